Source: an optimization exercise on an open RTL-to-GDS flow (aim: small area, a short achievable clock period and few clock cycles). Production flows keep margins and buffers that such runs may drop. RTL that was checked went through simulation tests only; none was proved equivalent to the original. Runs are listed by start time; runs that overlapped did not see each other's results, and the first one shown may already differ from the original design. The series may have gaps, and a smaller design here may also do less where the tests do not look. The RTL of runs 2 and 3 was laid out without a check of its function. Power figures rest on the tool's default switching activity, not on a simulated workload.

<file path="flow/config.mk">
export PLATFORM = sky130hd
export DESIGN_NAME = brv32p_core
export DESIGN_NICKNAME = brv32p_core
export VERILOG_FILES = /design/flow/design.v
export SDC_FILE = /design/flow/constraint.sdc
export NUM_CORES = 8
export LEC_CHECK = 0
export CAP_MARGIN = 20
export CORE_MARGIN = 2
export CORE_UTILIZATION = 45
export PLACE_DENSITY = 0.6
export SLEW_MARGIN = 20
</file>
<file path="flow/constraint.sdc">
create_clock -name core_clock -period 15.0 [get_ports {clk}]
set_input_delay 3.0000 -clock core_clock [delete_from_list [all_inputs] [get_ports {clk}]]
set_output_delay 3.0000 -clock core_clock [all_outputs]
set_load 0.01 [all_outputs]
</file>
<file path="flow/design.v">
package brv32p_pkg;
  typedef enum logic [6:0] {
    OP_LUI      = 7'b0110111,
    OP_AUIPC    = 7'b0010111,
    OP_JAL      = 7'b1101111,
    OP_JALR     = 7'b1100111,
    OP_BRANCH   = 7'b1100011,
    OP_LOAD     = 7'b0000011,
    OP_STORE    = 7'b0100011,
    OP_IMM      = 7'b0010011,
    OP_REG      = 7'b0110011,
    OP_FENCE    = 7'b0001111,
    OP_SYSTEM   = 7'b1110011
  } opcode_e;
  typedef enum logic [3:0] {
    ALU_ADD   = 4'b0000,
    ALU_SUB   = 4'b1000,
    ALU_SLL   = 4'b0001,
    ALU_SLT   = 4'b0010,
    ALU_SLTU  = 4'b0011,
    ALU_XOR   = 4'b0100,
    ALU_SRL   = 4'b0101,
    ALU_SRA   = 4'b1101,
    ALU_OR    = 4'b0110,
    ALU_AND   = 4'b0111,
    ALU_PASS_B = 4'b1111    
  } alu_op_e;
  typedef enum logic [2:0] {
    MD_MUL    = 3'b000,
    MD_MULH   = 3'b001,
    MD_MULHSU = 3'b010,
    MD_MULHU  = 3'b011,
    MD_DIV    = 3'b100,
    MD_DIVU   = 3'b101,
    MD_REM    = 3'b110,
    MD_REMU   = 3'b111
  } md_op_e;
  typedef enum logic [2:0] {
    WB_ALU    = 3'd0,
    WB_MEM    = 3'd1,
    WB_PC4    = 3'd2,   
    WB_CSR    = 3'd3,
    WB_MULDIV = 3'd4
  } wb_sel_e;
  typedef enum logic [1:0] {
    MEM_BYTE = 2'b00,
    MEM_HALF = 2'b01,
    MEM_WORD = 2'b10
  } mem_width_e;
  typedef enum logic [2:0] {
    BR_NONE = 3'b000,
    BR_EQ   = 3'b001,
    BR_NE   = 3'b010,
    BR_LT   = 3'b011,
    BR_GE   = 3'b100,
    BR_LTU  = 3'b101,
    BR_GEU  = 3'b110
  } branch_type_e;
  typedef enum logic [1:0] {
    FWD_NONE  = 2'b00,
    FWD_EX_MEM = 2'b01,
    FWD_MEM_WB = 2'b10
  } fwd_sel_e;
  typedef struct packed {
    alu_op_e      alu_op;
    logic         alu_src;         
    logic         muldiv_en;
    md_op_e       muldiv_op;
    logic         mem_rd;
    logic         mem_wr;
    mem_width_e   mem_width;
    logic         mem_sign_ext;
    logic         reg_wr;
    wb_sel_e      wb_sel;
    branch_type_e branch_type;
    logic         jal;
    logic         jalr;
    logic         auipc;           
    logic         csr_en;
    logic [2:0]   csr_op;
    logic [11:0]  csr_addr;
    logic         ecall;
    logic         ebreak;
    logic         mret;
    logic         fence;
    logic         illegal;
  } ctrl_t;
  localparam logic [11:0] CSR_MSTATUS   = 12'h300;
  localparam logic [11:0] CSR_MIE       = 12'h304;
  localparam logic [11:0] CSR_MTVEC     = 12'h305;
  localparam logic [11:0] CSR_MSCRATCH  = 12'h340;
  localparam logic [11:0] CSR_MEPC      = 12'h341;
  localparam logic [11:0] CSR_MCAUSE    = 12'h342;
  localparam logic [11:0] CSR_MTVAL     = 12'h343;
  localparam logic [11:0] CSR_MIP       = 12'h344;
  localparam logic [11:0] CSR_MCYCLE    = 12'hB00;
  localparam logic [11:0] CSR_MINSTRET  = 12'hB02;
  localparam logic [11:0] CSR_MHARTID   = 12'hF14;
  localparam logic [31:0] RESET_VECTOR  = 32'h0000_0000;
  localparam logic [31:0] IMEM_BASE     = 32'h0000_0000;
  localparam logic [31:0] DMEM_BASE     = 32'h1000_0000;
  localparam logic [31:0] PERIPH_BASE   = 32'h2000_0000;
  localparam logic [31:0] GPIO_BASE     = 32'h2000_0000;
  localparam logic [31:0] UART_BASE     = 32'h2000_0100;
  localparam logic [31:0] TIMER_BASE    = 32'h2000_0200;
  localparam int ICACHE_SETS     = 64;    
  localparam int ICACHE_WAYS     = 2;     
  localparam int ICACHE_LINE_W   = 128;   
  localparam int DCACHE_SETS     = 64;
  localparam int DCACHE_WAYS     = 2;
  localparam int DCACHE_LINE_W   = 128;
  localparam int AXI_ADDR_W = 32;
  localparam int AXI_DATA_W = 32;
  localparam int AXI_STRB_W = AXI_DATA_W / 8;
endpackage
module alu (
  input  logic [31:0] a,
  input  logic [31:0] b,
  input  brv32p_pkg::alu_op_e     op,
  output logic [31:0] result,
  output logic        zero
);
  always_comb begin
    case (op)
      brv32p_pkg::ALU_ADD:    result = a + b;
      brv32p_pkg::ALU_SUB:    result = a - b;
      brv32p_pkg::ALU_SLL:    result = a << b[4:0];
      brv32p_pkg::ALU_SLT:    result = {31'b0, $signed(a) < $signed(b)};
      brv32p_pkg::ALU_SLTU:   result = {31'b0, a < b};
      brv32p_pkg::ALU_XOR:    result = a ^ b;
      brv32p_pkg::ALU_SRL:    result = a >> b[4:0];
      brv32p_pkg::ALU_SRA:    result = $unsigned($signed(a) >>> b[4:0]);
      brv32p_pkg::ALU_OR:     result = a | b;
      brv32p_pkg::ALU_AND:    result = a & b;
      brv32p_pkg::ALU_PASS_B: result = b;
      default:    result = 32'b0;
    endcase
  end
  assign zero = (result == 32'b0);
endmodule
module compressed_decoder (
  input  logic [31:0] instr_in,      
  output logic [31:0] instr_out,     
  output logic        is_compressed,  
  output logic        illegal_c      
);
  logic [15:0] ci;   
  assign ci = instr_in[15:0];
  assign is_compressed = (ci[1:0] != 2'b11);
  function automatic logic [4:0] cr(input logic [2:0] r);
    cr = {2'b01, r};
  endfunction
  always_comb begin
    instr_out = instr_in;   
    illegal_c = 1'b0;
    if (is_compressed) begin
      instr_out = 32'h0000_0013;   
      illegal_c = 1'b0;
      case (ci[1:0])
        2'b00: begin
          case (ci[15:13])
            3'b000: begin  
              if (ci[12:5] == 8'b0) begin
                illegal_c = 1'b1;
              end else begin
                logic [9:0] nzuimm;
                nzuimm = {ci[10:7], ci[12:11], ci[5], ci[6], 2'b00};
                instr_out = {2'b0, nzuimm, 5'd2, 3'b000, cr(ci[4:2]), 7'b0010011};
              end
            end
            3'b010: begin  
              logic [6:0] off;
              off = {ci[5], ci[12:10], ci[6], 2'b00};
              instr_out = {5'b0, off, cr(ci[9:7]), 3'b010, cr(ci[4:2]), 7'b0000011};
            end
            3'b110: begin  
              logic [6:0] off;
              off = {ci[5], ci[12:10], ci[6], 2'b00};
              instr_out = {5'b0, off[6:5], cr(ci[4:2]), cr(ci[9:7]), 3'b010, off[4:0], 7'b0100011};
            end
            default: illegal_c = 1'b1;
          endcase
        end
        2'b01: begin
          case (ci[15:13])
            3'b000: begin  
              logic [5:0] imm;
              imm = {ci[12], ci[6:2]};
              instr_out = {{6{imm[5]}}, imm, ci[11:7], 3'b000, ci[11:7], 7'b0010011};
            end
            3'b001: begin  
              logic [20:0] jimm;
              jimm = {{10{ci[12]}}, ci[8], ci[10:9], ci[6], ci[7], ci[2], ci[11], ci[5:3], 1'b0};
              instr_out = {jimm[20], jimm[10:1], jimm[11], jimm[19:12], 5'd1, 7'b1101111};
            end
            3'b010: begin  
              logic [5:0] imm;
              imm = {ci[12], ci[6:2]};
              instr_out = {{6{imm[5]}}, imm, 5'd0, 3'b000, ci[11:7], 7'b0010011};
            end
            3'b011: begin
              if (ci[11:7] == 5'd2) begin  
                logic [9:0] nzimm;
                nzimm = {ci[12], ci[4:3], ci[5], ci[2], ci[6], 4'b0000};
                instr_out = {{2{nzimm[9]}}, nzimm, 5'd2, 3'b000, 5'd2, 7'b0010011};
              end else begin  
                logic [17:0] nzuimm;
                nzuimm = {ci[12], ci[6:2], 12'b0};
                instr_out = {{14{ci[12]}}, ci[12], ci[6:2], ci[11:7], 7'b0110111};
              end
            end
            3'b100: begin  
              case (ci[11:10])
                2'b00: begin  
                  instr_out = {7'b0000000, ci[6:2], cr(ci[9:7]), 3'b101, cr(ci[9:7]), 7'b0010011};
                end
                2'b01: begin  
                  instr_out = {7'b0100000, ci[6:2], cr(ci[9:7]), 3'b101, cr(ci[9:7]), 7'b0010011};
                end
                2'b10: begin  
                  logic [5:0] imm;
                  imm = {ci[12], ci[6:2]};
                  instr_out = {{6{imm[5]}}, imm, cr(ci[9:7]), 3'b111, cr(ci[9:7]), 7'b0010011};
                end
                2'b11: begin
                  case ({ci[12], ci[6:5]})
                    3'b000: instr_out = {7'b0100000, cr(ci[4:2]), cr(ci[9:7]), 3'b000, cr(ci[9:7]), 7'b0110011};  
                    3'b001: instr_out = {7'b0000000, cr(ci[4:2]), cr(ci[9:7]), 3'b100, cr(ci[9:7]), 7'b0110011};  
                    3'b010: instr_out = {7'b0000000, cr(ci[4:2]), cr(ci[9:7]), 3'b110, cr(ci[9:7]), 7'b0110011};  
                    3'b011: instr_out = {7'b0000000, cr(ci[4:2]), cr(ci[9:7]), 3'b111, cr(ci[9:7]), 7'b0110011};  
                    default: illegal_c = 1'b1;
                  endcase
                end
              endcase
            end
            3'b101: begin  
              logic [20:0] jimm;
              jimm = {{10{ci[12]}}, ci[8], ci[10:9], ci[6], ci[7], ci[2], ci[11], ci[5:3], 1'b0};
              instr_out = {jimm[20], jimm[10:1], jimm[11], jimm[19:12], 5'd0, 7'b1101111};
            end
            3'b110: begin  
              logic [8:0] boff;
              boff = {ci[12], ci[6:5], ci[2], ci[11:10], ci[4:3], 1'b0};
              instr_out = {boff[8], {3{boff[8]}}, boff[7:5], 5'd0, cr(ci[9:7]), 3'b000, boff[4:1], boff[8], 7'b1100011};
            end
            3'b111: begin  
              logic [8:0] boff;
              boff = {ci[12], ci[6:5], ci[2], ci[11:10], ci[4:3], 1'b0};
              instr_out = {boff[8], {3{boff[8]}}, boff[7:5], 5'd0, cr(ci[9:7]), 3'b001, boff[4:1], boff[8], 7'b1100011};
            end
            default: illegal_c = 1'b1;
          endcase
        end
        2'b10: begin
          case (ci[15:13])
            3'b000: begin  
              instr_out = {7'b0000000, ci[6:2], ci[11:7], 3'b001, ci[11:7], 7'b0010011};
            end
            3'b010: begin  
              logic [7:0] off;
              off = {ci[3:2], ci[12], ci[6:4], 2'b00};
              instr_out = {4'b0, off, 5'd2, 3'b010, ci[11:7], 7'b0000011};
            end
            3'b100: begin
              if (ci[12] == 1'b0) begin
                if (ci[6:2] == 5'b0) begin  
                  instr_out = {12'b0, ci[11:7], 3'b000, 5'd0, 7'b1100111};
                end else begin  
                  instr_out = {7'b0, ci[6:2], 5'd0, 3'b000, ci[11:7], 7'b0110011};
                end
              end else begin
                if (ci[6:2] == 5'b0) begin
                  if (ci[11:7] == 5'b0) begin  
                    instr_out = 32'h0010_0073;
                  end else begin  
                    instr_out = {12'b0, ci[11:7], 3'b000, 5'd1, 7'b1100111};
                  end
                end else begin  
                  instr_out = {7'b0, ci[6:2], ci[11:7], 3'b000, ci[11:7], 7'b0110011};
                end
              end
            end
            3'b110: begin  
              logic [7:0] off;
              off = {ci[8:7], ci[12:9], 2'b00};
              instr_out = {4'b0, off[7:5], ci[6:2], 5'd2, 3'b010, off[4:0], 7'b0100011};
            end
            default: illegal_c = 1'b1;
          endcase
        end
        default: begin
        end
      endcase
    end
  end
endmodule
module decoder (
  input  logic [31:0] instr,
  output logic [4:0]  rs1_addr,
  output logic [4:0]  rs2_addr,
  output logic [4:0]  rd_addr,
  output logic [31:0] imm,
  output brv32p_pkg::ctrl_t       ctrl
);
  brv32p_pkg::opcode_e opcode;
  logic [2:0] funct3;
  logic [6:0] funct7;
  assign opcode   = brv32p_pkg::opcode_e'(instr[6:0]);
  assign funct3   = instr[14:12];
  assign funct7   = instr[31:25];
  assign rs1_addr = instr[19:15];
  assign rs2_addr = instr[24:20];
  assign rd_addr  = instr[11:7];
  always_comb begin
    case (opcode)
      brv32p_pkg::OP_LOAD, brv32p_pkg::OP_JALR, brv32p_pkg::OP_IMM, brv32p_pkg::OP_SYSTEM:
        imm = {{20{instr[31]}}, instr[31:20]};
      brv32p_pkg::OP_STORE:
        imm = {{20{instr[31]}}, instr[31:25], instr[11:7]};
      brv32p_pkg::OP_BRANCH:
        imm = {{19{instr[31]}}, instr[31], instr[7], instr[30:25], instr[11:8], 1'b0};
      brv32p_pkg::OP_LUI, brv32p_pkg::OP_AUIPC:
        imm = {instr[31:12], 12'b0};
      brv32p_pkg::OP_JAL:
        imm = {{11{instr[31]}}, instr[31], instr[19:12], instr[20], instr[30:21], 1'b0};
      default:
        imm = 32'b0;
    endcase
  end
  always_comb begin
    ctrl = '0;
    case (opcode)
      brv32p_pkg::OP_LUI: begin
        ctrl.reg_wr  = 1'b1;
        ctrl.alu_op  = brv32p_pkg::ALU_PASS_B;
        ctrl.alu_src = 1'b1;
        ctrl.wb_sel  = brv32p_pkg::WB_ALU;
      end
      brv32p_pkg::OP_AUIPC: begin
        ctrl.reg_wr  = 1'b1;
        ctrl.alu_op  = brv32p_pkg::ALU_ADD;
        ctrl.alu_src = 1'b1;
        ctrl.auipc   = 1'b1;   
        ctrl.wb_sel  = brv32p_pkg::WB_ALU;
      end
      brv32p_pkg::OP_JAL: begin
        ctrl.jal     = 1'b1;
        ctrl.reg_wr  = 1'b1;
        ctrl.wb_sel  = brv32p_pkg::WB_PC4;
      end
      brv32p_pkg::OP_JALR: begin
        ctrl.jalr    = 1'b1;
        ctrl.reg_wr  = 1'b1;
        ctrl.alu_src = 1'b1;
        ctrl.alu_op  = brv32p_pkg::ALU_ADD;
        ctrl.wb_sel  = brv32p_pkg::WB_PC4;
      end
      brv32p_pkg::OP_BRANCH: begin
        case (funct3)
          3'b000: ctrl.branch_type = brv32p_pkg::BR_EQ;
          3'b001: ctrl.branch_type = brv32p_pkg::BR_NE;
          3'b100: ctrl.branch_type = brv32p_pkg::BR_LT;
          3'b101: ctrl.branch_type = brv32p_pkg::BR_GE;
          3'b110: ctrl.branch_type = brv32p_pkg::BR_LTU;
          3'b111: ctrl.branch_type = brv32p_pkg::BR_GEU;
          default: ctrl.illegal = 1'b1;
        endcase
      end
      brv32p_pkg::OP_LOAD: begin
        ctrl.mem_rd      = 1'b1;
        ctrl.reg_wr      = 1'b1;
        ctrl.alu_src     = 1'b1;
        ctrl.alu_op      = brv32p_pkg::ALU_ADD;
        ctrl.wb_sel      = brv32p_pkg::WB_MEM;
        ctrl.mem_width   = brv32p_pkg::mem_width_e'(funct3[1:0]);
        ctrl.mem_sign_ext = ~funct3[2];
      end
      brv32p_pkg::OP_STORE: begin
        ctrl.mem_wr    = 1'b1;
        ctrl.alu_src   = 1'b1;
        ctrl.alu_op    = brv32p_pkg::ALU_ADD;
        ctrl.mem_width = brv32p_pkg::mem_width_e'(funct3[1:0]);
      end
      brv32p_pkg::OP_IMM: begin
        ctrl.reg_wr  = 1'b1;
        ctrl.alu_src = 1'b1;
        ctrl.wb_sel  = brv32p_pkg::WB_ALU;
        case (funct3)
          3'b000: ctrl.alu_op = brv32p_pkg::ALU_ADD;
          3'b001: ctrl.alu_op = brv32p_pkg::ALU_SLL;
          3'b010: ctrl.alu_op = brv32p_pkg::ALU_SLT;
          3'b011: ctrl.alu_op = brv32p_pkg::ALU_SLTU;
          3'b100: ctrl.alu_op = brv32p_pkg::ALU_XOR;
          3'b101: ctrl.alu_op = funct7[5] ? brv32p_pkg::ALU_SRA : brv32p_pkg::ALU_SRL;
          3'b110: ctrl.alu_op = brv32p_pkg::ALU_OR;
          3'b111: ctrl.alu_op = brv32p_pkg::ALU_AND;
        endcase
      end
      brv32p_pkg::OP_REG: begin
        ctrl.reg_wr = 1'b1;
        ctrl.wb_sel = brv32p_pkg::WB_ALU;
        if (funct7 == 7'b0000001) begin
          ctrl.muldiv_en = 1'b1;
          ctrl.muldiv_op = brv32p_pkg::md_op_e'(funct3);
          ctrl.wb_sel    = brv32p_pkg::WB_MULDIV;
        end else begin
          case (funct3)
            3'b000: ctrl.alu_op = funct7[5] ? brv32p_pkg::ALU_SUB : brv32p_pkg::ALU_ADD;
            3'b001: ctrl.alu_op = brv32p_pkg::ALU_SLL;
            3'b010: ctrl.alu_op = brv32p_pkg::ALU_SLT;
            3'b011: ctrl.alu_op = brv32p_pkg::ALU_SLTU;
            3'b100: ctrl.alu_op = brv32p_pkg::ALU_XOR;
            3'b101: ctrl.alu_op = funct7[5] ? brv32p_pkg::ALU_SRA : brv32p_pkg::ALU_SRL;
            3'b110: ctrl.alu_op = brv32p_pkg::ALU_OR;
            3'b111: ctrl.alu_op = brv32p_pkg::ALU_AND;
          endcase
        end
      end
      brv32p_pkg::OP_SYSTEM: begin
        if (funct3 == 3'b000) begin
          case (instr[31:20])
            12'h000: ctrl.ecall  = 1'b1;
            12'h001: ctrl.ebreak = 1'b1;
            12'h302: ctrl.mret   = 1'b1;
            default: ctrl.illegal = 1'b1;
          endcase
        end else begin
          ctrl.csr_en   = 1'b1;
          ctrl.csr_op   = funct3;
          ctrl.csr_addr = instr[31:20];
          ctrl.reg_wr   = 1'b1;
          ctrl.wb_sel   = brv32p_pkg::WB_CSR;
        end
      end
      brv32p_pkg::OP_FENCE: begin
        ctrl.fence = 1'b1;
      end
      default: begin
        ctrl.illegal = 1'b1;
      end
    endcase
  end
endmodule
module regfile (
  input  logic        clk,
  input  logic        rst_n,
  input  logic [4:0]  rs1_addr,
  output logic [31:0] rs1_data,
  input  logic [4:0]  rs2_addr,
  output logic [31:0] rs2_data,
  input  logic        wr_en,
  input  logic [4:0]  rd_addr,
  input  logic [31:0] rd_data
);
  logic [31:0] regs [1:31];
  assign rs1_data = (rs1_addr == 5'd0) ? 32'd0 :
                    (wr_en && rd_addr == rs1_addr) ? rd_data : regs[rs1_addr];
  assign rs2_data = (rs2_addr == 5'd0) ? 32'd0 :
                    (wr_en && rd_addr == rs2_addr) ? rd_data : regs[rs2_addr];
  always_ff @(posedge clk or negedge rst_n) begin
    if (!rst_n) begin
      for (int i = 1; i < 32; i++)
        regs[i] <= 32'd0;
    end else if (wr_en && rd_addr != 5'd0) begin
      regs[rd_addr] <= rd_data;
    end
  end
endmodule
module muldiv (
  input  logic        clk,
  input  logic        rst_n,
  input  logic        start,
  input  logic        hold,        
  input  brv32p_pkg::md_op_e      op,
  input  logic [31:0] a,           
  input  logic [31:0] b,           
  output logic [31:0] result,
  output logic        busy,
  output logic        valid        
);
  logic signed [63:0] mul_ss;
  logic signed [63:0] mul_su;
  logic        [63:0] mul_uu;
  assign mul_ss = $signed(a) * $signed(b);
  assign mul_su = $signed(a) * $signed({1'b0, b});
  assign mul_uu = $unsigned(a) * $unsigned(b);
  logic        div_active;
  logic [5:0]  div_count;
  logic        div_signed;
  logic        div_rem;
  logic        negate_result;
  logic        negate_remainder;
  logic [31:0] dividend;
  logic [31:0] divisor_reg;
  logic [63:0] div_acc;     
  logic [31:0] div_result;
  logic        div_done;
  assign div_done = div_active && (div_count == 6'd32);
  logic is_div_op;
  logic div_launch;
  assign is_div_op  = (op == brv32p_pkg::MD_DIV || op == brv32p_pkg::MD_DIVU || op == brv32p_pkg::MD_REM || op == brv32p_pkg::MD_REMU);
  assign div_launch = start && !div_active && is_div_op;
  always_ff @(posedge clk or negedge rst_n) begin
    if (!rst_n) begin
      div_active       <= 1'b0;
      div_count        <= 6'd0;
      div_acc          <= 64'd0;
      divisor_reg      <= 32'd0;
      div_signed       <= 1'b0;
      div_rem          <= 1'b0;
      negate_result    <= 1'b0;
      negate_remainder <= 1'b0;
    end else if (div_launch) begin
      div_active <= 1'b1;
      div_count  <= 6'd0;
      div_signed <= (op == brv32p_pkg::MD_DIV) || (op == brv32p_pkg::MD_REM);
      div_rem    <= (op == brv32p_pkg::MD_REM) || (op == brv32p_pkg::MD_REMU);
      if ((op == brv32p_pkg::MD_DIV) || (op == brv32p_pkg::MD_REM)) begin
        logic [31:0] abs_a, abs_b;
        abs_a = a[31] ? (~a + 1) : a;
        abs_b = b[31] ? (~b + 1) : b;
        div_acc     <= {32'd0, abs_a};
        divisor_reg <= abs_b;
        negate_result    <= a[31] ^ b[31];
        negate_remainder <= a[31];
      end else begin
        div_acc     <= {32'd0, a};
        divisor_reg <= b;
        negate_result    <= 1'b0;
        negate_remainder <= 1'b0;
      end
    end else if (div_active) begin
      if (div_count < 6'd32) begin
        logic [32:0] rem_sh;
        logic [33:0] diff;
        rem_sh = {div_acc[63:32], div_acc[31]};
        diff   = {1'b0, rem_sh} - {2'b0, divisor_reg};
        if (!diff[33]) begin
          div_acc <= {diff[31:0], div_acc[30:0], 1'b1};
        end else begin
          div_acc <= {rem_sh[31:0], div_acc[30:0], 1'b0};
        end
        div_count <= div_count + 1'b1;
      end else if (!hold) begin
        div_active <= 1'b0;
      end
    end
  end
  always_comb begin
    if (div_rem) begin
      div_result = negate_remainder ? (~div_acc[63:32] + 1) : div_acc[63:32];
    end else begin
      div_result = negate_result ? (~div_acc[31:0] + 1) : div_acc[31:0];
    end
    if (divisor_reg == 32'd0) begin
      if (div_rem)
        div_result = dividend;
      else
        div_result = 32'hFFFF_FFFF;
    end
  end
  logic is_mul;
  assign is_mul = (op == brv32p_pkg::MD_MUL || op == brv32p_pkg::MD_MULH || op == brv32p_pkg::MD_MULHSU || op == brv32p_pkg::MD_MULHU);
  always_comb begin
    valid  = 1'b0;
    busy   = div_launch || (div_active && !div_done);
    result = 32'b0;
    if (start && !div_active && is_mul) begin
      valid = 1'b1;
      case (op)
        brv32p_pkg::MD_MUL:    result = mul_ss[31:0];
        brv32p_pkg::MD_MULH:   result = mul_ss[63:32];
        brv32p_pkg::MD_MULHSU: result = mul_su[63:32];
        brv32p_pkg::MD_MULHU:  result = mul_uu[63:32];
        default:   result = 32'b0;
      endcase
    end else if (div_done) begin
      valid  = 1'b1;
      result = div_result;
    end
  end
  always_ff @(posedge clk) begin
    if (div_launch)
      dividend <= a;
  end
endmodule
module hazard_unit (
  input  logic [4:0]  id_rs1,
  input  logic [4:0]  id_rs2,
  input  logic [4:0]  ex_rs1,
  input  logic [4:0]  ex_rs2,
  input  logic [4:0]  ex_rd,
  input  logic        ex_reg_wr,
  input  logic        ex_mem_rd,      
  input  brv32p_pkg::wb_sel_e     ex_wb_sel,
  input  logic [4:0]  mem_rd,
  input  logic        mem_reg_wr,
  input  logic [4:0]  wb_rd,
  input  logic        wb_reg_wr,
  input  logic        branch_mispredict,
  input  logic        mem_redirect,    
  input  logic        jump_ex,         
  input  logic        muldiv_busy,
  output brv32p_pkg::fwd_sel_e    fwd_rs1,
  output brv32p_pkg::fwd_sel_e    fwd_rs2,
  output logic        stall_if,
  output logic        stall_id,
  output logic        stall_ex,
  output logic        flush_id,
  output logic        flush_ex,
  output logic        flush_mem
);
  logic load_use_hazard;
  assign load_use_hazard = ex_mem_rd && (ex_rd != 5'd0) &&
                           ((ex_rd == id_rs1) || (ex_rd == id_rs2));
  always_comb begin
    if (mem_reg_wr && (mem_rd != 5'd0) && (mem_rd == ex_rs1))
      fwd_rs1 = brv32p_pkg::FWD_EX_MEM;
    else if (wb_reg_wr && (wb_rd != 5'd0) && (wb_rd == ex_rs1))
      fwd_rs1 = brv32p_pkg::FWD_MEM_WB;
    else
      fwd_rs1 = brv32p_pkg::FWD_NONE;
    if (mem_reg_wr && (mem_rd != 5'd0) && (mem_rd == ex_rs2))
      fwd_rs2 = brv32p_pkg::FWD_EX_MEM;
    else if (wb_reg_wr && (wb_rd != 5'd0) && (wb_rd == ex_rs2))
      fwd_rs2 = brv32p_pkg::FWD_MEM_WB;
    else
      fwd_rs2 = brv32p_pkg::FWD_NONE;
  end
  always_comb begin
    stall_if  = 1'b0;
    stall_id  = 1'b0;
    stall_ex  = 1'b0;
    flush_id  = 1'b0;
    flush_ex  = 1'b0;
    flush_mem = 1'b0;
    if (muldiv_busy) begin
      stall_if = 1'b1;
      stall_id = 1'b1;
      stall_ex = 1'b1;
    end
    else if (load_use_hazard) begin
      stall_if = 1'b1;
      stall_id = 1'b1;
      flush_ex = 1'b1;    
    end
    if (branch_mispredict) begin
      flush_id  = 1'b1;
      flush_ex  = 1'b1;
      stall_if  = 1'b0;
      stall_id  = 1'b0;
    end
    if (mem_redirect)
      flush_mem = 1'b1;
  end
endmodule
module csr (
  input  logic        clk,
  input  logic        rst_n,
  input  logic        csr_en,
  input  logic [11:0] csr_addr,
  input  logic [2:0]  csr_op,
  input  logic [31:0] csr_wdata,
  output logic [31:0] csr_rdata,
  input  logic        trap_enter,
  input  logic [31:0] trap_cause,
  input  logic [31:0] trap_val,
  input  logic [31:0] trap_pc,
  output logic [31:0] mtvec_out,
  output logic [31:0] mepc_out,
  input  logic        mret
);
  logic [31:0] mstatus, mie, mtvec, mscratch, mepc, mcause, mtval;
  assign mtvec_out = mtvec;
  assign mepc_out  = mepc;
  always_comb begin
    csr_rdata = 32'b0;
    case (csr_addr)
      brv32p_pkg::CSR_MSTATUS:  csr_rdata = mstatus;
      brv32p_pkg::CSR_MIE:      csr_rdata = mie;
      brv32p_pkg::CSR_MTVEC:    csr_rdata = mtvec;
      brv32p_pkg::CSR_MSCRATCH: csr_rdata = mscratch;
      brv32p_pkg::CSR_MEPC:     csr_rdata = mepc;
      brv32p_pkg::CSR_MCAUSE:   csr_rdata = mcause;
      brv32p_pkg::CSR_MTVAL:    csr_rdata = mtval;
      brv32p_pkg::CSR_MHARTID:  csr_rdata = 32'd0;
      default:      csr_rdata = 32'b0;
    endcase
  end
  always_ff @(posedge clk or negedge rst_n) begin
    if (!rst_n) begin
      mstatus  <= 32'b0;
      mie      <= 32'b0;
      mtvec    <= 32'b0;
      mscratch <= 32'b0;
      mepc     <= 32'b0;
      mcause   <= 32'b0;
      mtval    <= 32'b0;
    end else begin
      if (trap_enter) begin
        mepc       <= trap_pc;
        mcause     <= trap_cause;
        mtval      <= trap_val;
        mstatus[7] <= mstatus[3];
        mstatus[3] <= 1'b0;
      end else if (mret) begin
        mstatus[3] <= mstatus[7];
        mstatus[7] <= 1'b1;
      end else if (csr_en) begin
        logic [31:0] nv;
        case (csr_op[1:0])
          2'b01: nv = csr_wdata;
          2'b10: nv = csr_rdata | csr_wdata;
          2'b11: nv = csr_rdata & ~csr_wdata;
          default: nv = csr_rdata;
        endcase
        case (csr_addr)
          brv32p_pkg::CSR_MSTATUS:  mstatus  <= nv & 32'h88;
          brv32p_pkg::CSR_MIE:      mie      <= nv;
          brv32p_pkg::CSR_MTVEC:    mtvec    <= {nv[31:2], 2'b00};
          brv32p_pkg::CSR_MSCRATCH: mscratch <= nv;
          brv32p_pkg::CSR_MEPC:     mepc     <= {nv[31:1], 1'b0};
          brv32p_pkg::CSR_MCAUSE:   mcause   <= nv;
          brv32p_pkg::CSR_MTVAL:    mtval    <= nv;
          default: ;
        endcase
      end
    end
  end
endmodule
module brv32p_core (
  input  logic        clk,
  input  logic        rst_n,
  output logic [31:0] imem_addr,
  output logic        imem_rd,
  input  logic [31:0] imem_rdata,
  input  logic        imem_ready,
  output logic [31:0] dmem_addr,
  output logic        dmem_rd,
  output logic        dmem_wr,
  output logic [1:0]  dmem_width,
  output logic        dmem_sign_ext,
  output logic [31:0] dmem_wdata,
  input  logic [31:0] dmem_rdata,
  input  logic        dmem_ready
);
  logic stall_if, stall_id, stall_ex;
  logic flush_id, flush_ex, flush_mem;
  brv32p_pkg::fwd_sel_e fwd_rs1, fwd_rs2;
  logic mem_stall;
  logic dmem_stall;
  logic imem_stall;
  assign dmem_stall = (dmem_rd | dmem_wr) & ~dmem_ready;
  assign imem_stall = imem_rd & ~imem_ready;
  assign mem_stall  = dmem_stall | imem_stall;
  logic [31:0] pc_if, pc_next;
  logic [31:0] instr_raw_if;
  logic        is_compressed_if;
  always_ff @(posedge clk or negedge rst_n) begin
    if (!rst_n)
      pc_if <= brv32p_pkg::RESET_VECTOR;
    else if (!stall_if && !mem_stall)
      pc_if <= pc_next;
  end
  assign imem_addr = pc_if;
  assign imem_rd   = 1'b1;
  assign instr_raw_if = imem_rdata;
  logic [31:0] instr_expanded_if;
  logic        illegal_c_if;
  compressed_decoder u_cdec (
    .instr_in      (instr_raw_if),
    .instr_out     (instr_expanded_if),
    .is_compressed (is_compressed_if),
    .illegal_c     (illegal_c_if)
  );
  logic        branch_mispredict_ex;
  logic [31:0] branch_target_ex;
  logic        trap_enter;
  logic [31:0] mtvec_out, mepc_out;
  logic        mret_ex;
  logic [31:0] pc_inc;
  assign pc_inc = is_compressed_if ? 32'd2 : 32'd4;
  always_comb begin
    if (trap_enter)
      pc_next = mtvec_out;
    else if (mret_ex)
      pc_next = mepc_out;
    else if (branch_mispredict_ex)
      pc_next = branch_target_ex;
    else
      pc_next = pc_if + pc_inc;
  end
  logic [31:0] pc_id, instr_id;
  logic [31:0] pc_inc_id;
  logic        illegal_c_id;
  always_ff @(posedge clk or negedge rst_n) begin
    if (!rst_n) begin
      pc_id         <= 32'b0;
      instr_id      <= 32'h0000_0013;  
      pc_inc_id     <= 32'd4;
      illegal_c_id  <= 1'b0;
    end else if (flush_id && !mem_stall) begin
      pc_id         <= 32'b0;
      instr_id      <= 32'h0000_0013;  
      pc_inc_id     <= 32'd4;
      illegal_c_id  <= 1'b0;
    end else if (!stall_id && !mem_stall) begin
      pc_id         <= pc_if;
      instr_id      <= instr_expanded_if;
      pc_inc_id     <= pc_inc;
      illegal_c_id  <= illegal_c_if;
    end
  end
  logic [4:0]  rs1_addr_id, rs2_addr_id, rd_addr_id;
  logic [31:0] imm_id;
  brv32p_pkg::ctrl_t       ctrl_id;
  logic [31:0] rs1_data_raw, rs2_data_raw;
  decoder u_decoder (
    .instr    (instr_id),
    .rs1_addr (rs1_addr_id),
    .rs2_addr (rs2_addr_id),
    .rd_addr  (rd_addr_id),
    .imm      (imm_id),
    .ctrl     (ctrl_id)
  );
  logic        wb_wr_en;
  logic [4:0]  wb_rd_addr;
  logic [31:0] wb_rd_data;
  regfile u_regfile (
    .clk      (clk),
    .rst_n    (rst_n),
    .rs1_addr (rs1_addr_id),
    .rs1_data (rs1_data_raw),
    .rs2_addr (rs2_addr_id),
    .rs2_data (rs2_data_raw),
    .wr_en    (wb_wr_en),
    .rd_addr  (wb_rd_addr),
    .rd_data  (wb_rd_data)
  );
  logic [31:0] pc_ex, rs1_data_ex, rs2_data_ex, imm_ex;
  logic [31:0] pc_inc_ex;
  logic [4:0]  rs1_addr_ex, rs2_addr_ex, rd_addr_ex;
  brv32p_pkg::ctrl_t       ctrl_ex;
  always_ff @(posedge clk or negedge rst_n) begin
    if (!rst_n) begin
      ctrl_ex       <= '0;
      pc_ex         <= 32'b0;
      rs1_data_ex   <= 32'b0;
      rs2_data_ex   <= 32'b0;
      imm_ex        <= 32'b0;
      pc_inc_ex     <= 32'd4;
      rs1_addr_ex   <= 5'b0;
      rs2_addr_ex   <= 5'b0;
      rd_addr_ex    <= 5'b0;
    end else if (flush_ex && !stall_ex && !mem_stall) begin
      ctrl_ex       <= '0;
      pc_ex         <= 32'b0;
      rs1_data_ex   <= 32'b0;
      rs2_data_ex   <= 32'b0;
      imm_ex        <= 32'b0;
      pc_inc_ex     <= 32'd4;
      rs1_addr_ex   <= 5'b0;
      rs2_addr_ex   <= 5'b0;
      rd_addr_ex    <= 5'b0;
    end else if (!stall_ex && !mem_stall) begin
      ctrl_ex       <= ctrl_id;
      pc_ex         <= pc_id;
      rs1_data_ex   <= rs1_data_raw;
      rs2_data_ex   <= rs2_data_raw;
      imm_ex        <= imm_id;
      pc_inc_ex     <= pc_inc_id;
      rs1_addr_ex   <= rs1_addr_id;
      rs2_addr_ex   <= rs2_addr_id;
      rd_addr_ex    <= rd_addr_id;
    end
  end
  logic [31:0] rs1_fwd, rs2_fwd;
  logic [31:0] alu_result_mem;   
  logic [31:0] wb_data_fwd;      
  always_comb begin
    case (fwd_rs1)
      brv32p_pkg::FWD_EX_MEM:  rs1_fwd = alu_result_mem;
      brv32p_pkg::FWD_MEM_WB:  rs1_fwd = wb_data_fwd;
      default:     rs1_fwd = rs1_data_ex;
    endcase
    case (fwd_rs2)
      brv32p_pkg::FWD_EX_MEM:  rs2_fwd = alu_result_mem;
      brv32p_pkg::FWD_MEM_WB:  rs2_fwd = wb_data_fwd;
      default:     rs2_fwd = rs2_data_ex;
    endcase
  end
  logic [31:0] alu_a, alu_b, alu_result_ex;
  logic        alu_zero;
  assign alu_a = rs1_fwd;
  assign alu_b = ctrl_ex.alu_src ? imm_ex : rs2_fwd;
  alu u_alu (
    .a      (alu_a),
    .b      (alu_b),
    .op     (ctrl_ex.alu_op),
    .result (alu_result_ex),
    .zero   (alu_zero)
  );
  logic [31:0] auipc_result;
  assign auipc_result = pc_ex + imm_ex;
  logic [31:0] muldiv_result;
  logic        muldiv_busy, muldiv_valid;
  muldiv u_muldiv (
    .clk    (clk),
    .rst_n  (rst_n),
    .start  (ctrl_ex.muldiv_en && !flush_mem),
    .hold   (mem_stall),
    .op     (ctrl_ex.muldiv_op),
    .a      (rs1_fwd),
    .b      (rs2_fwd),
    .result (muldiv_result),
    .busy   (muldiv_busy),
    .valid  (muldiv_valid)
  );
  logic branch_taken_ex;
  logic [31:0] branch_target_computed;
  always_comb begin
    branch_taken_ex = 1'b0;
    case (ctrl_ex.branch_type)
      brv32p_pkg::BR_EQ:  branch_taken_ex = (rs1_fwd == rs2_fwd);
      brv32p_pkg::BR_NE:  branch_taken_ex = (rs1_fwd != rs2_fwd);
      brv32p_pkg::BR_LT:  branch_taken_ex = ($signed(rs1_fwd) < $signed(rs2_fwd));
      brv32p_pkg::BR_GE:  branch_taken_ex = ($signed(rs1_fwd) >= $signed(rs2_fwd));
      brv32p_pkg::BR_LTU: branch_taken_ex = (rs1_fwd < rs2_fwd);
      brv32p_pkg::BR_GEU: branch_taken_ex = (rs1_fwd >= rs2_fwd);
      default: branch_taken_ex = 1'b0;
    endcase
  end
  assign branch_target_computed = ctrl_ex.jalr ?
    {alu_result_ex[31:1], 1'b0} : (pc_ex + imm_ex);
  logic actual_taken;
  assign actual_taken = branch_taken_ex || ctrl_ex.jal || ctrl_ex.jalr;
  assign branch_mispredict_ex = actual_taken;
  assign branch_target_ex = actual_taken ? branch_target_computed :
                            (pc_ex + pc_inc_ex);  
  assign mret_ex = ctrl_mem.mret;
  logic [31:0] ex_result;
  always_comb begin
    case (ctrl_ex.wb_sel)
      brv32p_pkg::WB_ALU:    ex_result = alu_result_ex;
      brv32p_pkg::WB_PC4:    ex_result = pc_ex + pc_inc_ex;
      brv32p_pkg::WB_MULDIV: ex_result = muldiv_result;
      default:   ex_result = alu_result_ex;
    endcase
    if (ctrl_ex.auipc)
      ex_result = auipc_result;
    if (ctrl_ex.csr_en)
      ex_result = ctrl_ex.csr_op[2] ? {27'b0, rs1_addr_ex} : rs1_fwd;
  end
  logic [31:0] pc_mem;
  logic [31:0] ex_result_mem, rs2_data_mem;
  logic [4:0]  rd_addr_mem;
  brv32p_pkg::ctrl_t       ctrl_mem;
  assign alu_result_mem = (ctrl_mem.wb_sel == brv32p_pkg::WB_CSR) ? csr_rdata : ex_result_mem;
  always_ff @(posedge clk or negedge rst_n) begin
    if (!rst_n) begin
      ctrl_mem       <= '0;
      pc_mem         <= 32'b0;
      ex_result_mem  <= 32'b0;
      rs2_data_mem   <= 32'b0;
      rd_addr_mem    <= 5'b0;
    end else if ((flush_mem || stall_ex) && !mem_stall) begin
      ctrl_mem       <= '0;
      pc_mem         <= 32'b0;
      ex_result_mem  <= 32'b0;
      rs2_data_mem   <= 32'b0;
      rd_addr_mem    <= 5'b0;
    end else if (!mem_stall) begin
      ctrl_mem       <= ctrl_ex;
      pc_mem         <= pc_ex;
      ex_result_mem  <= ex_result;
      rs2_data_mem   <= rs2_fwd;
      rd_addr_mem    <= rd_addr_ex;
    end
  end
  assign dmem_addr     = ex_result_mem;
  assign dmem_rd       = ctrl_mem.mem_rd;
  assign dmem_wr       = ctrl_mem.mem_wr;
  assign dmem_width    = ctrl_mem.mem_width;
  assign dmem_sign_ext = ctrl_mem.mem_sign_ext;
  assign dmem_wdata    = rs2_data_mem;
  logic [31:0] mem_result;
  assign mem_result = ctrl_mem.mem_rd ? dmem_rdata : ex_result_mem;
  logic [31:0] csr_rdata;
  assign trap_enter = ctrl_mem.ecall || ctrl_mem.ebreak ||
                      ctrl_mem.illegal;
  logic [31:0] trap_cause, trap_val;
  always_comb begin
    trap_cause = 32'b0;
    trap_val   = 32'b0;
    if (ctrl_mem.illegal) begin
      trap_cause = 32'd2;
    end else if (ctrl_mem.ecall) begin
      trap_cause = 32'd11;
    end else if (ctrl_mem.ebreak) begin
      trap_cause = 32'd3;
    end
  end
  logic [31:0] mem_result_wb;
  logic [31:0] csr_rdata_wb;
  logic [4:0]  rd_addr_wb;
  brv32p_pkg::ctrl_t       ctrl_wb;
  always_ff @(posedge clk or negedge rst_n) begin
    if (!rst_n) begin
      ctrl_wb      <= '0;
      mem_result_wb <= 32'b0;
      csr_rdata_wb <= 32'b0;
      rd_addr_wb   <= 5'b0;
    end else if (!mem_stall) begin
      ctrl_wb      <= ctrl_mem;
      mem_result_wb <= mem_result;
      csr_rdata_wb <= csr_rdata;
      rd_addr_wb   <= rd_addr_mem;
    end
  end
  always_comb begin
    case (ctrl_wb.wb_sel)
      brv32p_pkg::WB_MEM:    wb_rd_data = mem_result_wb;
      brv32p_pkg::WB_CSR:    wb_rd_data = csr_rdata_wb;
      default:   wb_rd_data = mem_result_wb;
    endcase
  end
  assign wb_wr_en  = ctrl_wb.reg_wr;
  assign wb_rd_addr = rd_addr_wb;
  assign wb_data_fwd = wb_rd_data;   
  logic [31:0] csr_wdata;
  assign csr_wdata = ex_result_mem;    
  csr u_csr (
    .clk           (clk),
    .rst_n         (rst_n),
    .csr_en        (ctrl_mem.csr_en && !trap_enter && !mem_stall),
    .csr_addr      (ctrl_mem.csr_addr),
    .csr_op        (ctrl_mem.csr_op),
    .csr_wdata     (csr_wdata),
    .csr_rdata     (csr_rdata),
    .trap_enter    (trap_enter && !mem_stall),
    .trap_cause    (trap_cause),
    .trap_val      (trap_val),
    .trap_pc       (pc_mem),
    .mtvec_out     (mtvec_out),
    .mepc_out      (mepc_out),
    .mret          (mret_ex && !mem_stall)
  );
  hazard_unit u_hazard (
    .id_rs1           (rs1_addr_id),
    .id_rs2           (rs2_addr_id),
    .ex_rs1           (rs1_addr_ex),
    .ex_rs2           (rs2_addr_ex),
    .ex_rd            (rd_addr_ex),
    .ex_reg_wr        (ctrl_ex.reg_wr),
    .ex_mem_rd        (ctrl_ex.mem_rd),
    .ex_wb_sel        (ctrl_ex.wb_sel),
    .mem_rd           (rd_addr_mem),
    .mem_reg_wr       (ctrl_mem.reg_wr),
    .wb_rd            (rd_addr_wb),
    .wb_reg_wr        (ctrl_wb.reg_wr),
    .branch_mispredict(branch_mispredict_ex || trap_enter || mret_ex),
    .mem_redirect     (trap_enter || mret_ex),
    .jump_ex          (ctrl_ex.jal || ctrl_ex.jalr),
    .muldiv_busy      (muldiv_busy),
    .fwd_rs1          (fwd_rs1),
    .fwd_rs2          (fwd_rs2),
    .stall_if         (stall_if),
    .stall_id         (stall_id),
    .stall_ex         (stall_ex),
    .flush_id         (flush_id),
    .flush_ex         (flush_ex),
    .flush_mem        (flush_mem)
  );
endmodule
</file>
<file path="flow/run.sh">
#!/bin/bash
# synth_recipe.tcl (not shown) runs the flow's synth.tcl, then flattens the netlist and writes it again
# the make line also repeats each setting of config.mk as NAME=value (left out here)
make -C /OpenROAD-flow-scripts/flow DESIGN_CONFIG=/design/flow/config.mk WORK_HOME=/design/flow/orfs CLKGATE_MAP_FILE= SYNTH_SCRIPT=/design/flow/synth_recipe.tcl finish
</file>
==> results of run 1 <==
==> cells in the mapped netlist (163+ instances only) <==
master and number:
inv_1 2922, fa_1 2281, nand2_1 2104, dfrtp_1 1774
nor2_1 1757, o21ai_0 1269, a21oi_1 1185, clkbuf_1 1169
ha_1 892, a22oi_1 477, a22o_1 385, a221oi_1 376
nand3_1 356, nor3_1 238, xnor2_1 235, nand4_1 216
mux2i_1 195, xor2_1 163
==> metal layers <==
layer	track usage	wire [µm]	up-vias
met5	0.00142	606	-
met4	0.301	76900	48
met3	0.158	124000	3128
met2	0.626	376000	12331
met1	0.603	360000	84138
li1	-	-	67394
==> logic make-up after synthesis <==
family,count (synthesis),synth area share
xor+xnor,398,0.0193
simple gates,5289,0.128
mux,255,0.0149
flops,1811,0.251
buf+inv,4326,0.0905
compound gates,4977,0.182
fa+ha+maj,3173,0.314
other cells,1,0.0000207
==> worst max-delay path: cells and delay by family (launching register included) <==
| family | cells | cell delay [ps] |
|---|---|---|
| xor gates and xnor gates | 2 | 340 |
| and+or+nand+nor | 10 | 3750 |
| DFF | 1 | 460 |
| adders and majority gates | 9 | 4210 |
| AOI/OAI and AO/OA | 9 | 3810 |
| buffers and inverters | 6 | 1460 |
==> worst paths after layout <==
check                                             start                                end  slack, ps  cells past startpoint
max in group asynchronous                         rst_n       rs2_data_mem[16]$_DFFE_PN0P_       9640                      4
min in group asynchronous                         rst_n  u_regfile.regs[11][7]$_DFFE_PN0P_       1950                      1
worst min-delay path              pc_id[22]$_DFFE_PN0P_              pc_ex[22]$_DFFE_PN0P_        430                      1
worst max register to register  ctrl_mem[8]$_DFFE_PN0P_      ex_result_mem[29]$_DFFE_PN0P_        800                     36
worst min register to register    pc_id[22]$_DFFE_PN0P_              pc_ex[22]$_DFFE_PN0P_        430                      1
worst max-delay path            ctrl_mem[8]$_DFFE_PN0P_      ex_result_mem[29]$_DFFE_PN0P_        800                     36
==> cells in the final DEF (no fill, tap or decap), types with 51 or more instances in the layout <==
cell type / instances
a211oi_1: 136
a21o_1: 152
a21oi_1: 1184
a221oi_1: 351
a222oi_1: 78
a22o_1: 385
a22oi_1: 477
a31oi_1: 115
and3_1: 85
buf_4: 620
clkbuf_16: 213
clkdlybuf4s50_1: 167
dfrtp_1: 1769
diode_2: 100
fa_1: 2280
ha_1: 892
inv_1: 2909
mux2_2: 53
mux2i_1: 163
nand2_1: 2088
nand2b_1: 68
nand3_1: 355
nand3b_1: 71
nand4_1: 216
nor2_1: 1681
nor2_4: 74
nor3_1: 216
nor4_1: 74
o211ai_1: 79
o21a_1: 52
o21ai_0: 1262
o221ai_1: 59
o22ai_1: 64
o31ai_1: 59
or3_1: 51
xnor2_1: 232
xor2_1: 161
==> area by class of cell <==
| class | count | area [µm²] |
|---|---|---|
| fillers | 38105 | 201000 |
| well taps | 5265 | 6590 |
| diodes | 100 | 250 |
| inverters | 2958 | 11100 |
| multi-input cells | 14093 | 121000 |
| clock buffers | 297 | 6130 |
| flip-flops and latches | 1811 | 45500 |
| repair buffers | 817 | 6830 |
| clock inverters | 94 | 1210 |
==> through the flow <==
step	instance area (µm²)	utilization	hold WS, ps
6_report	199000	0.498	431
4_1_cts	199000	0.497	423
3_3_place_gp	191000	0.478	455
3_5_place_dp	191000	0.479	456
2_1_floorplan	181000	-	437
5_1_grt	199000	0.498	477
==> impl_results.md, run 1 <==
- Initial antenna violation count: 100
- Slew margin rel.: 0.0938
- Total negative slack: 0 ps
- Primary FF master, synth: dfrtp_1
- Ports: 170
- Top cells by area, synth: fa_1 25%, dfrtp_1 25%, ha_1 6.2%
- Mapped Cells: 20230
- TritonCTS clock tree: yes
- Worst EP arrival: 15010 ps
- Hold Fails Final Rpt: 0
- Max-Cap Viols: 0
- CTS Buf Count: 210
- Global-route wire length before repair: between 1000000 and 1500000 µm
- Synth unique cells: 115
- Slowest stage cell, crit path: a31oi_1
- Port bufs: 168
- Nets: 23132
- Max clock buf depth: 4
- Final WL: 937000 µm
- Pin count of the biggest net entering global routing: 169
- Crit share post-route: 0.946
- Req. time, crit path: 15820 ps
- Outcome: timing/DRC/antenna clean
- Routed vias: 167039
- Max FO, Critical Path: 25
- Cell area after synthesis: 181000 µm²
- Iter 0 DRT Violations: 26933
- Worst skew pair latency: 1090 ps
- Most used cell, CP: fa_1
- Largest Register: u_regfile.regs
- Number of synthesis warnings: 9
- Resized Gates After CTS: 0
- CTS sink count: approximately 1800
- Worst-path clk slew: 60 ps
- Unrepaired setup endpoints after global routing: no
- Seq/Total Area, Yosys: 0.251
- Post-route setup slack: 804 ps
- Setup Viol. Count Final: 0
- Vias in the first global route: 161774
- Die height: ~640 µm
- Clk_skew: roughly 210 ps
- Root Driver: clkbuf_16
- Row Count: between 200 and 250
- RD Place Congestion: between 1 and 1.5
- Vias/cell: 6.57
- Min-Delay Path Class: reg2reg
- Antenna Violating Nets Remaining: 0
- Largest register FFs: about 990
- Hold buffers post-CTS: 0
- Post-synth EDFFs: 32
- Async S/R FF share, synth: 0.982
- H-tree depth: 4
- Drt pass-1 iters: 10
- Die Wd: 638 µm
- Post-Place Cells: 24940
- Pre-CTS WS: between 1000 and 1500 ps
- CP max stage delay: 900 ps
- Starting Density: 0.453
- Layout cell share with drive strength beyond 1: 0.0735
- Synthesized flop and latch total: 1811
- Yosys top cell by area: fa_1
- Worst setup EP type: register
- Layout Area Growth over Synthesis: 9.97%
- Top cell type's share of synthesized area: 0.252
- Wire per inst: 36.9 µm
- CP Launch Type: register
- Total core area: 400000 µm²
- FMAX: about 70 MHz
- Synth Area per Inst: 8.95 µm²
- Post-Layout Cell Count: 25435
- Worst-Margin Slew: 1350 ps
- Setup CP Type: reg2reg
- Total GRT Usage: 0.455
- Pins Over Slew Limit: 0
- Total grt overflow: 0
- Die area: between 400000 and 500000 µm²
- Top flop regs: u_regfile.regs (992), u_muldiv.div_acc (64), ctrl_ex (44)
- Dpl hpwl: 683000 µm
- Setup bufs post-CTS: 0
- Min Tclk post-route: 14200 ps
- Residual DRC count: 0
Testbench counts, summed over its fixed seeds: cycles 679,071.
Power of run 1 is left out: the tool's default activity adds up to more than one toggle a clock period on the data nets, which glitch-free logic cannot reach.
==> inputs of run 2 (changes only) <==
==> flow/design.v (replaced) <==
package brv32p_pkg;
  typedef enum logic [6:0] {
    OP_LUI      = 7'b0110111,
    OP_AUIPC    = 7'b0010111,
    OP_JAL      = 7'b1101111,
    OP_JALR     = 7'b1100111,
    OP_BRANCH   = 7'b1100011,
    OP_LOAD     = 7'b0000011,
    OP_STORE    = 7'b0100011,
    OP_IMM      = 7'b0010011,
    OP_REG      = 7'b0110011,
    OP_FENCE    = 7'b0001111,
    OP_SYSTEM   = 7'b1110011
  } opcode_e;
  typedef enum logic [3:0] {
    ALU_ADD   = 4'b0000,
    ALU_SUB   = 4'b1000,
    ALU_SLL   = 4'b0001,
    ALU_SLT   = 4'b0010,
    ALU_SLTU  = 4'b0011,
    ALU_XOR   = 4'b0100,
    ALU_SRL   = 4'b0101,
    ALU_SRA   = 4'b1101,
    ALU_OR    = 4'b0110,
    ALU_AND   = 4'b0111,
    ALU_PASS_B = 4'b1111    
  } alu_op_e;
  typedef enum logic [2:0] {
    MD_MUL    = 3'b000,
    MD_MULH   = 3'b001,
    MD_MULHSU = 3'b010,
    MD_MULHU  = 3'b011,
    MD_DIV    = 3'b100,
    MD_DIVU   = 3'b101,
    MD_REM    = 3'b110,
    MD_REMU   = 3'b111
  } md_op_e;
  typedef enum logic [2:0] {
    WB_ALU    = 3'd0,
    WB_MEM    = 3'd1,
    WB_PC4    = 3'd2,   
    WB_CSR    = 3'd3,
    WB_MULDIV = 3'd4
  } wb_sel_e;
  typedef enum logic [1:0] {
    MEM_BYTE = 2'b00,
    MEM_HALF = 2'b01,
    MEM_WORD = 2'b10
  } mem_width_e;
  typedef enum logic [2:0] {
    BR_NONE = 3'b000,
    BR_EQ   = 3'b001,
    BR_NE   = 3'b010,
    BR_LT   = 3'b011,
    BR_GE   = 3'b100,
    BR_LTU  = 3'b101,
    BR_GEU  = 3'b110
  } branch_type_e;
  typedef enum logic [1:0] {
    FWD_NONE  = 2'b00,
    FWD_EX_MEM = 2'b01,
    FWD_MEM_WB = 2'b10
  } fwd_sel_e;
  typedef struct packed {
    alu_op_e      alu_op;
    logic         alu_src;         
    logic         muldiv_en;
    md_op_e       muldiv_op;
    logic         mem_rd;
    logic         mem_wr;
    mem_width_e   mem_width;
    logic         mem_sign_ext;
    logic         reg_wr;
    wb_sel_e      wb_sel;
    branch_type_e branch_type;
    logic         jal;
    logic         jalr;
    logic         auipc;           
    logic         csr_en;
    logic [2:0]   csr_op;
    logic [11:0]  csr_addr;
    logic         ecall;
    logic         ebreak;
    logic         mret;
    logic         fence;
    logic         illegal;
  } ctrl_t;
  localparam logic [11:0] CSR_MSTATUS   = 12'h300;
  localparam logic [11:0] CSR_MIE       = 12'h304;
  localparam logic [11:0] CSR_MTVEC     = 12'h305;
  localparam logic [11:0] CSR_MSCRATCH  = 12'h340;
  localparam logic [11:0] CSR_MEPC      = 12'h341;
  localparam logic [11:0] CSR_MCAUSE    = 12'h342;
  localparam logic [11:0] CSR_MTVAL     = 12'h343;
  localparam logic [11:0] CSR_MIP       = 12'h344;
  localparam logic [11:0] CSR_MCYCLE    = 12'hB00;
  localparam logic [11:0] CSR_MINSTRET  = 12'hB02;
  localparam logic [11:0] CSR_MHARTID   = 12'hF14;
  localparam logic [31:0] RESET_VECTOR  = 32'h0000_0000;
  localparam logic [31:0] IMEM_BASE     = 32'h0000_0000;
  localparam logic [31:0] DMEM_BASE     = 32'h1000_0000;
  localparam logic [31:0] PERIPH_BASE   = 32'h2000_0000;
  localparam logic [31:0] GPIO_BASE     = 32'h2000_0000;
  localparam logic [31:0] UART_BASE     = 32'h2000_0100;
  localparam logic [31:0] TIMER_BASE    = 32'h2000_0200;
  localparam int ICACHE_SETS     = 64;    
  localparam int ICACHE_WAYS     = 2;     
  localparam int ICACHE_LINE_W   = 128;   
  localparam int DCACHE_SETS     = 64;
  localparam int DCACHE_WAYS     = 2;
  localparam int DCACHE_LINE_W   = 128;
  localparam int AXI_ADDR_W = 32;
  localparam int AXI_DATA_W = 32;
  localparam int AXI_STRB_W = AXI_DATA_W / 8;
endpackage
module compressed_decoder (
  input  logic [31:0] instr_in,      
  output logic [31:0] instr_out,     
  output logic        is_compressed,  
  output logic        illegal_c      
);
  logic [15:0] ci;   
  assign ci = instr_in[15:0];
  assign is_compressed = (ci[1:0] != 2'b11);
  function automatic logic [4:0] cr(input logic [2:0] r);
    cr = {2'b01, r};
  endfunction
  always_comb begin
    instr_out = instr_in;   
    illegal_c = 1'b0;
    if (is_compressed) begin
      instr_out = 32'h0000_0013;   
      illegal_c = 1'b0;
      case (ci[1:0])
        2'b00: begin
          case (ci[15:13])
            3'b000: begin  
              if (ci[12:5] == 8'b0) begin
                illegal_c = 1'b1;
              end else begin
                logic [9:0] nzuimm;
                nzuimm = {ci[10:7], ci[12:11], ci[5], ci[6], 2'b00};
                instr_out = {2'b0, nzuimm, 5'd2, 3'b000, cr(ci[4:2]), 7'b0010011};
              end
            end
            3'b010: begin  
              logic [6:0] off;
              off = {ci[5], ci[12:10], ci[6], 2'b00};
              instr_out = {5'b0, off, cr(ci[9:7]), 3'b010, cr(ci[4:2]), 7'b0000011};
            end
            3'b110: begin  
              logic [6:0] off;
              off = {ci[5], ci[12:10], ci[6], 2'b00};
              instr_out = {5'b0, off[6:5], cr(ci[4:2]), cr(ci[9:7]), 3'b010, off[4:0], 7'b0100011};
            end
            default: illegal_c = 1'b1;
          endcase
        end
        2'b01: begin
          case (ci[15:13])
            3'b000: begin  
              logic [5:0] imm;
              imm = {ci[12], ci[6:2]};
              instr_out = {{6{imm[5]}}, imm, ci[11:7], 3'b000, ci[11:7], 7'b0010011};
            end
            3'b001: begin  
              logic [20:0] jimm;
              jimm = {{10{ci[12]}}, ci[8], ci[10:9], ci[6], ci[7], ci[2], ci[11], ci[5:3], 1'b0};
              instr_out = {jimm[20], jimm[10:1], jimm[11], jimm[19:12], 5'd1, 7'b1101111};
            end
            3'b010: begin  
              logic [5:0] imm;
              imm = {ci[12], ci[6:2]};
              instr_out = {{6{imm[5]}}, imm, 5'd0, 3'b000, ci[11:7], 7'b0010011};
            end
            3'b011: begin
              if (ci[11:7] == 5'd2) begin  
                logic [9:0] nzimm;
                nzimm = {ci[12], ci[4:3], ci[5], ci[2], ci[6], 4'b0000};
                instr_out = {{2{nzimm[9]}}, nzimm, 5'd2, 3'b000, 5'd2, 7'b0010011};
              end else begin  
                logic [17:0] nzuimm;
                nzuimm = {ci[12], ci[6:2], 12'b0};
                instr_out = {{14{ci[12]}}, ci[12], ci[6:2], ci[11:7], 7'b0110111};
              end
            end
            3'b100: begin  
              case (ci[11:10])
                2'b00: begin  
                  instr_out = {7'b0000000, ci[6:2], cr(ci[9:7]), 3'b101, cr(ci[9:7]), 7'b0010011};
                end
                2'b01: begin  
                  instr_out = {7'b0100000, ci[6:2], cr(ci[9:7]), 3'b101, cr(ci[9:7]), 7'b0010011};
                end
                2'b10: begin  
                  logic [5:0] imm;
                  imm = {ci[12], ci[6:2]};
                  instr_out = {{6{imm[5]}}, imm, cr(ci[9:7]), 3'b111, cr(ci[9:7]), 7'b0010011};
                end
                2'b11: begin
                  case ({ci[12], ci[6:5]})
                    3'b000: instr_out = {7'b0100000, cr(ci[4:2]), cr(ci[9:7]), 3'b000, cr(ci[9:7]), 7'b0110011};  
                    3'b001: instr_out = {7'b0000000, cr(ci[4:2]), cr(ci[9:7]), 3'b100, cr(ci[9:7]), 7'b0110011};  
                    3'b010: instr_out = {7'b0000000, cr(ci[4:2]), cr(ci[9:7]), 3'b110, cr(ci[9:7]), 7'b0110011};  
                    3'b011: instr_out = {7'b0000000, cr(ci[4:2]), cr(ci[9:7]), 3'b111, cr(ci[9:7]), 7'b0110011};  
                    default: illegal_c = 1'b1;
                  endcase
                end
              endcase
            end
            3'b101: begin  
              logic [20:0] jimm;
              jimm = {{10{ci[12]}}, ci[8], ci[10:9], ci[6], ci[7], ci[2], ci[11], ci[5:3], 1'b0};
              instr_out = {jimm[20], jimm[10:1], jimm[11], jimm[19:12], 5'd0, 7'b1101111};
            end
            3'b110: begin  
              logic [8:0] boff;
              boff = {ci[12], ci[6:5], ci[2], ci[11:10], ci[4:3], 1'b0};
              instr_out = {boff[8], {3{boff[8]}}, boff[7:5], 5'd0, cr(ci[9:7]), 3'b000, boff[4:1], boff[8], 7'b1100011};
            end
            3'b111: begin  
              logic [8:0] boff;
              boff = {ci[12], ci[6:5], ci[2], ci[11:10], ci[4:3], 1'b0};
              instr_out = {boff[8], {3{boff[8]}}, boff[7:5], 5'd0, cr(ci[9:7]), 3'b001, boff[4:1], boff[8], 7'b1100011};
            end
            default: illegal_c = 1'b1;
          endcase
        end
        2'b10: begin
          case (ci[15:13])
            3'b000: begin  
              instr_out = {7'b0000000, ci[6:2], ci[11:7], 3'b001, ci[11:7], 7'b0010011};
            end
            3'b010: begin  
              logic [7:0] off;
              off = {ci[3:2], ci[12], ci[6:4], 2'b00};
              instr_out = {4'b0, off, 5'd2, 3'b010, ci[11:7], 7'b0000011};
            end
            3'b100: begin
              if (ci[12] == 1'b0) begin
                if (ci[6:2] == 5'b0) begin  
                  instr_out = {12'b0, ci[11:7], 3'b000, 5'd0, 7'b1100111};
                end else begin  
                  instr_out = {7'b0, ci[6:2], 5'd0, 3'b000, ci[11:7], 7'b0110011};
                end
              end else begin
                if (ci[6:2] == 5'b0) begin
                  if (ci[11:7] == 5'b0) begin  
                    instr_out = 32'h0010_0073;
                  end else begin  
                    instr_out = {12'b0, ci[11:7], 3'b000, 5'd1, 7'b1100111};
                  end
                end else begin  
                  instr_out = {7'b0, ci[6:2], ci[11:7], 3'b000, ci[11:7], 7'b0110011};
                end
              end
            end
            3'b110: begin  
              logic [7:0] off;
              off = {ci[8:7], ci[12:9], 2'b00};
              instr_out = {4'b0, off[7:5], ci[6:2], 5'd2, 3'b010, off[4:0], 7'b0100011};
            end
            default: illegal_c = 1'b1;
          endcase
        end
        default: begin
        end
      endcase
    end
  end
endmodule
module muldiv (
  input  logic        clk,
  input  logic        rst_n,
  input  logic        en,       
  input  logic        req,      
  input  logic [2:0]  op,
  input  logic [31:0] a,
  input  logic [31:0] b,
  output logic        hold,     
  output logic [31:0] result    
);
  localparam logic [2:0] PH_IDLE = 3'd0, PH_NEGA = 3'd1, PH_NEGB = 3'd2,
                         PH_DIV  = 3'd3, PH_NEGR = 3'd4, PH_MUL  = 3'd5,
                         PH_MULH = 3'd6;
  logic [2:0]  ph;
  logic [31:0] H, L, D;
  logic [5:0]  cnt;
  logic        lead;       
  logic        negb_pend;  
  logic        neg_res;    
  logic        rem;        
  logic        msa, msb;   
  logic [33:0] x_sub, y_sub, diff;
  logic        q;
  always_comb begin
    x_sub = {1'b0, H, L[31]};
    y_sub = {2'b0, D};
    case (ph)
      PH_NEGA: begin x_sub = '0; y_sub = {2'b0, L}; end
      PH_NEGB: begin x_sub = '0; y_sub = {2'b0, D}; end
      PH_NEGR: begin x_sub = '0; y_sub = {2'b0, rem ? H : L}; end
      default: ;
    endcase
  end
  assign diff = x_sub - y_sub;
  assign q    = ~diff[33];
  logic [31:0] h_step, l_step;
  assign h_step = q ? diff[31:0] : {H[30:0], L[31]};
  assign l_step = {L[30:0], q};
  logic [35:0] hx, dx, r0, r1, r2, r3, s;
  logic        neg3;
  assign hx   = (ph == PH_MULH && msa) ? {{4{H[31]}}, H} : {4'b0, H};
  assign dx   = (ph == PH_MULH && msa) ? {{4{D[31]}}, D} : {4'b0, D};
  assign neg3 = (ph == PH_MULH) && msb && (cnt == 6'd0);
  assign r0   = L[0] ? dx : 36'b0;
  assign r1   = L[1] ? {dx[34:0], 1'b0} : 36'b0;
  assign r2   = L[2] ? {dx[33:0], 2'b0} : 36'b0;
  assign r3   = L[3] ? {dx[32:0], 3'b0} : 36'b0;
  assign s    = hx + r0 + r1 + r2 + (neg3 ? ~r3 : r3) + {35'b0, neg3};
  logic mul_last;
  assign mul_last = (L[31:4] == 28'b0);
  logic fin;
  always_comb begin
    case (ph)
      PH_MUL:  fin = mul_last;
      PH_MULH: fin = (cnt == 6'd0);
      PH_NEGR: fin = 1'b1;
      PH_DIV:  fin = (cnt == 6'd1) && !neg_res;
      default: fin = 1'b0;
    endcase
  end
  assign hold = req && !fin;
  always_comb begin
    case (ph)
      PH_MUL:  result = s[31:0];
      PH_MULH: result = s[35:4];
      PH_NEGR: result = diff[31:0];
      default: result = rem ? h_step : l_step;
    endcase
  end
  logic is_div, dsgn, a_neg, b_neg, b_zero;
  assign is_div = op[2];
  assign dsgn   = ~op[0];
  assign a_neg  = dsgn & a[31];
  assign b_neg  = dsgn & b[31];
  assign b_zero = (b == 32'b0);
  always_ff @(posedge clk or negedge rst_n) begin
    if (!rst_n) begin
      ph <= PH_IDLE;
    end else if (en) begin
      case (ph)
        PH_IDLE: if (req) begin
          if (!is_div)
            ph <= (op[1:0] == 2'b00) ? PH_MUL : PH_MULH;
          else if (b_zero)
            ph <= PH_DIV;
          else
            ph <= a_neg ? PH_NEGA : (b_neg ? PH_NEGB : PH_DIV);
        end
        PH_NEGA: ph <= negb_pend ? PH_NEGB : PH_DIV;
        PH_NEGB: ph <= PH_DIV;
        PH_DIV:  if (cnt == 6'd1) ph <= neg_res ? PH_NEGR : PH_IDLE;
        default: if (fin) ph <= PH_IDLE;
      endcase
    end
  end
  always_ff @(posedge clk) begin
    if (en) begin
      case (ph)
        PH_IDLE: if (req) begin
          D    <= is_div ? b : a;
          rem  <= op[1];
          msa  <= (op[1:0] == 2'b01) || (op[1:0] == 2'b10);
          msb  <= (op[1:0] == 2'b01);
          lead <= 1'b1;
          negb_pend <= b_neg;
          if (!is_div) begin
            H   <= 32'b0;
            L   <= b;
            cnt <= 6'd7;
            neg_res <= 1'b0;
          end else if (b_zero) begin
            H   <= {1'b0, a[31:1]};
            L   <= {op[1] ? a[0] : 1'b1, 31'h7FFF_FFFF};
            cnt <= 6'd1;
            lead <= 1'b0;
            neg_res <= 1'b0;
          end else begin
            H   <= 32'b0;
            L   <= a;
            cnt <= 6'd32;
            neg_res <= op[1] ? a_neg : (a_neg ^ b_neg);
          end
        end
        PH_NEGA: L <= diff[31:0];
        PH_NEGB: D <= diff[31:0];
        PH_DIV: begin
          if (lead && cnt > 6'd8 && L[31:24] == 8'b0) begin
            L   <= {L[23:0], 8'b0};
            cnt <= cnt - 6'd8;
          end else if (lead && cnt > 6'd4 && L[31:28] == 4'b0) begin
            L   <= {L[27:0], 4'b0};
            cnt <= cnt - 6'd4;
          end else begin
            lead <= 1'b0;
            H    <= h_step;
            L    <= l_step;
            cnt  <= cnt - 6'd1;
          end
        end
        PH_MUL: begin
          H <= s[31:0];
          D <= {D[27:0], 4'b0};
          L <= {4'b0, L[31:4]};
        end
        PH_MULH: begin
          H   <= s[35:4];
          L   <= {s[3:0], L[31:4]};
          cnt <= cnt - 6'd1;
        end
        default: ;
      endcase
    end
  end
endmodule
module brv32p_core (
  input  logic        clk,
  input  logic        rst_n,
  output logic [31:0] imem_addr,
  output logic        imem_rd,
  input  logic [31:0] imem_rdata,
  input  logic        imem_ready,
  output logic [31:0] dmem_addr,
  output logic        dmem_rd,
  output logic        dmem_wr,
  output logic [1:0]  dmem_width,
  output logic        dmem_sign_ext,
  output logic [31:0] dmem_wdata,
  input  logic [31:0] dmem_rdata,
  input  logic        dmem_ready
);
  logic m_rdq, m_wrq;
  logic adv;
  assign adv = imem_ready & ~((m_rdq | m_wrq) & ~dmem_ready);
  logic redirect;
  logic [31:0] redir_pc;
  logic md_hold, load_use, id_hold;
  assign id_hold = md_hold | load_use;
  logic [31:1] pc_if;
  assign imem_addr = {pc_if, 1'b0};
  assign imem_rd   = 1'b1;
  logic [31:0] raw;
  assign raw = imem_rdata;
  logic is_c_if;
  logic [31:0] instr_exp;
  logic        illegal_c_unused;
  compressed_decoder u_cdec (
    .instr_in      (raw),
    .instr_out     (instr_exp),
    .is_compressed (is_c_if),
    .illegal_c     (illegal_c_unused)
  );
  logic q1, cj, cb, j32, b32, pred_if;
  assign q1  = (raw[1:0] == 2'b01);
  assign cj  = q1 & (raw[14:13] == 2'b01);    
  assign cb  = q1 & (raw[15:14] == 2'b11);    
  assign j32 = (raw[6:0] == 7'b1101111);
  assign b32 = (raw[6:0] == 7'b1100011);
  assign pred_if = j32 | cj | (b32 & raw[31]) | (cb & raw[12]);
  logic [20:1] pimm;
  always_comb begin
    if (j32)
      pimm = {raw[31], raw[19:12], raw[20], raw[30:21]};
    else if (b32)
      pimm = {{9{raw[31]}}, raw[7], raw[30:25], raw[11:8]};
    else if (cj)
      pimm = {{10{raw[12]}}, raw[8], raw[10:9], raw[6], raw[7], raw[2], raw[11], raw[5:3]};
    else
      pimm = {{13{raw[12]}}, raw[6:5], raw[2], raw[11:10], raw[4:3]};
  end
  logic [31:1] pc_seq, pc_pred;
  assign pc_seq  = pc_if + {29'b0, ~is_c_if, is_c_if};
  assign pc_pred = pc_if + {{11{pimm[20]}}, pimm};
  always_ff @(posedge clk or negedge rst_n) begin
    if (!rst_n)
      pc_if <= 31'b0;
    else if (adv) begin
      if (redirect)
        pc_if <= redir_pc[31:1];
      else if (!id_hold)
        pc_if <= pred_if ? pc_pred : pc_seq;
    end
  end
  logic        id_valid;
  logic [31:2] id_instr;
  logic [31:1] id_pc;
  logic        id_c, id_pred;
  always_ff @(posedge clk or negedge rst_n) begin
    if (!rst_n)
      id_valid <= 1'b0;
    else if (adv && !id_hold)
      id_valid <= !redirect;
  end
  always_ff @(posedge clk) begin
    if (adv && !id_hold) begin
      id_instr <= instr_exp[31:2];
      id_pc    <= pc_if;
      id_c     <= is_c_if;
      id_pred  <= pred_if;
    end
  end
  logic [31:0] ins;
  assign ins = {id_instr, 2'b11};
  logic [6:0] opc;
  logic [2:0] f3;
  logic [4:0] rs1, rs2, rd;
  assign opc = ins[6:0];
  assign f3  = ins[14:12];
  assign rs1 = ins[19:15];
  assign rs2 = ins[24:20];
  assign rd  = ins[11:7];
  logic o_lui, o_auipc, o_jal, o_jalr, o_br, o_load, o_store, o_imm, o_reg, o_fence, o_sys;
  assign o_lui   = (opc == 7'b0110111);
  assign o_auipc = (opc == 7'b0010111);
  assign o_jal   = (opc == 7'b1101111);
  assign o_jalr  = (opc == 7'b1100111);
  assign o_br    = (opc == 7'b1100011);
  assign o_load  = (opc == 7'b0000011);
  assign o_store = (opc == 7'b0100011);
  assign o_imm   = (opc == 7'b0010011);
  assign o_reg   = (opc == 7'b0110011);
  assign o_fence = (opc == 7'b0001111);
  assign o_sys   = (opc == 7'b1110011);
  logic d_md, d_csr, d_ecall, d_ebreak, d_mret, d_ill, d_brok;
  assign d_md     = o_reg & (ins[31:25] == 7'b0000001);
  assign d_csr    = o_sys & (f3 != 3'b000);
  assign d_ecall  = o_sys & (f3 == 3'b000) & (ins[31:20] == 12'h000);
  assign d_ebreak = o_sys & (f3 == 3'b000) & (ins[31:20] == 12'h001);
  assign d_mret   = o_sys & (f3 == 3'b000) & (ins[31:20] == 12'h302);
  assign d_brok   = o_br & (f3[2:1] != 2'b01);
  assign d_ill    = (o_sys & (f3 == 3'b000) & !d_ecall & !d_ebreak & !d_mret) |
                    (o_br & !d_brok) |
                    !(o_lui | o_auipc | o_jal | o_jalr | o_br | o_load | o_store |
                      o_imm | o_reg | o_fence | o_sys);
  logic d_regwr, use1, use2;
  assign d_regwr = o_lui | o_auipc | o_jal | o_jalr | o_load | o_imm | o_reg | d_csr;
  assign use1    = o_jalr | o_br | o_load | o_store | o_imm | o_reg | (d_csr & !f3[2]);
  assign use2    = o_br | o_store | o_reg;
  logic d_alu, d_sub, d_slt, d_sltu, d_log, d_sh, d_sleft, d_sarith;
  logic [1:0] d_lop;
  assign d_alu    = (o_imm | o_reg) & !d_md;
  assign d_sub    = (o_reg & (f3 == 3'b000) & ins[30]) | o_br |
                    (d_alu & (f3 == 3'b010 || f3 == 3'b011));
  assign d_slt    = d_alu & (f3 == 3'b010);
  assign d_sltu   = d_alu & (f3 == 3'b011);
  assign d_log    = d_alu & f3[2] & (f3[1:0] != 2'b01);
  assign d_lop    = f3[1:0];
  assign d_sh     = d_alu & (f3[1:0] == 2'b01);
  assign d_sleft  = !f3[2];
  assign d_sarith = ins[30];
  logic d_radd;
  assign d_radd   = (d_alu & (f3 == 3'b000)) | o_load | o_store;
  logic [31:0] d_immv;
  always_comb begin
    if (o_store)
      d_immv = {{20{ins[31]}}, ins[31:25], ins[11:7]};
    else if (o_br)
      d_immv = {{19{ins[31]}}, ins[31], ins[7], ins[30:25], ins[11:8], 1'b0};
    else if (o_lui | o_auipc)
      d_immv = {ins[31:12], 12'b0};
    else if (o_jal)
      d_immv = {{11{ins[31]}}, ins[31], ins[19:12], ins[20], ins[30:21], 1'b0};
    else if (o_sys)
      d_immv = {27'b0, ins[19:15]};
    else
      d_immv = {{20{ins[31]}}, ins[31:20]};
  end
  logic [6:0] d_csel;
  always_comb begin
    d_csel = 7'b0;
    case (ins[31:20])
      12'h300: d_csel[0] = 1'b1;   
      12'h304: d_csel[1] = 1'b1;   
      12'h305: d_csel[2] = 1'b1;   
      12'h340: d_csel[3] = 1'b1;   
      12'h341: d_csel[4] = 1'b1;   
      12'h342: d_csel[5] = 1'b1;   
      12'h343: d_csel[6] = 1'b1;   
      default: ;
    endcase
  end
  logic        rf_we;
  logic [4:0]  rf_wa;
  logic [31:0] rf_wd;
  logic [31:0] regs [1:31];
  always_ff @(posedge clk) begin
    if (rf_we)
      regs[rf_wa] <= rf_wd;
  end
  logic [31:0] rs1_v, rs2_v;
  assign rs1_v = (rs1 == 5'd0) ? 32'd0 : (rf_we && rf_wa == rs1) ? rf_wd : regs[rs1];
  assign rs2_v = (rs2 == 5'd0) ? 32'd0 : (rf_we && rf_wa == rs2) ? rf_wd : regs[rs2];
  logic e_rfwe, e_load;
  logic [4:0] e_rd;
  assign load_use = e_load & id_valid &
                    (((e_rd == rs1) & use1) | ((e_rd == rs2) & use2));
  logic id_go;
  assign id_go = id_valid & !redirect & !load_use;
  logic e_store, e_md, e_csr, e_trap, e_mret, e_br, e_jalr;
  logic [31:0] e_rs1v, e_rs2v, e_imm;
  logic [31:1] e_pc;
  logic        e_c, e_pred, e_fwd1, e_fwd2, e_alusrc, e_xinc;
  logic        e_sub, e_slt, e_sltu, e_log, e_sh, e_sleft, e_sarith;
  logic        e_radd, e_rimm, e_rpc, e_rcsr, e_rmd;
  logic [1:0]  e_lop;
  logic [2:0]  e_f3;
  logic [1:0]  e_width;
  logic        e_sext;
  logic [3:0]  e_cause;
  logic [6:0]  e_csel;
  always_ff @(posedge clk or negedge rst_n) begin
    if (!rst_n) begin
      e_rfwe <= 1'b0; e_load <= 1'b0; e_store <= 1'b0; e_md <= 1'b0;
      e_csr  <= 1'b0; e_trap <= 1'b0; e_mret  <= 1'b0; e_br <= 1'b0;
      e_jalr <= 1'b0;
    end else if (adv && !md_hold) begin
      e_rfwe  <= id_go & d_regwr & (rd != 5'd0);
      e_load  <= id_go & o_load;
      e_store <= id_go & o_store;
      e_md    <= id_go & d_md;
      e_csr   <= id_go & d_csr;
      e_trap  <= id_go & (d_ecall | d_ebreak | d_ill);
      e_mret  <= id_go & d_mret;
      e_br    <= id_go & d_brok;
      e_jalr  <= id_go & o_jalr;
    end
  end
  always_ff @(posedge clk) begin
    if (adv && !md_hold) begin
      e_rs1v   <= rs1_v;
      e_rs2v   <= rs2_v;
      e_imm    <= d_immv;
      e_pc     <= id_pc;
      e_c      <= id_c;
      e_pred   <= id_pred;
      e_rd     <= rd;
      e_fwd1   <= e_rfwe & (e_rd == rs1) & use1;
      e_fwd2   <= e_rfwe & (e_rd == rs2) & use2;
      e_alusrc <= !(o_reg | o_br);
      e_xinc   <= o_jal | o_jalr | (o_br & id_pred);
      e_sub    <= d_sub;
      e_slt    <= d_slt;
      e_sltu   <= d_sltu;
      e_log    <= d_log;
      e_lop    <= d_lop;
      e_sh     <= d_sh;
      e_sleft  <= d_sleft;
      e_sarith <= d_sarith;
      e_radd   <= d_radd;
      e_rimm   <= o_lui;
      e_rpc    <= o_auipc | o_jal | o_jalr;
      e_rcsr   <= d_csr;
      e_rmd    <= d_md;
      e_f3     <= f3;
      e_width  <= f3[1:0];
      e_sext   <= !f3[2];
      e_cause  <= d_ill ? 4'd2 : d_ecall ? 4'd11 : 4'd3;
      e_csel   <= d_csel;
    end
  end
  logic [31:0] m_result;
  logic [31:0] opa, opb, alub;
  assign opa  = e_fwd1 ? m_result : e_rs1v;
  assign opb  = e_fwd2 ? m_result : e_rs2v;
  assign alub = e_alusrc ? e_imm : opb;
  logic [32:0] sum;
  assign sum = {1'b0, opa} + {1'b0, alub ^ {32{e_sub}}} + {32'b0, e_sub};
  logic lt, ltu, eq;
  assign ltu = ~sum[32];
  assign lt  = (opa[31] ^ alub[31]) ? opa[31] : sum[31];
  assign eq  = (opa == opb);
  logic [31:0] logv;
  always_comb begin
    case (e_lop)
      2'b00:   logv = opa ^ alub;
      2'b10:   logv = opa | alub;
      default: logv = opa & alub;
    endcase
  end
  logic [31:0] sh_in, sh_r, shv;
  always_comb begin
    for (int i = 0; i < 32; i++) sh_in[i] = e_sleft ? opa[31 - i] : opa[i];
  end
  assign sh_r = 32'($signed({e_sarith & !e_sleft & opa[31], sh_in}) >>> alub[4:0]);
  always_comb begin
    for (int i = 0; i < 32; i++) shv[i] = e_sleft ? sh_r[31 - i] : sh_r[i];
  end
  logic [31:0] pcadd;
  assign pcadd = {e_pc, 1'b0} + (e_xinc ? {29'b0, ~e_c, e_c, 1'b0} : e_imm);
  logic taken;
  assign taken = (e_f3[2] ? (e_f3[1] ? ltu : lt) : eq) ^ e_f3[0];
  logic        mie_b, mpie_b;
  logic [31:0] csr_mie, csr_mscratch, csr_mcause, csr_mtval;
  logic [31:2] csr_mtvec;
  logic [31:1] csr_mepc;
  logic [31:0] csr_rd;
  assign csr_rd = ({32{e_csel[0]}} & {24'b0, mpie_b, 3'b0, mie_b, 3'b0}) |
                  ({32{e_csel[1]}} & csr_mie) |
                  ({32{e_csel[2]}} & {csr_mtvec, 2'b0}) |
                  ({32{e_csel[3]}} & csr_mscratch) |
                  ({32{e_csel[4]}} & {csr_mepc, 1'b0}) |
                  ({32{e_csel[5]}} & csr_mcause) |
                  ({32{e_csel[6]}} & csr_mtval);
  logic [31:0] csr_wv, csr_nv;
  assign csr_wv = e_f3[2] ? e_imm : opa;
  always_comb begin
    case (e_f3[1:0])
      2'b01:   csr_nv = csr_wv;
      2'b10:   csr_nv = csr_rd | csr_wv;
      2'b11:   csr_nv = csr_rd & ~csr_wv;
      default: csr_nv = csr_rd;
    endcase
  end
  always_ff @(posedge clk or negedge rst_n) begin
    if (!rst_n) begin
      mie_b <= 1'b0; mpie_b <= 1'b0;
      csr_mie <= '0; csr_mtvec <= '0; csr_mscratch <= '0; csr_mepc <= '0;
      csr_mcause <= '0; csr_mtval <= '0;
    end else if (adv) begin
      if (e_trap) begin
        csr_mepc   <= e_pc;
        csr_mcause <= {28'b0, e_cause};
        csr_mtval  <= 32'b0;
        mpie_b     <= mie_b;
        mie_b      <= 1'b0;
      end else if (e_mret) begin
        mie_b  <= mpie_b;
        mpie_b <= 1'b1;
      end else if (e_csr) begin
        if (e_csel[0]) begin mie_b <= csr_nv[3]; mpie_b <= csr_nv[7]; end
        if (e_csel[1]) csr_mie      <= csr_nv;
        if (e_csel[2]) csr_mtvec    <= csr_nv[31:2];
        if (e_csel[3]) csr_mscratch <= csr_nv;
        if (e_csel[4]) csr_mepc     <= csr_nv[31:1];
        if (e_csel[5]) csr_mcause   <= csr_nv;
        if (e_csel[6]) csr_mtval    <= csr_nv;
      end
    end
  end
  logic [31:0] md_res;
  muldiv u_md (
    .clk    (clk),
    .rst_n  (rst_n),
    .en     (adv),
    .req    (e_md),
    .op     (e_f3),
    .a      (opa),
    .b      (opb),
    .hold   (md_hold),
    .result (md_res)
  );
  assign redirect = (e_br & (taken ^ e_pred)) | e_jalr | e_trap | e_mret;
  always_comb begin
    if (e_trap)      redir_pc = {csr_mtvec, 2'b0};
    else if (e_mret) redir_pc = {csr_mepc, 1'b0};
    else if (e_jalr) redir_pc = {sum[31:1], 1'b0};
    else             redir_pc = pcadd;
  end
  logic [31:0] ex_res;
  assign ex_res = ({32{e_radd}} & sum[31:0]) |
                  ({32{e_log}}  & logv) |
                  ({32{e_sh}}   & shv) |
                  {31'b0, (e_slt & lt) | (e_sltu & ltu)} |
                  ({32{e_rimm}} & e_imm) |
                  ({32{e_rpc}}  & pcadd) |
                  ({32{e_rcsr}} & csr_rd) |
                  ({32{e_rmd}}  & md_res);
  logic        m_rfwe;
  logic [4:0]  m_rd;
  logic [31:0] m_wdata;
  logic [1:0]  m_width;
  logic        m_sext;
  always_ff @(posedge clk or negedge rst_n) begin
    if (!rst_n) begin
      m_rfwe <= 1'b0; m_rdq <= 1'b0; m_wrq <= 1'b0;
    end else if (adv) begin
      m_rfwe <= e_rfwe & !md_hold;
      m_rdq  <= e_load;
      m_wrq  <= e_store;
    end
  end
  always_ff @(posedge clk) begin
    if (adv) begin
      m_rd     <= e_rd;
      m_result <= ex_res;
      m_wdata  <= opb;
      m_width  <= e_width;
      m_sext   <= e_sext;
    end
  end
  assign dmem_addr     = m_result;
  assign dmem_rd       = m_rdq;
  assign dmem_wr       = m_wrq;
  assign dmem_width    = m_width;
  assign dmem_sign_ext = m_sext;
  assign dmem_wdata    = m_wdata;
  assign rf_we = m_rfwe;
  assign rf_wa = m_rd;
  assign rf_wd = m_rdq ? dmem_rdata : m_result;
endmodule
==> impl_results.md, run 2 <==
- Outcome: timing/DRC/antenna clean
- Die Wd: 471 µm (-26%)
- Primary FF master, synth: edfxtp_1
- Pwr Density: roughly 230 nW/µm²
- Dpl hpwl: 266000 µm (-61%)
- Total GRT Usage: 0.351 (-0.104)
- Vias/cell: 6.80 (+3.5%)
- Worst-path clk slew: 60 ps (about the same)
- Setup CP Type: in2reg
- Residual DRC count: 0 (unchanged)
- TritonCTS clock tree: yes
- Cell area after synthesis: 98300 µm² (-46%)
- Worst Hold Launch: id_pc[13]$_DFFE_PP_
- Layout cell share with drive strength beyond 1: 0.148 (+0.0748)
- Worst-path cell chain: clkdlybuf4s50_1 > clkinv_1 > nor2_1 > buf_4 > nand3_1 > nor4_1 > a21oi_1 > nor2b_1 > nand2_1 > a21boi_0 > ha_1 > a211oi_1 > o211ai_1 > a41oi_1 > o21ai_0 > a221oi_1 > o21ai_0 > a21o_1 > a21oi_1 > xor2_1 > a22oi_1 > o22a_1
- CTS sink count: 1635 (-9.7%)
- FMAX: 106 MHz (+51%)
- Routed vias: 75824 (-55%)
- Root Driver: clkbuf_16
- Register-to-register setup slack: 7060 ps (+6260 ps)
- Worst path bufs/invs: 3 (-3)
- Worst path top cell family by delay: compound AO/OA/AOI/OAI gates
- Resized Gates After CTS: 0 (unchanged)
- RD Place Congestion: 1.02 (-5.2%)
- Slowest stage cell, crit path: clkdlybuf4s50_1
- Combinational Power Share: 0.560
- Sequential share of power: 0.266
- Sw frac: 0.476
- Area fraction in compound gates after synthesis: 0.154 (-0.0286)
- Final WL: 397000 µm (-58%)
- CP max stage delay: 990 ps (+90 ps)
- Post-synthesis adder-cell area fraction: 0.0513 (-0.263)
- Min Tclk post-route: 9410 ps (-4780 ps)
- Total core area: 217000 µm² (-46%)
- Psw: 12.2 mW
- Post-synth EDFFs: 1397 (+4300%)
- Max clock buf depth: 3 (-1)
- Largest register FFs: 992 (unchanged)
- Total negative slack: 0 ps (unchanged)
- CP Launch Type: input pin
- Largest Register: regs
- Iter 0 DRT Violations: 10661 (-60%)
- Commonest non-fill, non-tap cell in the layout: edfxtp_1
- Die area: 222000 µm² (-45%)
- Worst setup EP type: register
- Setup Viol. Count Final: 0 (unchanged)
- Clk pwr share: 0.174
- Top cell type's share of synthesized area: 0.427 (+0.174)
- Number of synthesis warnings: 3 (-6)
- Worst-Margin Slew: 1310 ps (-37.6 ps)
- Crit share post-route: 0.627 (-0.319)
- CTS Buf Count: 176 (-16%)
- Post-synth top cells: 1397 x edfxtp_1, 699 x nand2_1, 548 x o21ai_0
- Max-Cap Viols: 0 (unchanged)
- Mux contribution to synthesized area: 0.163 (+0.148)
- Core Util, Final: 0.503 (+0.00529)
- Die height: 471 µm (-26%)
- Max FO, Critical Path: 20 (-20%)
- Hold buffers post-CTS: 0 (unchanged)
- Leakage: ~39 nW
- Port bufs: 167 (-0.60%)
- Synth unique cells: 99 (-14%)
- Simple-gate share of the synthesized area: 0.0826 (-0.0450)
- Wire per inst: 35.6 µm (-3.5%)
- Row Count: 171 (-26%)
- Worst EP arrival: 10160 ps (-4850 ps)
- Min-Delay Path Class: reg2reg
- Unrepaired setup endpoints after global routing: no
- Hold Fails Final Rpt: 0 (unchanged)
- Total grt overflow: 0 (unchanged)
- Antenna Violating Nets Remaining: 0 (unchanged)
- Worst skew pair latency: 890 ps (-200 ps)
- Req. time, crit path: 15750 ps (-70 ps)
- Pin count of the biggest net entering global routing: 121 (-28%)
- Top cells by area, synth: edfxtp_1 43%, mux4_2 12%, dfrtp_1 6.1%
- Clk_skew: 88.9 ps (-123 ps)
- Seq/Total Area, Yosys: 0.487 (+0.236)
- H-tree depth: 4 (unchanged)
- CP Launch Point: imem_rdata[0]
- Internal power: 13.4 mW
- Post-synthesis xor/xnor area fraction: 0.0244 (+0.00514)
- Vias in the first global route: 73607 (-55%)
- Synthesized flop and latch total: 1635 (-9.7%)
- Yosys top cell by area: edfxtp_1
- Mapped Cells: 8193 (-60%)
- Most common cell in the netlist: edfxtp_1
- Maximum vdd drop: 0.000305 V
- Starting Density: 0.453 (about the same)
- Most frequent cells in the layout: 1397 x edfxtp_1, 692 x nand2_1, 546 x o21ai_0, 517 x mux4_2, 444 x a21oi_1
- Async S/R FF share, synth: 0.146 (-0.837)
- Nets: 8557 (-63%)
- Global-route wire length before repair: 559000 µm (-57%)
- Largest family of logic cells by synthesized area: multiplexers
- Pins Over Slew Limit: 0 (unchanged)
- Layout Area Growth over Synthesis: 11.2%
- Reg2Reg Launch Point: u_md.ph[0]$_DFFE_PN0P_
- Initial antenna violation count: 24 (-76%)
- Slew margin rel.: 0.115 (+0.0213)
- Ports: 170 (unchanged)
- Synth Area per Inst: 12.0 µm² (+34%)
- Drt pass-1 iters: 7 (-3)
- Setup bufs post-CTS: 0 (unchanged)
==> run 2: cells by family (layout without fill, tap and decap cells) <==
| family | Yosys count | in the layout |
|---|---|---|
| adder cells (fa/ha/maj) | 341 | 341 |
| AO/OA/AOI/OAI | 2255 | 2255 |
| multiplexers | 940 | 940 |
| other | 2 | 9 |
| XOR/XNOR | 273 | 273 |
| flip-flops | 1635 | 1635 |
| buffers and inverters | 953 | 1052 |
| AND/OR/NAND/NOR | 1794 | 1794 |
==> run 2: cell type report <==
type                       instances  area (µm²)
multi-input combinational       5605       47200
clock inverter                   107        1190
timing repair buffer             386        3420
tap                             2854        3570
fill                           18850      108000
clock buffer                     215        4650
inverter                         344        1300
sequential                      1635       47900
antenna                            7        17.5
==> run 2: worst register-to-register path, delay by kind of cell (launching register included) <==
family / cells / cell delay, ps
compound gates: 9 / 2860
fa+ha+maj: 5 / 1800
buf+inv: 6 / 1380
xor+xnor: 2 / 650
simple gates: 5 / 610
flops: 1 / 350
==> run 2: final timing paths <==
path | to | cells past startpoint
min in group asynchronous | csr_mcause[22]$_DFFE_PN0P_ | 1
max reg2reg | m_result[22]$_DFFE_PP_ | 27
min reg2reg | e_pc[13]$_DFFE_PP_ | 0
min | e_pc[13]$_DFFE_PP_ | 0
max | pc_if[30]$_DFFE_PN0P_ | 22
max in group asynchronous | csr_mtval[30]$_DFFE_PN0P_ | 2
==> run 2: routing by layer <==
metal / GRT usage / up-vias / wire (µm)
li1: - / 31601 / -
met1: 0.462 / 38581 / 152000
met2: 0.530 / 4616 / 176000
met3: 0.0808 / 1006 / 40900
met4: 0.208 / 20 / 28000
met5: 0 / - / 122
==> run 2: through the flow <==
step	setup WS, ps	power (mW)	hold WS (ps)	instance area (µm²)	std cells
after floorplan	6180	15.6	400	98300	8193
after CTS	5820	25.1	418	109000	11146
final	5590	25.6	418	109000	11153
after global placement	4970	20.5	403	103000	10820
after detailed placement	4890	20.6	405	103000	10824
after global routing	5230	26.8	430	109000	11147
==> run 2: power groups by stage <==
stage	combinational, mW	clock [mW]	sequential (mW)
after detailed placement	13.8	0	6.82
after CTS	13.9	4.51	6.73
after floorplan	9.23	0	6.35
final	14.3	4.46	6.79
after global routing	15.3	4.68	6.79
after global placement	13.7	0	6.81
==> inputs of run 3 (changes only) <==
--- a/flow/design.v
+++ b/flow/design.v
@@ -292,31 +292,44 @@
   logic        rem;        
   logic        msa, msb;   
-  logic [33:0] x_sub, y_sub, diff;
-  logic        q;
-  always_comb begin
-    x_sub = {1'b0, H, L[31]};
-    y_sub = {2'b0, D};
-    case (ph)
-      PH_NEGA: begin x_sub = '0; y_sub = {2'b0, L}; end
-      PH_NEGB: begin x_sub = '0; y_sub = {2'b0, D}; end
-      PH_NEGR: begin x_sub = '0; y_sub = {2'b0, rem ? H : L}; end
-      default: ;
-    endcase
+  logic [35:0] hx, dx, r0, r1, r2, r3;
+  logic        neg3, mulph;
+  assign hx    = msa ? {{4{H[31]}}, H} : {4'b0, H};
+  assign dx    = msa ? {{4{D[31]}}, D} : {4'b0, D};
+  assign neg3  = msb && (cnt == 6'd0);
+  assign mulph = (ph == PH_MUL) || (ph == PH_MULH);
+  assign r0    = L[0] ? dx : 36'b0;
+  assign r1    = L[1] ? {dx[34:0], 1'b0} : 36'b0;
+  assign r2    = L[2] ? {dx[33:0], 2'b0} : 36'b0;
+  assign r3    = (L[3] ? {dx[32:0], 3'b0} : 36'b0) ^ {36{neg3}};
+  logic [35:0] s1, c1, s2, c2, s3, c3;
+  assign s1 = hx ^ r0 ^ r1;
+  assign c1 = ((hx & r0) | (hx & r1) | (r0 & r1)) << 1;
+  assign s2 = s1 ^ c1 ^ r2;
+  assign c2 = ((s1 & c1) | (s1 & r2) | (c1 & r2)) << 1;
+  assign s3 = s2 ^ c2 ^ r3;
+  assign c3 = ((s2 & c2) | (s2 & r3) | (c2 & r3)) << 1;
+  logic [35:0] x_add, y_add, sum;
+  logic        cin;
+  always_comb begin
+    if (mulph) begin
+      x_add = s3;
+      y_add = c3;
+      cin   = neg3;
+    end else begin
+      x_add = (ph == PH_DIV) ? {3'b0, H, L[31]} : 36'b0;
+      case (ph)
+        PH_NEGA: y_add = ~{4'b0, L};
+        PH_NEGR: y_add = ~{4'b0, rem ? H : L};
+        default: y_add = ~{4'b0, D};
+      endcase
+      cin = 1'b1;
+    end
   end
-  assign diff = x_sub - y_sub;
-  assign q    = ~diff[33];
+  assign sum = x_add + y_add + {35'b0, cin};
+  logic        q;
   logic [31:0] h_step, l_step;
-  assign h_step = q ? diff[31:0] : {H[30:0], L[31]};
+  assign q      = ~sum[35];
+  assign h_step = q ? sum[31:0] : {H[30:0], L[31]};
   assign l_step = {L[30:0], q};
-  logic [35:0] hx, dx, r0, r1, r2, r3, s;
-  logic        neg3;
-  assign hx   = (ph == PH_MULH && msa) ? {{4{H[31]}}, H} : {4'b0, H};
-  assign dx   = (ph == PH_MULH && msa) ? {{4{D[31]}}, D} : {4'b0, D};
-  assign neg3 = (ph == PH_MULH) && msb && (cnt == 6'd0);
-  assign r0   = L[0] ? dx : 36'b0;
-  assign r1   = L[1] ? {dx[34:0], 1'b0} : 36'b0;
-  assign r2   = L[2] ? {dx[33:0], 2'b0} : 36'b0;
-  assign r3   = L[3] ? {dx[32:0], 3'b0} : 36'b0;
-  assign s    = hx + r0 + r1 + r2 + (neg3 ? ~r3 : r3) + {35'b0, neg3};
   logic mul_last;
   assign mul_last = (L[31:4] == 28'b0);
@@ -334,7 +347,7 @@
   always_comb begin
     case (ph)
-      PH_MUL:  result = s[31:0];
-      PH_MULH: result = s[35:4];
-      PH_NEGR: result = diff[31:0];
+      PH_MUL:  result = sum[31:0];
+      PH_MULH: result = sum[35:4];
+      PH_NEGR: result = sum[31:0];
       default: result = rem ? h_step : l_step;
     endcase
@@ -372,6 +385,6 @@
           D    <= is_div ? b : a;
           rem  <= op[1];
-          msa  <= (op[1:0] == 2'b01) || (op[1:0] == 2'b10);
-          msb  <= (op[1:0] == 2'b01);
+          msa  <= !op[2] && ((op[1:0] == 2'b01) || (op[1:0] == 2'b10));
+          msb  <= !op[2] && (op[1:0] == 2'b01);
           lead <= 1'b1;
           negb_pend <= b_neg;
@@ -394,6 +407,6 @@
           end
         end
-        PH_NEGA: L <= diff[31:0];
-        PH_NEGB: D <= diff[31:0];
+        PH_NEGA: L <= sum[31:0];
+        PH_NEGB: D <= sum[31:0];
         PH_DIV: begin
           if (lead && cnt > 6'd8 && L[31:24] == 8'b0) begin
@@ -411,11 +424,11 @@
         end
         PH_MUL: begin
-          H <= s[31:0];
+          H <= sum[31:0];
           D <= {D[27:0], 4'b0};
           L <= {4'b0, L[31:4]};
         end
         PH_MULH: begin
-          H   <= s[35:4];
-          L   <= {s[3:0], L[31:4]};
+          H   <= sum[35:4];
+          L   <= {sum[3:0], L[31:4]};
           cnt <= cnt - 6'd1;
         end
@@ -577,4 +590,9 @@
       d_immv = {{20{ins[31]}}, ins[31:20]};
   end
+  logic d_xinc, d_trap;
+  logic [31:0] pcx;
+  assign d_xinc = o_jal | o_jalr | (o_br & id_pred);
+  assign d_trap = d_ecall | d_ebreak | d_ill;
+  assign pcx    = {id_pc, 1'b0} + (d_xinc ? {29'b0, ~id_c, id_c, 1'b0} : d_immv);
   logic [6:0] d_csel;
   always_comb begin
@@ -594,12 +612,21 @@
   logic [4:0]  rf_wa;
   logic [31:0] rf_wd;
-  logic [31:0] regs [1:31];
+  logic [31:1][31:0] regs;
   always_ff @(posedge clk) begin
-    if (rf_we)
-      regs[rf_wa] <= rf_wd;
+    for (int i = 1; i < 32; i++)
+      if (rf_we && rf_wa == 5'(i))
+        regs[i] <= rf_wd;
+  end
+  logic [31:0] rs1_r, rs2_r, rs1_v, rs2_v;
+  always_comb begin
+    rs1_r = 32'b0;
+    rs2_r = 32'b0;
+    for (int i = 1; i < 32; i++) begin
+      rs1_r = rs1_r | (regs[i] & {32{rs1 == 5'(i)}});
+      rs2_r = rs2_r | (regs[i] & {32{rs2 == 5'(i)}});
+    end
   end
-  logic [31:0] rs1_v, rs2_v;
-  assign rs1_v = (rs1 == 5'd0) ? 32'd0 : (rf_we && rf_wa == rs1) ? rf_wd : regs[rs1];
-  assign rs2_v = (rs2 == 5'd0) ? 32'd0 : (rf_we && rf_wa == rs2) ? rf_wd : regs[rs2];
+  assign rs1_v = (rf_we && rf_wa == rs1) ? rf_wd : rs1_r;
+  assign rs2_v = (rf_we && rf_wa == rs2) ? rf_wd : rs2_r;
   logic e_rfwe, e_load;
   logic [4:0] e_rd;
@@ -610,8 +637,7 @@
   logic e_store, e_md, e_csr, e_trap, e_mret, e_br, e_jalr;
   logic [31:0] e_rs1v, e_rs2v, e_imm;
-  logic [31:1] e_pc;
-  logic        e_c, e_pred, e_fwd1, e_fwd2, e_alusrc, e_xinc;
+  logic        e_pred, e_fwd1, e_fwd2, e_alusrc;
   logic        e_sub, e_slt, e_sltu, e_log, e_sh, e_sleft, e_sarith;
-  logic        e_radd, e_rimm, e_rpc, e_rcsr, e_rmd;
+  logic        e_radd, e_rimm, e_rlink, e_rcsr, e_rmd;
   logic [1:0]  e_lop;
   logic [2:0]  e_f3;
@@ -631,5 +657,5 @@
       e_md    <= id_go & d_md;
       e_csr   <= id_go & d_csr;
-      e_trap  <= id_go & (d_ecall | d_ebreak | d_ill);
+      e_trap  <= id_go & d_trap;
       e_mret  <= id_go & d_mret;
       e_br    <= id_go & d_brok;
@@ -640,8 +666,6 @@
     if (adv && !md_hold) begin
       e_rs1v   <= rs1_v;
-      e_rs2v   <= rs2_v;
-      e_imm    <= d_immv;
-      e_pc     <= id_pc;
-      e_c      <= id_c;
+      e_rs2v   <= (o_jal | o_jalr) ? pcx : rs2_v;
+      e_imm    <= d_trap ? {id_pc, 1'b0} : (o_auipc | o_br) ? pcx : d_immv;
       e_pred   <= id_pred;
       e_rd     <= rd;
@@ -649,5 +673,4 @@
       e_fwd2   <= e_rfwe & (e_rd == rs2) & use2;
       e_alusrc <= !(o_reg | o_br);
-      e_xinc   <= o_jal | o_jalr | (o_br & id_pred);
       e_sub    <= d_sub;
       e_slt    <= d_slt;
@@ -659,6 +682,6 @@
       e_sarith <= d_sarith;
       e_radd   <= d_radd;
-      e_rimm   <= o_lui;
-      e_rpc    <= o_auipc | o_jal | o_jalr;
+      e_rimm   <= o_lui | o_auipc;
+      e_rlink  <= o_jal | o_jalr;
       e_rcsr   <= d_csr;
       e_rmd    <= d_md;
@@ -697,6 +720,4 @@
     for (int i = 0; i < 32; i++) shv[i] = e_sleft ? sh_r[31 - i] : sh_r[i];
   end
-  logic [31:0] pcadd;
-  assign pcadd = {e_pc, 1'b0} + (e_xinc ? {29'b0, ~e_c, e_c, 1'b0} : e_imm);
   logic taken;
   assign taken = (e_f3[2] ? (e_f3[1] ? ltu : lt) : eq) ^ e_f3[0];
@@ -705,12 +726,16 @@
   logic [31:2] csr_mtvec;
   logic [31:1] csr_mepc;
+  logic        v_mie, v_mtvec, v_mscratch, v_mepc, v_mcause, v_mtval;
+  logic [31:0] mtvec_q, mepc_q;
+  assign mtvec_q = {csr_mtvec & {30{v_mtvec}}, 2'b0};
+  assign mepc_q  = {csr_mepc & {31{v_mepc}}, 1'b0};
   logic [31:0] csr_rd;
   assign csr_rd = ({32{e_csel[0]}} & {24'b0, mpie_b, 3'b0, mie_b, 3'b0}) |
-                  ({32{e_csel[1]}} & csr_mie) |
-                  ({32{e_csel[2]}} & {csr_mtvec, 2'b0}) |
-                  ({32{e_csel[3]}} & csr_mscratch) |
-                  ({32{e_csel[4]}} & {csr_mepc, 1'b0}) |
-                  ({32{e_csel[5]}} & csr_mcause) |
-                  ({32{e_csel[6]}} & csr_mtval);
+                  ({32{e_csel[1] & v_mie}} & csr_mie) |
+                  ({32{e_csel[2]}} & mtvec_q) |
+                  ({32{e_csel[3] & v_mscratch}} & csr_mscratch) |
+                  ({32{e_csel[4]}} & mepc_q) |
+                  ({32{e_csel[5] & v_mcause}} & csr_mcause) |
+                  ({32{e_csel[6] & v_mtval}} & csr_mtval);
   logic [31:0] csr_wv, csr_nv;
   assign csr_wv = e_f3[2] ? e_imm : opa;
@@ -723,16 +748,18 @@
     endcase
   end
+  logic csr_wr;
+  assign csr_wr = adv & e_csr;
   always_ff @(posedge clk or negedge rst_n) begin
     if (!rst_n) begin
       mie_b <= 1'b0; mpie_b <= 1'b0;
-      csr_mie <= '0; csr_mtvec <= '0; csr_mscratch <= '0; csr_mepc <= '0;
-      csr_mcause <= '0; csr_mtval <= '0;
+      v_mie <= 1'b0; v_mtvec <= 1'b0; v_mscratch <= 1'b0; v_mepc <= 1'b0;
+      v_mcause <= 1'b0; v_mtval <= 1'b0;
     end else if (adv) begin
       if (e_trap) begin
-        csr_mepc   <= e_pc;
-        csr_mcause <= {28'b0, e_cause};
-        csr_mtval  <= 32'b0;
-        mpie_b     <= mie_b;
-        mie_b      <= 1'b0;
+        v_mepc   <= 1'b1;
+        v_mcause <= 1'b1;
+        v_mtval  <= 1'b0;    
+        mpie_b   <= mie_b;
+        mie_b    <= 1'b0;
       end else if (e_mret) begin
         mie_b  <= mpie_b;
@@ -740,13 +767,26 @@
       end else if (e_csr) begin
         if (e_csel[0]) begin mie_b <= csr_nv[3]; mpie_b <= csr_nv[7]; end
-        if (e_csel[1]) csr_mie      <= csr_nv;
-        if (e_csel[2]) csr_mtvec    <= csr_nv[31:2];
-        if (e_csel[3]) csr_mscratch <= csr_nv;
-        if (e_csel[4]) csr_mepc     <= csr_nv[31:1];
-        if (e_csel[5]) csr_mcause   <= csr_nv;
-        if (e_csel[6]) csr_mtval    <= csr_nv;
+        if (e_csel[1]) v_mie      <= 1'b1;
+        if (e_csel[2]) v_mtvec    <= 1'b1;
+        if (e_csel[3]) v_mscratch <= 1'b1;
+        if (e_csel[4]) v_mepc     <= 1'b1;
+        if (e_csel[5]) v_mcause   <= 1'b1;
+        if (e_csel[6]) v_mtval    <= 1'b1;
       end
     end
   end
+  always_ff @(posedge clk) begin
+    if (adv & e_trap) begin
+      csr_mepc   <= e_imm[31:1];
+      csr_mcause <= {28'b0, e_cause};
+    end else begin
+      if (csr_wr & e_csel[4]) csr_mepc   <= csr_nv[31:1];
+      if (csr_wr & e_csel[5]) csr_mcause <= csr_nv;
+    end
+    if (csr_wr & e_csel[1]) csr_mie      <= csr_nv;
+    if (csr_wr & e_csel[2]) csr_mtvec    <= csr_nv[31:2];
+    if (csr_wr & e_csel[3]) csr_mscratch <= csr_nv;
+    if (csr_wr & e_csel[6]) csr_mtval    <= csr_nv;
+  end
   logic [31:0] md_res;
   muldiv u_md (
@@ -763,8 +803,8 @@
   assign redirect = (e_br & (taken ^ e_pred)) | e_jalr | e_trap | e_mret;
   always_comb begin
-    if (e_trap)      redir_pc = {csr_mtvec, 2'b0};
-    else if (e_mret) redir_pc = {csr_mepc, 1'b0};
+    if (e_trap)      redir_pc = mtvec_q;
+    else if (e_mret) redir_pc = mepc_q;
     else if (e_jalr) redir_pc = {sum[31:1], 1'b0};
-    else             redir_pc = pcadd;
+    else             redir_pc = e_imm;
   end
   logic [31:0] ex_res;
@@ -774,5 +814,5 @@
                   {31'b0, (e_slt & lt) | (e_sltu & ltu)} |
                   ({32{e_rimm}} & e_imm) |
-                  ({32{e_rpc}}  & pcadd) |
+                  ({32{e_rlink}} & opb) |
                   ({32{e_rcsr}} & csr_rd) |
                   ({32{e_rmd}}  & md_res);
--- a/flow/config.mk
+++ b/flow/config.mk
@@ -10,3 +10,4 @@
 export CORE_UTILIZATION = 45
 export PLACE_DENSITY = 0.6
+export SETUP_SLACK_MARGIN = 5
 export SLEW_MARGIN = 20
==> impl_results.md, run 3 <==
- Top cells by area, synth: edfxtp_1 50%, a22oi_1 3.9%, a221oi_1 3.3%
- Root Driver: clkbuf_16
- Post-Place Cells: 10885 (+0.56%)
- Post-Layout Cell Count: 11245 (+0.82%)
- Layout Area Growth over Synthesis: 12.9%
- Worst setup EP type: register
- WHS Path Cells: 1 (+1)
- Seq/Total Area, Yosys: 0.518 (+0.0306)
- Reg2reg path depth: 21 (-22%)
- Largest register FFs: 992 (unchanged)
- Fin area: 104000 µm² (-4.8%)
- Synth unique cells: 95 (-4.0%)
- Vias in the first global route: 79729 (+8.3%)
- Worst-Margin Slew: 1370 ps (+59.9 ps)
- Max clock buf depth: 3 (unchanged)
- Pre-CTS WS: 5490 ps (+598 ps)
- DP Area: 98000 µm² (-5.2%)
- Routed vias: 85905 (+13%)
- Max-Cap Viols: 0 (unchanged)
- Hold buffers post-CTS: 0 (unchanged)
- Starting Density: 0.451 (-0.00128)
- Vias/cell: 7.64 (+12%)
- H-tree depth: 4 (unchanged)
- Min Tclk post-route: 8880 ps (-529 ps)
- Pwr Density: 197 nW/µm² (-16%)
- Drt pass-1 iters: 14 (+7)
- GR Util met2: 0.632 (+0.102)
- Setup Viol. Count Final: 0 (unchanged)
- Busiest grt layer: met2
- Die Wd: 457 µm (-3.1%)
- Global-route wire length before repair: 654000 µm (+17%)
- Most common cell in the netlist: edfxtp_1
- Pins Over Slew Limit: 0 (unchanged)
- Cell area after synthesis: 92200 µm² (-6.2%)
- M3 GR Usage: 0.178 (+0.0972)
- Worst skew pair latency: 880 ps (about the same)
- Total GRT Usage: 0.448 (+0.0974)
- Total core area: 204000 µm² (-6.0%)
- Met1 usage: 0.531 (+0.0687)
- Die height: 457 µm (-3.1%)
- Yosys top cell by area: edfxtp_1
- Residual DRC count: 0 (unchanged)
- Most frequent cells in the layout: 1525 x edfxtp_1, 608 x nor2_1, 578 x nand2_1, 484 x a22oi_1, 399 x a21oi_1
- Post-synth EDFFs: 1525 (+9.2%)
- Iter 0 DRT Violations: 18170 (+70%)
- Hold Fails Final Rpt: 0 (unchanged)
- Crit path depth: 22 (unchanged)
- Number of synthesis warnings: 3 (unchanged)
- Total negative slack: 0 ps (unchanged)
- Setup bufs post-CTS: 0 (unchanged)
- FF+latch area: 47700 µm² (-0.37%)
- Clk_skew: 85.8 ps (-3.08 ps)
- Maximum vdd drop: 0.000174 V (-43%)
- Port bufs: 167 (unchanged)
- Mapped Cells: 8341 (+1.8%)
- Largest Register: regs
- Dpl hpwl: 306000 µm (+15%)
- Post-synth top cells: 1525 x edfxtp_1, 704 x nor2_1, 578 x nand2_1
- Total grt overflow: 0 (unchanged)
- Worst path top cell family by delay: compound AO/OA/AOI/OAI gates
- FMAX: 113 MHz (+6.0%)
- Layout cell share with drive strength beyond 1: 0.103 (-0.0453)
- Antenna Violating Nets Remaining: 0 (unchanged)
- Fin Hold WS: 454 ps (+35.4 ps)
- TritonCTS clock tree: yes
- Nets: 8751 (+2.3%)
- Initial antenna violation count: 50 (+110%)
- Wire per inst: 43.0 µm (+21%)
- Outcome: timing/DRC/antenna clean
- Worst EP arrival: 9640 ps (-520 ps)
- Top cell type's share of synthesized area: 0.497 (+0.0702)
- Primary FF master, synth: edfxtp_1
- Min-Delay Path Class: reg2reg
- Crit share post-route: 0.592 (-0.0353)
- Leakage: 36.3 nW (-7.7%)
- Die area: 208000 µm² (-6.2%)
- Async S/R FF share, synth: 0.0342 (-0.111)
- Final WL: 484000 µm (+22%)
- CP Launch Type: input pin
- Max FO, Critical Path: 20 (unchanged)
- Row Count: 166 (-2.9%)
- CP max stage delay: 930 ps (-60 ps)
- Unrepaired setup endpoints after global routing: no
- Fillers: 17936 (-4.8%)
- CTS sink count: 1608 (-1.7%)
- Ports: 170 (unchanged)
- Worst-path cell chain: clkdlybuf4s50_1 > inv_1 > nor2_1 > buf_4 > nand3_1 > nor3_1 > a21oi_1 > nor2b_1 > nand2_1 > o31ai_1 > ha_1 > fa_1 > a211oi_1 > nor2_1 > nor3_1 > a21oi_1 > a22o_1 > o311a_1 > o211ai_1 > nand4_1 > a31o_2 > a211oi_1
- Setup CP Type: in2reg
- Worst path bufs/invs: 3 (unchanged)
- RD Place Congestion: 1.07 (+4.3%)
- Worst-path clk slew: 60 ps (about the same)
- Commonest non-fill, non-tap cell in the layout: edfxtp_1
- Post-route setup slack: 6120 ps (+529 ps)
- Resized Gates After CTS: 0 (unchanged)
- Slowest stage cell, crit path: clkdlybuf4s50_1
- Slew margin rel.: 0.0844 (-0.0306)
- Synth Area per Inst: 11.0 µm² (-7.9%)
- Req. time, crit path: 15750 ps (about the same)
- Multi-input logic area: 41900 µm² (-11%)
- CTS Buf Count: 173 (-1.7%)
- Pin count of the biggest net entering global routing: 69 (-43%)
- Synthesized flop and latch total: 1608 (-1.7%)
## run 3: cell types whose count changed in the layout (fill, tap and decap cells not counted), sizes merged, moves of 128 or more
cell and delta:
a211oi -177, a221oi +252, a22o +278, a22oi +322
dfrtp -183, edfxtp +128, mux2i -209, mux4 -477
nand4 +136, nor2 +232, o21ai -177
## run 3: kinds of logic after synthesis
logic type               after synthesis  synth area share
AO/OA/AOI/OAI                       2794             0.222
XOR/XNOR                             272            0.0258
adder cells (fa/ha/maj)              308            0.0503
buffers and inverters                892            0.0373
flip-flops                          1608             0.518
multiplexers                         265            0.0355
other                                  2         0.0000815
AND/OR/NAND/NOR                     2200             0.111
## run 3: stage by stage
stage / util / total power [mW]
after global routing: 0.509 / 21.1
after floorplan: - / 11.5
after detailed placement: 0.480 / 15.5
final: 0.510 / 20.5
after global placement: 0.480 / 15.4
after CTS: 0.509 / 19.9
## run 3: worst reg2reg max path, cell delays in order (launching register included)
cell	delay [ps]
dfrtp_1	330
buf_4	280
inv_1	110
nor2_1	660
nor2_1	160
nor2_1	270
buf_4	380
o22ai_1	140
nor2_1	110
nor2_1	60
fa_1	540
a211oi_1	330
nor2_1	180
a21oi_1	240
o21ai_0	260
o21ai_1	530
a21oi_1	250
or3_1	420
buf_4	280
nand2_1	770
a211oi_1	280
o31ai_1	650
## run 3: area by class of cell
cell class	count	area share
flip-flops and latches	1608	0.459
multi-input cells	5841	0.403
clock buffers	209	0.0443
repair buffers	479	0.0384
well taps	2688	0.0323
clock inverters	112	0.0122
inverters	272	0.00989
diodes	36	0.000866
## run 3: final timing paths
| kind | start | endpoint | slack (ps) |
|---|---|---|---|
| min | v_mie$_DFFE_PN0P_ | v_mie$_DFFE_PN0P_ | 450 |
| max | imem_rdata[0] | pc_if[31]$_DFFE_PN0P_ | 6120 |
| max reg2reg | u_md.ph[2]$_DFFE_PN0P_ | m_result[7]$_DFFE_PP_ | 7500 |
| max in group asynchronous | rst_n | u_md.ph[0]$_DFFE_PN0P_ | 11940 |
| min in group asynchronous | rst_n | pc_if[10]$_DFFE_PN0P_ | 2370 |
| min reg2reg | v_mie$_DFFE_PN0P_ | v_mie$_DFFE_PN0P_ | 450 |
## run 3: per-layer routing
metal	part of all wire	routed length [µm]
met4	0.11	53000
met5	0.0011	552
met1	0.33	160000
met3	0.15	72500
met2	0.41	197000
## run 3: power breakdown
| part | switching (mW) | internal, mW |
|---|---|---|
| combinational | 6.53 | 2.99 |
| clock | 1.97 | 2.51 |
| sequential | 0.740 | 5.76 |
==> inputs of run 4 (changes only) <==
--- a/flow/design.v
+++ b/flow/design.v
@@ -278,79 +278,76 @@
   input  logic [31:0] a,
   input  logic [31:0] b,
+  input  logic [4:0]  ra,       
+  input  logic [4:0]  rb,
+  input  logic        wb_we,    
+  input  logic [4:0]  wb_wa,
   output logic        hold,     
   output logic [31:0] result    
 );
-  localparam logic [2:0] PH_IDLE = 3'd0, PH_NEGA = 3'd1, PH_NEGB = 3'd2,
-                         PH_DIV  = 3'd3, PH_NEGR = 3'd4, PH_MUL  = 3'd5,
-                         PH_MULH = 3'd6;
-  logic [2:0]  ph;
+  localparam logic [3:0] PH_IDLE = 4'd0, PH_NEGA = 4'd1, PH_NEGB = 4'd2,
+                         PH_DIV  = 4'd3, PH_NEGR = 4'd4, PH_MUL  = 4'd5,
+                         PH_MULH = 4'd6, PH_OUT  = 4'd7;
+  logic [3:0]  ph;
   logic [31:0] H, L, D;
   logic [5:0]  cnt;
+  logic        lp;         
   logic        lead;       
   logic        negb_pend;  
   logic        neg_res;    
   logic        rem;        
-  logic        msa, msb;   
-  logic [35:0] hx, dx, r0, r1, r2, r3;
-  logic        neg3, mulph;
-  assign hx    = msa ? {{4{H[31]}}, H} : {4'b0, H};
-  assign dx    = msa ? {{4{D[31]}}, D} : {4'b0, D};
-  assign neg3  = msb && (cnt == 6'd0);
-  assign mulph = (ph == PH_MUL) || (ph == PH_MULH);
-  assign r0    = L[0] ? dx : 36'b0;
-  assign r1    = L[1] ? {dx[34:0], 1'b0} : 36'b0;
-  assign r2    = L[2] ? {dx[33:0], 2'b0} : 36'b0;
-  assign r3    = (L[3] ? {dx[32:0], 3'b0} : 36'b0) ^ {36{neg3}};
-  logic [35:0] s1, c1, s2, c2, s3, c3;
-  assign s1 = hx ^ r0 ^ r1;
-  assign c1 = ((hx & r0) | (hx & r1) | (r0 & r1)) << 1;
-  assign s2 = s1 ^ c1 ^ r2;
-  assign c2 = ((s1 & c1) | (s1 & r2) | (c1 & r2)) << 1;
-  assign s3 = s2 ^ c2 ^ r3;
-  assign c3 = ((s2 & c2) | (s2 & r3) | (c2 & r3)) << 1;
-  logic [35:0] x_add, y_add, sum;
-  logic        cin;
+  logic        msa;        
+  logic        mhf;        
+  logic        fixb;       
+  logic        dsgn_q;     
+  logic        out_l;      
+  logic [35:0] hx, dx;
+  assign hx = mhf ? {{4{H[31]}}, H} : {4'b0, H};
+  assign dx = msa ? {{4{D[31]}}, D} : {4'b0, D};
+  logic one0, two0, neg0, one1, two1, neg1;
+  assign one0 = L[0] ^ lp;
+  assign two0 = (L[1] & !L[0] & !lp) | (!L[1] & L[0] & lp);
+  assign neg0 = L[1];
+  assign one1 = L[2] ^ L[1];
+  assign two1 = (L[3] & !L[2] & !L[1]) | (!L[3] & L[2] & L[1]);
+  assign neg1 = L[3];
+  logic [35:0] mag0, mag1, pp0, pp1;
+  assign mag0 = one0 ? dx : two0 ? {dx[34:0], 1'b0} : 36'b0;
+  assign mag1 = one1 ? dx : two1 ? {dx[34:0], 1'b0} : 36'b0;
+  assign pp0  = mag0 ^ {36{neg0}};
+  assign pp1  = {mag1[33:0] ^ {34{neg1}}, neg1, neg1};    
+  logic [35:0] cs_s, cs_c, prod;
+  assign cs_s = hx ^ pp0 ^ pp1;
+  assign cs_c = {(hx[34:0] & pp0[34:0]) | (hx[34:0] & pp1[34:0]) | (pp0[34:0] & pp1[34:0]), neg1};
+  assign prod = cs_s + cs_c + {35'b0, neg0};
+  logic mul_last;
+  assign mul_last = (L[31:3] == {29{L[3]}});
+  logic [32:0] x_sub;
+  logic [31:0] y_sub;
+  logic [33:0] dsum;
   always_comb begin
-    if (mulph) begin
-      x_add = s3;
-      y_add = c3;
-      cin   = neg3;
-    end else begin
-      x_add = (ph == PH_DIV) ? {3'b0, H, L[31]} : 36'b0;
-      case (ph)
-        PH_NEGA: y_add = ~{4'b0, L};
-        PH_NEGR: y_add = ~{4'b0, rem ? H : L};
-        default: y_add = ~{4'b0, D};
-      endcase
-      cin = 1'b1;
-    end
+    x_sub = (ph == PH_DIV) ? {H, L[31]} : 33'b0;
+    case (ph)
+      PH_NEGA: y_sub = L;
+      PH_NEGR: y_sub = rem ? H : L;
+      default: y_sub = D;
+    endcase
   end
-  assign sum = x_add + y_add + {35'b0, cin};
+  assign dsum = {1'b0, x_sub} - {2'b0, y_sub};
   logic        q;
   logic [31:0] h_step, l_step;
-  assign q      = ~sum[35];
-  assign h_step = q ? sum[31:0] : {H[30:0], L[31]};
+  assign q      = ~dsum[33];
+  assign h_step = q ? dsum[31:0] : {H[30:0], L[31]};
   assign l_step = {L[30:0], q};
-  logic mul_last;
-  assign mul_last = (L[31:4] == 28'b0);
+  logic       rem_n;
+  logic       fz;         
+  logic [4:0] fra, frb;
+  logic       hit;
+  assign rem_n = op[1];
+  assign hit   = fz && op[2] && op[0] && ra == fra && rb == frb &&
+                 !(wb_we && (wb_wa == ra || wb_wa == rb));
   logic fin;
-  always_comb begin
-    case (ph)
-      PH_MUL:  fin = mul_last;
-      PH_MULH: fin = (cnt == 6'd0);
-      PH_NEGR: fin = 1'b1;
-      PH_DIV:  fin = (cnt == 6'd1) && !neg_res;
-      default: fin = 1'b0;
-    endcase
-  end
+  assign fin  = (ph == PH_OUT) || (ph == PH_IDLE && hit);
   assign hold = req && !fin;
-  always_comb begin
-    case (ph)
-      PH_MUL:  result = sum[31:0];
-      PH_MULH: result = sum[35:4];
-      PH_NEGR: result = sum[31:0];
-      default: result = rem ? h_step : l_step;
-    endcase
-  end
+  assign result = ((ph == PH_IDLE) ? !rem_n : out_l) ? L : H;
   logic is_div, dsgn, a_neg, b_neg, b_zero;
   assign is_div = op[2];
@@ -360,9 +357,19 @@
   assign b_zero = (b == 32'b0);
   always_ff @(posedge clk or negedge rst_n) begin
+    if (!rst_n)
+      fz <= 1'b0;
+    else if (en && ph == PH_IDLE && req && !hit)
+      fz <= 1'b0;
+    else if (en && ph == PH_DIV && cnt == 6'd1 && !dsgn_q)
+      fz <= 1'b1;
+    else if (wb_we && (wb_wa == fra || wb_wa == frb))
+      fz <= 1'b0;
+  end
+  always_ff @(posedge clk or negedge rst_n) begin
     if (!rst_n) begin
       ph <= PH_IDLE;
     end else if (en) begin
       case (ph)
-        PH_IDLE: if (req) begin
+        PH_IDLE: if (req && !hit) begin
           if (!is_div)
             ph <= (op[1:0] == 2'b00) ? PH_MUL : PH_MULH;
@@ -374,6 +381,9 @@
         PH_NEGA: ph <= negb_pend ? PH_NEGB : PH_DIV;
         PH_NEGB: ph <= PH_DIV;
-        PH_DIV:  if (cnt == 6'd1) ph <= neg_res ? PH_NEGR : PH_IDLE;
-        default: if (fin) ph <= PH_IDLE;
+        PH_DIV:  if (cnt == 6'd1) ph <= neg_res ? PH_NEGR : PH_OUT;
+        PH_NEGR: ph <= PH_OUT;
+        PH_MUL:  if (mul_last) ph <= PH_OUT;
+        PH_MULH: if (cnt == 6'd0) ph <= fixb ? PH_MUL : PH_OUT;
+        default: ph <= PH_IDLE;
       endcase
     end
@@ -382,10 +392,16 @@
     if (en) begin
       case (ph)
-        PH_IDLE: if (req) begin
-          D    <= is_div ? b : a;
-          rem  <= op[1];
-          msa  <= !op[2] && ((op[1:0] == 2'b01) || (op[1:0] == 2'b10));
-          msb  <= !op[2] && (op[1:0] == 2'b01);
-          lead <= 1'b1;
+        PH_IDLE: if (req && !hit) begin
+          fra    <= ra;
+          frb    <= rb;
+          dsgn_q <= !op[2] || dsgn;
+          D      <= is_div ? b : a;
+          rem    <= op[1];
+          out_l  <= op[2] && !op[1];
+          msa    <= !op[2] && ((op[1:0] == 2'b01) || (op[1:0] == 2'b10));
+          mhf    <= !op[2] && (op[1:0] != 2'b00);
+          fixb   <= !op[2] && op[1] && b[31];
+          lp     <= 1'b0;
+          lead   <= 1'b1;
           negb_pend <= b_neg;
           if (!is_div) begin
@@ -396,5 +412,5 @@
           end else if (b_zero) begin
             H   <= {1'b0, a[31:1]};
-            L   <= {op[1] ? a[0] : 1'b1, 31'h7FFF_FFFF};
+            L   <= {a[0], 31'h7FFF_FFFF};
             cnt <= 6'd1;
             lead <= 1'b0;
@@ -407,6 +423,10 @@
           end
         end
-        PH_NEGA: L <= sum[31:0];
-        PH_NEGB: D <= sum[31:0];
+        PH_NEGA: L <= dsum[31:0];
+        PH_NEGB: D <= dsum[31:0];
+        PH_NEGR: begin
+          H     <= dsum[31:0];
+          out_l <= 1'b0;
+        end
         PH_DIV: begin
           if (lead && cnt > 6'd8 && L[31:24] == 8'b0) begin
@@ -424,11 +444,13 @@
         end
         PH_MUL: begin
-          H <= sum[31:0];
-          D <= {D[27:0], 4'b0};
-          L <= {4'b0, L[31:4]};
+          H  <= prod[31:0];
+          D  <= {D[27:0], 4'b0};
+          L  <= {{4{L[31]}}, L[31:4]};
+          lp <= L[3];
         end
         PH_MULH: begin
-          H   <= sum[35:4];
-          L   <= {sum[3:0], L[31:4]};
+          H   <= prod[35:4];
+          L   <= (cnt == 6'd0) ? 32'd1 : {prod[3:0], L[31:4]};
+          lp  <= (cnt == 6'd0) ? 1'b0 : L[3];
           cnt <= cnt - 6'd1;
         end
@@ -475,36 +497,44 @@
     .illegal_c     (illegal_c_unused)
   );
-  logic q1, cj, cb, j32, b32, pred_if;
-  assign q1  = (raw[1:0] == 2'b01);
-  assign cj  = q1 & (raw[14:13] == 2'b01);    
-  assign cb  = q1 & (raw[15:14] == 2'b11);    
-  assign j32 = (raw[6:0] == 7'b1101111);
-  assign b32 = (raw[6:0] == 7'b1100011);
-  assign pred_if = j32 | cj | (b32 & raw[31]) | (cb & raw[12]);
-  logic [20:1] pimm;
-  always_comb begin
-    if (j32)
-      pimm = {raw[31], raw[19:12], raw[20], raw[30:21]};
-    else if (b32)
-      pimm = {{9{raw[31]}}, raw[7], raw[30:25], raw[11:8]};
-    else if (cj)
-      pimm = {{10{raw[12]}}, raw[8], raw[10:9], raw[6], raw[7], raw[2], raw[11], raw[5:3]};
-    else
-      pimm = {{13{raw[12]}}, raw[6:5], raw[2], raw[11:10], raw[4:3]};
-  end
-  logic [31:1] pc_seq, pc_pred;
-  assign pc_seq  = pc_if + {29'b0, ~is_c_if, is_c_if};
-  assign pc_pred = pc_if + {{11{pimm[20]}}, pimm};
+  logic        pred_if;
+  logic [31:1] pc_other, pc_d;
+  assign pc_other = redirect ? redir_pc[31:1] : pc_if;
+  fetch_next u_fnext (
+    .raw      (raw),
+    .pc       (pc_if),
+    .pc_other (pc_other),
+    .go       (!redirect & !id_hold),
+    .pred     (pred_if),
+    .pc_d     (pc_d)
+  );
   always_ff @(posedge clk or negedge rst_n) begin
     if (!rst_n)
       pc_if <= 31'b0;
-    else if (adv) begin
-      if (redirect)
-        pc_if <= redir_pc[31:1];
-      else if (!id_hold)
-        pc_if <= pred_if ? pc_pred : pc_seq;
-    end
+    else if (adv)
+      pc_if <= pc_d;
   end
+  logic [6:0] fo;
+  logic [2:0] ff3;
+  logic       f_br, f_store, f_reg, f_sys, f_trap;
+  logic       pf_rb, pf_auipc, pf_use1, pf_use2, pf_jal;
+  assign fo      = instr_exp[6:0];
+  assign ff3     = instr_exp[14:12];
+  assign f_br    = (fo == 7'b1100011);
+  assign f_store = (fo == 7'b0100011);
+  assign f_reg   = (fo == 7'b0110011);
+  assign f_sys   = (fo == 7'b1110011);
+  assign pf_rb    = f_reg | f_br;
+  assign pf_auipc = (fo == 7'b0010111);
+  assign pf_use1  = (fo == 7'b1100111) | f_br | (fo == 7'b0000011) | f_store |
+                    (fo == 7'b0010011) | f_reg | (f_sys & (ff3 != 3'b000) & !ff3[2]);
+  assign pf_use2  = f_br | f_store | f_reg;
+  assign pf_jal   = (fo == 7'b1101111);
+  assign f_trap   = (f_sys & (ff3 == 3'b000) & (instr_exp[31:20] != 12'h302)) |
+                    (f_br & (ff3[2:1] == 2'b01)) |
+                    !((fo == 7'b0110111) | pf_auipc | (fo == 7'b1101111) | (fo == 7'b1100111) |
+                      f_br | (fo == 7'b0000011) | f_store | (fo == 7'b0010011) | f_reg |
+                      (fo == 7'b0001111) | f_sys);
   logic        id_valid;
+  logic        id_rb, id_auipc, id_store, id_br, id_use1, id_use2, id_trap, id_jal;
   logic [31:2] id_instr;
   logic [31:1] id_pc;
@@ -522,4 +552,12 @@
       id_c     <= is_c_if;
       id_pred  <= pred_if;
+      id_rb    <= pf_rb;
+      id_auipc <= pf_auipc;
+      id_store <= f_store;
+      id_br    <= f_br;
+      id_use1  <= pf_use1;
+      id_use2  <= pf_use2;
+      id_trap  <= f_trap;
+      id_jal   <= pf_jal;
     end
   end
@@ -559,6 +597,6 @@
   logic d_regwr, use1, use2;
   assign d_regwr = o_lui | o_auipc | o_jal | o_jalr | o_load | o_imm | o_reg | d_csr;
-  assign use1    = o_jalr | o_br | o_load | o_store | o_imm | o_reg | (d_csr & !f3[2]);
-  assign use2    = o_br | o_store | o_reg;
+  assign use1    = id_use1;
+  assign use2    = id_use2;
   logic d_alu, d_sub, d_slt, d_sltu, d_log, d_sh, d_sleft, d_sarith;
   logic [1:0] d_lop;
@@ -590,9 +628,11 @@
       d_immv = {{20{ins[31]}}, ins[31:20]};
   end
-  logic d_xinc, d_trap;
-  logic [31:0] pcx;
-  assign d_xinc = o_jal | o_jalr | (o_br & id_pred);
-  assign d_trap = d_ecall | d_ebreak | d_ill;
-  assign pcx    = {id_pc, 1'b0} + (d_xinc ? {29'b0, ~id_c, id_c, 1'b0} : d_immv);
+  logic d_trap;
+  logic [31:1] pc_inc_id, pc_imm_id;
+  assign d_trap    = id_trap;    
+  assign pc_inc_id = id_pc + {29'b0, ~id_c, id_c};
+  assign pc_imm_id = id_pc + (ins[3] ? {{12{ins[31]}}, ins[19:12], ins[20], ins[30:21]}      
+                             : ins[2] ? {ins[31:12], 11'b0}                                   
+                                      : {{20{ins[31]}}, ins[7], ins[30:25], ins[11:8]});     
   logic [6:0] d_csel;
   always_comb begin
@@ -630,12 +670,17 @@
   assign rs2_v = (rf_we && rf_wa == rs2) ? rf_wd : rs2_r;
   logic e_rfwe, e_load;
-  logic [4:0] e_rd;
+  logic [4:0] e_rd, e_ra, e_rb;
   assign load_use = e_load & id_valid &
                     (((e_rd == rs1) & use1) | ((e_rd == rs2) & use2));
   logic id_go;
   assign id_go = id_valid & !redirect & !load_use;
-  logic e_store, e_md, e_csr, e_trap, e_mret, e_br, e_jalr;
-  logic [31:0] e_rs1v, e_rs2v, e_imm;
-  logic        e_pred, e_fwd1, e_fwd2, e_alusrc;
+  logic        fwd1_n, fwd2_n;
+  logic [31:0] ex_res, rs2_f;
+  assign fwd1_n = e_rfwe & (e_rd == rs1) & use1;
+  assign fwd2_n = e_rfwe & (e_rd == rs2) & use2;
+  assign rs2_f  = fwd2_n ? ex_res : rs2_v;
+  logic e_store, e_md, e_csr, e_trap, e_mret, e_br, e_jalr, e_jalf;
+  logic [31:0] e_rs1v, e_b, e_x;
+  logic        e_pred;
   logic        e_sub, e_slt, e_sltu, e_log, e_sh, e_sleft, e_sarith;
   logic        e_radd, e_rimm, e_rlink, e_rcsr, e_rmd;
@@ -650,5 +695,5 @@
       e_rfwe <= 1'b0; e_load <= 1'b0; e_store <= 1'b0; e_md <= 1'b0;
       e_csr  <= 1'b0; e_trap <= 1'b0; e_mret  <= 1'b0; e_br <= 1'b0;
-      e_jalr <= 1'b0;
+      e_jalr <= 1'b0; e_jalf <= 1'b0;
     end else if (adv && !md_hold) begin
       e_rfwe  <= id_go & d_regwr & (rd != 5'd0);
@@ -661,16 +706,19 @@
       e_br    <= id_go & d_brok;
       e_jalr  <= id_go & o_jalr;
+      e_jalf  <= id_go & o_jal & !id_pred;    
     end
   end
   always_ff @(posedge clk) begin
     if (adv && !md_hold) begin
-      e_rs1v   <= rs1_v;
-      e_rs2v   <= (o_jal | o_jalr) ? pcx : rs2_v;
-      e_imm    <= d_trap ? {id_pc, 1'b0} : (o_auipc | o_br) ? pcx : d_immv;
+      e_rs1v   <= fwd1_n ? ex_res : rs1_v;
+      e_b      <= id_rb ? rs2_f : id_auipc ? {pc_imm_id, 1'b0} :
+                  id_jal ? {pc_inc_id, 1'b0} : d_immv;
+      e_x      <= id_store ? rs2_f :
+                  d_trap ? {id_pc, 1'b0} :
+                  ((id_br | id_jal) & !id_pred) ? {pc_imm_id, 1'b0} : {pc_inc_id, 1'b0};
       e_pred   <= id_pred;
       e_rd     <= rd;
-      e_fwd1   <= e_rfwe & (e_rd == rs1) & use1;
-      e_fwd2   <= e_rfwe & (e_rd == rs2) & use2;
-      e_alusrc <= !(o_reg | o_br);
+      e_ra     <= rs1;
+      e_rb     <= rs2;
       e_sub    <= d_sub;
       e_slt    <= d_slt;
@@ -682,6 +730,6 @@
       e_sarith <= d_sarith;
       e_radd   <= d_radd;
-      e_rimm   <= o_lui | o_auipc;
-      e_rlink  <= o_jal | o_jalr;
+      e_rimm   <= o_lui | o_auipc | o_jal;
+      e_rlink  <= o_jalr;
       e_rcsr   <= d_csr;
       e_rmd    <= d_md;
@@ -694,8 +742,7 @@
   end
   logic [31:0] m_result;
-  logic [31:0] opa, opb, alub;
-  assign opa  = e_fwd1 ? m_result : e_rs1v;
-  assign opb  = e_fwd2 ? m_result : e_rs2v;
-  assign alub = e_alusrc ? e_imm : opb;
+  logic [31:0] opa, alub;
+  assign opa  = e_rs1v;
+  assign alub = e_b;
   logic [32:0] sum;
   assign sum = {1'b0, opa} + {1'b0, alub ^ {32{e_sub}}} + {32'b0, e_sub};
@@ -703,5 +750,5 @@
   assign ltu = ~sum[32];
   assign lt  = (opa[31] ^ alub[31]) ? opa[31] : sum[31];
-  assign eq  = (opa == opb);
+  assign eq  = (opa == alub);
   logic [31:0] logv;
   always_comb begin
@@ -739,5 +786,5 @@
                   ({32{e_csel[6] & v_mtval}} & csr_mtval);
   logic [31:0] csr_wv, csr_nv;
-  assign csr_wv = e_f3[2] ? e_imm : opa;
+  assign csr_wv = e_f3[2] ? e_b : opa;
   always_comb begin
     case (e_f3[1:0])
@@ -778,5 +825,5 @@
   always_ff @(posedge clk) begin
     if (adv & e_trap) begin
-      csr_mepc   <= e_imm[31:1];
+      csr_mepc   <= e_x[31:1];
       csr_mcause <= {28'b0, e_cause};
     end else begin
@@ -797,22 +844,25 @@
     .op     (e_f3),
     .a      (opa),
-    .b      (opb),
+    .b      (alub),
+    .ra     (e_ra),
+    .rb     (e_rb),
+    .wb_we  (rf_we),
+    .wb_wa  (rf_wa),
     .hold   (md_hold),
     .result (md_res)
   );
-  assign redirect = (e_br & (taken ^ e_pred)) | e_jalr | e_trap | e_mret;
+  assign redirect = (e_br & (taken ^ e_pred)) | e_jalr | e_jalf | e_trap | e_mret;
   always_comb begin
     if (e_trap)      redir_pc = mtvec_q;
     else if (e_mret) redir_pc = mepc_q;
     else if (e_jalr) redir_pc = {sum[31:1], 1'b0};
-    else             redir_pc = e_imm;
+    else             redir_pc = e_x;
   end
-  logic [31:0] ex_res;
   assign ex_res = ({32{e_radd}} & sum[31:0]) |
                   ({32{e_log}}  & logv) |
                   ({32{e_sh}}   & shv) |
                   {31'b0, (e_slt & lt) | (e_sltu & ltu)} |
-                  ({32{e_rimm}} & e_imm) |
-                  ({32{e_rlink}} & opb) |
+                  ({32{e_rimm}} & e_b) |
+                  ({32{e_rlink}} & e_x) |
                   ({32{e_rcsr}} & csr_rd) |
                   ({32{e_rmd}}  & md_res);
@@ -835,5 +885,5 @@
       m_rd     <= e_rd;
       m_result <= ex_res;
-      m_wdata  <= opb;
+      m_wdata  <= e_x;
       m_width  <= e_width;
       m_sext   <= e_sext;
@@ -850,2 +900,91 @@
   assign rf_wd = m_rdq ? dmem_rdata : m_result;
 endmodule
+module fetch_next (
+  input  logic [31:0] raw,
+  input  logic [31:1] pc,
+  input  logic [31:1] pc_other,    
+  input  logic        go,          
+  output logic        pred,
+  output logic [31:1] pc_d
+);
+  logic is_c, q1, cj, cb, j32, b32, jnear;
+  assign is_c  = (raw[1:0] != 2'b11);
+  assign q1    = (raw[1:0] == 2'b01);
+  assign cj    = q1 & (raw[14:13] == 2'b01);    
+  assign cb    = q1 & (raw[15:14] == 2'b11);    
+  assign j32   = (raw[6:0] == 7'b1101111);
+  assign b32   = (raw[6:0] == 7'b1100011);
+  assign jnear = (raw[19:12] == {8{raw[31]}});   
+  assign pred  = (j32 & jnear) | cj | (b32 & raw[31]) | (cb & raw[12]);
+  logic [12:1] imm32, immc;
+  assign imm32 = raw[3] ? {raw[31], raw[20], raw[30:21]}                   
+                        : {raw[31], raw[7], raw[30:25], raw[11:8]};         
+  assign immc  = raw[14] ? {{5{raw[12]}}, raw[6:5], raw[2], raw[11:10], raw[4:3]}           
+                         : {raw[12], raw[12], raw[8], raw[10:9], raw[6], raw[7], raw[2], raw[11], raw[5:3]};  
+  logic [31:13] ph_inc, ph_dec;
+  logic [12:1]  pl_1, pl_2;
+  logic         pl_1c, pl_2c;
+  incr #(19) u_hinc (.a(pc[31:13]), .s(ph_inc));
+  decr #(19) u_hdec (.a(pc[31:13]), .s(ph_dec));
+  incr #(13) u_l1   (.a({1'b0, pc[12:1]}), .s({pl_1c, pl_1}));
+  incr #(12) u_l2   (.a({1'b0, pc[12:2]}), .s({pl_2c, pl_2[12:2]}));
+  assign pl_2[1] = pc[1];
+  logic [31:13] hj1, hj0, hc1, hc0;
+  assign hj1 = raw[31] ? pc[31:13] : ph_inc;
+  assign hj0 = raw[31] ? ph_dec    : pc[31:13];
+  assign hc1 = raw[12] ? pc[31:13] : ph_inc;
+  assign hc0 = raw[12] ? ph_dec    : pc[31:13];
+  logic [12:1] c_lo, j_lo, s_lo;
+  logic        c_co, j_co, s_co;
+  addc #(12) u_tc (.a(pc[12:1]), .b(immc),  .s(c_lo), .co(c_co));
+  addc #(12) u_tj (.a(pc[12:1]), .b(imm32), .s(j_lo), .co(j_co));
+  assign s_lo = is_c ? pl_1  : pl_2;
+  assign s_co = is_c ? pl_1c : pl_2c;
+  logic [31:1] pc_seq;
+  assign pc_seq = {s_co ? ph_inc : pc[31:13], s_lo};
+  pc_pick u_pick (
+    .psel  (go & pred),
+    .is_c  (is_c),
+    .j_co  (j_co), .j_lo (j_lo), .hj1 (hj1), .hj0 (hj0),
+    .c_co  (c_co), .c_lo (c_lo), .hc1 (hc1), .hc0 (hc0),
+    .other (go ? pc_seq : pc_other),
+    .pc_d  (pc_d)
+  );
+endmodule
+module pc_pick (
+  input  logic         psel,
+  input  logic         is_c,
+  input  logic         j_co,
+  input  logic [12:1]  j_lo,
+  input  logic [31:13] hj1, hj0,
+  input  logic         c_co,
+  input  logic [12:1]  c_lo,
+  input  logic [31:13] hc1, hc0,
+  input  logic [31:1]  other,
+  output logic [31:1]  pc_d
+);
+  logic [31:1] tgt32, tgtc;
+  assign tgt32 = {j_co ? hj1 : hj0, j_lo};
+  assign tgtc  = {c_co ? hc1 : hc0, c_lo};
+  assign pc_d  = !psel ? other : is_c ? tgtc : tgt32;
+endmodule
+module addc #(parameter int W = 8) (
+  input  logic [W-1:0] a,
+  input  logic [W-1:0] b,
+  output logic [W-1:0] s,
+  output logic         co
+);
+  assign {co, s} = {1'b0, a} + {1'b0, b};
+endmodule
+module incr #(parameter int W = 8) (
+  input  logic [W-1:0] a,
+  output logic [W-1:0] s
+);
+  assign s = a + 1'b1;
+endmodule
+module decr #(parameter int W = 8) (
+  input  logic [W-1:0] a,
+  output logic [W-1:0] s
+);
+  assign s = a - 1'b1;
+endmodule
==> flow/flow/run.sh (new file) <==
#!/bin/bash
set -euo pipefail
MARGIN=${MARGIN:-10}
bash standard.sh synth > synth.log 2>&1
bash standard.sh SETUP_SLACK_MARGIN=$MARGIN finish > layout.log 2>&1
==> flow/standard.sh (new file) <==
#!/bin/bash
# synth_recipe.tcl (not shown) runs the flow's synth.tcl, then flattens the netlist and writes it again
# the make line also repeats each setting of config.mk as NAME=value (left out here)
make -C /OpenROAD-flow-scripts/flow DESIGN_CONFIG=/design/flow/config.mk WORK_HOME=/design/flow/orfs CLKGATE_MAP_FILE= SYNTH_SCRIPT=/design/flow/synth_recipe.tcl "${@:-finish}"
--- a/flow/config.mk
+++ b/flow/config.mk
@@ -10,4 +10,4 @@
 export CORE_UTILIZATION = 45
 export PLACE_DENSITY = 0.6
-export SETUP_SLACK_MARGIN = 5
 export SLEW_MARGIN = 20
+export SYNTH_HIERARCHICAL = 1
removed: flow/run.sh
==> impl_results.md, run 4 <==
- Drt pass-1 iters: 15 (+1)
- Routed vias: 94923 (+10%)
- Ports: 170 (unchanged)
- Setup Viol. Count Final: 0 (unchanged)
- Hold Fails Final Rpt: 0 (unchanged)
- Unrepaired setup endpoints after global routing: yes
- Nets: 9840 (+12%)
- Max FO, Critical Path: 25 (+25%)
- Worst-path clk slew: 60 ps (about the same)
- Slowest stage cell, crit path: edfxtp_1
- Wire per inst: 42.0 µm (-2.4%)
- CP Launch Point: id_instr[19]$_DFFE_PP_
- End of the critical path: e_rs1v[2]$_DFFE_PP_
- Largest register FFs: 992 (unchanged)
- Maximum vdd drop: 0.000327 V (+88%)
- Max clock buf depth: 3 (unchanged)
- Commonest non-fill, non-tap cell in the layout: edfxtp_1
- Crit share post-route: 0.341 (-0.251)
- Slew margin rel.: 0.125 (+0.0411)
- Synth Area per Inst: 10.5 µm² (-4.7%)
- Port bufs: 167 (unchanged)
- Pins Over Slew Limit: 0 (unchanged)
- Vias in the first global route: 87000 (+9.1%)
- Min Tclk post-route: 5110 ps (-3770 ps)
- CP max stage delay: 920 ps (about the same)
- Pwr Density: 215 nW/µm² (+9.3%)
- CTS Buf Count: 178 (+2.9%)
- Clk_skew: 76.6 ps (-9.22 ps)
- FMAX: 196 MHz (+74%)
- CP Launch Type: register
- Reg2Reg Launch Point: id_instr[19]$_DFFE_PP_
- Post-Place Cells: 12130 (+11%)
- Final WL: 530000 µm (+9.6%)
- Number of synthesis warnings: 9 (+6)
- Register-to-register setup slack: 9890 ps (+2390 ps)
- Total GRT Usage: 0.451 (+0.00328)
- Dpl hpwl: 326000 µm (+6.5%)
- Worst EP arrival: 5750 ps (-3890 ps)
- Post-Layout Cell Count: 12626 (+12%)
- Reg2reg path depth: 10 (-52%)
- Global-route wire length before repair: 708000 µm (+8.3%)
- Largest Register: regs
- Pin count of the biggest net entering global routing: 75 (+8.7%)
- TritonCTS clock tree: yes
- Mapped Cells: 9446 (+13%)
- Min-Delay Path Class: reg2reg
- Starting Density: 0.452 (+0.00104)
- Vias/cell: 7.52 (-1.6%)
- Layout cell share with drive strength beyond 1: 0.148 (+0.0452)
- Total grt overflow: 0 (unchanged)
- Initial antenna violation count: 35 (-30%)
- Worst-path cell chain: nand2_1 > nor2_4 > buf_4 > a22oi_1 > nand2_1 > nor4_1 > and3_1 > a31oi_1 > nor2_1 > a21oi_1
- Most used cell, CP: nand2_1
- Die Wd: 474 µm (+3.8%)
- Worst Hold Launch: v_mie$_DFFE_PN0P_
- Max-Cap Viols: 0 (unchanged)
- Residual DRC count: 0 (unchanged)
- Die height: 474 µm (+3.8%)
- Cell area after synthesis: 99400 µm² (+7.9%)
- Worst-Margin Slew: 1300 ps (-75.3 ps)
- Leakage: 40.6 nW (+12%)
- Iter 0 DRT Violations: 20580 (+13%)
- Antenna Violating Nets Remaining: 0 (unchanged)
- RR Endpoint: e_rs1v[2]$_DFFE_PP_
- Outcome: timing/DRC/antenna clean
- RD Place Congestion: 1.04 (-2.1%)
- Worst setup EP type: register
- Most frequent cells in the layout: 1554 x edfxtp_1, 946 x a22oi_1, 865 x nand2_1, 726 x nor2_1, 528 x a21oi_1
- CTS sink count: 1639 (+1.9%)
- Row Count: 172 (+3.6%)
- Die area: 225000 µm² (+7.8%)
- Total core area: 220000 µm² (+7.6%)
- Layout Area Growth over Synthesis: 15.1%
- Worst skew pair latency: 920 ps (+40 ps)
- Req. time, crit path: 15640 ps (-110 ps)
- Root Driver: clkbuf_16
- Setup CP Type: reg2reg
- H-tree depth: 4 (unchanged)
- Total negative slack: 0 ps (unchanged)
run 4: worst max-delay path: cells and delay by family (launching register included):
family | cells | cell delay, ps
DFF | 1 | 920
AOI/OAI and AO/OA | 3 | 1340
buffers and inverters | 1 | 780
and+or+nand+nor | 6 | 1870
run 4: worst min path at each step:
| stage | cells past startpoint | end |
|---|---|---|
| 2_1_floorplan | 1 | v_mie$_DFFE_PN0P_ |
| 3_3_place_gp | 1 | v_mscratch$_DFFE_PN0P_ |
| 3_5_place_dp | 1 | v_mie$_DFFE_PN0P_ |
| 4_1_cts | 1 | v_mie$_DFFE_PN0P_ |
| 5_1_grt | 1 | v_mie$_DFFE_PN0P_ |
| 6_report | 1 | v_mie$_DFFE_PN0P_ |
run 4: per-stage QoR:
step	cell area, µm²	power, mW	worst slack, ps	util	hold slack (ps)
after floorplan	99600	13.6	8990	-	420
after global placement	105000	17.9	7720	0.477	433
after detailed placement	105000	18.0	7670	0.478	440
after CTS	113000	23.0	10000	0.512	453
after global routing	114000	25.4	9930	0.521	485
final	114000	24.7	9890	0.521	464
run 4: timing repair:
item,CTS,global route
setup endpoints to repair,581,243
setup buffers,67,53
resized for setup,237,244
gates cloned,10,15
pin swaps,15,34
hold buffers,0,0
run 4: power by group:
| part | switching [mW] | total [mW] | internal (mW) |
|---|---|---|---|
| Clock | 2.05 | 4.62 | 2.57 |
| Sequential | 0.701 | 6.50 | 5.80 |
| Combinational | 8.71 | 13.5 | 4.82 |
| Total | 11.5 | 24.7 | 13.2 |
run 4: layout make-up:
type | count | area, µm²
repair buffers | 617 | 6010
multi-input cells | 6852 | 49000
well taps | 2958 | 3700
clock buffers | 214 | 4640
inverters | 211 | 860
diodes | 19 | 47.5
clock inverters | 116 | 1430
flip-flops and latches | 1639 | 48700
fillers | 19361 | 105000
run 4: metal layers:
layer	GRT usage	vias up	routed length [µm]
li1	-	37042	-
met1	0.561	45944	181000
met4	0.338	22	52500
met5	0.00498	-	253
met3	0.172	2543	83400
met2	0.634	9372	213000
Testbench counts for the RTL of run 4, summed over its fixed seeds: cycles 513,230.
==> inputs of run 5 (changes only) <==
==> flow/flow/run.sh (replaced) <==
#!/bin/bash
set -euo pipefail
MARGIN=${MARGIN:-10}
bash standard.sh synth > synth.log 2>&1
bash standard.sh SETUP_SLACK_MARGIN=$MARGIN "BUFFER_PORTS_ARGS=-buffer_cell sky130_fd_sc_hd__buf_4" finish > layout.log 2>&1
--- a/flow/config.mk
+++ b/flow/config.mk
@@ -9,4 +9,5 @@
 export CORE_MARGIN = 2
 export CORE_UTILIZATION = 45
+export CTS_BUF_LIST = sky130_fd_sc_hd__clkbuf_8
 export PLACE_DENSITY = 0.6
 export SLEW_MARGIN = 20
==> impl_results.md, run 5 <==
- Die Wd: 474 µm (unchanged)
- Port bufs: 167 (unchanged)
- GR Util met2: 0.636 (+0.00223)
- Ports: 170 (unchanged)
- Pre-CTS WS: 7610 ps (-55.9 ps)
- Pins Over Slew Limit: 0 (unchanged)
- Worst skew pair latency: 1130 ps (+210 ps)
- Multi-input logic area: 48800 µm² (-0.53%)
- Pin count of the biggest net entering global routing: 155 (+110%)
- Clk_skew: 113 ps (+36.5 ps)
- RD Place Congestion: 1.01 (-3.2%)
- CTS sink count: 1639 (unchanged)
- Most frequent cells in the layout: 1554 x edfxtp_1, 946 x a22oi_1, 867 x nand2_1, 729 x nor2_1, 530 x a21oi_1
- Root Driver: clkbuf_8
- Crit share post-route: 0.356 (+0.0150)
- Final WL: 531000 µm (about the same)
- Synth Area per Inst: 10.5 µm² (unchanged)
- Largest Register: regs
- Maximum vdd drop: 0.000274 V (-16%)
- Setup CP Type: reg2reg
- Number of synthesis warnings: 9 (unchanged)
- Total negative slack: 0 ps (unchanged)
- Iter 0 DRT Violations: 20611 (+0.15%)
- Cell area after synthesis: 99400 µm² (unchanged)
- Setup Viol. Count Final: 0 (unchanged)
- TritonCTS clock tree: yes
- FMAX: 187 MHz (-4.2%)
- Leakage: 40.4 nW (-0.52%)
- Max-Cap Viols: 0 (unchanged)
- Met1 usage: 0.558 (-0.00290)
- Post-route setup slack: 9660 ps (-224 ps)
- CP Launch Point: u_md.ph[2]$_DFFE_PN0P_
- Min-Delay Path Class: reg2reg
- M3 GR Usage: 0.184 (+0.0118)
- Wire per inst: 41.6 µm (-0.93%)
- Layout Area Growth over Synthesis: 13.0%
- Global-route wire length before repair: 711000 µm (+0.42%)
- Worst-path clk slew: 60 ps (about the same)
- Routed vias: 96059 (+1.2%)
- FF+latch area: 48700 µm² (about the same)
- Reg2Reg Launch Point: u_md.ph[2]$_DFFE_PN0P_
- Hold Fails Final Rpt: 0 (unchanged)
- Commonest non-fill, non-tap cell in the layout: edfxtp_1
- Max FO, Critical Path: 35 (+40%)
- Mapped Cells: 9446 (unchanged)
- Fin Hold WS: 455 ps (-8.69 ps)
- Die height: 474 µm (unchanged)
- Row Count: 172 (unchanged)
- Fillers: 19589 (+1.2%)
- H-tree depth: 5 (+1)
- Die area: 225000 µm² (unchanged)
- Vias/cell: 7.54 (+0.24%)
- Dpl hpwl: 329000 µm (+0.99%)
- Min Tclk post-route: 5340 ps (+224 ps)
- Slew margin rel.: 0.0936 (-0.0319)
- Post-Layout Cell Count: 12747 (+0.96%)
- Worst EP arrival: 6070 ps (+320 ps)
- Total GRT Usage: 0.453 (+0.00171)
- CTS Buf Count: 298 (+67%)
- Unrepaired setup endpoints after global routing: yes
- Max clock buf depth: 4 (+1)
- CP Launch Type: register
- Largest register FFs: 992 (unchanged)
- Starting Density: 0.452 (unchanged)
- Outcome: timing/DRC/antenna clean
- Total grt overflow: 0 (unchanged)
- Worst Hold Launch: v_mie$_DFFE_PN0P_
- Hold buffers post-CTS: 0 (unchanged)
- Busiest grt layer: met2
- Worst-Margin Slew: 1350 ps (+52.5 ps)
- Initial antenna violation count: 51 (+46%)
- Layout cell share with drive strength beyond 1: 0.164 (+0.0156)
- Pwr Density: 212 nW/µm² (-1.6%)
- Drt pass-1 iters: 22 (+7)
- Antenna Violating Nets Remaining: 0 (unchanged)
- Total core area: 220000 µm² (unchanged)
- Vias in the first global route: 87983 (+1.1%)
- Post-Place Cells: 12125 (-0.041%)
- Worst setup EP type: register
- Req. time, crit path: 15730 ps (+90 ps)
- Nets: 9903 (+0.64%)
- Residual DRC count: 0 (unchanged)
## run 5: changes by cell type in the layout (fill, tap and decap cells not counted), moves of 27 or more
cell | previous run | this run
clkinv_1 | 34 | 61
inv_1 | 194 | 269
buf_4 | 365 | 504
clkbuf_1 | 31 | 0
clkdlybuf4s50_1 | 145 | 0
clkbuf_16 | 193 | 13
clkbuf_8 | 6 | 311
## run 5: metal layers
layer	wire, µm	part of all wire
met5	235	0.00044
met3	84800	0.16
met4	52000	0.098
met2	213000	0.40
met1	181000	0.34
## run 5: report_power, final
group | internal [mW] | leakage, nW | switching (mW)
registers | 5.79 | 15.2 | 0.857
clock network | 2.08 | 3.02 | 2.00
logic | 4.56 | 22.2 | 8.52
total | 12.4 | 40.4 | 11.4
## run 5: timing repair
item	4_1_cts	5_1_grt
pin swaps	9	39
resized for setup	157	154
gates cloned	6	14
endpoints found under the setup margin	298	175
buffers inserted	14	58
## run 5: critical path, cell delays in order, from the launching register on
cell and delay (ps):
dfrtp_4 560, or3_4 530, o21ai_2 160, buf_6 360
o21ai_0 460, a222oi_1 420, o21ai_0 270, a221oi_1 470
o211ai_1 460, mux2i_1 970, a21oi_1 280
## run 5: path summary, 6_finish.rpt
| kind | endpoint | slack [ps] | cells after the start |
|---|---|---|---|
| worst max-delay path | e_b[3]$_DFFE_PP_ | 9660 | 10 |
| worst min-delay path | v_mie$_DFFE_PN0P_ | 460 | 1 |
| worst max register to register | e_b[3]$_DFFE_PP_ | 9660 | 10 |
| worst min register to register | v_mie$_DFFE_PN0P_ | 460 | 1 |
| max in group asynchronous | u_md.ph[2]$_DFFE_PN0P_ | 12090 | 1 |
| min in group asynchronous | v_mcause$_DFFE_PN0P_ | 2070 | 1 |
## run 5: cell type report
| type | instances | area share |
|---|---|---|
| multi-input cells | 6851 | 0.434 |
| well taps | 2958 | 0.0330 |
| clock inverters | 188 | 0.00946 |
| inverters | 211 | 0.00752 |
| clock buffers | 311 | 0.0381 |
| flip-flops and latches | 1639 | 0.434 |
| repair buffers | 561 | 0.0435 |
| diodes | 28 | 0.000624 |
## run 5: per-stage QoR
stage          power [mW]  cell area (µm²)   util
2_1_floorplan        13.6            99600      -
3_3_place_gp         18.0           104000  0.475
3_5_place_dp         18.0           105000  0.476
4_1_cts              22.5           111000  0.504
5_1_grt              24.5           112000  0.511
6_report             23.8           112000  0.511
==> inputs of run 6 (changes only) <==
--- a/flow/design.v
+++ b/flow/design.v
@@ -304,11 +304,15 @@
   assign hx = mhf ? {{4{H[31]}}, H} : {4'b0, H};
   assign dx = msa ? {{4{D[31]}}, D} : {4'b0, D};
+  function automatic logic [5:0] booth2(input logic [3:0] m, input logic below);
+    booth2 = {m[3],                                           
+              (m[3] & !m[2] & !m[1]) | (!m[3] & m[2] & m[1]),   
+              m[2] ^ m[1],                                    
+              m[1],                                           
+              (m[1] & !m[0] & !below) | (!m[1] & m[0] & below),  
+              m[0] ^ below};                                  
+  endfunction
+  logic [5:0] bd;
   logic one0, two0, neg0, one1, two1, neg1;
-  assign one0 = L[0] ^ lp;
-  assign two0 = (L[1] & !L[0] & !lp) | (!L[1] & L[0] & lp);
-  assign neg0 = L[1];
-  assign one1 = L[2] ^ L[1];
-  assign two1 = (L[3] & !L[2] & !L[1]) | (!L[3] & L[2] & L[1]);
-  assign neg1 = L[3];
+  assign {neg1, two1, one1, neg0, two0, one0} = bd;
   logic [35:0] mag0, mag1, pp0, pp1;
   assign mag0 = one0 ? dx : two0 ? {dx[34:0], 1'b0} : 36'b0;
@@ -403,4 +407,5 @@
           fixb   <= !op[2] && op[1] && b[31];
           lp     <= 1'b0;
+          bd     <= booth2(b[3:0], 1'b0);
           lead   <= 1'b1;
           negb_pend <= b_neg;
@@ -448,4 +453,5 @@
           L  <= {{4{L[31]}}, L[31:4]};
           lp <= L[3];
+          bd <= booth2(L[7:4], L[3]);
         end
         PH_MULH: begin
@@ -453,4 +459,5 @@
           L   <= (cnt == 6'd0) ? 32'd1 : {prod[3:0], L[31:4]};
           lp  <= (cnt == 6'd0) ? 1'b0 : L[3];
+          bd  <= (cnt == 6'd0) ? booth2(4'd1, 1'b0) : booth2(L[7:4], L[3]);
           cnt <= cnt - 6'd1;
         end
@@ -632,7 +639,7 @@
   assign d_trap    = id_trap;    
   assign pc_inc_id = id_pc + {29'b0, ~id_c, id_c};
-  assign pc_imm_id = id_pc + (ins[3] ? {{12{ins[31]}}, ins[19:12], ins[20], ins[30:21]}      
-                             : ins[2] ? {ins[31:12], 11'b0}                                   
-                                      : {{20{ins[31]}}, ins[7], ins[30:25], ins[11:8]});     
+  assign pc_imm_id = id_pc + (id_jal   ? {{12{ins[31]}}, ins[19:12], ins[20], ins[30:21]}    
+                             : id_auipc ? {ins[31:12], 11'b0}                                 
+                                        : {{20{ins[31]}}, ins[7], ins[30:25], ins[11:8]});   
   logic [6:0] d_csel;
   always_comb begin
@@ -917,7 +924,7 @@
   assign jnear = (raw[19:12] == {8{raw[31]}});   
   assign pred  = (j32 & jnear) | cj | (b32 & raw[31]) | (cb & raw[12]);
-  logic [12:1] imm32, immc;
-  assign imm32 = raw[3] ? {raw[31], raw[20], raw[30:21]}                   
-                        : {raw[31], raw[7], raw[30:25], raw[11:8]};         
+  logic [12:1] immj, immb, immc;
+  assign immj  = {raw[31], raw[20], raw[30:21]};                           
+  assign immb  = {raw[31], raw[7], raw[30:25], raw[11:8]};                 
   assign immc  = raw[14] ? {{5{raw[12]}}, raw[6:5], raw[2], raw[11:10], raw[4:3]}           
                          : {raw[12], raw[12], raw[8], raw[10:9], raw[6], raw[7], raw[2], raw[11], raw[5:3]};  
@@ -935,8 +942,11 @@
   assign hc1 = raw[12] ? pc[31:13] : ph_inc;
   assign hc0 = raw[12] ? ph_dec    : pc[31:13];
-  logic [12:1] c_lo, j_lo, s_lo;
-  logic        c_co, j_co, s_co;
-  addc #(12) u_tc (.a(pc[12:1]), .b(immc),  .s(c_lo), .co(c_co));
-  addc #(12) u_tj (.a(pc[12:1]), .b(imm32), .s(j_lo), .co(j_co));
+  logic [12:1] c_lo, jj_lo, jb_lo, j_lo, s_lo;
+  logic        c_co, jj_co, jb_co, j_co, s_co;
+  addc #(12) u_tc (.a(pc[12:1]), .b(immc), .s(c_lo),  .co(c_co));
+  addc #(12) u_tj (.a(pc[12:1]), .b(immj), .s(jj_lo), .co(jj_co));
+  addc #(12) u_tb (.a(pc[12:1]), .b(immb), .s(jb_lo), .co(jb_co));
+  assign j_lo = raw[3] ? jj_lo : jb_lo;
+  assign j_co = raw[3] ? jj_co : jb_co;
   assign s_lo = is_c ? pl_1  : pl_2;
   assign s_co = is_c ? pl_1c : pl_2c;
==> impl_results.md, run 6 <==
- Layout cell share with drive strength beyond 1: 0.154 (-0.00996)
- Ports: 170 (unchanged)
- Total grt overflow: 0 (unchanged)
- Max clock buf depth: 4 (unchanged)
- CP max stage delay: 1010 ps (+40 ps)
- Antenna Violating Nets Remaining: 0 (unchanged)
- WHS Path Cells: 1 (unchanged)
- Worst-path cell chain: buf_4 > buf_6 > buf_6 > nor3_2 > buf_4 > a22oi_1 > and3_1 > nand4_1 > nor3_1 > nor2_1 > a21oi_1 > o21ai_0
- Max-Cap Viols: 0 (unchanged)
- Synth Area per Inst: 10.6 µm² (+0.96%)
- Total core area: 220000 µm² (about the same)
- Outcome: timing/DRC/antenna clean
- Pin count of the biggest net entering global routing: 88 (-43%)
- Maximum vdd drop: 0.000394 V (+44%)
- Internal power: 12.5 mW (+0.64%)
- Worst skew pair latency: 1150 ps (+20 ps)
- Worst setup EP type: register
- CP Launch Type: register
- Die area: 225000 µm² (about the same)
- Sequential share of power: 0.286 (+0.007)
- Register-to-register setup slack: 9830 ps (+170 ps)
- Global-route wire length before repair: 697000 µm (-2.0%)
- Combinational Power Share: 0.541 (-0.009)
- Mapped Cells: 9350 (-1.0%)
- Worst EP arrival: 5860 ps (-210 ps)
- Worst-Margin Slew: 1350 ps (-5.30 ps)
- Starting Density: 0.453 (about the same)
- Routed vias: 94097 (-2.0%)
- Wire per inst: 41.3 µm (-0.77%)
- Pwr Total: 24.0 mW (+0.87%)
- Req. time, crit path: 15690 ps (-40 ps)
- Nets: 9834 (-0.70%)
- Unrepaired setup endpoints after global routing: yes
- Slew margin rel.: 0.102 (+0.00793)
- Hold buffers post-CTS: 0 (unchanged)
- Pins Over Slew Limit: 0 (unchanged)
- Largest Register: regs
- Sw frac: 0.479 (+0.00119)
- Die height: 474 µm (about the same)
- Layout Area Growth over Synthesis: 12.1%
- Setup CP Type: reg2reg
- RD Place Congestion: 1.03 (+1.9%)
- CTS sink count: 1644 (+0.31%)
- Fillers: 19700 (+0.57%)
- Die Wd: 474 µm (about the same)
- Initial antenna violation count: 35 (-31%)
- Slowest stage cell, crit path: nor3_1
- Worst-path clk slew: 50 ps (about the same)
- Cell area after synthesis: 99300 µm² (about the same)
- CTS Buf Count: 300 (+0.67%)
- Setup Viol. Count Final: 0 (unchanged)
- FF+latch area: 48800 µm² (+0.32%)
- DP Area: 105000 µm² (about the same)
- Clk_skew: 161 ps (+47.8 ps)
- Total negative slack: 0 ps (unchanged)
- Min-Delay Path Class: reg2reg
- Max FO, Critical Path: 24 (-31%)
- Vias in the first global route: 85795 (-2.5%)
- H-tree depth: 5 (unchanged)
- Residual DRC count: 0 (unchanged)
- Final WL: 520000 µm (-2.0%)
- Clk pwr share: 0.174 (+0.003)
- Pwr Density: 216 nW/µm² (+1.7%)
- Drt pass-1 iters: 10 (-55%)
- Fin Hold WS: 458 ps (+2.42 ps)
- Dpl hpwl: 325000 µm (-1.2%)
- Leakage: 40.1 nW (-0.65%)
- Multi-input logic area: 48300 µm² (-0.99%)
- Number of synthesis warnings: 9 (unchanged)
- FMAX: 194 MHz (+3.3%)
- Reg2reg path depth: 12 (+2)
- Row Count: 172 (unchanged)
- Total GRT Usage: 0.445 (-0.00835)
- Iter 0 DRT Violations: 20104 (-2.5%)
- Vias/cell: 7.48 (-0.81%)
- Crit share post-route: 0.345 (-0.0114)
- TritonCTS clock tree: yes
- Fin area: 111000 µm² (-0.85%)
- Largest register FFs: 992 (unchanged)
- Most frequent cells in the layout: 1559 x edfxtp_1, 940 x a22oi_1, 917 x nand2_1, 631 x nor2_1, 470 x buf_4
- Root Driver: clkbuf_8
- Hold Fails Final Rpt: 0 (unchanged)
- Min Tclk post-route: 5170 ps (-171 ps)
- Psw: 11.5 mW (+1.1%)
- Port bufs: 167 (unchanged)
- Commonest non-fill, non-tap cell in the layout: edfxtp_1
## run 6: per-stage QoR
stage	util	setup slack (ps)	cells
3_5_place_dp	0.476	8420	11989
5_1_grt	0.507	9950	12564
3_3_place_gp	0.476	8520	11985
4_1_cts	0.503	9970	12515
6_report	0.507	9830	12588
2_1_floorplan	-	9170	9352
## run 6: timing repair
action	CTS	global route
pin swaps	7	24
resized for setup	89	87
cloned	1	7
setup endpoints to repair	226	160
setup buffers	12	34
## run 6: metal layers
metal / GRT usage / share of wire
met3: 0.164 / 0.15
met5: 0.00281 / 0.00046
met4: 0.330 / 0.095
met2: 0.631 / 0.41
met1: 0.552 / 0.35
## run 6: area by class of cell
class                   count  share of cell area
clock buffers             314              0.0388
diodes                     26            0.000584
repair buffers            521              0.0386
clock inverters           199              0.0105
well taps                2871              0.0323
inverters                 196             0.00690
flip-flops and latches   1644               0.439
multi-input cells        6817               0.434
## run 6: final timing paths
check / startpoint / to
min in group asynchronous: rst_n / m_wrq$_DFFE_PN0P_
min: v_mie$_DFFE_PN0P_ / v_mie$_DFFE_PN0P_
max: id_instr[24]$_DFFE_PP_ / e_b[11]$_DFFE_PP_
max in group asynchronous: rst_n / e_rfwe$_DFFE_PN0P_
max reg2reg: id_instr[24]$_DFFE_PP_ / e_b[11]$_DFFE_PP_
min reg2reg: v_mie$_DFFE_PN0P_ / v_mie$_DFFE_PN0P_
## run 6: critical path: cells and delay by family (launching register included)
family,cells,cell delay (ps)
AO/OA/AOI/OAI,3,840
buffers and inverters,4,1730
flip-flops,1,370
AND/OR/NAND/NOR,5,1840
## run 6: power groups by stage
stage / clock network [mW] / logic (mW) / registers (mW)
after CTS: 4.15 / 12.3 / 6.80
after global routing: 4.35 / 13.6 / 6.84
final: 4.17 / 13.0 / 6.86
after floorplan: 0 / 7.92 / 6.40
after detailed placement: 0 / 12.1 / 6.90
after global placement: 0 / 12.0 / 6.89
Testbench counts for the RTL of run 6, summed over its fixed seeds: cycles 513,230.
==> inputs of run 7 (changes only) <==
--- a/flow/design.v
+++ b/flow/design.v
@@ -544,4 +544,5 @@
   logic        id_valid;
   logic        id_rb, id_auipc, id_store, id_br, id_use1, id_use2, id_trap, id_jal;
+  logic [31:1] id_s1, id_s2;    
   logic [31:2] id_instr;
   logic [31:1] id_pc;
@@ -567,4 +568,8 @@
       id_trap  <= f_trap;
       id_jal   <= pf_jal;
+      for (int i = 1; i < 32; i++) begin
+        id_s1[i] <= (instr_exp[19:15] == 5'(i));
+        id_s2[i] <= (instr_exp[24:20] == 5'(i));
+      end
     end
   end
@@ -670,6 +675,6 @@
     rs2_r = 32'b0;
     for (int i = 1; i < 32; i++) begin
-      rs1_r = rs1_r | (regs[i] & {32{rs1 == 5'(i)}});
-      rs2_r = rs2_r | (regs[i] & {32{rs2 == 5'(i)}});
+      rs1_r = rs1_r | (regs[i] & {32{id_s1[i]}});
+      rs2_r = rs2_r | (regs[i] & {32{id_s2[i]}});
     end
   end
==> impl_results.md, run 7 <==
- Outcome: timing/DRC/antenna clean
- TritonCTS clock tree: yes
- Pins Over Slew Limit: 0 (unchanged)
- Drt pass-1 iters: 14 (+4)
- Slew margin rel.: 0.0508 (-0.0508)
- CP max stage delay: 530 ps (-480 ps)
- Slowest stage cell, crit path: a2111o_2
- Min Tclk post-route: 5420 ps (+250 ps)
- Reg2Reg Launch Point: e_sub$_DFFE_PP_
- Clk_skew: 158 ps (-2.51 ps)
- Die area: 227000 µm² (+1.2%)
- FMAX: 185 MHz (-4.6%)
- Dpl hpwl: 328000 µm (+0.87%)
- Worst-path clk slew: 70 ps (+20 ps)
- Global-route wire length before repair: 706000 µm (+1.3%)
- Hold Path Sink: v_mie$_DFFE_PN0P_
- Sequential share of power: 0.313 (+0.027)
- Ports: 170 (unchanged)
- Total negative slack: 0 ps (unchanged)
- Row Count: 173 (+0.58%)
- Total grt overflow: 0 (unchanged)
- RD Place Congestion: 1.07 (+3.6%)
- Routed vias: 93752 (-0.37%)
- Hold Fails Final Rpt: 0 (unchanged)
- Max FO, Critical Path: 8 (-67%)
- Residual DRC count: 0 (unchanged)
- Layout Area Growth over Synthesis: 13.7%
- Req. time, crit path: 15960 ps (+270 ps)
- Largest Register: regs
- Post-route setup slack: 9580 ps (-250 ps)
- Worst path bufs/invs: 9 (+5)
- Starting Density: 0.453 (about the same)
- Commonest non-fill, non-tap cell in the layout: edfxtp_1
- Antenna Violating Nets Remaining: 0 (unchanged)
- Register-to-register setup slack: 9580 ps (-250 ps)
- Total GRT Usage: 0.440 (-0.00493)
- Wire per inst: 41.2 µm (-0.31%)
- Maximum vdd drop: 0.000278 V (-29%)
- Clk pwr share: 0.198 (+0.024)
- Pin count of the biggest net entering global routing: 89 (+1.1%)
- Reg2reg path depth: 26 (+14)
- Synth Area per Inst: 11.0 µm² (+3.2%)
- Worst path top cell family by delay: compound AO/OA/AOI/OAI gates
- Setup CP Type: reg2reg
- H-tree depth: 5 (unchanged)
- RR Endpoint: pc_if[10]$_DFFE_PN0P_
- Worst-Margin Slew: 1410 ps (+63.7 ps)
- Setup Viol. Count Final: 0 (unchanged)
- Root Driver: clkbuf_8
- Pwr Density: 188 nW/µm² (-13%)
- Initial antenna violation count: 33 (-5.7%)
- Pre-CTS WS: 8020 ps (-394 ps)
- Most used cell, CP: nand2_1
- Largest register FFs: 992 (unchanged)
- Vias in the first global route: 87618 (+2.1%)
- Mapped Cells: 9167 (-2.0%)
- Die Wd: 477 µm (+0.60%)
- Worst Hold Launch: e_csel[1]$_DFFE_PP_
- Die height: 477 µm (+0.60%)
- CTS Buf Count: 309 (+3.0%)
- Layout cell share with drive strength beyond 1: 0.170 (+0.0156)
- Total core area: 222000 µm² (+1.2%)
- Worst EP arrival: 6370 ps (+510 ps)
- Port bufs: 167 (unchanged)
- DP Area: 106000 µm² (+1.1%)
- Combinational Power Share: 0.489 (-0.052)
- WHS Path Cells: 1 (unchanged)
- Internal power: 11.8 mW (-5.9%)
- Crit share post-route: 0.361 (+0.0166)
- CP Launch Type: register
- Cell area after synthesis: 101000 µm² (+1.2%)
- Max clock buf depth: 4 (unchanged)
- Sw frac: 0.452 (-0.0269)
- Leakage: 40.5 nW (+0.97%)
- Psw: 9.72 mW (-16%)
- Worst setup EP type: register
- Unrepaired setup endpoints after global routing: yes
- Max-Cap Viols: 0 (unchanged)
- Vias/cell: 7.42 (-0.80%)
- Most frequent cells in the layout: 1621 x edfxtp_1, 792 x nand2_1, 572 x nor2_1, 554 x buf_4, 443 x a22oi_1
- Number of synthesis warnings: 9 (unchanged)
- Iter 0 DRT Violations: 19676 (-2.1%)
- CTS sink count: 1706 (+3.8%)
- CP Launch Point: e_sub$_DFFE_PP_
- Min-Delay Path Class: reg2reg
- Nets: 9776 (-0.59%)
- Final WL: 521000 µm (+0.13%)
- Worst skew pair latency: 1130 ps (-20 ps)
- Fin area: 114000 µm² (+2.7%)
-- run 7: final cells by class --
cell class	count	area [µm²]
antenna	22	55.1
clock buffer	320	4400
clock inverter	215	1270
fill	19804	108000
inverter	206	802
multi-input combinational	6576	48000
sequential	1706	50700
tap	2975	3720
timing repair buffer	623	5440
-- run 7: power by group through the flow --
| stage | clock network [mW] | logic, mW | registers (mW) |
|---|---|---|---|
| final | 4.27 | 10.5 | 6.73 |
| after global routing | 4.46 | 11.0 | 6.72 |
| after CTS | 4.25 | 9.96 | 6.67 |
| after detailed placement | 0 | 9.59 | 6.77 |
| after global placement | 0 | 9.54 | 6.78 |
| after floorplan | 0 | 6.30 | 6.35 |
-- run 7: worst reg2reg max path, cell delays in order, from the launching register on --
cell and delay, ps:
edfxtp_1 520, buf_6 200, buf_16 150, xor2_1 150
ha_2 360, buf_4 130, nand4_1 140, nor3_2 210
nand2_1 140, a2bb2oi_4 170, and3_4 180, a311oi_4 340
xnor2_1 120, a311o_1 340, a2111o_2 530, buf_12 150
nor3_4 210, buf_12 160, nor3b_4 250, buf_6 140
buf_4 110, buf_8 120, clkbuf_16 150, nor2_1 40
a21oi_1 130, nand2_1 100, nand2_1 90
-- run 7: how the worst max path moves through the flow --
stage,to,slack (ps),cells past startpoint
2_1_floorplan,e_br$_DFFE_PN0P_,8540,6
3_3_place_gp,pc_if[14]$_DFFE_PN0P_,8140,21
3_5_place_dp,pc_if[17]$_DFFE_PN0P_,8020,21
4_1_cts,pc_if[23]$_DFFE_PN0P_,9840,25
5_1_grt,pc_if[10]$_DFFE_PN0P_,9590,25
6_report,pc_if[10]$_DFFE_PN0P_,9580,26
-- run 7: per-layer routing --
| metal | track usage | share of wire |
|---|---|---|
| met1 | 0.539 | 0.35 |
| met2 | 0.630 | 0.41 |
| met3 | 0.159 | 0.15 |
| met4 | 0.334 | 0.096 |
| met5 | 0.00714 | 0.00070 |
-- run 7: timing repair --
action                                 4_1_cts  5_1_grt
setup endpoints to repair                  394      275
pin swaps                                   70       69
cloned                                      22        3
gates resized for setup                    228      106
hold buffers                                 0        0
endpoints found under the hold margin        0        0
buffers inserted                            85       26
-- run 7: stage by stage --
stage	instances	hold slack, ps	total power [mW]	utilization
floorplan	9169	420	12.6	-
global placement	11943	434	16.3	0.476
detailed placement	11944	441	16.4	0.476
CTS	12586	454	20.9	0.511
global route	12625	473	22.2	0.515
finish	12643	454	21.5	0.515
Testbench counts for the RTL of run 7, summed over its fixed seeds: cycles 513,230.
==> inputs of run 8 (changes only) <==
--- a/flow/design.v
+++ b/flow/design.v
@@ -351,7 +351,8 @@
                  !(wb_we && (wb_wa == ra || wb_wa == rb));
   logic fin;
-  assign fin  = (ph == PH_OUT) || (ph == PH_IDLE && hit);
+  logic in_out;    
+  assign fin  = in_out || (ph == PH_IDLE && hit);
   assign hold = req && !fin;
-  assign result = ((ph == PH_IDLE) ? !rem_n : out_l) ? L : H;
+  assign result = (in_out ? out_l : !rem_n) ? L : H;
   logic is_div, dsgn, a_neg, b_neg, b_zero;
   assign is_div = op[2];
@@ -373,5 +374,7 @@
     if (!rst_n) begin
       ph <= PH_IDLE;
+      in_out <= 1'b0;
     end else if (en) begin
+      in_out <= 1'b0;
       case (ph)
         PH_IDLE: if (req && !hit) begin
@@ -385,8 +388,14 @@
         PH_NEGA: ph <= negb_pend ? PH_NEGB : PH_DIV;
         PH_NEGB: ph <= PH_DIV;
-        PH_DIV:  if (cnt == 6'd1) ph <= neg_res ? PH_NEGR : PH_OUT;
-        PH_NEGR: ph <= PH_OUT;
-        PH_MUL:  if (mul_last) ph <= PH_OUT;
-        PH_MULH: if (cnt == 6'd0) ph <= fixb ? PH_MUL : PH_OUT;
+        PH_DIV:  if (cnt == 6'd1) begin
+                   ph <= neg_res ? PH_NEGR : PH_OUT;
+                   in_out <= !neg_res;
+                 end
+        PH_NEGR: begin ph <= PH_OUT; in_out <= 1'b1; end
+        PH_MUL:  if (mul_last) begin ph <= PH_OUT; in_out <= 1'b1; end
+        PH_MULH: if (cnt == 6'd0) begin
+                   ph <= fixb ? PH_MUL : PH_OUT;
+                   in_out <= !fixb;
+                 end
         default: ph <= PH_IDLE;
       endcase
@@ -544,5 +553,4 @@
   logic        id_valid;
   logic        id_rb, id_auipc, id_store, id_br, id_use1, id_use2, id_trap, id_jal;
-  logic [31:1] id_s1, id_s2;    
   logic [31:2] id_instr;
   logic [31:1] id_pc;
@@ -568,8 +576,4 @@
       id_trap  <= f_trap;
       id_jal   <= pf_jal;
-      for (int i = 1; i < 32; i++) begin
-        id_s1[i] <= (instr_exp[19:15] == 5'(i));
-        id_s2[i] <= (instr_exp[24:20] == 5'(i));
-      end
     end
   end
@@ -675,6 +679,6 @@
     rs2_r = 32'b0;
     for (int i = 1; i < 32; i++) begin
-      rs1_r = rs1_r | (regs[i] & {32{id_s1[i]}});
-      rs2_r = rs2_r | (regs[i] & {32{id_s2[i]}});
+      rs1_r = rs1_r | (regs[i] & {32{rs1 == 5'(i)}});
+      rs2_r = rs2_r | (regs[i] & {32{rs2 == 5'(i)}});
     end
   end
==> impl_results.md, run 8 <==
- Slowest stage cell, crit path: a211oi_1
- Number of synthesis warnings: 9 (unchanged)
- Largest Register: regs
- Total GRT Usage: 0.451 (+0.0108)
- Multi-input logic area: 48800 µm² (+1.7%)
- Worst EP arrival: 6350 ps (-20 ps)
- Mapped Cells: 9406 (+2.6%)
- Crit share post-route: 0.362 (+0.00115)
- Commonest non-fill, non-tap cell in the layout: edfxtp_1
- Highest Signal Layer: met5
- Maximum vdd drop: 0.000242 V (-13%)
- RD Place Congestion: 1.05 (-1.5%)
- Root Driver: clkbuf_8
- Most frequent cells in the layout: 1559 x edfxtp_1, 936 x a22oi_1, 886 x nand2_1, 665 x nor2_1, 528 x buf_4
- Worst-path cell chain: buf_4 > buf_4 > nand2b_2 > nor2_4 > buf_4 > buf_4 > a22oi_1 > nand4_1 > nor3_1 > a211oi_1 > a21oi_1 > o22ai_1
- Pwr Density: 207 nW/µm² (+10%)
- CTS sink count: 1645 (-3.6%)
- Hold buffers post-CTS: 0 (unchanged)
- Vias in the first global route: 87920 (+0.34%)
- Leakage: 40.7 nW (+0.30%)
- Max clock buf depth: 4 (unchanged)
- Total negative slack: 0 ps (unchanged)
- Max-Cap Viols: 0 (unchanged)
- Die Wd: 475 µm (-0.43%)
- Pins Over Slew Limit: 0 (unchanged)
- Pin count of the biggest net entering global routing: 95 (+6.7%)
- Slew margin rel.: 0.0898 (+0.0391)
- FMAX: 184 MHz (-0.32%)
- Worst skew pair latency: 1170 ps (+40 ps)
- Total grt overflow: 0 (unchanged)
- Global-route wire length before repair: 709000 µm (+0.40%)
- Antenna Violating Nets Remaining: 0 (unchanged)
- Hold Fails Final Rpt: 0 (unchanged)
- Residual DRC count: 0 (unchanged)
- CP max stage delay: 960 ps (+430 ps)
- Iter 0 DRT Violations: 19606 (-0.36%)
- Reg2reg path depth: 12 (-54%)
- Outcome: timing/DRC/antenna clean
- Synth Area per Inst: 10.6 µm² (-3.4%)
- Largest register FFs: 992 (unchanged)
- Layout cell share with drive strength beyond 1: 0.159 (-0.0102)
- Met3 wire length: 81700 µm (+8.1%)
- WHS Path Cells: 0 (-1)
- Final WL: 526000 µm (+1.1%)
- Worst-Margin Slew: 1350 ps (-58.0 ps)
- Total core area: 220000 µm² (-0.97%)
- Req. time, crit path: 15910 ps (-50 ps)
- Drt pass-1 iters: 17 (+3)
- Initial antenna violation count: 44 (+33%)
- Routed vias: 95117 (+1.5%)
- Layout Area Growth over Synthesis: 12.9%
- Die height: 475 µm (-0.43%)
- Worst setup EP type: register
- Max FO, Critical Path: 20 (+12)
- Nets: 9961 (+1.9%)
- Ports: 170 (unchanged)
- Most used cell, CP: buf_4
- Wire per inst: 41.1 µm (-0.20%)
- CP Launch Type: register
- TritonCTS clock tree: yes
- Clk_skew: 145 ps (-13.0 ps)
- Min Tclk post-route: 5430 ps (+17.2 ps)
- Met1 WL: 182000 µm (+1.1%)
- Setup Viol. Count Final: 0 (unchanged)
- Cell area after synthesis: 99700 µm² (-0.86%)
- Port bufs: 167 (unchanged)
- FF+latch area: 48900 µm² (-3.6%)
- Min-Delay Path Class: reg2reg
- Pwr Total: 23.3 mW (+8.6%)
- Worst-path clk slew: 70 ps (about the same)
- Row Count: 172 (-0.58%)
- Setup CP Type: reg2reg
- Dpl hpwl: 330000 µm (+0.42%)
- Die area: 225000 µm² (-0.85%)
- H-tree depth: 5 (unchanged)
- Starting Density: 0.453 (+0.000484)
- Unrepaired setup endpoints after global routing: yes
- Fillers: 19856 (+0.26%)
- CTS Buf Count: 306 (-0.97%)
- Length of routed met2 wiring: 212000 µm (-1.3%)
- Vias/cell: 7.43 (+0.15%)
[run 8: repair_timing]
item	in CTS	in global routing
pin swaps	14	20
resized for setup	105	87
setup buffers	39	50
cloned	7	8
endpoints found under the setup margin	435	105
[run 8: final timing paths]
check / to / start / slack, ps
hold / removal: u_md.frb[3]$_DFFE_PP_ / e_rb[3]$_DFFE_PP_ / 390
hold reg to reg: u_md.frb[3]$_DFFE_PP_ / e_rb[3]$_DFFE_PP_ / 390
setup / recovery: e_x[24]$_DFFE_PP_ / id_instr[24]$_DFFE_PP_ / 9570
setup reg to reg: e_x[24]$_DFFE_PP_ / id_instr[24]$_DFFE_PP_ / 9570
min in group asynchronous: v_mie$_DFFE_PN0P_ / rst_n / 2090
max in group asynchronous: u_md.ph[1]$_DFFE_PN0P_ / rst_n / 12000
[run 8: worst max-delay path, delay by kind of cell (launching register included)]
family	cells	cell delay [ps]
buf+inv	4	1690
compound gates	4	1780
flops	1	710
simple gates	4	1070
[run 8: per-stage QoR]
step	hold WS, ps	instance area (µm²)	worst slack (ps)	cells	util
finish	392	113000	9570	12808	0.512
global route	431	113000	9970	12783	0.512
CTS	409	112000	9990	12720	0.507
detailed placement	436	105000	7780	12149	0.478
global placement	430	105000	7920	12144	0.478
floorplan	420	99900	9170	9408	-
[run 8: per-layer routing]
metal,GRT usage,vias up
li1,-,37220
met1,0.562,46029
met2,0.632,9306
met3,0.170,2526
met4,0.337,36
met5,0,-
[run 8: cell type report]
class / instances / share of cell area
Sequential cell: 1645 / 0.434
Clock buffer: 325 / 0.0397
Antenna cell: 26 / 0.000578
Timing Repair Buffer: 579 / 0.0424
Inverter: 201 / 0.00699
Clock inverter: 200 / 0.00978
Multi-Input combinational cell: 6874 / 0.434
Tap cell: 2958 / 0.0329
[run 8: power breakdown]
| part | internal [mW] | leakage (nW) | switching [mW] | total (mW) |
|---|---|---|---|---|
| registers | 5.89 | 15.2 | 0.902 | 6.79 |
| clock network | 2.15 | 3.16 | 2.04 | 4.19 |
| logic | 4.23 | 22.3 | 8.13 | 12.4 |
| total | 12.3 | 40.7 | 11.1 | 23.3 |
Testbench counts for the RTL of run 8, summed over its fixed seeds: cycles 513,230.
==> inputs of run 9 (changes only) <==
--- a/flow/design.v
+++ b/flow/design.v
@@ -784,5 +784,8 @@
   end
   logic taken;
-  assign taken = (e_f3[2] ? (e_f3[1] ? ltu : lt) : eq) ^ e_f3[0];
+  logic blt, bltu;
+  assign bltu  = (opa < alub);
+  assign blt   = ($signed(opa) < $signed(alub));
+  assign taken = (e_f3[2] ? (e_f3[1] ? bltu : blt) : eq) ^ e_f3[0];
   logic        mie_b, mpie_b;
   logic [31:0] csr_mie, csr_mscratch, csr_mcause, csr_mtval;
==> impl_results.md, run 9 <==
- Register-to-register setup slack: 9650 ps (+90 ps)
- Die height: 474 µm (-0.10%)
- Post-Layout Cell Count: 12692 (-0.91%)
- Largest register FFs: 992 (unchanged)
- FMAX: 187 MHz (+1.6%)
- Row Count: 172 (unchanged)
- Total negative slack: 0 ps (unchanged)
- Layout cell share with drive strength beyond 1: 0.158 (-0.00152)
- Slowest stage cell, crit path: nor2_4
- Max-Cap Viols: 0 (unchanged)
- Req. time, crit path: 15760 ps (-150 ps)
- Leakage: 40.2 nW (-1.2%)
- Clk_skew: 136 ps (-9.23 ps)
- Mapped Cells: 9327 (-0.84%)
- CTS sink count: 1645 (unchanged)
- Antenna Violating Nets Remaining: 0 (unchanged)
- Port bufs: 167 (unchanged)
- Maximum vdd drop: 0.000350 V (+45%)
- Worst-Margin Slew: 1350 ps (-5.13 ps)
- Routed vias: 94288 (-0.87%)
- Worst setup EP type: register
- Worst skew pair latency: 1110 ps (-60 ps)
- Min-Delay Path Class: reg2reg
- Outcome: timing/DRC/antenna clean
- Drt pass-1 iters: 12 (-5)
- Setup CP Type: reg2reg
- Pre-CTS WS: 7920 ps (+138 ps)
- Die Wd: 474 µm (-0.10%)
- Pins Over Slew Limit: 0 (unchanged)
- Post-Place Cells: 12075 (-0.61%)
- Core Util, Final: 0.511 (-0.000877)
- Final WL: 524000 µm (-0.45%)
- Initial antenna violation count: 44 (unchanged)
- Largest Register: regs
- Fin Hold WS: 447 ps (+55.7 ps)
- DP Area: 105000 µm² (-0.15%)
- Worst EP arrival: 6100 ps (-250 ps)
- Global-route wire length before repair: 706000 µm (-0.41%)
- Synth Area per Inst: 10.7 µm² (+0.64%)
- CP max stage delay: 820 ps (-140 ps)
- Residual DRC count: 0 (unchanged)
- RD Place Congestion: 1.06 (+0.75%)
- Nets: 9875 (-0.86%)
- CP Launch Type: register
- Worst-path cell chain: buf_4 > nand2_1 > nor2_4 > buf_4 > a22oi_1 > nand2_1 > nand4b_1 > nor4_1 > nand3_1 > o211ai_1 > a21boi_0 > o21ai_0
- Total core area: 220000 µm² (about the same)
- Pin count of the biggest net entering global routing: 74 (-22%)
- TritonCTS clock tree: yes
- Unrepaired setup endpoints after global routing: yes
- Hold Fails Final Rpt: 0 (unchanged)
- CTS Buf Count: 304 (-0.65%)
- Min Tclk post-route: 5350 ps (-88.0 ps)
- Most frequent cells in the layout: 1559 x edfxtp_1, 830 x a22oi_1, 727 x nand2_1, 694 x nor2_1, 500 x buf_4
- Total GRT Usage: 0.450 (-0.00107)
- Post-route setup slack: 9650 ps (+88.0 ps)
- Starting Density: 0.453 (-0.000507)
- Wire per inst: 41.3 µm (+0.46%)
- Commonest non-fill, non-tap cell in the layout: edfxtp_1
- Pwr Total: 23.7 mW (+1.3%)
- Vias/cell: 7.43 (about the same)
- Fillers: 19618 (-1.2%)
- Fin area: 112000 µm² (-0.27%)
- Vias in the first global route: 87117 (-0.91%)
- Cell area after synthesis: 99500 µm² (-0.21%)
- Iter 0 DRT Violations: 19334 (-1.4%)
- H-tree depth: 5 (unchanged)
- Slew margin rel.: 0.0933 (+0.00345)
- Total grt overflow: 0 (unchanged)
- Worst path bufs/invs: 2 (-2)
- Pwr Density: 211 nW/µm² (+1.6%)
- Root Driver: clkbuf_8
- Ports: 170 (unchanged)
- Layout Area Growth over Synthesis: 12.9% (about the same)
- Setup Viol. Count Final: 0 (unchanged)
- Dpl hpwl: 338000 µm (+2.4%)
- Worst path top cell family by delay: simple AND/OR/NAND/NOR gates
- Number of synthesis warnings: 9 (unchanged)
- Max clock buf depth: 4 (unchanged)
- Worst-path clk slew: 70 ps (about the same)
- Die area: 225000 µm² (-0.21%)
- Crit share post-route: 0.356 (-0.00587)
- Max FO, Critical Path: 25 (+25%)
==> run 9: final timing paths <==
| path | startpoint | to | cells after the start |
|---|---|---|---|
| worst min register to register | v_mscratch$_DFFE_PN0P_ | v_mscratch$_DFFE_PN0P_ | 1 |
| worst min-delay path | v_mscratch$_DFFE_PN0P_ | v_mscratch$_DFFE_PN0P_ | 1 |
| max in group asynchronous | rst_n | u_md.ph[2]$_DFFE_PN0P_ | 1 |
| worst max-delay path | id_instr[23]$_DFFE_PP_ | e_b[11]$_DFFE_PP_ | 12 |
| worst max register to register | id_instr[23]$_DFFE_PP_ | e_b[11]$_DFFE_PP_ | 12 |
| min in group asynchronous | rst_n | pc_if[30]$_DFFE_PN0P_ | 1 |
==> run 9: worst reg2reg max path, cell delays in order (launching register included) <==
cell	delay, ps
edfxtp_1	320
buf_4	350
nand2_1	570
nor2_4	820
buf_4	780
a22oi_1	250
nand2_1	130
nand4b_1	110
nor4_1	50
nand3_1	280
o211ai_1	350
a21boi_0	310
o21ai_0	780
==> run 9: layout make-up <==
class	instances	area, µm²	share of cell area
well taps	2958	3700	0.0330
clock buffers	318	4380	0.0390
flip-flops and latches	1645	48900	0.435
repair buffers	546	4560	0.0406
inverters	215	853	0.00760
diodes	31	77.6	0.000691
multi-input cells	6777	48700	0.434
clock inverters	202	1130	0.0100
==> run 9: metal layers <==
metal | wire length, µm | up-vias | share of wire | global-route usage
met3 | 75800 | 2463 | 0.14 | 0.157
met5 | 372 | - | 0.00071 | 0.00519
li1 | - | 36938 | - | -
met4 | 48400 | 36 | 0.092 | 0.332
met2 | 219000 | 9039 | 0.42 | 0.650
met1 | 181000 | 45812 | 0.34 | 0.553
==> run 9: where the power goes <==
group | switching, mW | internal (mW) | total, mW
clock network | 2.04 | 2.13 | 4.16
logic | 8.50 | 4.23 | 12.7
registers | 0.904 | 5.86 | 6.76
==> run 9: what timing repair did <==
action | CTS | global route
pin swaps | 12 | 27
cloned | 2 | 7
hold buffers | 0 | 0
gates resized for setup | 115 | 119
setup buffers | 16 | 39
hold endpoints to repair | 0 | 0
setup endpoints to repair | 242 | 139
Testbench counts for the RTL of run 9, summed over its fixed seeds: cycles 513,230.
==> inputs of run 10 (changes only) <==
--- a/flow/design.v
+++ b/flow/design.v
@@ -553,4 +553,5 @@
   logic        id_valid;
   logic        id_rb, id_auipc, id_store, id_br, id_use1, id_use2, id_trap, id_jal;
+  logic [31:1] id_s1, id_s2;    
   logic [31:2] id_instr;
   logic [31:1] id_pc;
@@ -576,4 +577,8 @@
       id_trap  <= f_trap;
       id_jal   <= pf_jal;
+      for (int i = 1; i < 32; i++) begin
+        id_s1[i] <= (instr_exp[19:15] == 5'(i));
+        id_s2[i] <= (instr_exp[24:20] == 5'(i));
+      end
     end
   end
@@ -679,6 +684,6 @@
     rs2_r = 32'b0;
     for (int i = 1; i < 32; i++) begin
-      rs1_r = rs1_r | (regs[i] & {32{rs1 == 5'(i)}});
-      rs2_r = rs2_r | (regs[i] & {32{rs2 == 5'(i)}});
+      rs1_r = rs1_r | (regs[i] & {32{id_s1[i]}});
+      rs2_r = rs2_r | (regs[i] & {32{id_s2[i]}});
     end
   end
==> impl_results.md, run 10 <==
- Commonest non-fill, non-tap cell in the layout: edfxtp_1
- Synth Area per Inst: 11.0 µm² (+3.2%)
- Total negative slack: 0 ps (unchanged)
- Met3 wire length: 73900 µm (-2.5%)
- Reg2reg path depth: 10 (-2)
- Leakage: 40.1 nW (-0.25%)
- Vias in the first global route: 86186 (-1.1%)
- Nets: 9743 (-1.3%)
- Total core area: 224000 µm² (+2.1%)
- Worst Hold Launch: v_mie$_DFFE_PN0P_
- Largest register FFs: 992 (unchanged)
- Mapped Cells: 9196 (-1.4%)
- Root Driver: clkbuf_8
- Worst EP arrival: 5830 ps (-270 ps)
- Dpl hpwl: 319000 µm (-5.5%)
- RR Endpoint: e_x[22]$_DFFE_PP_
- Global-route wire length before repair: 688000 µm (-2.7%)
- Vias/cell: 7.39 (-0.51%)
- Hold Fails Final Rpt: 0 (unchanged)
- Port bufs: 167 (unchanged)
- Layout Area Growth over Synthesis: 12.2%
- Worst skew pair latency: 1140 ps (+30 ps)
- Clk_skew: 135 ps (-1.23 ps)
- Worst setup EP type: register
- Die height: 478 µm (+0.84%)
- Drt pass-1 iters: 14 (+2)
- Number of synthesis warnings: 9 (unchanged)
- CP Launch Type: input pin
- Pins Over Slew Limit: 0 (unchanged)
- Post-Layout Cell Count: 12597 (-0.75%)
- Wire per inst: 40.3 µm (-2.5%)
- Maximum vdd drop: 0.000309 V (-12%)
- Iter 0 DRT Violations: 19649 (+1.6%)
- Final WL: 507000 µm (-3.2%)
- FF+latch area: 50700 µm² (+3.8%)
- Largest Register: regs
- Fin Hold WS: 450 ps (+3.00 ps)
- CTS sink count: 1707 (+3.8%)
- Req. time, crit path: 15770 ps (about the same)
- Antenna Violating Nets Remaining: 0 (unchanged)
- Core Util, Final: 0.506 (-0.00482)
- Fillers: 20075 (+2.3%)
- TritonCTS clock tree: yes
- Length of routed met2 wiring: 210000 µm (-4.0%)
- Max-Cap Viols: 0 (unchanged)
- Routed vias: 93106 (-1.3%)
- Register-to-register setup slack: 9970 ps (+320 ps)
- Pwr Density: 190 nW/µm² (-9.9%)
- Row Count: 174 (+1.2%)
- Die Wd: 478 µm (+0.84%)
- Highest Signal Layer: met5
- Min-Delay Path Class: reg2reg
- Total GRT Usage: 0.426 (-0.0238)
- Min Tclk post-route: 5060 ps (-285 ps)
- Crit share post-route: 0.337 (-0.0190)
- Hold buffers post-CTS: 0 (unchanged)
- Initial antenna violation count: 31 (-30%)
- Pin count of the biggest net entering global routing: 156 (+110%)
- CTS Buf Count: 308 (+1.3%)
- Setup Viol. Count Final: 0 (unchanged)
- Total grt overflow: 0 (unchanged)
- Pre-CTS WS: 8050 ps (+133 ps)
- Outcome: timing/DRC/antenna clean
- Max clock buf depth: 4 (unchanged)
- WHS Path Cells: 1 (unchanged)
- RD Place Congestion: 1.05 (-1.0%)
- H-tree depth: 5 (unchanged)
- Layout cell share with drive strength beyond 1: 0.151 (-0.00632)
- Die area: 229000 µm² (+1.7%)
- Most frequent cells in the layout: 1621 x edfxtp_1, 670 x nand2_1, 621 x nor2_1, 492 x buf_4, 470 x a22oi_1
- Setup CP Type: in2reg
- FMAX: 198 MHz (+5.6%)
- Met1 WL: 175000 µm (-3.3%)
- Residual DRC count: 0 (unchanged)
- Slew margin rel.: 0.0906 (-0.00273)
- Reg2Reg Launch Point: e_sext$_DFFE_PP_
- Worst-path clk slew: 60 ps (about the same)
- Starting Density: 0.451 (-0.00156)
- Hold Path Sink: v_mie$_DFFE_PN0P_
- Ports: 170 (unchanged)
- Max FO, Critical Path: 33 (+32%)
- Unrepaired setup endpoints after global routing: no
- Post-Place Cells: 11986 (-0.74%)
- Post-route setup slack: 9940 ps (+285 ps)
- Cell area after synthesis: 101000 µm² (+1.7%)
- Multi-input logic area: 47800 µm² (-1.8%)
- Worst-Margin Slew: 1350 ps (+4.05 ps)
-- run 10: worst max path at each step --
stage / depth (start not counted) / end / from
global placement: 13 / id_trap$_DFFE_PP_ / imem_rdata[0]
floorplan: 5 / e_b[0]$_DFFE_PP_ / dmem_ready
global route: 20 / u_md.H[28]$_DFFE_PP_ / u_md.ph[1]$_DFFE_PN0P_
finish: 6 / e_rs1v[19]$_DFFE_PP_ / dmem_rdata[19]
detailed placement: 13 / id_trap$_DFFE_PP_ / imem_rdata[0]
CTS: 10 / e_x[22]$_DFFE_PP_ / e_sext$_DFFE_PP_
-- run 10: per-layer routing --
| layer | global-route usage | vias up |
|---|---|---|
| li1 | - | 36842 |
| met3 | 0.153 | 2453 |
| met1 | 0.523 | 45068 |
| met2 | 0.612 | 8723 |
| met5 | 0.00273 | - |
| met4 | 0.319 | 20 |
-- run 10: timing repair --
action                                  CTS  global route
gates cloned                              2             6
endpoints found under the setup margin  349           249
setup buffers                            17            23
pin swaps                                 9            17
gates resized for setup                  94            83
-- run 10: cell type report --
class | count | share of cell area
diodes | 32 | 0.000706
clock buffers | 320 | 0.0388
repair buffers | 544 | 0.0407
inverters | 208 | 0.00715
multi-input cells | 6588 | 0.421
clock inverters | 206 | 0.0113
well taps | 2992 | 0.0330
flip-flops and latches | 1707 | 0.447
-- run 10: stage by stage --
| step | power (mW) | cell area, µm² |
|---|---|---|
| after floorplan | 13.1 | 101000 |
| after global placement | 16.5 | 106000 |
| after detailed placement | 16.6 | 106000 |
| after CTS | 21.0 | 113000 |
| after global routing | 22.4 | 113000 |
| final | 21.6 | 113000 |
-- run 10: power breakdown --
part	internal (mW)	switching, mW
logic	3.79	6.68
registers	5.96	0.821
clock network	2.24	2.07
total	12.0	9.57
-- run 10: worst max-delay path, stage by stage --
cell and delay [ps]:
buf_4 110, mux2i_1 630, clkinv_1 1120, nor2_1 330, a21oi_1 210, mux2_2 400
Testbench counts for the RTL of run 10, summed over its fixed seeds: cycles 513,230.

re-timing with driven ports:
How much do the figures lean on ideal ports? The routed layouts below were timed once more, with nothing changed but the port constraints. Step 1 (the two cells are an assumption about what drives the block):
set clk [get_ports {clk}]
set_driving_cell -lib_cell sky130_fd_sc_hd__clkbuf_16 $clk
set_driving_cell -lib_cell sky130_fd_sc_hd__buf_2 [delete_from_list [all_inputs] $clk]
Step 2, shift: input delay + t, output delay - t, t = (earliest + latest rising clock arrival at the registers) / 2. This alone moves slack from input paths to output paths. a / b / c = ideal ports / drivers / drivers and shift; a / b = the first two.
run | t, ns | slack for setup (ns) | cell pins on the clock port's net
run 1 | 1.079 | 0.804 / 0.804 / 0.804 | 1
run 2 | 0.926 | 5.588 / 5.649 / 4.723 | 1
run 3 | 0.929 | 6.117 / 6.188 / 5.259 | 1
run 4 | 0.957 | 9.886 / 9.886 / 9.004 | 1
run 5 | 1.167 | 9.662 / 9.662 / 8.972 | 1
run 6 | 1.155 | 9.832 / 9.832 / 8.960 | 1
run 7 | 1.150 | 9.583 / 9.583 / 8.922 | 1
run 8 | 1.166 | 9.565 / 9.565 / 8.958 | 1
run 9 | 1.145 | 9.653 / 9.653 / 9.016 | 1
run 10 | 1.156 | 9.938 / 9.968 / 8.854 | 1
After both steps setup and hold are still met in every run listed. For run 10, which loses most, drivers alone change the setup slack by +0.030 ns; drivers and shift together by -1.084 ns.
